Background: an optimization exercise with open tools, aiming at small area and a short achievable clock period. Do not read the settings as production practice.
The RTL was checked by simulation tests, not by an equivalence proof against the original design.
Runs are listed by start time; runs that overlapped did not see each other's results, and the first one shown may already differ from the original design.
Some runs may be left out. An edit can pass the tests and still lose a function that they never use.
No activity file was given, so power comes from the tool's default toggle rates.

File: flow/design.v
module processor (
    input             CLOCK_50,
    input             rst,
    input             step,
    input             prog_we,
    input       [4:0] prog_addr,
    input      [15:0] prog_data,
    input       [4:0] dbg_addr,
    output reg  [7:0] LED,
    output     [15:0] dbg_data
);
    reg [15:0] sram [15:0];
    reg [15:0] dram [15:0];
    reg [15:0] address;
    reg [15:0] instruction;
    reg [15:0] a;
    reg [15:0] b;
    reg [15:0] c;
    assign dbg_data = dbg_addr[4] ? dram[dbg_addr[3:0]] : sram[dbg_addr[3:0]];
    always @(posedge CLOCK_50) begin
        LED <= sram[0][7:0];
    end
    always @(posedge CLOCK_50) begin
        if (!step && prog_we) begin
            if (prog_addr[4])
                dram[prog_addr[3:0]] <= prog_data;
            else
                sram[prog_addr[3:0]] <= prog_data;
        end
        if (rst) begin
            address <= 16'h0000;
            instruction <= 16'h0000;
            a <= 16'h0000;
            b <= 16'h0000;
            c <= 16'h0000;
        end else if (step) begin
            address <= sram[15];
            instruction <= dram[address[3:0]];
            b <= sram[instruction[7:4]];
            c <= sram[instruction[3:0]];
            case (instruction[15:12])
                'h0: a <= instruction[7:4];
                'h1: a <= dram[b[3:0]];
                'h2: dram[a[3:0]] <= b;
                'h3: a <= b;
                'h4: a <= b + c;
                'h5: a <= b - c;
                'h6: a <= b * c;
                'h7: a <= (c == 16'h0000) ? 16'hffff : b / c;
                'h8: a <= (c == 16'h0000) ? b : b % c;
                'h9: a <= ~b;
                'ha: a <= b | c;
                'hb: a <= b & c;
                'hc: a <= b ^ c;
                'hd: a <= b << c;
                'he: a <= b == c;
                'hf: a <= b < c;
            endcase
            sram[15] <= address + 1;
            sram[instruction[11:8]] <= a;
        end
    end
endmodule
File: flow/run.sh
#!/bin/bash
# synth_recipe.tcl (not shown) runs the flow's synth.tcl, then flattens the netlist and writes it again
# the make line also repeats each setting of config.mk as NAME=value (left out here)
make -C /OpenROAD-flow-scripts/flow DESIGN_CONFIG=/design/flow/config.mk WORK_HOME=/design/flow/orfs CLKGATE_MAP_FILE= SYNTH_SCRIPT=/design/flow/synth_recipe.tcl finish
File: flow/config.mk
export PLATFORM = sky130hd
export DESIGN_NAME = processor
export DESIGN_NICKNAME = processor
export VERILOG_FILES = /design/flow/design.v
export SDC_FILE = /design/flow/constraint.sdc
export NUM_CORES = 4
export LEC_CHECK = 0
export CAP_MARGIN = 30
export CORE_MARGIN = 2
export CORE_UTILIZATION = 40
export SLEW_MARGIN = 30
File: flow/constraint.sdc
create_clock -name core_clock -period 26.0 [get_ports {CLOCK_50}]
set_input_delay 5.2000 -clock core_clock [delete_from_list [all_inputs] [get_ports {CLOCK_50}]]
set_output_delay 5.2000 -clock core_clock [all_outputs]
set_load 0.01 [all_outputs]
==> flow_summary.toml, run 1 <==
[cts]
cts.sinks = 600
clk_pin_slew_worst_paths_ns = 0.06
htree_levels = 3
cts_tree = "done"
clockBufferDepth = 3
insertion_delay_ns = 0.63
hold_buffers = 0
cts-buffers-inserted = 71
cts_root_buf = "clkbuf_16"

[hold_path]
whs_path_depth = 0
hold_end = "LED[6]"
min_from = "sram[0][6]"
hold_path.class = "reg2reg"

[sta]
finalHoldViolCount = 0
holdWs_ns = 0.433
finalSetupViolations = 0
fmax_mhz = 39.4
finalCritPeriodShare = 0.977
tightest_slew_ns = 1.10
period_minus_slack_ns = 25.41
slew-limit-headroom = 0.263
skew_ns = 0.0330
maxSlewViolCount = 0

[grt]
grt_pass1_wl_um = 272000
grt_pass1_vias = 38934
grt_overflow = 0
grt_usage = 0.297
antenna_found_initial = 10
grt_max_degree = 72

[logic_synthesis]
synth_edf_count = 512
async_flop_share = 0
yosysSeqAreaShare = 0.351
synthDominantCellAreaShare = 0.315
synthFlopType = "edfxtp_1"
synth_nets = 4656
synthesis.area_um2 = 48900
ys_top_cells_by_area = "edfxtp_1, mux4_2, ha_1, dfxtp_1, fa_1"
yosys_register_bits = 600
syn_area_per_cell_um2 = 11.4
synthCells = 4306
synth_area_leader_cell = "edfxtp_1"
ys_types = 98
yosysWarnings = 1

[detailed_routing]
wl_um = 191000
final_antenna_net_count = 0
wl_per_cell_um = 30.6
dr.pass1.iters = 6
viasPerCell = 6.52
vias = 40618
route.detailed.drc = 0
drt-initial-drc-count = 6113

[finish]
area_growth_pct = 16.9
layout.cells.non_filler = 6232
mostFrequentLayoutCell = "edfxtp_1"
nets = 4895
utilization = 0.470
drive_above_1_share = 0.301
final_cell_mix = "edfxtp_1, mux4_2, nand2_1, buf_4, nor2_1"

[floorplan]
dieArea_um2 = 125000
io_pins = 54
initial_core_util = 0.402
core-area_um2 = 122000
dieHeight_um = 354
fp-row-count = 128
fp.dieW_um = 354

[setup_path]
reg2reg_slack_ns = 0.59
cp_slowest_cell = "a222oi_1"
worst_r2r_startpoint = "c[11]"
critPathKind = "reg2reg"
cp_data_required_time_ns = 26.51
crit_top_cell = "buf_4"
crit_path_start_kind = "register"
end_kind = "register"
critPathArrivalTime_ns = 25.91
r2r_end = "a[12]"
rr_worst_depth = 121
crit_fanout = 8
max_stage_delay_ns = 0.57

[place]
dpl.hpwl_um = 131000
portBuffers = 53
gp_congestion = 1.00
placedCellCount = 6026

[outcome]
outcome = "finished clean"

[run]
drv_cap = 0
[registers in the layout, indices dropped and copies added, names as in the netlist]
register     count
dram           256
sram           256
a               16
address         16
b               16
c               16
instruction     16
LED              8
[routing by layer]
layer  GRT usage  up-vias  part of all wire
li1            -    17045                 -
met1       0.397    20389              0.38
met2       0.459     2661              0.45
met3      0.0708      515              0.12
met4       0.133        8             0.052
met5           0        -           0.00047
[synth_stat cells (11+ instances only)]
master and instances:
or4_1 11, clkbuf_1 250, nor2_1 355, a21o_1 37
buf_1 66, o221ai_1 16, edfxtp_1 512, or2_2 14
o22ai_1 19, xor2_1 62, nand3_1 56, o2111ai_1 11
xnor2_1 86, o21ai_1 11, a31oi_1 37, a221oi_1 22
o21ai_0 293, o31ai_1 14, mux2i_1 107, mux4_2 483
nand4_1 17, nand2b_1 21, dfxtp_1 88, o211ai_1 35
inv_1 189, a21oi_1 211, nand2_1 434, or3_1 25
nor2b_1 23, ha_1 237, fa_1 83, mux2_2 107
nor4_1 13, and3_1 25, a211oi_1 12, o21a_1 56
nor3_1 74, and2_1 23
[how the worst max path moves through the flow]
stage | start | endpoint | slack [ns] | cells after the start
final | c[11] | a[12] | 0.59 | 121
after global routing | c[11] | a[12] | -0.28 | 120
after CTS | c[15] | a[12] | 0.002 | 113
after detailed placement | c[15] | a[12] | -0.87 | 111
after global placement | c[15] | a[12] | -0.81 | 109
after floorplan | c[15] | a[14] | 0.002 | 116
[cell families after synthesis]
family / Yosys count / synth area share
compound gates: 899 / 0.116
xor+xnor: 148 / 0.0265
fa+ha+maj: 320 / 0.0947
buf+inv: 521 / 0.0407
flops: 600 / 0.351
mux: 698 / 0.269
simple gates: 1120 / 0.102
[cell type report]
class                      count  area [um2]
timing repair buffer         491        3930
clock buffer                 100        1960
multi-input combinational   3186       31100
inverter                     195         732
antenna                        6        15.0
sequential                   600       17200
fill                       10924       64400
tap                         1625        2030
clock inverter                29         254
[timing repair]
action | in CTS | in global routing
resized for setup | 24 | 201
cloned | 0 | 2
pin swaps | 9 | 80
setup buffers | 7 | 60
endpoints found under the setup margin | 16 | 16
[metrics by stage]
stage	setup TNS, ns	instance area (um2)	setup WS, ns
after floorplan	0	48900	0.00150
after global routing	-1.89	57100	-0.282
after global placement	-8.13	53200	-0.812
after CTS	0	55600	0.00217
after detailed placement	-9.33	53300	-0.868
final	0	57200	0.590
[critical path: cells and delay by family, from the launching register on]
kind | cells | cell delay, ns
DFF | 1 | 0.31
muxes | 3 | 0.99
buffers and inverters | 17 | 2.45
and+or+nand+nor | 28 | 5.22
adders and majority gates | 15 | 3.93
AOI/OAI and AO/OA | 58 | 12.37
Power of run 1 is left out: the tool's default activity adds up to more than one toggle a clock period on the data nets, which glitch-free logic cannot reach.
==> run 2: changes to the inputs <==
==> flow/design.v (replaced) <==
module aoi222 (input a, input b, input c, input d, input e, input f, output y);
    assign y = ~((a & b) | (c & d) | (e & f));
endmodule
module aoi22 (input a, input b, input c, input d, output y);
    assign y = ~((a & b) | (c & d));
endmodule
module div_first (
    input  [15:0] bn,
    input  [15:0] cn,
    output [8-1:0] qh_n,
    output [8-1:0] rh_n
);
    wire da_hz0 = ~|cn[15:1];
    wire da0_g0 = ~bn[15] & cn[0];
    wire da0_p0 = ~bn[15] | cn[0];
    wire da0_ge = da_hz0 & ~da0_g0;
    wire da0_r0 = bn[15] ^ (da0_ge & cn[0]);
    wire da_hz1 = ~|cn[15:2];
    wire da1_g0 = ~bn[14] & cn[0];
    wire da1_p0 = ~bn[14] | cn[0];
    wire da1_g1 = ~da0_r0 & cn[1];
    wire da1_p1 = ~da0_r0 | cn[1];
    wire da1_G0_1 = da1_g1 | (da1_p1 & da1_g0);
    wire da1_P0_1 = da1_p1 & da1_p0;
    wire da1_ge = da_hz1 & ~da1_G0_1;
    wire da1_r0 = bn[14] ^ (da1_ge & cn[0]);
    wire da1_r1 = da0_r0 ^ (da1_ge & (cn[1] ^ da1_g0));
    wire da_hz2 = ~|cn[15:3];
    wire da2_g0 = ~bn[13] & cn[0];
    wire da2_p0 = ~bn[13] | cn[0];
    wire da2_g1 = ~da1_r0 & cn[1];
    wire da2_p1 = ~da1_r0 | cn[1];
    wire da2_g2 = ~da1_r1 & cn[2];
    wire da2_p2 = ~da1_r1 | cn[2];
    wire da2_G0_1 = da2_g1 | (da2_p1 & da2_g0);
    wire da2_P0_1 = da2_p1 & da2_p0;
    wire da2_G1_2 = da2_g2 | (da2_p2 & da2_G0_1);
    wire da2_P1_2 = da2_p2 & da2_P0_1;
    wire da2_ge = da_hz2 & ~da2_G1_2;
    wire da2_r0 = bn[13] ^ (da2_ge & cn[0]);
    wire da2_r1 = da1_r0 ^ (da2_ge & (cn[1] ^ da2_g0));
    wire da2_r2 = da1_r1 ^ (da2_ge & (cn[2] ^ da2_G0_1));
    wire da_hz3 = ~|cn[15:4];
    wire da3_g0 = ~bn[12] & cn[0];
    wire da3_p0 = ~bn[12] | cn[0];
    wire da3_g1 = ~da2_r0 & cn[1];
    wire da3_p1 = ~da2_r0 | cn[1];
    wire da3_g2 = ~da2_r1 & cn[2];
    wire da3_p2 = ~da2_r1 | cn[2];
    wire da3_g3 = ~da2_r2 & cn[3];
    wire da3_p3 = ~da2_r2 | cn[3];
    wire da3_G0_1 = da3_g1 | (da3_p1 & da3_g0);
    wire da3_P0_1 = da3_p1 & da3_p0;
    wire da3_G0_3 = da3_g3 | (da3_p3 & da3_g2);
    wire da3_P0_3 = da3_p3 & da3_p2;
    wire da3_G1_2 = da3_g2 | (da3_p2 & da3_G0_1);
    wire da3_P1_2 = da3_p2 & da3_P0_1;
    wire da3_G1_3 = da3_G0_3 | (da3_P0_3 & da3_G0_1);
    wire da3_P1_3 = da3_P0_3 & da3_P0_1;
    wire da3_ge = da_hz3 & ~da3_G1_3;
    wire da3_r0 = bn[12] ^ (da3_ge & cn[0]);
    wire da3_r1 = da2_r0 ^ (da3_ge & (cn[1] ^ da3_g0));
    wire da3_r2 = da2_r1 ^ (da3_ge & (cn[2] ^ da3_G0_1));
    wire da3_r3 = da2_r2 ^ (da3_ge & (cn[3] ^ da3_G1_2));
    wire da_hz4 = ~|cn[15:5];
    wire da4_g0 = ~bn[11] & cn[0];
    wire da4_p0 = ~bn[11] | cn[0];
    wire da4_g1 = ~da3_r0 & cn[1];
    wire da4_p1 = ~da3_r0 | cn[1];
    wire da4_g2 = ~da3_r1 & cn[2];
    wire da4_p2 = ~da3_r1 | cn[2];
    wire da4_g3 = ~da3_r2 & cn[3];
    wire da4_p3 = ~da3_r2 | cn[3];
    wire da4_g4 = ~da3_r3 & cn[4];
    wire da4_p4 = ~da3_r3 | cn[4];
    wire da4_G0_1 = da4_g1 | (da4_p1 & da4_g0);
    wire da4_P0_1 = da4_p1 & da4_p0;
    wire da4_G0_3 = da4_g3 | (da4_p3 & da4_g2);
    wire da4_P0_3 = da4_p3 & da4_p2;
    wire da4_G1_2 = da4_g2 | (da4_p2 & da4_G0_1);
    wire da4_P1_2 = da4_p2 & da4_P0_1;
    wire da4_G1_3 = da4_G0_3 | (da4_P0_3 & da4_G0_1);
    wire da4_P1_3 = da4_P0_3 & da4_P0_1;
    wire da4_G2_4 = da4_g4 | (da4_p4 & da4_G1_3);
    wire da4_P2_4 = da4_p4 & da4_P1_3;
    wire da4_ge = da_hz4 & ~da4_G2_4;
    wire da4_r0 = bn[11] ^ (da4_ge & cn[0]);
    wire da4_r1 = da3_r0 ^ (da4_ge & (cn[1] ^ da4_g0));
    wire da4_r2 = da3_r1 ^ (da4_ge & (cn[2] ^ da4_G0_1));
    wire da4_r3 = da3_r2 ^ (da4_ge & (cn[3] ^ da4_G1_2));
    wire da4_r4 = da3_r3 ^ (da4_ge & (cn[4] ^ da4_G1_3));
    wire da_hz5 = ~|cn[15:6];
    wire da5_g0 = ~bn[10] & cn[0];
    wire da5_p0 = ~bn[10] | cn[0];
    wire da5_g1 = ~da4_r0 & cn[1];
    wire da5_p1 = ~da4_r0 | cn[1];
    wire da5_g2 = ~da4_r1 & cn[2];
    wire da5_p2 = ~da4_r1 | cn[2];
    wire da5_g3 = ~da4_r2 & cn[3];
    wire da5_p3 = ~da4_r2 | cn[3];
    wire da5_g4 = ~da4_r3 & cn[4];
    wire da5_p4 = ~da4_r3 | cn[4];
    wire da5_g5 = ~da4_r4 & cn[5];
    wire da5_p5 = ~da4_r4 | cn[5];
    wire da5_G0_1 = da5_g1 | (da5_p1 & da5_g0);
    wire da5_P0_1 = da5_p1 & da5_p0;
    wire da5_G0_3 = da5_g3 | (da5_p3 & da5_g2);
    wire da5_P0_3 = da5_p3 & da5_p2;
    wire da5_G0_5 = da5_g5 | (da5_p5 & da5_g4);
    wire da5_P0_5 = da5_p5 & da5_p4;
    wire da5_G1_2 = da5_g2 | (da5_p2 & da5_G0_1);
    wire da5_P1_2 = da5_p2 & da5_P0_1;
    wire da5_G1_3 = da5_G0_3 | (da5_P0_3 & da5_G0_1);
    wire da5_P1_3 = da5_P0_3 & da5_P0_1;
    wire da5_G2_4 = da5_g4 | (da5_p4 & da5_G1_3);
    wire da5_P2_4 = da5_p4 & da5_P1_3;
    wire da5_G2_5 = da5_G0_5 | (da5_P0_5 & da5_G1_3);
    wire da5_P2_5 = da5_P0_5 & da5_P1_3;
    wire da5_ge = da_hz5 & ~da5_G2_5;
    wire da5_r0 = bn[10] ^ (da5_ge & cn[0]);
    wire da5_r1 = da4_r0 ^ (da5_ge & (cn[1] ^ da5_g0));
    wire da5_r2 = da4_r1 ^ (da5_ge & (cn[2] ^ da5_G0_1));
    wire da5_r3 = da4_r2 ^ (da5_ge & (cn[3] ^ da5_G1_2));
    wire da5_r4 = da4_r3 ^ (da5_ge & (cn[4] ^ da5_G1_3));
    wire da5_r5 = da4_r4 ^ (da5_ge & (cn[5] ^ da5_G2_4));
    wire da_hz6 = ~|cn[15:7];
    wire da6_g0 = ~bn[9] & cn[0];
    wire da6_p0 = ~bn[9] | cn[0];
    wire da6_g1 = ~da5_r0 & cn[1];
    wire da6_p1 = ~da5_r0 | cn[1];
    wire da6_g2 = ~da5_r1 & cn[2];
    wire da6_p2 = ~da5_r1 | cn[2];
    wire da6_g3 = ~da5_r2 & cn[3];
    wire da6_p3 = ~da5_r2 | cn[3];
    wire da6_g4 = ~da5_r3 & cn[4];
    wire da6_p4 = ~da5_r3 | cn[4];
    wire da6_g5 = ~da5_r4 & cn[5];
    wire da6_p5 = ~da5_r4 | cn[5];
    wire da6_g6 = ~da5_r5 & cn[6];
    wire da6_p6 = ~da5_r5 | cn[6];
    wire da6_G0_1 = da6_g1 | (da6_p1 & da6_g0);
    wire da6_P0_1 = da6_p1 & da6_p0;
    wire da6_G0_3 = da6_g3 | (da6_p3 & da6_g2);
    wire da6_P0_3 = da6_p3 & da6_p2;
    wire da6_G0_5 = da6_g5 | (da6_p5 & da6_g4);
    wire da6_P0_5 = da6_p5 & da6_p4;
    wire da6_G1_2 = da6_g2 | (da6_p2 & da6_G0_1);
    wire da6_P1_2 = da6_p2 & da6_P0_1;
    wire da6_G1_3 = da6_G0_3 | (da6_P0_3 & da6_G0_1);
    wire da6_P1_3 = da6_P0_3 & da6_P0_1;
    wire da6_G1_6 = da6_g6 | (da6_p6 & da6_G0_5);
    wire da6_P1_6 = da6_p6 & da6_P0_5;
    wire da6_G2_4 = da6_g4 | (da6_p4 & da6_G1_3);
    wire da6_P2_4 = da6_p4 & da6_P1_3;
    wire da6_G2_5 = da6_G0_5 | (da6_P0_5 & da6_G1_3);
    wire da6_P2_5 = da6_P0_5 & da6_P1_3;
    wire da6_G2_6 = da6_G1_6 | (da6_P1_6 & da6_G1_3);
    wire da6_P2_6 = da6_P1_6 & da6_P1_3;
    wire da6_ge = da_hz6 & ~da6_G2_6;
    wire da6_r0 = bn[9] ^ (da6_ge & cn[0]);
    wire da6_r1 = da5_r0 ^ (da6_ge & (cn[1] ^ da6_g0));
    wire da6_r2 = da5_r1 ^ (da6_ge & (cn[2] ^ da6_G0_1));
    wire da6_r3 = da5_r2 ^ (da6_ge & (cn[3] ^ da6_G1_2));
    wire da6_r4 = da5_r3 ^ (da6_ge & (cn[4] ^ da6_G1_3));
    wire da6_r5 = da5_r4 ^ (da6_ge & (cn[5] ^ da6_G2_4));
    wire da6_r6 = da5_r5 ^ (da6_ge & (cn[6] ^ da6_G2_5));
    wire da_hz7 = ~|cn[15:8];
    wire da7_g0 = ~bn[8] & cn[0];
    wire da7_p0 = ~bn[8] | cn[0];
    wire da7_g1 = ~da6_r0 & cn[1];
    wire da7_p1 = ~da6_r0 | cn[1];
    wire da7_g2 = ~da6_r1 & cn[2];
    wire da7_p2 = ~da6_r1 | cn[2];
    wire da7_g3 = ~da6_r2 & cn[3];
    wire da7_p3 = ~da6_r2 | cn[3];
    wire da7_g4 = ~da6_r3 & cn[4];
    wire da7_p4 = ~da6_r3 | cn[4];
    wire da7_g5 = ~da6_r4 & cn[5];
    wire da7_p5 = ~da6_r4 | cn[5];
    wire da7_g6 = ~da6_r5 & cn[6];
    wire da7_p6 = ~da6_r5 | cn[6];
    wire da7_g7 = ~da6_r6 & cn[7];
    wire da7_p7 = ~da6_r6 | cn[7];
    wire da7_G0_1 = da7_g1 | (da7_p1 & da7_g0);
    wire da7_P0_1 = da7_p1 & da7_p0;
    wire da7_G0_3 = da7_g3 | (da7_p3 & da7_g2);
    wire da7_P0_3 = da7_p3 & da7_p2;
    wire da7_G0_5 = da7_g5 | (da7_p5 & da7_g4);
    wire da7_P0_5 = da7_p5 & da7_p4;
    wire da7_G0_7 = da7_g7 | (da7_p7 & da7_g6);
    wire da7_P0_7 = da7_p7 & da7_p6;
    wire da7_G1_2 = da7_g2 | (da7_p2 & da7_G0_1);
    wire da7_P1_2 = da7_p2 & da7_P0_1;
    wire da7_G1_3 = da7_G0_3 | (da7_P0_3 & da7_G0_1);
    wire da7_P1_3 = da7_P0_3 & da7_P0_1;
    wire da7_G1_6 = da7_g6 | (da7_p6 & da7_G0_5);
    wire da7_P1_6 = da7_p6 & da7_P0_5;
    wire da7_G1_7 = da7_G0_7 | (da7_P0_7 & da7_G0_5);
    wire da7_P1_7 = da7_P0_7 & da7_P0_5;
    wire da7_G2_4 = da7_g4 | (da7_p4 & da7_G1_3);
    wire da7_P2_4 = da7_p4 & da7_P1_3;
    wire da7_G2_5 = da7_G0_5 | (da7_P0_5 & da7_G1_3);
    wire da7_P2_5 = da7_P0_5 & da7_P1_3;
    wire da7_G2_6 = da7_G1_6 | (da7_P1_6 & da7_G1_3);
    wire da7_P2_6 = da7_P1_6 & da7_P1_3;
    wire da7_G2_7 = da7_G1_7 | (da7_P1_7 & da7_G1_3);
    wire da7_P2_7 = da7_P1_7 & da7_P1_3;
    wire da7_ge = da_hz7 & ~da7_G2_7;
    wire da7_r0 = bn[8] ^ (da7_ge & cn[0]);
    wire da7_r1 = da6_r0 ^ (da7_ge & (cn[1] ^ da7_g0));
    wire da7_r2 = da6_r1 ^ (da7_ge & (cn[2] ^ da7_G0_1));
    wire da7_r3 = da6_r2 ^ (da7_ge & (cn[3] ^ da7_G1_2));
    wire da7_r4 = da6_r3 ^ (da7_ge & (cn[4] ^ da7_G1_3));
    wire da7_r5 = da6_r4 ^ (da7_ge & (cn[5] ^ da7_G2_4));
    wire da7_r6 = da6_r5 ^ (da7_ge & (cn[6] ^ da7_G2_5));
    wire da7_r7 = da6_r6 ^ (da7_ge & (cn[7] ^ da7_G2_6));
    assign qh_n = {da0_ge, da1_ge, da2_ge, da3_ge, da4_ge, da5_ge, da6_ge, da7_ge};
    assign rh_n = {da7_r7, da7_r6, da7_r5, da7_r4, da7_r3, da7_r2, da7_r1, da7_r0};
endmodule
module div_rest (
    input  [15:0] b,
    input  [15:0] c,
    input  [8-1:0] rh,
    output [16-8-1:0] qlo,
    output [15:0] rem
);
    wire db_hz8 = ~|c[15:9];
    wire db8_g0 = ~b[7] & c[0];
    wire db8_p0 = ~b[7] | c[0];
    wire db8_g1 = ~rh[0] & c[1];
    wire db8_p1 = ~rh[0] | c[1];
    wire db8_g2 = ~rh[1] & c[2];
    wire db8_p2 = ~rh[1] | c[2];
    wire db8_g3 = ~rh[2] & c[3];
    wire db8_p3 = ~rh[2] | c[3];
    wire db8_g4 = ~rh[3] & c[4];
    wire db8_p4 = ~rh[3] | c[4];
    wire db8_g5 = ~rh[4] & c[5];
    wire db8_p5 = ~rh[4] | c[5];
    wire db8_g6 = ~rh[5] & c[6];
    wire db8_p6 = ~rh[5] | c[6];
    wire db8_g7 = ~rh[6] & c[7];
    wire db8_p7 = ~rh[6] | c[7];
    wire db8_g8 = ~rh[7] & c[8];
    wire db8_p8 = ~rh[7] | c[8];
    wire db8_G0_1 = db8_g1 | (db8_p1 & db8_g0);
    wire db8_P0_1 = db8_p1 & db8_p0;
    wire db8_G0_3 = db8_g3 | (db8_p3 & db8_g2);
    wire db8_P0_3 = db8_p3 & db8_p2;
    wire db8_G0_5 = db8_g5 | (db8_p5 & db8_g4);
    wire db8_P0_5 = db8_p5 & db8_p4;
    wire db8_G0_7 = db8_g7 | (db8_p7 & db8_g6);
    wire db8_P0_7 = db8_p7 & db8_p6;
    wire db8_G1_2 = db8_g2 | (db8_p2 & db8_G0_1);
    wire db8_P1_2 = db8_p2 & db8_P0_1;
    wire db8_G1_3 = db8_G0_3 | (db8_P0_3 & db8_G0_1);
    wire db8_P1_3 = db8_P0_3 & db8_P0_1;
    wire db8_G1_6 = db8_g6 | (db8_p6 & db8_G0_5);
    wire db8_P1_6 = db8_p6 & db8_P0_5;
    wire db8_G1_7 = db8_G0_7 | (db8_P0_7 & db8_G0_5);
    wire db8_P1_7 = db8_P0_7 & db8_P0_5;
    wire db8_G2_4 = db8_g4 | (db8_p4 & db8_G1_3);
    wire db8_P2_4 = db8_p4 & db8_P1_3;
    wire db8_G2_5 = db8_G0_5 | (db8_P0_5 & db8_G1_3);
    wire db8_P2_5 = db8_P0_5 & db8_P1_3;
    wire db8_G2_6 = db8_G1_6 | (db8_P1_6 & db8_G1_3);
    wire db8_P2_6 = db8_P1_6 & db8_P1_3;
    wire db8_G2_7 = db8_G1_7 | (db8_P1_7 & db8_G1_3);
    wire db8_P2_7 = db8_P1_7 & db8_P1_3;
    wire db8_G3_8 = db8_g8 | (db8_p8 & db8_G2_7);
    wire db8_P3_8 = db8_p8 & db8_P2_7;
    wire db8_ge = db_hz8 & ~db8_G3_8;
    wire db8_r0 = b[7] ^ (db8_ge & c[0]);
    wire db8_r1 = rh[0] ^ (db8_ge & (c[1] ^ db8_g0));
    wire db8_r2 = rh[1] ^ (db8_ge & (c[2] ^ db8_G0_1));
    wire db8_r3 = rh[2] ^ (db8_ge & (c[3] ^ db8_G1_2));
    wire db8_r4 = rh[3] ^ (db8_ge & (c[4] ^ db8_G1_3));
    wire db8_r5 = rh[4] ^ (db8_ge & (c[5] ^ db8_G2_4));
    wire db8_r6 = rh[5] ^ (db8_ge & (c[6] ^ db8_G2_5));
    wire db8_r7 = rh[6] ^ (db8_ge & (c[7] ^ db8_G2_6));
    wire db8_r8 = rh[7] ^ (db8_ge & (c[8] ^ db8_G2_7));
    wire db_hz9 = ~|c[15:10];
    wire db9_g0 = ~b[6] & c[0];
    wire db9_p0 = ~b[6] | c[0];
    wire db9_g1 = ~db8_r0 & c[1];
    wire db9_p1 = ~db8_r0 | c[1];
    wire db9_g2 = ~db8_r1 & c[2];
    wire db9_p2 = ~db8_r1 | c[2];
    wire db9_g3 = ~db8_r2 & c[3];
    wire db9_p3 = ~db8_r2 | c[3];
    wire db9_g4 = ~db8_r3 & c[4];
    wire db9_p4 = ~db8_r3 | c[4];
    wire db9_g5 = ~db8_r4 & c[5];
    wire db9_p5 = ~db8_r4 | c[5];
    wire db9_g6 = ~db8_r5 & c[6];
    wire db9_p6 = ~db8_r5 | c[6];
    wire db9_g7 = ~db8_r6 & c[7];
    wire db9_p7 = ~db8_r6 | c[7];
    wire db9_g8 = ~db8_r7 & c[8];
    wire db9_p8 = ~db8_r7 | c[8];
    wire db9_g9 = ~db8_r8 & c[9];
    wire db9_p9 = ~db8_r8 | c[9];
    wire db9_G0_1 = db9_g1 | (db9_p1 & db9_g0);
    wire db9_P0_1 = db9_p1 & db9_p0;
    wire db9_G0_3 = db9_g3 | (db9_p3 & db9_g2);
    wire db9_P0_3 = db9_p3 & db9_p2;
    wire db9_G0_5 = db9_g5 | (db9_p5 & db9_g4);
    wire db9_P0_5 = db9_p5 & db9_p4;
    wire db9_G0_7 = db9_g7 | (db9_p7 & db9_g6);
    wire db9_P0_7 = db9_p7 & db9_p6;
    wire db9_G0_9 = db9_g9 | (db9_p9 & db9_g8);
    wire db9_P0_9 = db9_p9 & db9_p8;
    wire db9_G1_2 = db9_g2 | (db9_p2 & db9_G0_1);
    wire db9_P1_2 = db9_p2 & db9_P0_1;
    wire db9_G1_3 = db9_G0_3 | (db9_P0_3 & db9_G0_1);
    wire db9_P1_3 = db9_P0_3 & db9_P0_1;
    wire db9_G1_6 = db9_g6 | (db9_p6 & db9_G0_5);
    wire db9_P1_6 = db9_p6 & db9_P0_5;
    wire db9_G1_7 = db9_G0_7 | (db9_P0_7 & db9_G0_5);
    wire db9_P1_7 = db9_P0_7 & db9_P0_5;
    wire db9_G2_4 = db9_g4 | (db9_p4 & db9_G1_3);
    wire db9_P2_4 = db9_p4 & db9_P1_3;
    wire db9_G2_5 = db9_G0_5 | (db9_P0_5 & db9_G1_3);
    wire db9_P2_5 = db9_P0_5 & db9_P1_3;
    wire db9_G2_6 = db9_G1_6 | (db9_P1_6 & db9_G1_3);
    wire db9_P2_6 = db9_P1_6 & db9_P1_3;
    wire db9_G2_7 = db9_G1_7 | (db9_P1_7 & db9_G1_3);
    wire db9_P2_7 = db9_P1_7 & db9_P1_3;
    wire db9_G3_8 = db9_g8 | (db9_p8 & db9_G2_7);
    wire db9_P3_8 = db9_p8 & db9_P2_7;
    wire db9_G3_9 = db9_G0_9 | (db9_P0_9 & db9_G2_7);
    wire db9_P3_9 = db9_P0_9 & db9_P2_7;
    wire db9_ge = db_hz9 & ~db9_G3_9;
    wire db9_r0 = b[6] ^ (db9_ge & c[0]);
    wire db9_r1 = db8_r0 ^ (db9_ge & (c[1] ^ db9_g0));
    wire db9_r2 = db8_r1 ^ (db9_ge & (c[2] ^ db9_G0_1));
    wire db9_r3 = db8_r2 ^ (db9_ge & (c[3] ^ db9_G1_2));
    wire db9_r4 = db8_r3 ^ (db9_ge & (c[4] ^ db9_G1_3));
    wire db9_r5 = db8_r4 ^ (db9_ge & (c[5] ^ db9_G2_4));
    wire db9_r6 = db8_r5 ^ (db9_ge & (c[6] ^ db9_G2_5));
    wire db9_r7 = db8_r6 ^ (db9_ge & (c[7] ^ db9_G2_6));
    wire db9_r8 = db8_r7 ^ (db9_ge & (c[8] ^ db9_G2_7));
    wire db9_r9 = db8_r8 ^ (db9_ge & (c[9] ^ db9_G3_8));
    wire db_hz10 = ~|c[15:11];
    wire db10_g0 = ~b[5] & c[0];
    wire db10_p0 = ~b[5] | c[0];
    wire db10_g1 = ~db9_r0 & c[1];
    wire db10_p1 = ~db9_r0 | c[1];
    wire db10_g2 = ~db9_r1 & c[2];
    wire db10_p2 = ~db9_r1 | c[2];
    wire db10_g3 = ~db9_r2 & c[3];
    wire db10_p3 = ~db9_r2 | c[3];
    wire db10_g4 = ~db9_r3 & c[4];
    wire db10_p4 = ~db9_r3 | c[4];
    wire db10_g5 = ~db9_r4 & c[5];
    wire db10_p5 = ~db9_r4 | c[5];
    wire db10_g6 = ~db9_r5 & c[6];
    wire db10_p6 = ~db9_r5 | c[6];
    wire db10_g7 = ~db9_r6 & c[7];
    wire db10_p7 = ~db9_r6 | c[7];
    wire db10_g8 = ~db9_r7 & c[8];
    wire db10_p8 = ~db9_r7 | c[8];
    wire db10_g9 = ~db9_r8 & c[9];
    wire db10_p9 = ~db9_r8 | c[9];
    wire db10_g10 = ~db9_r9 & c[10];
    wire db10_p10 = ~db9_r9 | c[10];
    wire db10_G0_1 = db10_g1 | (db10_p1 & db10_g0);
    wire db10_P0_1 = db10_p1 & db10_p0;
    wire db10_G0_3 = db10_g3 | (db10_p3 & db10_g2);
    wire db10_P0_3 = db10_p3 & db10_p2;
    wire db10_G0_5 = db10_g5 | (db10_p5 & db10_g4);
    wire db10_P0_5 = db10_p5 & db10_p4;
    wire db10_G0_7 = db10_g7 | (db10_p7 & db10_g6);
    wire db10_P0_7 = db10_p7 & db10_p6;
    wire db10_G0_9 = db10_g9 | (db10_p9 & db10_g8);
    wire db10_P0_9 = db10_p9 & db10_p8;
    wire db10_G1_2 = db10_g2 | (db10_p2 & db10_G0_1);
    wire db10_P1_2 = db10_p2 & db10_P0_1;
    wire db10_G1_3 = db10_G0_3 | (db10_P0_3 & db10_G0_1);
    wire db10_P1_3 = db10_P0_3 & db10_P0_1;
    wire db10_G1_6 = db10_g6 | (db10_p6 & db10_G0_5);
    wire db10_P1_6 = db10_p6 & db10_P0_5;
    wire db10_G1_7 = db10_G0_7 | (db10_P0_7 & db10_G0_5);
    wire db10_P1_7 = db10_P0_7 & db10_P0_5;
    wire db10_G1_10 = db10_g10 | (db10_p10 & db10_G0_9);
    wire db10_P1_10 = db10_p10 & db10_P0_9;
    wire db10_G2_4 = db10_g4 | (db10_p4 & db10_G1_3);
    wire db10_P2_4 = db10_p4 & db10_P1_3;
    wire db10_G2_5 = db10_G0_5 | (db10_P0_5 & db10_G1_3);
    wire db10_P2_5 = db10_P0_5 & db10_P1_3;
    wire db10_G2_6 = db10_G1_6 | (db10_P1_6 & db10_G1_3);
    wire db10_P2_6 = db10_P1_6 & db10_P1_3;
    wire db10_G2_7 = db10_G1_7 | (db10_P1_7 & db10_G1_3);
    wire db10_P2_7 = db10_P1_7 & db10_P1_3;
    wire db10_G3_8 = db10_g8 | (db10_p8 & db10_G2_7);
    wire db10_P3_8 = db10_p8 & db10_P2_7;
    wire db10_G3_9 = db10_G0_9 | (db10_P0_9 & db10_G2_7);
    wire db10_P3_9 = db10_P0_9 & db10_P2_7;
    wire db10_G3_10 = db10_G1_10 | (db10_P1_10 & db10_G2_7);
    wire db10_P3_10 = db10_P1_10 & db10_P2_7;
    wire db10_ge = db_hz10 & ~db10_G3_10;
    wire db10_r0 = b[5] ^ (db10_ge & c[0]);
    wire db10_r1 = db9_r0 ^ (db10_ge & (c[1] ^ db10_g0));
    wire db10_r2 = db9_r1 ^ (db10_ge & (c[2] ^ db10_G0_1));
    wire db10_r3 = db9_r2 ^ (db10_ge & (c[3] ^ db10_G1_2));
    wire db10_r4 = db9_r3 ^ (db10_ge & (c[4] ^ db10_G1_3));
    wire db10_r5 = db9_r4 ^ (db10_ge & (c[5] ^ db10_G2_4));
    wire db10_r6 = db9_r5 ^ (db10_ge & (c[6] ^ db10_G2_5));
    wire db10_r7 = db9_r6 ^ (db10_ge & (c[7] ^ db10_G2_6));
    wire db10_r8 = db9_r7 ^ (db10_ge & (c[8] ^ db10_G2_7));
    wire db10_r9 = db9_r8 ^ (db10_ge & (c[9] ^ db10_G3_8));
    wire db10_r10 = db9_r9 ^ (db10_ge & (c[10] ^ db10_G3_9));
    wire db_hz11 = ~|c[15:12];
    wire db11_g0 = ~b[4] & c[0];
    wire db11_p0 = ~b[4] | c[0];
    wire db11_g1 = ~db10_r0 & c[1];
    wire db11_p1 = ~db10_r0 | c[1];
    wire db11_g2 = ~db10_r1 & c[2];
    wire db11_p2 = ~db10_r1 | c[2];
    wire db11_g3 = ~db10_r2 & c[3];
    wire db11_p3 = ~db10_r2 | c[3];
    wire db11_g4 = ~db10_r3 & c[4];
    wire db11_p4 = ~db10_r3 | c[4];
    wire db11_g5 = ~db10_r4 & c[5];
    wire db11_p5 = ~db10_r4 | c[5];
    wire db11_g6 = ~db10_r5 & c[6];
    wire db11_p6 = ~db10_r5 | c[6];
    wire db11_g7 = ~db10_r6 & c[7];
    wire db11_p7 = ~db10_r6 | c[7];
    wire db11_g8 = ~db10_r7 & c[8];
    wire db11_p8 = ~db10_r7 | c[8];
    wire db11_g9 = ~db10_r8 & c[9];
    wire db11_p9 = ~db10_r8 | c[9];
    wire db11_g10 = ~db10_r9 & c[10];
    wire db11_p10 = ~db10_r9 | c[10];
    wire db11_g11 = ~db10_r10 & c[11];
    wire db11_p11 = ~db10_r10 | c[11];
    wire db11_G0_1 = db11_g1 | (db11_p1 & db11_g0);
    wire db11_P0_1 = db11_p1 & db11_p0;
    wire db11_G0_3 = db11_g3 | (db11_p3 & db11_g2);
    wire db11_P0_3 = db11_p3 & db11_p2;
    wire db11_G0_5 = db11_g5 | (db11_p5 & db11_g4);
    wire db11_P0_5 = db11_p5 & db11_p4;
    wire db11_G0_7 = db11_g7 | (db11_p7 & db11_g6);
    wire db11_P0_7 = db11_p7 & db11_p6;
    wire db11_G0_9 = db11_g9 | (db11_p9 & db11_g8);
    wire db11_P0_9 = db11_p9 & db11_p8;
    wire db11_G0_11 = db11_g11 | (db11_p11 & db11_g10);
    wire db11_P0_11 = db11_p11 & db11_p10;
    wire db11_G1_2 = db11_g2 | (db11_p2 & db11_G0_1);
    wire db11_P1_2 = db11_p2 & db11_P0_1;
    wire db11_G1_3 = db11_G0_3 | (db11_P0_3 & db11_G0_1);
    wire db11_P1_3 = db11_P0_3 & db11_P0_1;
    wire db11_G1_6 = db11_g6 | (db11_p6 & db11_G0_5);
    wire db11_P1_6 = db11_p6 & db11_P0_5;
    wire db11_G1_7 = db11_G0_7 | (db11_P0_7 & db11_G0_5);
    wire db11_P1_7 = db11_P0_7 & db11_P0_5;
    wire db11_G1_10 = db11_g10 | (db11_p10 & db11_G0_9);
    wire db11_P1_10 = db11_p10 & db11_P0_9;
    wire db11_G1_11 = db11_G0_11 | (db11_P0_11 & db11_G0_9);
    wire db11_P1_11 = db11_P0_11 & db11_P0_9;
    wire db11_G2_4 = db11_g4 | (db11_p4 & db11_G1_3);
    wire db11_P2_4 = db11_p4 & db11_P1_3;
    wire db11_G2_5 = db11_G0_5 | (db11_P0_5 & db11_G1_3);
    wire db11_P2_5 = db11_P0_5 & db11_P1_3;
    wire db11_G2_6 = db11_G1_6 | (db11_P1_6 & db11_G1_3);
    wire db11_P2_6 = db11_P1_6 & db11_P1_3;
    wire db11_G2_7 = db11_G1_7 | (db11_P1_7 & db11_G1_3);
    wire db11_P2_7 = db11_P1_7 & db11_P1_3;
    wire db11_G3_8 = db11_g8 | (db11_p8 & db11_G2_7);
    wire db11_P3_8 = db11_p8 & db11_P2_7;
    wire db11_G3_9 = db11_G0_9 | (db11_P0_9 & db11_G2_7);
    wire db11_P3_9 = db11_P0_9 & db11_P2_7;
    wire db11_G3_10 = db11_G1_10 | (db11_P1_10 & db11_G2_7);
    wire db11_P3_10 = db11_P1_10 & db11_P2_7;
    wire db11_G3_11 = db11_G1_11 | (db11_P1_11 & db11_G2_7);
    wire db11_P3_11 = db11_P1_11 & db11_P2_7;
    wire db11_ge = db_hz11 & ~db11_G3_11;
    wire db11_r0 = b[4] ^ (db11_ge & c[0]);
    wire db11_r1 = db10_r0 ^ (db11_ge & (c[1] ^ db11_g0));
    wire db11_r2 = db10_r1 ^ (db11_ge & (c[2] ^ db11_G0_1));
    wire db11_r3 = db10_r2 ^ (db11_ge & (c[3] ^ db11_G1_2));
    wire db11_r4 = db10_r3 ^ (db11_ge & (c[4] ^ db11_G1_3));
    wire db11_r5 = db10_r4 ^ (db11_ge & (c[5] ^ db11_G2_4));
    wire db11_r6 = db10_r5 ^ (db11_ge & (c[6] ^ db11_G2_5));
    wire db11_r7 = db10_r6 ^ (db11_ge & (c[7] ^ db11_G2_6));
    wire db11_r8 = db10_r7 ^ (db11_ge & (c[8] ^ db11_G2_7));
    wire db11_r9 = db10_r8 ^ (db11_ge & (c[9] ^ db11_G3_8));
    wire db11_r10 = db10_r9 ^ (db11_ge & (c[10] ^ db11_G3_9));
    wire db11_r11 = db10_r10 ^ (db11_ge & (c[11] ^ db11_G3_10));
    wire db_hz12 = ~|c[15:13];
    wire db12_g0 = ~b[3] & c[0];
    wire db12_p0 = ~b[3] | c[0];
    wire db12_g1 = ~db11_r0 & c[1];
    wire db12_p1 = ~db11_r0 | c[1];
    wire db12_g2 = ~db11_r1 & c[2];
    wire db12_p2 = ~db11_r1 | c[2];
    wire db12_g3 = ~db11_r2 & c[3];
    wire db12_p3 = ~db11_r2 | c[3];
    wire db12_g4 = ~db11_r3 & c[4];
    wire db12_p4 = ~db11_r3 | c[4];
    wire db12_g5 = ~db11_r4 & c[5];
    wire db12_p5 = ~db11_r4 | c[5];
    wire db12_g6 = ~db11_r5 & c[6];
    wire db12_p6 = ~db11_r5 | c[6];
    wire db12_g7 = ~db11_r6 & c[7];
    wire db12_p7 = ~db11_r6 | c[7];
    wire db12_g8 = ~db11_r7 & c[8];
    wire db12_p8 = ~db11_r7 | c[8];
    wire db12_g9 = ~db11_r8 & c[9];
    wire db12_p9 = ~db11_r8 | c[9];
    wire db12_g10 = ~db11_r9 & c[10];
    wire db12_p10 = ~db11_r9 | c[10];
    wire db12_g11 = ~db11_r10 & c[11];
    wire db12_p11 = ~db11_r10 | c[11];
    wire db12_g12 = ~db11_r11 & c[12];
    wire db12_p12 = ~db11_r11 | c[12];
    wire db12_G0_1 = db12_g1 | (db12_p1 & db12_g0);
    wire db12_P0_1 = db12_p1 & db12_p0;
    wire db12_G0_3 = db12_g3 | (db12_p3 & db12_g2);
    wire db12_P0_3 = db12_p3 & db12_p2;
    wire db12_G0_5 = db12_g5 | (db12_p5 & db12_g4);
    wire db12_P0_5 = db12_p5 & db12_p4;
    wire db12_G0_7 = db12_g7 | (db12_p7 & db12_g6);
    wire db12_P0_7 = db12_p7 & db12_p6;
    wire db12_G0_9 = db12_g9 | (db12_p9 & db12_g8);
    wire db12_P0_9 = db12_p9 & db12_p8;
    wire db12_G0_11 = db12_g11 | (db12_p11 & db12_g10);
    wire db12_P0_11 = db12_p11 & db12_p10;
    wire db12_G1_2 = db12_g2 | (db12_p2 & db12_G0_1);
    wire db12_P1_2 = db12_p2 & db12_P0_1;
    wire db12_G1_3 = db12_G0_3 | (db12_P0_3 & db12_G0_1);
    wire db12_P1_3 = db12_P0_3 & db12_P0_1;
    wire db12_G1_6 = db12_g6 | (db12_p6 & db12_G0_5);
    wire db12_P1_6 = db12_p6 & db12_P0_5;
    wire db12_G1_7 = db12_G0_7 | (db12_P0_7 & db12_G0_5);
    wire db12_P1_7 = db12_P0_7 & db12_P0_5;
    wire db12_G1_10 = db12_g10 | (db12_p10 & db12_G0_9);
    wire db12_P1_10 = db12_p10 & db12_P0_9;
    wire db12_G1_11 = db12_G0_11 | (db12_P0_11 & db12_G0_9);
    wire db12_P1_11 = db12_P0_11 & db12_P0_9;
    wire db12_G2_4 = db12_g4 | (db12_p4 & db12_G1_3);
    wire db12_P2_4 = db12_p4 & db12_P1_3;
    wire db12_G2_5 = db12_G0_5 | (db12_P0_5 & db12_G1_3);
    wire db12_P2_5 = db12_P0_5 & db12_P1_3;
    wire db12_G2_6 = db12_G1_6 | (db12_P1_6 & db12_G1_3);
    wire db12_P2_6 = db12_P1_6 & db12_P1_3;
    wire db12_G2_7 = db12_G1_7 | (db12_P1_7 & db12_G1_3);
    wire db12_P2_7 = db12_P1_7 & db12_P1_3;
    wire db12_G2_12 = db12_g12 | (db12_p12 & db12_G1_11);
    wire db12_P2_12 = db12_p12 & db12_P1_11;
    wire db12_G3_8 = db12_g8 | (db12_p8 & db12_G2_7);
    wire db12_P3_8 = db12_p8 & db12_P2_7;
    wire db12_G3_9 = db12_G0_9 | (db12_P0_9 & db12_G2_7);
    wire db12_P3_9 = db12_P0_9 & db12_P2_7;
    wire db12_G3_10 = db12_G1_10 | (db12_P1_10 & db12_G2_7);
    wire db12_P3_10 = db12_P1_10 & db12_P2_7;
    wire db12_G3_11 = db12_G1_11 | (db12_P1_11 & db12_G2_7);
    wire db12_P3_11 = db12_P1_11 & db12_P2_7;
    wire db12_G3_12 = db12_G2_12 | (db12_P2_12 & db12_G2_7);
    wire db12_P3_12 = db12_P2_12 & db12_P2_7;
    wire db12_ge = db_hz12 & ~db12_G3_12;
    wire db12_r0 = b[3] ^ (db12_ge & c[0]);
    wire db12_r1 = db11_r0 ^ (db12_ge & (c[1] ^ db12_g0));
    wire db12_r2 = db11_r1 ^ (db12_ge & (c[2] ^ db12_G0_1));
    wire db12_r3 = db11_r2 ^ (db12_ge & (c[3] ^ db12_G1_2));
    wire db12_r4 = db11_r3 ^ (db12_ge & (c[4] ^ db12_G1_3));
    wire db12_r5 = db11_r4 ^ (db12_ge & (c[5] ^ db12_G2_4));
    wire db12_r6 = db11_r5 ^ (db12_ge & (c[6] ^ db12_G2_5));
    wire db12_r7 = db11_r6 ^ (db12_ge & (c[7] ^ db12_G2_6));
    wire db12_r8 = db11_r7 ^ (db12_ge & (c[8] ^ db12_G2_7));
    wire db12_r9 = db11_r8 ^ (db12_ge & (c[9] ^ db12_G3_8));
    wire db12_r10 = db11_r9 ^ (db12_ge & (c[10] ^ db12_G3_9));
    wire db12_r11 = db11_r10 ^ (db12_ge & (c[11] ^ db12_G3_10));
    wire db12_r12 = db11_r11 ^ (db12_ge & (c[12] ^ db12_G3_11));
    wire db_hz13 = ~|c[15:14];
    wire db13_g0 = ~b[2] & c[0];
    wire db13_p0 = ~b[2] | c[0];
    wire db13_g1 = ~db12_r0 & c[1];
    wire db13_p1 = ~db12_r0 | c[1];
    wire db13_g2 = ~db12_r1 & c[2];
    wire db13_p2 = ~db12_r1 | c[2];
    wire db13_g3 = ~db12_r2 & c[3];
    wire db13_p3 = ~db12_r2 | c[3];
    wire db13_g4 = ~db12_r3 & c[4];
    wire db13_p4 = ~db12_r3 | c[4];
    wire db13_g5 = ~db12_r4 & c[5];
    wire db13_p5 = ~db12_r4 | c[5];
    wire db13_g6 = ~db12_r5 & c[6];
    wire db13_p6 = ~db12_r5 | c[6];
    wire db13_g7 = ~db12_r6 & c[7];
    wire db13_p7 = ~db12_r6 | c[7];
    wire db13_g8 = ~db12_r7 & c[8];
    wire db13_p8 = ~db12_r7 | c[8];
    wire db13_g9 = ~db12_r8 & c[9];
    wire db13_p9 = ~db12_r8 | c[9];
    wire db13_g10 = ~db12_r9 & c[10];
    wire db13_p10 = ~db12_r9 | c[10];
    wire db13_g11 = ~db12_r10 & c[11];
    wire db13_p11 = ~db12_r10 | c[11];
    wire db13_g12 = ~db12_r11 & c[12];
    wire db13_p12 = ~db12_r11 | c[12];
    wire db13_g13 = ~db12_r12 & c[13];
    wire db13_p13 = ~db12_r12 | c[13];
    wire db13_G0_1 = db13_g1 | (db13_p1 & db13_g0);
    wire db13_P0_1 = db13_p1 & db13_p0;
    wire db13_G0_3 = db13_g3 | (db13_p3 & db13_g2);
    wire db13_P0_3 = db13_p3 & db13_p2;
    wire db13_G0_5 = db13_g5 | (db13_p5 & db13_g4);
    wire db13_P0_5 = db13_p5 & db13_p4;
    wire db13_G0_7 = db13_g7 | (db13_p7 & db13_g6);
    wire db13_P0_7 = db13_p7 & db13_p6;
    wire db13_G0_9 = db13_g9 | (db13_p9 & db13_g8);
    wire db13_P0_9 = db13_p9 & db13_p8;
    wire db13_G0_11 = db13_g11 | (db13_p11 & db13_g10);
    wire db13_P0_11 = db13_p11 & db13_p10;
    wire db13_G0_13 = db13_g13 | (db13_p13 & db13_g12);
    wire db13_P0_13 = db13_p13 & db13_p12;
    wire db13_G1_2 = db13_g2 | (db13_p2 & db13_G0_1);
    wire db13_P1_2 = db13_p2 & db13_P0_1;
    wire db13_G1_3 = db13_G0_3 | (db13_P0_3 & db13_G0_1);
    wire db13_P1_3 = db13_P0_3 & db13_P0_1;
    wire db13_G1_6 = db13_g6 | (db13_p6 & db13_G0_5);
    wire db13_P1_6 = db13_p6 & db13_P0_5;
    wire db13_G1_7 = db13_G0_7 | (db13_P0_7 & db13_G0_5);
    wire db13_P1_7 = db13_P0_7 & db13_P0_5;
    wire db13_G1_10 = db13_g10 | (db13_p10 & db13_G0_9);
    wire db13_P1_10 = db13_p10 & db13_P0_9;
    wire db13_G1_11 = db13_G0_11 | (db13_P0_11 & db13_G0_9);
    wire db13_P1_11 = db13_P0_11 & db13_P0_9;
    wire db13_G2_4 = db13_g4 | (db13_p4 & db13_G1_3);
    wire db13_P2_4 = db13_p4 & db13_P1_3;
    wire db13_G2_5 = db13_G0_5 | (db13_P0_5 & db13_G1_3);
    wire db13_P2_5 = db13_P0_5 & db13_P1_3;
    wire db13_G2_6 = db13_G1_6 | (db13_P1_6 & db13_G1_3);
    wire db13_P2_6 = db13_P1_6 & db13_P1_3;
    wire db13_G2_7 = db13_G1_7 | (db13_P1_7 & db13_G1_3);
    wire db13_P2_7 = db13_P1_7 & db13_P1_3;
    wire db13_G2_12 = db13_g12 | (db13_p12 & db13_G1_11);
    wire db13_P2_12 = db13_p12 & db13_P1_11;
    wire db13_G2_13 = db13_G0_13 | (db13_P0_13 & db13_G1_11);
    wire db13_P2_13 = db13_P0_13 & db13_P1_11;
    wire db13_G3_8 = db13_g8 | (db13_p8 & db13_G2_7);
    wire db13_P3_8 = db13_p8 & db13_P2_7;
    wire db13_G3_9 = db13_G0_9 | (db13_P0_9 & db13_G2_7);
    wire db13_P3_9 = db13_P0_9 & db13_P2_7;
    wire db13_G3_10 = db13_G1_10 | (db13_P1_10 & db13_G2_7);
    wire db13_P3_10 = db13_P1_10 & db13_P2_7;
    wire db13_G3_11 = db13_G1_11 | (db13_P1_11 & db13_G2_7);
    wire db13_P3_11 = db13_P1_11 & db13_P2_7;
    wire db13_G3_12 = db13_G2_12 | (db13_P2_12 & db13_G2_7);
    wire db13_P3_12 = db13_P2_12 & db13_P2_7;
    wire db13_G3_13 = db13_G2_13 | (db13_P2_13 & db13_G2_7);
    wire db13_P3_13 = db13_P2_13 & db13_P2_7;
    wire db13_ge = db_hz13 & ~db13_G3_13;
    wire db13_r0 = b[2] ^ (db13_ge & c[0]);
    wire db13_r1 = db12_r0 ^ (db13_ge & (c[1] ^ db13_g0));
    wire db13_r2 = db12_r1 ^ (db13_ge & (c[2] ^ db13_G0_1));
    wire db13_r3 = db12_r2 ^ (db13_ge & (c[3] ^ db13_G1_2));
    wire db13_r4 = db12_r3 ^ (db13_ge & (c[4] ^ db13_G1_3));
    wire db13_r5 = db12_r4 ^ (db13_ge & (c[5] ^ db13_G2_4));
    wire db13_r6 = db12_r5 ^ (db13_ge & (c[6] ^ db13_G2_5));
    wire db13_r7 = db12_r6 ^ (db13_ge & (c[7] ^ db13_G2_6));
    wire db13_r8 = db12_r7 ^ (db13_ge & (c[8] ^ db13_G2_7));
    wire db13_r9 = db12_r8 ^ (db13_ge & (c[9] ^ db13_G3_8));
    wire db13_r10 = db12_r9 ^ (db13_ge & (c[10] ^ db13_G3_9));
    wire db13_r11 = db12_r10 ^ (db13_ge & (c[11] ^ db13_G3_10));
    wire db13_r12 = db12_r11 ^ (db13_ge & (c[12] ^ db13_G3_11));
    wire db13_r13 = db12_r12 ^ (db13_ge & (c[13] ^ db13_G3_12));
    wire db_hz14 = ~|c[15:15];
    wire db14_g0 = ~b[1] & c[0];
    wire db14_p0 = ~b[1] | c[0];
    wire db14_g1 = ~db13_r0 & c[1];
    wire db14_p1 = ~db13_r0 | c[1];
    wire db14_g2 = ~db13_r1 & c[2];
    wire db14_p2 = ~db13_r1 | c[2];
    wire db14_g3 = ~db13_r2 & c[3];
    wire db14_p3 = ~db13_r2 | c[3];
    wire db14_g4 = ~db13_r3 & c[4];
    wire db14_p4 = ~db13_r3 | c[4];
    wire db14_g5 = ~db13_r4 & c[5];
    wire db14_p5 = ~db13_r4 | c[5];
    wire db14_g6 = ~db13_r5 & c[6];
    wire db14_p6 = ~db13_r5 | c[6];
    wire db14_g7 = ~db13_r6 & c[7];
    wire db14_p7 = ~db13_r6 | c[7];
    wire db14_g8 = ~db13_r7 & c[8];
    wire db14_p8 = ~db13_r7 | c[8];
    wire db14_g9 = ~db13_r8 & c[9];
    wire db14_p9 = ~db13_r8 | c[9];
    wire db14_g10 = ~db13_r9 & c[10];
    wire db14_p10 = ~db13_r9 | c[10];
    wire db14_g11 = ~db13_r10 & c[11];
    wire db14_p11 = ~db13_r10 | c[11];
    wire db14_g12 = ~db13_r11 & c[12];
    wire db14_p12 = ~db13_r11 | c[12];
    wire db14_g13 = ~db13_r12 & c[13];
    wire db14_p13 = ~db13_r12 | c[13];
    wire db14_g14 = ~db13_r13 & c[14];
    wire db14_p14 = ~db13_r13 | c[14];
    wire db14_G0_1 = db14_g1 | (db14_p1 & db14_g0);
    wire db14_P0_1 = db14_p1 & db14_p0;
    wire db14_G0_3 = db14_g3 | (db14_p3 & db14_g2);
    wire db14_P0_3 = db14_p3 & db14_p2;
    wire db14_G0_5 = db14_g5 | (db14_p5 & db14_g4);
    wire db14_P0_5 = db14_p5 & db14_p4;
    wire db14_G0_7 = db14_g7 | (db14_p7 & db14_g6);
    wire db14_P0_7 = db14_p7 & db14_p6;
    wire db14_G0_9 = db14_g9 | (db14_p9 & db14_g8);
    wire db14_P0_9 = db14_p9 & db14_p8;
    wire db14_G0_11 = db14_g11 | (db14_p11 & db14_g10);
    wire db14_P0_11 = db14_p11 & db14_p10;
    wire db14_G0_13 = db14_g13 | (db14_p13 & db14_g12);
    wire db14_P0_13 = db14_p13 & db14_p12;
    wire db14_G1_2 = db14_g2 | (db14_p2 & db14_G0_1);
    wire db14_P1_2 = db14_p2 & db14_P0_1;
    wire db14_G1_3 = db14_G0_3 | (db14_P0_3 & db14_G0_1);
    wire db14_P1_3 = db14_P0_3 & db14_P0_1;
    wire db14_G1_6 = db14_g6 | (db14_p6 & db14_G0_5);
    wire db14_P1_6 = db14_p6 & db14_P0_5;
    wire db14_G1_7 = db14_G0_7 | (db14_P0_7 & db14_G0_5);
    wire db14_P1_7 = db14_P0_7 & db14_P0_5;
    wire db14_G1_10 = db14_g10 | (db14_p10 & db14_G0_9);
    wire db14_P1_10 = db14_p10 & db14_P0_9;
    wire db14_G1_11 = db14_G0_11 | (db14_P0_11 & db14_G0_9);
    wire db14_P1_11 = db14_P0_11 & db14_P0_9;
    wire db14_G1_14 = db14_g14 | (db14_p14 & db14_G0_13);
    wire db14_P1_14 = db14_p14 & db14_P0_13;
    wire db14_G2_4 = db14_g4 | (db14_p4 & db14_G1_3);
    wire db14_P2_4 = db14_p4 & db14_P1_3;
    wire db14_G2_5 = db14_G0_5 | (db14_P0_5 & db14_G1_3);
    wire db14_P2_5 = db14_P0_5 & db14_P1_3;
    wire db14_G2_6 = db14_G1_6 | (db14_P1_6 & db14_G1_3);
    wire db14_P2_6 = db14_P1_6 & db14_P1_3;
    wire db14_G2_7 = db14_G1_7 | (db14_P1_7 & db14_G1_3);
    wire db14_P2_7 = db14_P1_7 & db14_P1_3;
    wire db14_G2_12 = db14_g12 | (db14_p12 & db14_G1_11);
    wire db14_P2_12 = db14_p12 & db14_P1_11;
    wire db14_G2_13 = db14_G0_13 | (db14_P0_13 & db14_G1_11);
    wire db14_P2_13 = db14_P0_13 & db14_P1_11;
    wire db14_G2_14 = db14_G1_14 | (db14_P1_14 & db14_G1_11);
    wire db14_P2_14 = db14_P1_14 & db14_P1_11;
    wire db14_G3_8 = db14_g8 | (db14_p8 & db14_G2_7);
    wire db14_P3_8 = db14_p8 & db14_P2_7;
    wire db14_G3_9 = db14_G0_9 | (db14_P0_9 & db14_G2_7);
    wire db14_P3_9 = db14_P0_9 & db14_P2_7;
    wire db14_G3_10 = db14_G1_10 | (db14_P1_10 & db14_G2_7);
    wire db14_P3_10 = db14_P1_10 & db14_P2_7;
    wire db14_G3_11 = db14_G1_11 | (db14_P1_11 & db14_G2_7);
    wire db14_P3_11 = db14_P1_11 & db14_P2_7;
    wire db14_G3_12 = db14_G2_12 | (db14_P2_12 & db14_G2_7);
    wire db14_P3_12 = db14_P2_12 & db14_P2_7;
    wire db14_G3_13 = db14_G2_13 | (db14_P2_13 & db14_G2_7);
    wire db14_P3_13 = db14_P2_13 & db14_P2_7;
    wire db14_G3_14 = db14_G2_14 | (db14_P2_14 & db14_G2_7);
    wire db14_P3_14 = db14_P2_14 & db14_P2_7;
    wire db14_ge = db_hz14 & ~db14_G3_14;
    wire db14_r0 = b[1] ^ (db14_ge & c[0]);
    wire db14_r1 = db13_r0 ^ (db14_ge & (c[1] ^ db14_g0));
    wire db14_r2 = db13_r1 ^ (db14_ge & (c[2] ^ db14_G0_1));
    wire db14_r3 = db13_r2 ^ (db14_ge & (c[3] ^ db14_G1_2));
    wire db14_r4 = db13_r3 ^ (db14_ge & (c[4] ^ db14_G1_3));
    wire db14_r5 = db13_r4 ^ (db14_ge & (c[5] ^ db14_G2_4));
    wire db14_r6 = db13_r5 ^ (db14_ge & (c[6] ^ db14_G2_5));
    wire db14_r7 = db13_r6 ^ (db14_ge & (c[7] ^ db14_G2_6));
    wire db14_r8 = db13_r7 ^ (db14_ge & (c[8] ^ db14_G2_7));
    wire db14_r9 = db13_r8 ^ (db14_ge & (c[9] ^ db14_G3_8));
    wire db14_r10 = db13_r9 ^ (db14_ge & (c[10] ^ db14_G3_9));
    wire db14_r11 = db13_r10 ^ (db14_ge & (c[11] ^ db14_G3_10));
    wire db14_r12 = db13_r11 ^ (db14_ge & (c[12] ^ db14_G3_11));
    wire db14_r13 = db13_r12 ^ (db14_ge & (c[13] ^ db14_G3_12));
    wire db14_r14 = db13_r13 ^ (db14_ge & (c[14] ^ db14_G3_13));
    wire db_hz15 = 1'b1;
    wire db15_g0 = ~b[0] & c[0];
    wire db15_p0 = ~b[0] | c[0];
    wire db15_g1 = ~db14_r0 & c[1];
    wire db15_p1 = ~db14_r0 | c[1];
    wire db15_g2 = ~db14_r1 & c[2];
    wire db15_p2 = ~db14_r1 | c[2];
    wire db15_g3 = ~db14_r2 & c[3];
    wire db15_p3 = ~db14_r2 | c[3];
    wire db15_g4 = ~db14_r3 & c[4];
    wire db15_p4 = ~db14_r3 | c[4];
    wire db15_g5 = ~db14_r4 & c[5];
    wire db15_p5 = ~db14_r4 | c[5];
    wire db15_g6 = ~db14_r5 & c[6];
    wire db15_p6 = ~db14_r5 | c[6];
    wire db15_g7 = ~db14_r6 & c[7];
    wire db15_p7 = ~db14_r6 | c[7];
    wire db15_g8 = ~db14_r7 & c[8];
    wire db15_p8 = ~db14_r7 | c[8];
    wire db15_g9 = ~db14_r8 & c[9];
    wire db15_p9 = ~db14_r8 | c[9];
    wire db15_g10 = ~db14_r9 & c[10];
    wire db15_p10 = ~db14_r9 | c[10];
    wire db15_g11 = ~db14_r10 & c[11];
    wire db15_p11 = ~db14_r10 | c[11];
    wire db15_g12 = ~db14_r11 & c[12];
    wire db15_p12 = ~db14_r11 | c[12];
    wire db15_g13 = ~db14_r12 & c[13];
    wire db15_p13 = ~db14_r12 | c[13];
    wire db15_g14 = ~db14_r13 & c[14];
    wire db15_p14 = ~db14_r13 | c[14];
    wire db15_g15 = ~db14_r14 & c[15];
    wire db15_p15 = ~db14_r14 | c[15];
    wire db15_G0_1 = db15_g1 | (db15_p1 & db15_g0);
    wire db15_P0_1 = db15_p1 & db15_p0;
    wire db15_G0_3 = db15_g3 | (db15_p3 & db15_g2);
    wire db15_P0_3 = db15_p3 & db15_p2;
    wire db15_G0_5 = db15_g5 | (db15_p5 & db15_g4);
    wire db15_P0_5 = db15_p5 & db15_p4;
    wire db15_G0_7 = db15_g7 | (db15_p7 & db15_g6);
    wire db15_P0_7 = db15_p7 & db15_p6;
    wire db15_G0_9 = db15_g9 | (db15_p9 & db15_g8);
    wire db15_P0_9 = db15_p9 & db15_p8;
    wire db15_G0_11 = db15_g11 | (db15_p11 & db15_g10);
    wire db15_P0_11 = db15_p11 & db15_p10;
    wire db15_G0_13 = db15_g13 | (db15_p13 & db15_g12);
    wire db15_P0_13 = db15_p13 & db15_p12;
    wire db15_G0_15 = db15_g15 | (db15_p15 & db15_g14);
    wire db15_P0_15 = db15_p15 & db15_p14;
    wire db15_G1_2 = db15_g2 | (db15_p2 & db15_G0_1);
    wire db15_P1_2 = db15_p2 & db15_P0_1;
    wire db15_G1_3 = db15_G0_3 | (db15_P0_3 & db15_G0_1);
    wire db15_P1_3 = db15_P0_3 & db15_P0_1;
    wire db15_G1_6 = db15_g6 | (db15_p6 & db15_G0_5);
    wire db15_P1_6 = db15_p6 & db15_P0_5;
    wire db15_G1_7 = db15_G0_7 | (db15_P0_7 & db15_G0_5);
    wire db15_P1_7 = db15_P0_7 & db15_P0_5;
    wire db15_G1_10 = db15_g10 | (db15_p10 & db15_G0_9);
    wire db15_P1_10 = db15_p10 & db15_P0_9;
    wire db15_G1_11 = db15_G0_11 | (db15_P0_11 & db15_G0_9);
    wire db15_P1_11 = db15_P0_11 & db15_P0_9;
    wire db15_G1_14 = db15_g14 | (db15_p14 & db15_G0_13);
    wire db15_P1_14 = db15_p14 & db15_P0_13;
    wire db15_G1_15 = db15_G0_15 | (db15_P0_15 & db15_G0_13);
    wire db15_P1_15 = db15_P0_15 & db15_P0_13;
    wire db15_G2_4 = db15_g4 | (db15_p4 & db15_G1_3);
    wire db15_P2_4 = db15_p4 & db15_P1_3;
    wire db15_G2_5 = db15_G0_5 | (db15_P0_5 & db15_G1_3);
    wire db15_P2_5 = db15_P0_5 & db15_P1_3;
    wire db15_G2_6 = db15_G1_6 | (db15_P1_6 & db15_G1_3);
    wire db15_P2_6 = db15_P1_6 & db15_P1_3;
    wire db15_G2_7 = db15_G1_7 | (db15_P1_7 & db15_G1_3);
    wire db15_P2_7 = db15_P1_7 & db15_P1_3;
    wire db15_G2_12 = db15_g12 | (db15_p12 & db15_G1_11);
    wire db15_P2_12 = db15_p12 & db15_P1_11;
    wire db15_G2_13 = db15_G0_13 | (db15_P0_13 & db15_G1_11);
    wire db15_P2_13 = db15_P0_13 & db15_P1_11;
    wire db15_G2_14 = db15_G1_14 | (db15_P1_14 & db15_G1_11);
    wire db15_P2_14 = db15_P1_14 & db15_P1_11;
    wire db15_G2_15 = db15_G1_15 | (db15_P1_15 & db15_G1_11);
    wire db15_P2_15 = db15_P1_15 & db15_P1_11;
    wire db15_G3_8 = db15_g8 | (db15_p8 & db15_G2_7);
    wire db15_P3_8 = db15_p8 & db15_P2_7;
    wire db15_G3_9 = db15_G0_9 | (db15_P0_9 & db15_G2_7);
    wire db15_P3_9 = db15_P0_9 & db15_P2_7;
    wire db15_G3_10 = db15_G1_10 | (db15_P1_10 & db15_G2_7);
    wire db15_P3_10 = db15_P1_10 & db15_P2_7;
    wire db15_G3_11 = db15_G1_11 | (db15_P1_11 & db15_G2_7);
    wire db15_P3_11 = db15_P1_11 & db15_P2_7;
    wire db15_G3_12 = db15_G2_12 | (db15_P2_12 & db15_G2_7);
    wire db15_P3_12 = db15_P2_12 & db15_P2_7;
    wire db15_G3_13 = db15_G2_13 | (db15_P2_13 & db15_G2_7);
    wire db15_P3_13 = db15_P2_13 & db15_P2_7;
    wire db15_G3_14 = db15_G2_14 | (db15_P2_14 & db15_G2_7);
    wire db15_P3_14 = db15_P2_14 & db15_P2_7;
    wire db15_G3_15 = db15_G2_15 | (db15_P2_15 & db15_G2_7);
    wire db15_P3_15 = db15_P2_15 & db15_P2_7;
    wire db15_ge = db_hz15 & ~db15_G3_15;
    wire db15_r0 = b[0] ^ (db15_ge & c[0]);
    wire db15_r1 = db14_r0 ^ (db15_ge & (c[1] ^ db15_g0));
    wire db15_r2 = db14_r1 ^ (db15_ge & (c[2] ^ db15_G0_1));
    wire db15_r3 = db14_r2 ^ (db15_ge & (c[3] ^ db15_G1_2));
    wire db15_r4 = db14_r3 ^ (db15_ge & (c[4] ^ db15_G1_3));
    wire db15_r5 = db14_r4 ^ (db15_ge & (c[5] ^ db15_G2_4));
    wire db15_r6 = db14_r5 ^ (db15_ge & (c[6] ^ db15_G2_5));
    wire db15_r7 = db14_r6 ^ (db15_ge & (c[7] ^ db15_G2_6));
    wire db15_r8 = db14_r7 ^ (db15_ge & (c[8] ^ db15_G2_7));
    wire db15_r9 = db14_r8 ^ (db15_ge & (c[9] ^ db15_G3_8));
    wire db15_r10 = db14_r9 ^ (db15_ge & (c[10] ^ db15_G3_9));
    wire db15_r11 = db14_r10 ^ (db15_ge & (c[11] ^ db15_G3_10));
    wire db15_r12 = db14_r11 ^ (db15_ge & (c[12] ^ db15_G3_11));
    wire db15_r13 = db14_r12 ^ (db15_ge & (c[13] ^ db15_G3_12));
    wire db15_r14 = db14_r13 ^ (db15_ge & (c[14] ^ db15_G3_13));
    wire db15_r15 = db14_r14 ^ (db15_ge & (c[15] ^ db15_G3_14));
    assign qlo = {db8_ge, db9_ge, db10_ge, db11_ge, db12_ge, db13_ge, db14_ge, db15_ge};
    assign rem = {db15_r15, db15_r14, db15_r13, db15_r12, db15_r11, db15_r10, db15_r9, db15_r8, db15_r7, db15_r6, db15_r5, db15_r4, db15_r3, db15_r2, db15_r1, db15_r0};
endmodule
module processor (
    input             CLOCK_50,
    input             rst,
    input             step,
    input             prog_we,
    input       [4:0] prog_addr,
    input      [15:0] prog_data,
    input       [4:0] dbg_addr,
    output reg  [7:0] LED,
    output     [15:0] dbg_data
);
    localparam K = 8;
    reg [15:0] address;
    reg [15:0] instruction;
    reg [15:0] a;
    reg [15:0] b;
    reg [15:0] c;
    reg [K-1:0] qh;
    reg [K-1:0] rh;
    wire [3:0] op = instruction[15:12];
    wire [3:0] d  = instruction[11:8];
    wire [3:0] s  = instruction[7:4];
    wire [3:0] t  = instruction[3:0];
    wire run  = step & ~rst;
    wire load = ~step & prog_we;
    wire [15:0] pc_next = address + 16'd1;
    wire [15:0] sram_wd = step ? a : prog_data;
    wire [15:0] dram_wd = step ? b : prog_data;
    genvar w, gi;
    generate
        for (w = 0; w < 16; w = w + 1) begin : S
            reg [15:0] q;
            wire ld = load & ~prog_addr[4] & (prog_addr[3:0] == w);
            wire wr = run & (d == w);
            always @(posedge CLOCK_50) begin
                if (w == 15) begin
                    if (ld | run)
                        q <= step ? (wr ? a : pc_next) : prog_data;
                end else begin
                    if (ld | wr)
                        q <= sram_wd;
                end
            end
        end
        for (w = 0; w < 16; w = w + 1) begin : D
            reg [15:0] q;
            wire ld = load & prog_addr[4] & (prog_addr[3:0] == w);
            wire wr = run & (op == 4'h2) & (a[3:0] == w);
            always @(posedge CLOCK_50) begin
                if (ld | wr)
                    q <= dram_wd;
            end
        end
    endgenerate
    wire [15:0] oh_s   = 16'd1 << s;
    wire [15:0] oh_t   = 16'd1 << t;
    wire [15:0] oh_pc  = 16'd1 << address[3:0];
    wire [15:0] oh_b   = 16'd1 << b[3:0];
    wire [31:0] oh_dbg = 32'd1 << dbg_addr;
    wire [15:0] bn;
    generate for (gi = 0; gi < 16; gi = gi + 1) begin : bn_b
        wire [5:0] n;
        aoi222 u0 (.a(oh_s[0]), .b(S[0].q[gi]), .c(oh_s[1]), .d(S[1].q[gi]), .e(oh_s[2]), .f(S[2].q[gi]), .y(n[0]));
        aoi222 u1 (.a(oh_s[3]), .b(S[3].q[gi]), .c(oh_s[4]), .d(S[4].q[gi]), .e(oh_s[5]), .f(S[5].q[gi]), .y(n[1]));
        aoi222 u2 (.a(oh_s[6]), .b(S[6].q[gi]), .c(oh_s[7]), .d(S[7].q[gi]), .e(oh_s[8]), .f(S[8].q[gi]), .y(n[2]));
        aoi222 u3 (.a(oh_s[9]), .b(S[9].q[gi]), .c(oh_s[10]), .d(S[10].q[gi]), .e(oh_s[11]), .f(S[11].q[gi]), .y(n[3]));
        aoi222 u4 (.a(oh_s[12]), .b(S[12].q[gi]), .c(oh_s[13]), .d(S[13].q[gi]), .e(oh_s[14]), .f(S[14].q[gi]), .y(n[4]));
        assign n[5] = ~(oh_s[15] & S[15].q[gi]);
        assign bn[gi] = ~&n;
    end endgenerate
    wire [15:0] cn;
    generate for (gi = 0; gi < 16; gi = gi + 1) begin : cn_b
        wire [5:0] n;
        aoi222 u0 (.a(oh_t[0]), .b(S[0].q[gi]), .c(oh_t[1]), .d(S[1].q[gi]), .e(oh_t[2]), .f(S[2].q[gi]), .y(n[0]));
        aoi222 u1 (.a(oh_t[3]), .b(S[3].q[gi]), .c(oh_t[4]), .d(S[4].q[gi]), .e(oh_t[5]), .f(S[5].q[gi]), .y(n[1]));
        aoi222 u2 (.a(oh_t[6]), .b(S[6].q[gi]), .c(oh_t[7]), .d(S[7].q[gi]), .e(oh_t[8]), .f(S[8].q[gi]), .y(n[2]));
        aoi222 u3 (.a(oh_t[9]), .b(S[9].q[gi]), .c(oh_t[10]), .d(S[10].q[gi]), .e(oh_t[11]), .f(S[11].q[gi]), .y(n[3]));
        aoi222 u4 (.a(oh_t[12]), .b(S[12].q[gi]), .c(oh_t[13]), .d(S[13].q[gi]), .e(oh_t[14]), .f(S[14].q[gi]), .y(n[4]));
        assign n[5] = ~(oh_t[15] & S[15].q[gi]);
        assign cn[gi] = ~&n;
    end endgenerate
    wire [15:0] ins_n;
    generate for (gi = 0; gi < 16; gi = gi + 1) begin : ins_n_b
        wire [5:0] n;
        aoi222 u0 (.a(oh_pc[0]), .b(D[0].q[gi]), .c(oh_pc[1]), .d(D[1].q[gi]), .e(oh_pc[2]), .f(D[2].q[gi]), .y(n[0]));
        aoi222 u1 (.a(oh_pc[3]), .b(D[3].q[gi]), .c(oh_pc[4]), .d(D[4].q[gi]), .e(oh_pc[5]), .f(D[5].q[gi]), .y(n[1]));
        aoi222 u2 (.a(oh_pc[6]), .b(D[6].q[gi]), .c(oh_pc[7]), .d(D[7].q[gi]), .e(oh_pc[8]), .f(D[8].q[gi]), .y(n[2]));
        aoi222 u3 (.a(oh_pc[9]), .b(D[9].q[gi]), .c(oh_pc[10]), .d(D[10].q[gi]), .e(oh_pc[11]), .f(D[11].q[gi]), .y(n[3]));
        aoi222 u4 (.a(oh_pc[12]), .b(D[12].q[gi]), .c(oh_pc[13]), .d(D[13].q[gi]), .e(oh_pc[14]), .f(D[14].q[gi]), .y(n[4]));
        assign n[5] = ~(oh_pc[15] & D[15].q[gi]);
        assign ins_n[gi] = ~&n;
    end endgenerate
    wire [15:0] ld_q;
    generate for (gi = 0; gi < 16; gi = gi + 1) begin : ld_q_b
        wire [5:0] n;
        aoi222 u0 (.a(oh_b[0]), .b(D[0].q[gi]), .c(oh_b[1]), .d(D[1].q[gi]), .e(oh_b[2]), .f(D[2].q[gi]), .y(n[0]));
        aoi222 u1 (.a(oh_b[3]), .b(D[3].q[gi]), .c(oh_b[4]), .d(D[4].q[gi]), .e(oh_b[5]), .f(D[5].q[gi]), .y(n[1]));
        aoi222 u2 (.a(oh_b[6]), .b(D[6].q[gi]), .c(oh_b[7]), .d(D[7].q[gi]), .e(oh_b[8]), .f(D[8].q[gi]), .y(n[2]));
        aoi222 u3 (.a(oh_b[9]), .b(D[9].q[gi]), .c(oh_b[10]), .d(D[10].q[gi]), .e(oh_b[11]), .f(D[11].q[gi]), .y(n[3]));
        aoi222 u4 (.a(oh_b[12]), .b(D[12].q[gi]), .c(oh_b[13]), .d(D[13].q[gi]), .e(oh_b[14]), .f(D[14].q[gi]), .y(n[4]));
        assign n[5] = ~(oh_b[15] & D[15].q[gi]);
        assign ld_q[gi] = ~&n;
    end endgenerate
    wire [15:0] dbg_q;
    generate for (gi = 0; gi < 16; gi = gi + 1) begin : dbg_q_b
        wire [10:0] n;
        aoi222 u0 (.a(oh_dbg[0]), .b(S[0].q[gi]), .c(oh_dbg[1]), .d(S[1].q[gi]), .e(oh_dbg[2]), .f(S[2].q[gi]), .y(n[0]));
        aoi222 u1 (.a(oh_dbg[3]), .b(S[3].q[gi]), .c(oh_dbg[4]), .d(S[4].q[gi]), .e(oh_dbg[5]), .f(S[5].q[gi]), .y(n[1]));
        aoi222 u2 (.a(oh_dbg[6]), .b(S[6].q[gi]), .c(oh_dbg[7]), .d(S[7].q[gi]), .e(oh_dbg[8]), .f(S[8].q[gi]), .y(n[2]));
        aoi222 u3 (.a(oh_dbg[9]), .b(S[9].q[gi]), .c(oh_dbg[10]), .d(S[10].q[gi]), .e(oh_dbg[11]), .f(S[11].q[gi]), .y(n[3]));
        aoi222 u4 (.a(oh_dbg[12]), .b(S[12].q[gi]), .c(oh_dbg[13]), .d(S[13].q[gi]), .e(oh_dbg[14]), .f(S[14].q[gi]), .y(n[4]));
        aoi222 u5 (.a(oh_dbg[15]), .b(S[15].q[gi]), .c(oh_dbg[16]), .d(D[0].q[gi]), .e(oh_dbg[17]), .f(D[1].q[gi]), .y(n[5]));
        aoi222 u6 (.a(oh_dbg[18]), .b(D[2].q[gi]), .c(oh_dbg[19]), .d(D[3].q[gi]), .e(oh_dbg[20]), .f(D[4].q[gi]), .y(n[6]));
        aoi222 u7 (.a(oh_dbg[21]), .b(D[5].q[gi]), .c(oh_dbg[22]), .d(D[6].q[gi]), .e(oh_dbg[23]), .f(D[7].q[gi]), .y(n[7]));
        aoi222 u8 (.a(oh_dbg[24]), .b(D[8].q[gi]), .c(oh_dbg[25]), .d(D[9].q[gi]), .e(oh_dbg[26]), .f(D[10].q[gi]), .y(n[8]));
        aoi222 u9 (.a(oh_dbg[27]), .b(D[11].q[gi]), .c(oh_dbg[28]), .d(D[12].q[gi]), .e(oh_dbg[29]), .f(D[13].q[gi]), .y(n[9]));
        aoi22 u10 (.a(oh_dbg[30]), .b(D[14].q[gi]), .c(oh_dbg[31]), .d(D[15].q[gi]), .y(n[10]));
        assign dbg_q[gi] = ~&n;
    end endgenerate
    assign dbg_data = dbg_q;
    always @(posedge CLOCK_50)
        LED <= S[0].q[7:0];
    wire [K-1:0] qh_n;
    wire [K-1:0] rh_n;
    div_first u_div_first (.bn(bn), .cn(cn), .qh_n(qh_n), .rh_n(rh_n));
    wire [16-K-1:0] qlo;
    wire [15:0] rem;
    div_rest u_div_rest (.b(b), .c(c), .rh(rh), .qlo(qlo), .rem(rem));
    wire [15:0] quo = {qh, qlo};
    wire        sub = (op != 4'h4);
    wire [16:0] sum = {1'b0, b} + {1'b0, c ^ {16{sub}}} + {16'd0, sub};
    reg [15:0] alu;
    always @(*) begin
        case (op)
            4'h0: alu = {12'h000, s};
            4'h1: alu = ld_q;
            4'h2: alu = a;
            4'h3: alu = b;
            4'h4: alu = sum[15:0];
            4'h5: alu = sum[15:0];
            4'h6: alu = b * c;
            4'h7: alu = quo;
            4'h8: alu = rem;
            4'h9: alu = ~b;
            4'ha: alu = b | c;
            4'hb: alu = b & c;
            4'hc: alu = b ^ c;
            4'hd: alu = (|c[15:4]) ? 16'h0000 : (b << c[3:0]);
            4'he: alu = {15'd0, b == c};
            4'hf: alu = {15'd0, ~sum[16]};
        endcase
    end
    always @(posedge CLOCK_50) begin
        if (rst) begin
            address <= 16'h0000;
            instruction <= 16'h0000;
            a <= 16'h0000;
        end else if (step) begin
            address <= S[15].q;
            instruction <= ins_n;
            if (op != 4'h2)
                a <= alu;
        end
        if (rst) begin
            b <= 16'h0000;
            c <= 16'h0000;
            qh <= {K{1'b1}};
            rh <= {K{1'b0}};
        end else if (step) begin
            b <= bn;
            c <= cn;
            qh <= qh_n;
            rh <= rh_n;
        end
    end
endmodule
==> flow/flow/run.sh (new file) <==
#!/bin/bash
# Layout with ORFS through standard.sh. Changes from the standard layout:
#  - synthesis runs flow/my_synth.tcl: the standard flow's synthesis script with the ABC step split by module;
#  - repair_timing over-fixes setup (SETUP_SLACK_MARGIN); the clock and constraints are unchanged.
export MYWORK=$PWD
export MYFLOW=$PWD/flow
bash standard.sh SYNTH_SCRIPT=$PWD/flow/my_synth.tcl SETUP_SLACK_MARGIN=14 TNS_END_PERCENT=5 finish > standard.log 2>&1
==> flow/flow/abc_fast.script (new file) <==
strash
dch
map -B 0.9
topo
stime -c
buffer -c
upsize -c
dnsize -c
==> flow/flow/abc_small.script (new file) <==
&get -n
&st
&dch
&nf -R 30
&put
topo
stime -c
buffer -c
upsize -c
dnsize -c
==> flow/flow/my_synth.tcl (new file) <==
# The standard flow's synthesis script, with the ABC mapping step split by module:
# the divider modules with ORFS's area script, the rest with an area-recovering &nf script.
proc abc {args} {
  set dir $::env(MYFLOW)
  set i [lsearch $args -script]
  set fast $args
  lset fast [expr {$i + 1}] $dir/abc_fast.script
  set small $args
  lset small [expr {$i + 1}] $dir/abc_small.script
  yosys abc {*}$fast div_first div_rest
  yosys abc {*}$small processor aoi222 aoi22
}
source $::env(MYWORK)/synth_recipe.tcl
==> flow/standard.sh (new file) <==
#!/bin/bash
# synth_recipe.tcl (not shown) runs the flow's synth.tcl, then flattens the netlist and writes it again
# the make line also repeats each setting of config.mk as NAME=value (left out here)
make -C /OpenROAD-flow-scripts/flow DESIGN_CONFIG=/design/flow/config.mk WORK_HOME=/design/flow/orfs CLKGATE_MAP_FILE= SYNTH_SCRIPT=/design/flow/synth_recipe.tcl "${@:-finish}"
--- a/flow/config.mk
+++ b/flow/config.mk
@@ -5,7 +5,10 @@
 export SDC_FILE = /design/flow/constraint.sdc
 export NUM_CORES = 4
 export LEC_CHECK = 0
+export ABC_AREA = 1
 export CAP_MARGIN = 30
 export CORE_MARGIN = 2
 export CORE_UTILIZATION = 40
 export SLEW_MARGIN = 30
+export SYNTH_HIERARCHICAL = 1
+export SYNTH_MINIMUM_KEEP_SIZE = 0
removed: flow/run.sh
==> flow_summary.toml, run 2 <==
[sta]
finalCritPeriodShare = 0.475
fmax_mhz = 80.9
rsz0062_at_grt = "yes"
finalSetupTns_ns = 0
maxSlewViolCount = 0
finalSetupViolations = 0
period_minus_slack_ns = 12.36
finalHoldViolCount = 0
slew-limit-headroom = 0.242
tightest_slew_ns = 1.14
skew_ns = 0.0329

[power_and_ir_drop]
p_seq_frac = 0.285
p_per_area_nw_per_um2 = 80.8
p_switching_mw = 1.76
intPower_mw = 2.27
clkPwrFrac = 0.255
p_sw_frac = 0.437
vdd_drop_max_v = 0.0000494
p_leak_nw = 19.2
comb_power_share = 0.460

[place]
portBuffers = 53
gp_congestion = 1.04
dpl.hpwl_um = 136000

[detailed_routing]
final_antenna_net_count = 0
wl_per_cell_um = 29.9
viasPerCell = 6.76
dr.pass1.iters = 17
drt-initial-drc-count = 9458
route.detailed.drc = 0
vias = 43722
wl_um = 193000

[grt]
grt_overflow = 0
grt_max_degree = 69
grt_pass1_wl_um = 275000
grt_pass1_vias = 40905
grt_usage = 0.333
antenna_found_initial = 10

[setup_path]
critPathArrivalTime_ns = 7.16
crit_path_start_kind = "primary input"
critPathKind = "in2out"
end_kind = "primary output"
cp_data_required_time_ns = 20.80
crit_fanout = 8

[logic_synthesis]
yosys_register_bits = 616
syn_area_per_cell_um2 = 8.91
synthCells = 4885
synth_edf_count = 512
synthesis.area_um2 = 43500
yosysWarnings = 7
yosysSeqAreaShare = 0.401
synth_area_leader_cell = "edfxtp_1"
synthDominantCellAreaShare = 0.353
synth_most_common_cell = "nand2_1"
ys_top_cells_by_area = "edfxtp_1, a222oi_1, nand2_1, dfxtp_1, nand3_1"
synthTopCellsByCount = "nand2_1, edfxtp_1, a222oi_1"
ys_types = 88
synthFlopType = "edfxtp_1"
async_flop_share = 0
synth_nets = 5099

[cts]
clockBufferDepth = 3
insertion_delay_ns = 0.63
htree_levels = 3
cts.sinks = 616
hold_buffers = 0
cts-buffers-inserted = 66
clk_pin_slew_worst_paths_ns = 0.06
cts_tree = "done"
cts_root_buf = "clkbuf_16"

[floorplan]
dieArea_um2 = 112000
fp-row-count = 121
io_pins = 54
initial_core_util = 0.402
core-area_um2 = 108000
dieHeight_um = 334
fp.dieW_um = 334

[finish]
fill_cells = 10365
area_growth_pct = 14.5
utilization = 0.460
drive_above_1_share = 0.141
final_cell_mix = "nand2_1, edfxtp_1, a222oi_1, inv_1, nand3_1"
mostFrequentLayoutCell = "nand2_1"
nets = 5209

[hold_path]
hold_path.class = "reg2reg"

[run]
drv_cap = 0

[outcome]
outcome = "finished clean"
[run 2: changes by cell type after synthesis, moves of 58 or more]
cell and change:
a222oi_1 +483, nand2_1 +564, ha_1 -134, mux4_2 -481, clkbuf_1 -141, o21ai_0 -167, mux2i_1 -79, nand4_1 +184
inv_1 +210, nand3_1 +333, nor2_1 -58, mux2_2 -106
[run 2: path summary, 6_finish.rpt]
kind,slack [ns],startpoint,end,cells past startpoint
max,13.64,dbg_addr[0],dbg_data[5],10
max reg2reg,14.68,c[11],a[4],78
min reg2reg,0.49,instruction[7],instruction[7],2
min,0.49,instruction[7],instruction[7],2
[run 2: area by class of cell]
class / instances / area, um2 / share of cell area
Sequential cell: 616 / 17500 / 0.350
Antenna cell: 4 / 10.0 / 0.000201
Timing Repair Buffer: 249 / 2220 / 0.0445
Tap cell: 1414 / 1770 / 0.0355
Clock buffer: 76 / 1710 / 0.0343
Inverter: 452 / 1750 / 0.0351
Multi-Input combinational cell: 3610 / 24300 / 0.488
Clock inverter: 46 / 626 / 0.0126
[run 2: worst max-delay path, stage by stage]
cell	delay (ns)
buf_12	0.11
nand2b_4	0.15
or2_4	0.14
nor3_4	0.05
buf_6	0.16
a222oi_1	0.37
nand4_1	0.33
nor2_2	0.29
nand4_1	0.17
buf_2	0.19
[run 2: through the flow]
step	worst slack, ns	hold slack, ns	instance area [um2]	cells	power [mW]
after floorplan	14.03	0.389	43700	4885	2.50
after global placement	11.66	0.471	46400	6274	2.87
after detailed placement	11.61	0.476	46500	6277	2.89
after CTS	13.73	0.489	49400	6434	3.92
after global routing	13.63	0.500	49800	6463	4.25
final	13.64	0.493	49800	6467	4.03
[run 2: timing repair]
action,in CTS,in global routing
pin swaps,72,28
cloned,5,5
gates resized for setup,167,54
endpoints found under the setup margin,32,32
buffers inserted,30,21
hold endpoints to repair,0,0
[run 2: cells by family after synthesis]
logic type               share of synthesized area
buffers and inverters                       0.0652
XOR/XNOR                                    0.0193
flip-flops                                   0.401
AO/OA/AOI/OAI                                0.191
AND/OR/NAND/NOR                              0.249
multiplexers                               0.00807
adder cells (fa/ha/maj)                     0.0668
[run 2: per-module statistics from Yosys (local to each module, per instance)]
module,flops+latches,cells
aoi22,0,1
aoi222,0,1
div_first,0,443
div_rest,0,1495
processor,616,2451
[run 2: power by group through the flow]
| stage | logic [mW] | clock network, mW | registers (mW) |
|---|---|---|---|
| floorplan | 1.35 | 0 | 1.15 |
| global placement | 1.70 | 0 | 1.17 |
| detailed placement | 1.72 | 0 | 1.17 |
| CTS | 1.75 | 1.03 | 1.15 |
| global route | 2.03 | 1.07 | 1.15 |
| finish | 1.85 | 1.03 | 1.15 |
[run 2: per-layer routing]
metal / wire length, um / GRT usage
met1: 68300 / 0.409
met2: 82600 / 0.508
met3: 26700 / 0.101
met4: 15300 / 0.213
met5: 130 / 0.00782
==> run 3: changes to the inputs <==
==> flow/design.v (replaced) <==
module aoi222 (input a, input b, input c, input d, input e, input f, output y);
    assign y = ~((a & b) | (c & d) | (e & f));
endmodule
module aoi22 (input a, input b, input c, input d, output y);
    assign y = ~((a & b) | (c & d));
endmodule
module div_first (
    input  [15:0] bn,
    input  [15:0] cn,
    output [7-1:0] q,
    output [7-1:0] r
);
    wire da_hz0 = ~|cn[15:1];
    wire da0_g0 = ~bn[15] & cn[0];
    wire da0_p0 = ~bn[15] | cn[0];
    wire da0_ge = da_hz0 & ~da0_g0;
    wire da0_r0 = bn[15] ^ (da0_ge & cn[0]);
    wire da_hz1 = ~|cn[15:2];
    wire da1_g0 = ~bn[14] & cn[0];
    wire da1_p0 = ~bn[14] | cn[0];
    wire da1_g1 = ~da0_r0 & cn[1];
    wire da1_p1 = ~da0_r0 | cn[1];
    wire da1_G0_1 = da1_g1 | (da1_p1 & da1_g0);
    wire da1_P0_1 = da1_p1 & da1_p0;
    wire da1_ge = da_hz1 & ~da1_G0_1;
    wire da1_r0 = bn[14] ^ (da1_ge & cn[0]);
    wire da1_r1 = da0_r0 ^ (da1_ge & (cn[1] ^ da1_g0));
    wire da_hz2 = ~|cn[15:3];
    wire da2_g0 = ~bn[13] & cn[0];
    wire da2_p0 = ~bn[13] | cn[0];
    wire da2_g1 = ~da1_r0 & cn[1];
    wire da2_p1 = ~da1_r0 | cn[1];
    wire da2_g2 = ~da1_r1 & cn[2];
    wire da2_p2 = ~da1_r1 | cn[2];
    wire da2_G0_1 = da2_g1 | (da2_p1 & da2_g0);
    wire da2_P0_1 = da2_p1 & da2_p0;
    wire da2_G1_2 = da2_g2 | (da2_p2 & da2_G0_1);
    wire da2_P1_2 = da2_p2 & da2_P0_1;
    wire da2_ge = da_hz2 & ~da2_G1_2;
    wire da2_r0 = bn[13] ^ (da2_ge & cn[0]);
    wire da2_r1 = da1_r0 ^ (da2_ge & (cn[1] ^ da2_g0));
    wire da2_r2 = da1_r1 ^ (da2_ge & (cn[2] ^ da2_G0_1));
    wire da_hz3 = ~|cn[15:4];
    wire da3_g0 = ~bn[12] & cn[0];
    wire da3_p0 = ~bn[12] | cn[0];
    wire da3_g1 = ~da2_r0 & cn[1];
    wire da3_p1 = ~da2_r0 | cn[1];
    wire da3_g2 = ~da2_r1 & cn[2];
    wire da3_p2 = ~da2_r1 | cn[2];
    wire da3_g3 = ~da2_r2 & cn[3];
    wire da3_p3 = ~da2_r2 | cn[3];
    wire da3_G0_1 = da3_g1 | (da3_p1 & da3_g0);
    wire da3_P0_1 = da3_p1 & da3_p0;
    wire da3_G0_3 = da3_g3 | (da3_p3 & da3_g2);
    wire da3_P0_3 = da3_p3 & da3_p2;
    wire da3_G1_2 = da3_g2 | (da3_p2 & da3_G0_1);
    wire da3_P1_2 = da3_p2 & da3_P0_1;
    wire da3_G1_3 = da3_G0_3 | (da3_P0_3 & da3_G0_1);
    wire da3_P1_3 = da3_P0_3 & da3_P0_1;
    wire da3_ge = da_hz3 & ~da3_G1_3;
    wire da3_r0 = bn[12] ^ (da3_ge & cn[0]);
    wire da3_r1 = da2_r0 ^ (da3_ge & (cn[1] ^ da3_g0));
    wire da3_r2 = da2_r1 ^ (da3_ge & (cn[2] ^ da3_G0_1));
    wire da3_r3 = da2_r2 ^ (da3_ge & (cn[3] ^ da3_G1_2));
    wire da_hz4 = ~|cn[15:5];
    wire da4_g0 = ~bn[11] & cn[0];
    wire da4_p0 = ~bn[11] | cn[0];
    wire da4_g1 = ~da3_r0 & cn[1];
    wire da4_p1 = ~da3_r0 | cn[1];
    wire da4_g2 = ~da3_r1 & cn[2];
    wire da4_p2 = ~da3_r1 | cn[2];
    wire da4_g3 = ~da3_r2 & cn[3];
    wire da4_p3 = ~da3_r2 | cn[3];
    wire da4_g4 = ~da3_r3 & cn[4];
    wire da4_p4 = ~da3_r3 | cn[4];
    wire da4_G0_1 = da4_g1 | (da4_p1 & da4_g0);
    wire da4_P0_1 = da4_p1 & da4_p0;
    wire da4_G0_3 = da4_g3 | (da4_p3 & da4_g2);
    wire da4_P0_3 = da4_p3 & da4_p2;
    wire da4_G1_2 = da4_g2 | (da4_p2 & da4_G0_1);
    wire da4_P1_2 = da4_p2 & da4_P0_1;
    wire da4_G1_3 = da4_G0_3 | (da4_P0_3 & da4_G0_1);
    wire da4_P1_3 = da4_P0_3 & da4_P0_1;
    wire da4_G2_4 = da4_g4 | (da4_p4 & da4_G1_3);
    wire da4_P2_4 = da4_p4 & da4_P1_3;
    wire da4_ge = da_hz4 & ~da4_G2_4;
    wire da4_r0 = bn[11] ^ (da4_ge & cn[0]);
    wire da4_r1 = da3_r0 ^ (da4_ge & (cn[1] ^ da4_g0));
    wire da4_r2 = da3_r1 ^ (da4_ge & (cn[2] ^ da4_G0_1));
    wire da4_r3 = da3_r2 ^ (da4_ge & (cn[3] ^ da4_G1_2));
    wire da4_r4 = da3_r3 ^ (da4_ge & (cn[4] ^ da4_G1_3));
    wire da_hz5 = ~|cn[15:6];
    wire da5_g0 = ~bn[10] & cn[0];
    wire da5_p0 = ~bn[10] | cn[0];
    wire da5_g1 = ~da4_r0 & cn[1];
    wire da5_p1 = ~da4_r0 | cn[1];
    wire da5_g2 = ~da4_r1 & cn[2];
    wire da5_p2 = ~da4_r1 | cn[2];
    wire da5_g3 = ~da4_r2 & cn[3];
    wire da5_p3 = ~da4_r2 | cn[3];
    wire da5_g4 = ~da4_r3 & cn[4];
    wire da5_p4 = ~da4_r3 | cn[4];
    wire da5_g5 = ~da4_r4 & cn[5];
    wire da5_p5 = ~da4_r4 | cn[5];
    wire da5_G0_1 = da5_g1 | (da5_p1 & da5_g0);
    wire da5_P0_1 = da5_p1 & da5_p0;
    wire da5_G0_3 = da5_g3 | (da5_p3 & da5_g2);
    wire da5_P0_3 = da5_p3 & da5_p2;
    wire da5_G0_5 = da5_g5 | (da5_p5 & da5_g4);
    wire da5_P0_5 = da5_p5 & da5_p4;
    wire da5_G1_2 = da5_g2 | (da5_p2 & da5_G0_1);
    wire da5_P1_2 = da5_p2 & da5_P0_1;
    wire da5_G1_3 = da5_G0_3 | (da5_P0_3 & da5_G0_1);
    wire da5_P1_3 = da5_P0_3 & da5_P0_1;
    wire da5_G2_4 = da5_g4 | (da5_p4 & da5_G1_3);
    wire da5_P2_4 = da5_p4 & da5_P1_3;
    wire da5_G2_5 = da5_G0_5 | (da5_P0_5 & da5_G1_3);
    wire da5_P2_5 = da5_P0_5 & da5_P1_3;
    wire da5_ge = da_hz5 & ~da5_G2_5;
    wire da5_r0 = bn[10] ^ (da5_ge & cn[0]);
    wire da5_r1 = da4_r0 ^ (da5_ge & (cn[1] ^ da5_g0));
    wire da5_r2 = da4_r1 ^ (da5_ge & (cn[2] ^ da5_G0_1));
    wire da5_r3 = da4_r2 ^ (da5_ge & (cn[3] ^ da5_G1_2));
    wire da5_r4 = da4_r3 ^ (da5_ge & (cn[4] ^ da5_G1_3));
    wire da5_r5 = da4_r4 ^ (da5_ge & (cn[5] ^ da5_G2_4));
    wire da_hz6 = ~|cn[15:7];
    wire da6_g0 = ~bn[9] & cn[0];
    wire da6_p0 = ~bn[9] | cn[0];
    wire da6_g1 = ~da5_r0 & cn[1];
    wire da6_p1 = ~da5_r0 | cn[1];
    wire da6_g2 = ~da5_r1 & cn[2];
    wire da6_p2 = ~da5_r1 | cn[2];
    wire da6_g3 = ~da5_r2 & cn[3];
    wire da6_p3 = ~da5_r2 | cn[3];
    wire da6_g4 = ~da5_r3 & cn[4];
    wire da6_p4 = ~da5_r3 | cn[4];
    wire da6_g5 = ~da5_r4 & cn[5];
    wire da6_p5 = ~da5_r4 | cn[5];
    wire da6_g6 = ~da5_r5 & cn[6];
    wire da6_p6 = ~da5_r5 | cn[6];
    wire da6_G0_1 = da6_g1 | (da6_p1 & da6_g0);
    wire da6_P0_1 = da6_p1 & da6_p0;
    wire da6_G0_3 = da6_g3 | (da6_p3 & da6_g2);
    wire da6_P0_3 = da6_p3 & da6_p2;
    wire da6_G0_5 = da6_g5 | (da6_p5 & da6_g4);
    wire da6_P0_5 = da6_p5 & da6_p4;
    wire da6_G1_2 = da6_g2 | (da6_p2 & da6_G0_1);
    wire da6_P1_2 = da6_p2 & da6_P0_1;
    wire da6_G1_3 = da6_G0_3 | (da6_P0_3 & da6_G0_1);
    wire da6_P1_3 = da6_P0_3 & da6_P0_1;
    wire da6_G1_6 = da6_g6 | (da6_p6 & da6_G0_5);
    wire da6_P1_6 = da6_p6 & da6_P0_5;
    wire da6_G2_4 = da6_g4 | (da6_p4 & da6_G1_3);
    wire da6_P2_4 = da6_p4 & da6_P1_3;
    wire da6_G2_5 = da6_G0_5 | (da6_P0_5 & da6_G1_3);
    wire da6_P2_5 = da6_P0_5 & da6_P1_3;
    wire da6_G2_6 = da6_G1_6 | (da6_P1_6 & da6_G1_3);
    wire da6_P2_6 = da6_P1_6 & da6_P1_3;
    wire da6_ge = da_hz6 & ~da6_G2_6;
    wire da6_r0 = bn[9] ^ (da6_ge & cn[0]);
    wire da6_r1 = da5_r0 ^ (da6_ge & (cn[1] ^ da6_g0));
    wire da6_r2 = da5_r1 ^ (da6_ge & (cn[2] ^ da6_G0_1));
    wire da6_r3 = da5_r2 ^ (da6_ge & (cn[3] ^ da6_G1_2));
    wire da6_r4 = da5_r3 ^ (da6_ge & (cn[4] ^ da6_G1_3));
    wire da6_r5 = da5_r4 ^ (da6_ge & (cn[5] ^ da6_G2_4));
    wire da6_r6 = da5_r5 ^ (da6_ge & (cn[6] ^ da6_G2_5));
    assign q = {da0_ge, da1_ge, da2_ge, da3_ge, da4_ge, da5_ge, da6_ge};
    assign r = {da6_r6, da6_r5, da6_r4, da6_r3, da6_r2, da6_r1, da6_r0};
endmodule
module div_mid (
    input  [15:0] b,
    input  [15:0] c,
    input  [7-1:0] rh,
    output [12-7-1:0] q,
    output [12-1:0] r
);
    wire db_hz7 = ~|c[15:8];
    wire db7_g0 = ~b[8] & c[0];
    wire db7_p0 = ~b[8] | c[0];
    wire db7_g1 = ~rh[0] & c[1];
    wire db7_p1 = ~rh[0] | c[1];
    wire db7_g2 = ~rh[1] & c[2];
    wire db7_p2 = ~rh[1] | c[2];
    wire db7_g3 = ~rh[2] & c[3];
    wire db7_p3 = ~rh[2] | c[3];
    wire db7_g4 = ~rh[3] & c[4];
    wire db7_p4 = ~rh[3] | c[4];
    wire db7_g5 = ~rh[4] & c[5];
    wire db7_p5 = ~rh[4] | c[5];
    wire db7_g6 = ~rh[5] & c[6];
    wire db7_p6 = ~rh[5] | c[6];
    wire db7_g7 = ~rh[6] & c[7];
    wire db7_p7 = ~rh[6] | c[7];
    wire db7_G0_1 = db7_g1 | (db7_p1 & db7_g0);
    wire db7_P0_1 = db7_p1 & db7_p0;
    wire db7_G0_3 = db7_g3 | (db7_p3 & db7_g2);
    wire db7_P0_3 = db7_p3 & db7_p2;
    wire db7_G0_5 = db7_g5 | (db7_p5 & db7_g4);
    wire db7_P0_5 = db7_p5 & db7_p4;
    wire db7_G0_7 = db7_g7 | (db7_p7 & db7_g6);
    wire db7_P0_7 = db7_p7 & db7_p6;
    wire db7_G1_2 = db7_g2 | (db7_p2 & db7_G0_1);
    wire db7_P1_2 = db7_p2 & db7_P0_1;
    wire db7_G1_3 = db7_G0_3 | (db7_P0_3 & db7_G0_1);
    wire db7_P1_3 = db7_P0_3 & db7_P0_1;
    wire db7_G1_6 = db7_g6 | (db7_p6 & db7_G0_5);
    wire db7_P1_6 = db7_p6 & db7_P0_5;
    wire db7_G1_7 = db7_G0_7 | (db7_P0_7 & db7_G0_5);
    wire db7_P1_7 = db7_P0_7 & db7_P0_5;
    wire db7_G2_4 = db7_g4 | (db7_p4 & db7_G1_3);
    wire db7_P2_4 = db7_p4 & db7_P1_3;
    wire db7_G2_5 = db7_G0_5 | (db7_P0_5 & db7_G1_3);
    wire db7_P2_5 = db7_P0_5 & db7_P1_3;
    wire db7_G2_6 = db7_G1_6 | (db7_P1_6 & db7_G1_3);
    wire db7_P2_6 = db7_P1_6 & db7_P1_3;
    wire db7_G2_7 = db7_G1_7 | (db7_P1_7 & db7_G1_3);
    wire db7_P2_7 = db7_P1_7 & db7_P1_3;
    wire db7_ge = db_hz7 & ~db7_G2_7;
    wire db7_r0 = b[8] ^ (db7_ge & c[0]);
    wire db7_r1 = rh[0] ^ (db7_ge & (c[1] ^ db7_g0));
    wire db7_r2 = rh[1] ^ (db7_ge & (c[2] ^ db7_G0_1));
    wire db7_r3 = rh[2] ^ (db7_ge & (c[3] ^ db7_G1_2));
    wire db7_r4 = rh[3] ^ (db7_ge & (c[4] ^ db7_G1_3));
    wire db7_r5 = rh[4] ^ (db7_ge & (c[5] ^ db7_G2_4));
    wire db7_r6 = rh[5] ^ (db7_ge & (c[6] ^ db7_G2_5));
    wire db7_r7 = rh[6] ^ (db7_ge & (c[7] ^ db7_G2_6));
    wire db_hz8 = ~|c[15:9];
    wire db8_g0 = ~b[7] & c[0];
    wire db8_p0 = ~b[7] | c[0];
    wire db8_g1 = ~db7_r0 & c[1];
    wire db8_p1 = ~db7_r0 | c[1];
    wire db8_g2 = ~db7_r1 & c[2];
    wire db8_p2 = ~db7_r1 | c[2];
    wire db8_g3 = ~db7_r2 & c[3];
    wire db8_p3 = ~db7_r2 | c[3];
    wire db8_g4 = ~db7_r3 & c[4];
    wire db8_p4 = ~db7_r3 | c[4];
    wire db8_g5 = ~db7_r4 & c[5];
    wire db8_p5 = ~db7_r4 | c[5];
    wire db8_g6 = ~db7_r5 & c[6];
    wire db8_p6 = ~db7_r5 | c[6];
    wire db8_g7 = ~db7_r6 & c[7];
    wire db8_p7 = ~db7_r6 | c[7];
    wire db8_g8 = ~db7_r7 & c[8];
    wire db8_p8 = ~db7_r7 | c[8];
    wire db8_G0_1 = db8_g1 | (db8_p1 & db8_g0);
    wire db8_P0_1 = db8_p1 & db8_p0;
    wire db8_G0_3 = db8_g3 | (db8_p3 & db8_g2);
    wire db8_P0_3 = db8_p3 & db8_p2;
    wire db8_G0_5 = db8_g5 | (db8_p5 & db8_g4);
    wire db8_P0_5 = db8_p5 & db8_p4;
    wire db8_G0_7 = db8_g7 | (db8_p7 & db8_g6);
    wire db8_P0_7 = db8_p7 & db8_p6;
    wire db8_G1_2 = db8_g2 | (db8_p2 & db8_G0_1);
    wire db8_P1_2 = db8_p2 & db8_P0_1;
    wire db8_G1_3 = db8_G0_3 | (db8_P0_3 & db8_G0_1);
    wire db8_P1_3 = db8_P0_3 & db8_P0_1;
    wire db8_G1_6 = db8_g6 | (db8_p6 & db8_G0_5);
    wire db8_P1_6 = db8_p6 & db8_P0_5;
    wire db8_G1_7 = db8_G0_7 | (db8_P0_7 & db8_G0_5);
    wire db8_P1_7 = db8_P0_7 & db8_P0_5;
    wire db8_G2_4 = db8_g4 | (db8_p4 & db8_G1_3);
    wire db8_P2_4 = db8_p4 & db8_P1_3;
    wire db8_G2_5 = db8_G0_5 | (db8_P0_5 & db8_G1_3);
    wire db8_P2_5 = db8_P0_5 & db8_P1_3;
    wire db8_G2_6 = db8_G1_6 | (db8_P1_6 & db8_G1_3);
    wire db8_P2_6 = db8_P1_6 & db8_P1_3;
    wire db8_G2_7 = db8_G1_7 | (db8_P1_7 & db8_G1_3);
    wire db8_P2_7 = db8_P1_7 & db8_P1_3;
    wire db8_G3_8 = db8_g8 | (db8_p8 & db8_G2_7);
    wire db8_P3_8 = db8_p8 & db8_P2_7;
    wire db8_ge = db_hz8 & ~db8_G3_8;
    wire db8_r0 = b[7] ^ (db8_ge & c[0]);
    wire db8_r1 = db7_r0 ^ (db8_ge & (c[1] ^ db8_g0));
    wire db8_r2 = db7_r1 ^ (db8_ge & (c[2] ^ db8_G0_1));
    wire db8_r3 = db7_r2 ^ (db8_ge & (c[3] ^ db8_G1_2));
    wire db8_r4 = db7_r3 ^ (db8_ge & (c[4] ^ db8_G1_3));
    wire db8_r5 = db7_r4 ^ (db8_ge & (c[5] ^ db8_G2_4));
    wire db8_r6 = db7_r5 ^ (db8_ge & (c[6] ^ db8_G2_5));
    wire db8_r7 = db7_r6 ^ (db8_ge & (c[7] ^ db8_G2_6));
    wire db8_r8 = db7_r7 ^ (db8_ge & (c[8] ^ db8_G2_7));
    wire db_hz9 = ~|c[15:10];
    wire db9_g0 = ~b[6] & c[0];
    wire db9_p0 = ~b[6] | c[0];
    wire db9_g1 = ~db8_r0 & c[1];
    wire db9_p1 = ~db8_r0 | c[1];
    wire db9_g2 = ~db8_r1 & c[2];
    wire db9_p2 = ~db8_r1 | c[2];
    wire db9_g3 = ~db8_r2 & c[3];
    wire db9_p3 = ~db8_r2 | c[3];
    wire db9_g4 = ~db8_r3 & c[4];
    wire db9_p4 = ~db8_r3 | c[4];
    wire db9_g5 = ~db8_r4 & c[5];
    wire db9_p5 = ~db8_r4 | c[5];
    wire db9_g6 = ~db8_r5 & c[6];
    wire db9_p6 = ~db8_r5 | c[6];
    wire db9_g7 = ~db8_r6 & c[7];
    wire db9_p7 = ~db8_r6 | c[7];
    wire db9_g8 = ~db8_r7 & c[8];
    wire db9_p8 = ~db8_r7 | c[8];
    wire db9_g9 = ~db8_r8 & c[9];
    wire db9_p9 = ~db8_r8 | c[9];
    wire db9_G0_1 = db9_g1 | (db9_p1 & db9_g0);
    wire db9_P0_1 = db9_p1 & db9_p0;
    wire db9_G0_3 = db9_g3 | (db9_p3 & db9_g2);
    wire db9_P0_3 = db9_p3 & db9_p2;
    wire db9_G0_5 = db9_g5 | (db9_p5 & db9_g4);
    wire db9_P0_5 = db9_p5 & db9_p4;
    wire db9_G0_7 = db9_g7 | (db9_p7 & db9_g6);
    wire db9_P0_7 = db9_p7 & db9_p6;
    wire db9_G0_9 = db9_g9 | (db9_p9 & db9_g8);
    wire db9_P0_9 = db9_p9 & db9_p8;
    wire db9_G1_2 = db9_g2 | (db9_p2 & db9_G0_1);
    wire db9_P1_2 = db9_p2 & db9_P0_1;
    wire db9_G1_3 = db9_G0_3 | (db9_P0_3 & db9_G0_1);
    wire db9_P1_3 = db9_P0_3 & db9_P0_1;
    wire db9_G1_6 = db9_g6 | (db9_p6 & db9_G0_5);
    wire db9_P1_6 = db9_p6 & db9_P0_5;
    wire db9_G1_7 = db9_G0_7 | (db9_P0_7 & db9_G0_5);
    wire db9_P1_7 = db9_P0_7 & db9_P0_5;
    wire db9_G2_4 = db9_g4 | (db9_p4 & db9_G1_3);
    wire db9_P2_4 = db9_p4 & db9_P1_3;
    wire db9_G2_5 = db9_G0_5 | (db9_P0_5 & db9_G1_3);
    wire db9_P2_5 = db9_P0_5 & db9_P1_3;
    wire db9_G2_6 = db9_G1_6 | (db9_P1_6 & db9_G1_3);
    wire db9_P2_6 = db9_P1_6 & db9_P1_3;
    wire db9_G2_7 = db9_G1_7 | (db9_P1_7 & db9_G1_3);
    wire db9_P2_7 = db9_P1_7 & db9_P1_3;
    wire db9_G3_8 = db9_g8 | (db9_p8 & db9_G2_7);
    wire db9_P3_8 = db9_p8 & db9_P2_7;
    wire db9_G3_9 = db9_G0_9 | (db9_P0_9 & db9_G2_7);
    wire db9_P3_9 = db9_P0_9 & db9_P2_7;
    wire db9_ge = db_hz9 & ~db9_G3_9;
    wire db9_r0 = b[6] ^ (db9_ge & c[0]);
    wire db9_r1 = db8_r0 ^ (db9_ge & (c[1] ^ db9_g0));
    wire db9_r2 = db8_r1 ^ (db9_ge & (c[2] ^ db9_G0_1));
    wire db9_r3 = db8_r2 ^ (db9_ge & (c[3] ^ db9_G1_2));
    wire db9_r4 = db8_r3 ^ (db9_ge & (c[4] ^ db9_G1_3));
    wire db9_r5 = db8_r4 ^ (db9_ge & (c[5] ^ db9_G2_4));
    wire db9_r6 = db8_r5 ^ (db9_ge & (c[6] ^ db9_G2_5));
    wire db9_r7 = db8_r6 ^ (db9_ge & (c[7] ^ db9_G2_6));
    wire db9_r8 = db8_r7 ^ (db9_ge & (c[8] ^ db9_G2_7));
    wire db9_r9 = db8_r8 ^ (db9_ge & (c[9] ^ db9_G3_8));
    wire db_hz10 = ~|c[15:11];
    wire db10_g0 = ~b[5] & c[0];
    wire db10_p0 = ~b[5] | c[0];
    wire db10_g1 = ~db9_r0 & c[1];
    wire db10_p1 = ~db9_r0 | c[1];
    wire db10_g2 = ~db9_r1 & c[2];
    wire db10_p2 = ~db9_r1 | c[2];
    wire db10_g3 = ~db9_r2 & c[3];
    wire db10_p3 = ~db9_r2 | c[3];
    wire db10_g4 = ~db9_r3 & c[4];
    wire db10_p4 = ~db9_r3 | c[4];
    wire db10_g5 = ~db9_r4 & c[5];
    wire db10_p5 = ~db9_r4 | c[5];
    wire db10_g6 = ~db9_r5 & c[6];
    wire db10_p6 = ~db9_r5 | c[6];
    wire db10_g7 = ~db9_r6 & c[7];
    wire db10_p7 = ~db9_r6 | c[7];
    wire db10_g8 = ~db9_r7 & c[8];
    wire db10_p8 = ~db9_r7 | c[8];
    wire db10_g9 = ~db9_r8 & c[9];
    wire db10_p9 = ~db9_r8 | c[9];
    wire db10_g10 = ~db9_r9 & c[10];
    wire db10_p10 = ~db9_r9 | c[10];
    wire db10_G0_1 = db10_g1 | (db10_p1 & db10_g0);
    wire db10_P0_1 = db10_p1 & db10_p0;
    wire db10_G0_3 = db10_g3 | (db10_p3 & db10_g2);
    wire db10_P0_3 = db10_p3 & db10_p2;
    wire db10_G0_5 = db10_g5 | (db10_p5 & db10_g4);
    wire db10_P0_5 = db10_p5 & db10_p4;
    wire db10_G0_7 = db10_g7 | (db10_p7 & db10_g6);
    wire db10_P0_7 = db10_p7 & db10_p6;
    wire db10_G0_9 = db10_g9 | (db10_p9 & db10_g8);
    wire db10_P0_9 = db10_p9 & db10_p8;
    wire db10_G1_2 = db10_g2 | (db10_p2 & db10_G0_1);
    wire db10_P1_2 = db10_p2 & db10_P0_1;
    wire db10_G1_3 = db10_G0_3 | (db10_P0_3 & db10_G0_1);
    wire db10_P1_3 = db10_P0_3 & db10_P0_1;
    wire db10_G1_6 = db10_g6 | (db10_p6 & db10_G0_5);
    wire db10_P1_6 = db10_p6 & db10_P0_5;
    wire db10_G1_7 = db10_G0_7 | (db10_P0_7 & db10_G0_5);
    wire db10_P1_7 = db10_P0_7 & db10_P0_5;
    wire db10_G1_10 = db10_g10 | (db10_p10 & db10_G0_9);
    wire db10_P1_10 = db10_p10 & db10_P0_9;
    wire db10_G2_4 = db10_g4 | (db10_p4 & db10_G1_3);
    wire db10_P2_4 = db10_p4 & db10_P1_3;
    wire db10_G2_5 = db10_G0_5 | (db10_P0_5 & db10_G1_3);
    wire db10_P2_5 = db10_P0_5 & db10_P1_3;
    wire db10_G2_6 = db10_G1_6 | (db10_P1_6 & db10_G1_3);
    wire db10_P2_6 = db10_P1_6 & db10_P1_3;
    wire db10_G2_7 = db10_G1_7 | (db10_P1_7 & db10_G1_3);
    wire db10_P2_7 = db10_P1_7 & db10_P1_3;
    wire db10_G3_8 = db10_g8 | (db10_p8 & db10_G2_7);
    wire db10_P3_8 = db10_p8 & db10_P2_7;
    wire db10_G3_9 = db10_G0_9 | (db10_P0_9 & db10_G2_7);
    wire db10_P3_9 = db10_P0_9 & db10_P2_7;
    wire db10_G3_10 = db10_G1_10 | (db10_P1_10 & db10_G2_7);
    wire db10_P3_10 = db10_P1_10 & db10_P2_7;
    wire db10_ge = db_hz10 & ~db10_G3_10;
    wire db10_r0 = b[5] ^ (db10_ge & c[0]);
    wire db10_r1 = db9_r0 ^ (db10_ge & (c[1] ^ db10_g0));
    wire db10_r2 = db9_r1 ^ (db10_ge & (c[2] ^ db10_G0_1));
    wire db10_r3 = db9_r2 ^ (db10_ge & (c[3] ^ db10_G1_2));
    wire db10_r4 = db9_r3 ^ (db10_ge & (c[4] ^ db10_G1_3));
    wire db10_r5 = db9_r4 ^ (db10_ge & (c[5] ^ db10_G2_4));
    wire db10_r6 = db9_r5 ^ (db10_ge & (c[6] ^ db10_G2_5));
    wire db10_r7 = db9_r6 ^ (db10_ge & (c[7] ^ db10_G2_6));
    wire db10_r8 = db9_r7 ^ (db10_ge & (c[8] ^ db10_G2_7));
    wire db10_r9 = db9_r8 ^ (db10_ge & (c[9] ^ db10_G3_8));
    wire db10_r10 = db9_r9 ^ (db10_ge & (c[10] ^ db10_G3_9));
    wire db_hz11 = ~|c[15:12];
    wire db11_g0 = ~b[4] & c[0];
    wire db11_p0 = ~b[4] | c[0];
    wire db11_g1 = ~db10_r0 & c[1];
    wire db11_p1 = ~db10_r0 | c[1];
    wire db11_g2 = ~db10_r1 & c[2];
    wire db11_p2 = ~db10_r1 | c[2];
    wire db11_g3 = ~db10_r2 & c[3];
    wire db11_p3 = ~db10_r2 | c[3];
    wire db11_g4 = ~db10_r3 & c[4];
    wire db11_p4 = ~db10_r3 | c[4];
    wire db11_g5 = ~db10_r4 & c[5];
    wire db11_p5 = ~db10_r4 | c[5];
    wire db11_g6 = ~db10_r5 & c[6];
    wire db11_p6 = ~db10_r5 | c[6];
    wire db11_g7 = ~db10_r6 & c[7];
    wire db11_p7 = ~db10_r6 | c[7];
    wire db11_g8 = ~db10_r7 & c[8];
    wire db11_p8 = ~db10_r7 | c[8];
    wire db11_g9 = ~db10_r8 & c[9];
    wire db11_p9 = ~db10_r8 | c[9];
    wire db11_g10 = ~db10_r9 & c[10];
    wire db11_p10 = ~db10_r9 | c[10];
    wire db11_g11 = ~db10_r10 & c[11];
    wire db11_p11 = ~db10_r10 | c[11];
    wire db11_G0_1 = db11_g1 | (db11_p1 & db11_g0);
    wire db11_P0_1 = db11_p1 & db11_p0;
    wire db11_G0_3 = db11_g3 | (db11_p3 & db11_g2);
    wire db11_P0_3 = db11_p3 & db11_p2;
    wire db11_G0_5 = db11_g5 | (db11_p5 & db11_g4);
    wire db11_P0_5 = db11_p5 & db11_p4;
    wire db11_G0_7 = db11_g7 | (db11_p7 & db11_g6);
    wire db11_P0_7 = db11_p7 & db11_p6;
    wire db11_G0_9 = db11_g9 | (db11_p9 & db11_g8);
    wire db11_P0_9 = db11_p9 & db11_p8;
    wire db11_G0_11 = db11_g11 | (db11_p11 & db11_g10);
    wire db11_P0_11 = db11_p11 & db11_p10;
    wire db11_G1_2 = db11_g2 | (db11_p2 & db11_G0_1);
    wire db11_P1_2 = db11_p2 & db11_P0_1;
    wire db11_G1_3 = db11_G0_3 | (db11_P0_3 & db11_G0_1);
    wire db11_P1_3 = db11_P0_3 & db11_P0_1;
    wire db11_G1_6 = db11_g6 | (db11_p6 & db11_G0_5);
    wire db11_P1_6 = db11_p6 & db11_P0_5;
    wire db11_G1_7 = db11_G0_7 | (db11_P0_7 & db11_G0_5);
    wire db11_P1_7 = db11_P0_7 & db11_P0_5;
    wire db11_G1_10 = db11_g10 | (db11_p10 & db11_G0_9);
    wire db11_P1_10 = db11_p10 & db11_P0_9;
    wire db11_G1_11 = db11_G0_11 | (db11_P0_11 & db11_G0_9);
    wire db11_P1_11 = db11_P0_11 & db11_P0_9;
    wire db11_G2_4 = db11_g4 | (db11_p4 & db11_G1_3);
    wire db11_P2_4 = db11_p4 & db11_P1_3;
    wire db11_G2_5 = db11_G0_5 | (db11_P0_5 & db11_G1_3);
    wire db11_P2_5 = db11_P0_5 & db11_P1_3;
    wire db11_G2_6 = db11_G1_6 | (db11_P1_6 & db11_G1_3);
    wire db11_P2_6 = db11_P1_6 & db11_P1_3;
    wire db11_G2_7 = db11_G1_7 | (db11_P1_7 & db11_G1_3);
    wire db11_P2_7 = db11_P1_7 & db11_P1_3;
    wire db11_G3_8 = db11_g8 | (db11_p8 & db11_G2_7);
    wire db11_P3_8 = db11_p8 & db11_P2_7;
    wire db11_G3_9 = db11_G0_9 | (db11_P0_9 & db11_G2_7);
    wire db11_P3_9 = db11_P0_9 & db11_P2_7;
    wire db11_G3_10 = db11_G1_10 | (db11_P1_10 & db11_G2_7);
    wire db11_P3_10 = db11_P1_10 & db11_P2_7;
    wire db11_G3_11 = db11_G1_11 | (db11_P1_11 & db11_G2_7);
    wire db11_P3_11 = db11_P1_11 & db11_P2_7;
    wire db11_ge = db_hz11 & ~db11_G3_11;
    wire db11_r0 = b[4] ^ (db11_ge & c[0]);
    wire db11_r1 = db10_r0 ^ (db11_ge & (c[1] ^ db11_g0));
    wire db11_r2 = db10_r1 ^ (db11_ge & (c[2] ^ db11_G0_1));
    wire db11_r3 = db10_r2 ^ (db11_ge & (c[3] ^ db11_G1_2));
    wire db11_r4 = db10_r3 ^ (db11_ge & (c[4] ^ db11_G1_3));
    wire db11_r5 = db10_r4 ^ (db11_ge & (c[5] ^ db11_G2_4));
    wire db11_r6 = db10_r5 ^ (db11_ge & (c[6] ^ db11_G2_5));
    wire db11_r7 = db10_r6 ^ (db11_ge & (c[7] ^ db11_G2_6));
    wire db11_r8 = db10_r7 ^ (db11_ge & (c[8] ^ db11_G2_7));
    wire db11_r9 = db10_r8 ^ (db11_ge & (c[9] ^ db11_G3_8));
    wire db11_r10 = db10_r9 ^ (db11_ge & (c[10] ^ db11_G3_9));
    wire db11_r11 = db10_r10 ^ (db11_ge & (c[11] ^ db11_G3_10));
    assign q = {db7_ge, db8_ge, db9_ge, db10_ge, db11_ge};
    assign r = {db11_r11, db11_r10, db11_r9, db11_r8, db11_r7, db11_r6, db11_r5, db11_r4, db11_r3, db11_r2, db11_r1, db11_r0};
endmodule
module div_last (
    input  [15:0] a,
    input  [15:0] cl,
    output [16-12-1:0] q,
    output [15:0] r
);
    wire dc_hz12 = ~|cl[15:13];
    wire dc12_g0 = ~a[3] & cl[0];
    wire dc12_p0 = ~a[3] | cl[0];
    wire dc12_g1 = ~a[4] & cl[1];
    wire dc12_p1 = ~a[4] | cl[1];
    wire dc12_g2 = ~a[5] & cl[2];
    wire dc12_p2 = ~a[5] | cl[2];
    wire dc12_g3 = ~a[6] & cl[3];
    wire dc12_p3 = ~a[6] | cl[3];
    wire dc12_g4 = ~a[7] & cl[4];
    wire dc12_p4 = ~a[7] | cl[4];
    wire dc12_g5 = ~a[8] & cl[5];
    wire dc12_p5 = ~a[8] | cl[5];
    wire dc12_g6 = ~a[9] & cl[6];
    wire dc12_p6 = ~a[9] | cl[6];
    wire dc12_g7 = ~a[10] & cl[7];
    wire dc12_p7 = ~a[10] | cl[7];
    wire dc12_g8 = ~a[11] & cl[8];
    wire dc12_p8 = ~a[11] | cl[8];
    wire dc12_g9 = ~a[12] & cl[9];
    wire dc12_p9 = ~a[12] | cl[9];
    wire dc12_g10 = ~a[13] & cl[10];
    wire dc12_p10 = ~a[13] | cl[10];
    wire dc12_g11 = ~a[14] & cl[11];
    wire dc12_p11 = ~a[14] | cl[11];
    wire dc12_g12 = ~a[15] & cl[12];
    wire dc12_p12 = ~a[15] | cl[12];
    wire dc12_G0_1 = dc12_g1 | (dc12_p1 & dc12_g0);
    wire dc12_P0_1 = dc12_p1 & dc12_p0;
    wire dc12_G0_3 = dc12_g3 | (dc12_p3 & dc12_g2);
    wire dc12_P0_3 = dc12_p3 & dc12_p2;
    wire dc12_G0_5 = dc12_g5 | (dc12_p5 & dc12_g4);
    wire dc12_P0_5 = dc12_p5 & dc12_p4;
    wire dc12_G0_7 = dc12_g7 | (dc12_p7 & dc12_g6);
    wire dc12_P0_7 = dc12_p7 & dc12_p6;
    wire dc12_G0_9 = dc12_g9 | (dc12_p9 & dc12_g8);
    wire dc12_P0_9 = dc12_p9 & dc12_p8;
    wire dc12_G0_11 = dc12_g11 | (dc12_p11 & dc12_g10);
    wire dc12_P0_11 = dc12_p11 & dc12_p10;
    wire dc12_G1_2 = dc12_g2 | (dc12_p2 & dc12_G0_1);
    wire dc12_P1_2 = dc12_p2 & dc12_P0_1;
    wire dc12_G1_3 = dc12_G0_3 | (dc12_P0_3 & dc12_G0_1);
    wire dc12_P1_3 = dc12_P0_3 & dc12_P0_1;
    wire dc12_G1_6 = dc12_g6 | (dc12_p6 & dc12_G0_5);
    wire dc12_P1_6 = dc12_p6 & dc12_P0_5;
    wire dc12_G1_7 = dc12_G0_7 | (dc12_P0_7 & dc12_G0_5);
    wire dc12_P1_7 = dc12_P0_7 & dc12_P0_5;
    wire dc12_G1_10 = dc12_g10 | (dc12_p10 & dc12_G0_9);
    wire dc12_P1_10 = dc12_p10 & dc12_P0_9;
    wire dc12_G1_11 = dc12_G0_11 | (dc12_P0_11 & dc12_G0_9);
    wire dc12_P1_11 = dc12_P0_11 & dc12_P0_9;
    wire dc12_G2_4 = dc12_g4 | (dc12_p4 & dc12_G1_3);
    wire dc12_P2_4 = dc12_p4 & dc12_P1_3;
    wire dc12_G2_5 = dc12_G0_5 | (dc12_P0_5 & dc12_G1_3);
    wire dc12_P2_5 = dc12_P0_5 & dc12_P1_3;
    wire dc12_G2_6 = dc12_G1_6 | (dc12_P1_6 & dc12_G1_3);
    wire dc12_P2_6 = dc12_P1_6 & dc12_P1_3;
    wire dc12_G2_7 = dc12_G1_7 | (dc12_P1_7 & dc12_G1_3);
    wire dc12_P2_7 = dc12_P1_7 & dc12_P1_3;
    wire dc12_G2_12 = dc12_g12 | (dc12_p12 & dc12_G1_11);
    wire dc12_P2_12 = dc12_p12 & dc12_P1_11;
    wire dc12_G3_8 = dc12_g8 | (dc12_p8 & dc12_G2_7);
    wire dc12_P3_8 = dc12_p8 & dc12_P2_7;
    wire dc12_G3_9 = dc12_G0_9 | (dc12_P0_9 & dc12_G2_7);
    wire dc12_P3_9 = dc12_P0_9 & dc12_P2_7;
    wire dc12_G3_10 = dc12_G1_10 | (dc12_P1_10 & dc12_G2_7);
    wire dc12_P3_10 = dc12_P1_10 & dc12_P2_7;
    wire dc12_G3_11 = dc12_G1_11 | (dc12_P1_11 & dc12_G2_7);
    wire dc12_P3_11 = dc12_P1_11 & dc12_P2_7;
    wire dc12_G3_12 = dc12_G2_12 | (dc12_P2_12 & dc12_G2_7);
    wire dc12_P3_12 = dc12_P2_12 & dc12_P2_7;
    wire dc12_ge = dc_hz12 & ~dc12_G3_12;
    wire dc12_r0 = a[3] ^ (dc12_ge & cl[0]);
    wire dc12_r1 = a[4] ^ (dc12_ge & (cl[1] ^ dc12_g0));
    wire dc12_r2 = a[5] ^ (dc12_ge & (cl[2] ^ dc12_G0_1));
    wire dc12_r3 = a[6] ^ (dc12_ge & (cl[3] ^ dc12_G1_2));
    wire dc12_r4 = a[7] ^ (dc12_ge & (cl[4] ^ dc12_G1_3));
    wire dc12_r5 = a[8] ^ (dc12_ge & (cl[5] ^ dc12_G2_4));
    wire dc12_r6 = a[9] ^ (dc12_ge & (cl[6] ^ dc12_G2_5));
    wire dc12_r7 = a[10] ^ (dc12_ge & (cl[7] ^ dc12_G2_6));
    wire dc12_r8 = a[11] ^ (dc12_ge & (cl[8] ^ dc12_G2_7));
    wire dc12_r9 = a[12] ^ (dc12_ge & (cl[9] ^ dc12_G3_8));
    wire dc12_r10 = a[13] ^ (dc12_ge & (cl[10] ^ dc12_G3_9));
    wire dc12_r11 = a[14] ^ (dc12_ge & (cl[11] ^ dc12_G3_10));
    wire dc12_r12 = a[15] ^ (dc12_ge & (cl[12] ^ dc12_G3_11));
    wire dc_hz13 = ~|cl[15:14];
    wire dc13_g0 = ~a[2] & cl[0];
    wire dc13_p0 = ~a[2] | cl[0];
    wire dc13_g1 = ~dc12_r0 & cl[1];
    wire dc13_p1 = ~dc12_r0 | cl[1];
    wire dc13_g2 = ~dc12_r1 & cl[2];
    wire dc13_p2 = ~dc12_r1 | cl[2];
    wire dc13_g3 = ~dc12_r2 & cl[3];
    wire dc13_p3 = ~dc12_r2 | cl[3];
    wire dc13_g4 = ~dc12_r3 & cl[4];
    wire dc13_p4 = ~dc12_r3 | cl[4];
    wire dc13_g5 = ~dc12_r4 & cl[5];
    wire dc13_p5 = ~dc12_r4 | cl[5];
    wire dc13_g6 = ~dc12_r5 & cl[6];
    wire dc13_p6 = ~dc12_r5 | cl[6];
    wire dc13_g7 = ~dc12_r6 & cl[7];
    wire dc13_p7 = ~dc12_r6 | cl[7];
    wire dc13_g8 = ~dc12_r7 & cl[8];
    wire dc13_p8 = ~dc12_r7 | cl[8];
    wire dc13_g9 = ~dc12_r8 & cl[9];
    wire dc13_p9 = ~dc12_r8 | cl[9];
    wire dc13_g10 = ~dc12_r9 & cl[10];
    wire dc13_p10 = ~dc12_r9 | cl[10];
    wire dc13_g11 = ~dc12_r10 & cl[11];
    wire dc13_p11 = ~dc12_r10 | cl[11];
    wire dc13_g12 = ~dc12_r11 & cl[12];
    wire dc13_p12 = ~dc12_r11 | cl[12];
    wire dc13_g13 = ~dc12_r12 & cl[13];
    wire dc13_p13 = ~dc12_r12 | cl[13];
    wire dc13_G0_1 = dc13_g1 | (dc13_p1 & dc13_g0);
    wire dc13_P0_1 = dc13_p1 & dc13_p0;
    wire dc13_G0_3 = dc13_g3 | (dc13_p3 & dc13_g2);
    wire dc13_P0_3 = dc13_p3 & dc13_p2;
    wire dc13_G0_5 = dc13_g5 | (dc13_p5 & dc13_g4);
    wire dc13_P0_5 = dc13_p5 & dc13_p4;
    wire dc13_G0_7 = dc13_g7 | (dc13_p7 & dc13_g6);
    wire dc13_P0_7 = dc13_p7 & dc13_p6;
    wire dc13_G0_9 = dc13_g9 | (dc13_p9 & dc13_g8);
    wire dc13_P0_9 = dc13_p9 & dc13_p8;
    wire dc13_G0_11 = dc13_g11 | (dc13_p11 & dc13_g10);
    wire dc13_P0_11 = dc13_p11 & dc13_p10;
    wire dc13_G0_13 = dc13_g13 | (dc13_p13 & dc13_g12);
    wire dc13_P0_13 = dc13_p13 & dc13_p12;
    wire dc13_G1_2 = dc13_g2 | (dc13_p2 & dc13_G0_1);
    wire dc13_P1_2 = dc13_p2 & dc13_P0_1;
    wire dc13_G1_3 = dc13_G0_3 | (dc13_P0_3 & dc13_G0_1);
    wire dc13_P1_3 = dc13_P0_3 & dc13_P0_1;
    wire dc13_G1_6 = dc13_g6 | (dc13_p6 & dc13_G0_5);
    wire dc13_P1_6 = dc13_p6 & dc13_P0_5;
    wire dc13_G1_7 = dc13_G0_7 | (dc13_P0_7 & dc13_G0_5);
    wire dc13_P1_7 = dc13_P0_7 & dc13_P0_5;
    wire dc13_G1_10 = dc13_g10 | (dc13_p10 & dc13_G0_9);
    wire dc13_P1_10 = dc13_p10 & dc13_P0_9;
    wire dc13_G1_11 = dc13_G0_11 | (dc13_P0_11 & dc13_G0_9);
    wire dc13_P1_11 = dc13_P0_11 & dc13_P0_9;
    wire dc13_G2_4 = dc13_g4 | (dc13_p4 & dc13_G1_3);
    wire dc13_P2_4 = dc13_p4 & dc13_P1_3;
    wire dc13_G2_5 = dc13_G0_5 | (dc13_P0_5 & dc13_G1_3);
    wire dc13_P2_5 = dc13_P0_5 & dc13_P1_3;
    wire dc13_G2_6 = dc13_G1_6 | (dc13_P1_6 & dc13_G1_3);
    wire dc13_P2_6 = dc13_P1_6 & dc13_P1_3;
    wire dc13_G2_7 = dc13_G1_7 | (dc13_P1_7 & dc13_G1_3);
    wire dc13_P2_7 = dc13_P1_7 & dc13_P1_3;
    wire dc13_G2_12 = dc13_g12 | (dc13_p12 & dc13_G1_11);
    wire dc13_P2_12 = dc13_p12 & dc13_P1_11;
    wire dc13_G2_13 = dc13_G0_13 | (dc13_P0_13 & dc13_G1_11);
    wire dc13_P2_13 = dc13_P0_13 & dc13_P1_11;
    wire dc13_G3_8 = dc13_g8 | (dc13_p8 & dc13_G2_7);
    wire dc13_P3_8 = dc13_p8 & dc13_P2_7;
    wire dc13_G3_9 = dc13_G0_9 | (dc13_P0_9 & dc13_G2_7);
    wire dc13_P3_9 = dc13_P0_9 & dc13_P2_7;
    wire dc13_G3_10 = dc13_G1_10 | (dc13_P1_10 & dc13_G2_7);
    wire dc13_P3_10 = dc13_P1_10 & dc13_P2_7;
    wire dc13_G3_11 = dc13_G1_11 | (dc13_P1_11 & dc13_G2_7);
    wire dc13_P3_11 = dc13_P1_11 & dc13_P2_7;
    wire dc13_G3_12 = dc13_G2_12 | (dc13_P2_12 & dc13_G2_7);
    wire dc13_P3_12 = dc13_P2_12 & dc13_P2_7;
    wire dc13_G3_13 = dc13_G2_13 | (dc13_P2_13 & dc13_G2_7);
    wire dc13_P3_13 = dc13_P2_13 & dc13_P2_7;
    wire dc13_ge = dc_hz13 & ~dc13_G3_13;
    wire dc13_r0 = a[2] ^ (dc13_ge & cl[0]);
    wire dc13_r1 = dc12_r0 ^ (dc13_ge & (cl[1] ^ dc13_g0));
    wire dc13_r2 = dc12_r1 ^ (dc13_ge & (cl[2] ^ dc13_G0_1));
    wire dc13_r3 = dc12_r2 ^ (dc13_ge & (cl[3] ^ dc13_G1_2));
    wire dc13_r4 = dc12_r3 ^ (dc13_ge & (cl[4] ^ dc13_G1_3));
    wire dc13_r5 = dc12_r4 ^ (dc13_ge & (cl[5] ^ dc13_G2_4));
    wire dc13_r6 = dc12_r5 ^ (dc13_ge & (cl[6] ^ dc13_G2_5));
    wire dc13_r7 = dc12_r6 ^ (dc13_ge & (cl[7] ^ dc13_G2_6));
    wire dc13_r8 = dc12_r7 ^ (dc13_ge & (cl[8] ^ dc13_G2_7));
    wire dc13_r9 = dc12_r8 ^ (dc13_ge & (cl[9] ^ dc13_G3_8));
    wire dc13_r10 = dc12_r9 ^ (dc13_ge & (cl[10] ^ dc13_G3_9));
    wire dc13_r11 = dc12_r10 ^ (dc13_ge & (cl[11] ^ dc13_G3_10));
    wire dc13_r12 = dc12_r11 ^ (dc13_ge & (cl[12] ^ dc13_G3_11));
    wire dc13_r13 = dc12_r12 ^ (dc13_ge & (cl[13] ^ dc13_G3_12));
    wire dc_hz14 = ~|cl[15:15];
    wire dc14_g0 = ~a[1] & cl[0];
    wire dc14_p0 = ~a[1] | cl[0];
    wire dc14_g1 = ~dc13_r0 & cl[1];
    wire dc14_p1 = ~dc13_r0 | cl[1];
    wire dc14_g2 = ~dc13_r1 & cl[2];
    wire dc14_p2 = ~dc13_r1 | cl[2];
    wire dc14_g3 = ~dc13_r2 & cl[3];
    wire dc14_p3 = ~dc13_r2 | cl[3];
    wire dc14_g4 = ~dc13_r3 & cl[4];
    wire dc14_p4 = ~dc13_r3 | cl[4];
    wire dc14_g5 = ~dc13_r4 & cl[5];
    wire dc14_p5 = ~dc13_r4 | cl[5];
    wire dc14_g6 = ~dc13_r5 & cl[6];
    wire dc14_p6 = ~dc13_r5 | cl[6];
    wire dc14_g7 = ~dc13_r6 & cl[7];
    wire dc14_p7 = ~dc13_r6 | cl[7];
    wire dc14_g8 = ~dc13_r7 & cl[8];
    wire dc14_p8 = ~dc13_r7 | cl[8];
    wire dc14_g9 = ~dc13_r8 & cl[9];
    wire dc14_p9 = ~dc13_r8 | cl[9];
    wire dc14_g10 = ~dc13_r9 & cl[10];
    wire dc14_p10 = ~dc13_r9 | cl[10];
    wire dc14_g11 = ~dc13_r10 & cl[11];
    wire dc14_p11 = ~dc13_r10 | cl[11];
    wire dc14_g12 = ~dc13_r11 & cl[12];
    wire dc14_p12 = ~dc13_r11 | cl[12];
    wire dc14_g13 = ~dc13_r12 & cl[13];
    wire dc14_p13 = ~dc13_r12 | cl[13];
    wire dc14_g14 = ~dc13_r13 & cl[14];
    wire dc14_p14 = ~dc13_r13 | cl[14];
    wire dc14_G0_1 = dc14_g1 | (dc14_p1 & dc14_g0);
    wire dc14_P0_1 = dc14_p1 & dc14_p0;
    wire dc14_G0_3 = dc14_g3 | (dc14_p3 & dc14_g2);
    wire dc14_P0_3 = dc14_p3 & dc14_p2;
    wire dc14_G0_5 = dc14_g5 | (dc14_p5 & dc14_g4);
    wire dc14_P0_5 = dc14_p5 & dc14_p4;
    wire dc14_G0_7 = dc14_g7 | (dc14_p7 & dc14_g6);
    wire dc14_P0_7 = dc14_p7 & dc14_p6;
    wire dc14_G0_9 = dc14_g9 | (dc14_p9 & dc14_g8);
    wire dc14_P0_9 = dc14_p9 & dc14_p8;
    wire dc14_G0_11 = dc14_g11 | (dc14_p11 & dc14_g10);
    wire dc14_P0_11 = dc14_p11 & dc14_p10;
    wire dc14_G0_13 = dc14_g13 | (dc14_p13 & dc14_g12);
    wire dc14_P0_13 = dc14_p13 & dc14_p12;
    wire dc14_G1_2 = dc14_g2 | (dc14_p2 & dc14_G0_1);
    wire dc14_P1_2 = dc14_p2 & dc14_P0_1;
    wire dc14_G1_3 = dc14_G0_3 | (dc14_P0_3 & dc14_G0_1);
    wire dc14_P1_3 = dc14_P0_3 & dc14_P0_1;
    wire dc14_G1_6 = dc14_g6 | (dc14_p6 & dc14_G0_5);
    wire dc14_P1_6 = dc14_p6 & dc14_P0_5;
    wire dc14_G1_7 = dc14_G0_7 | (dc14_P0_7 & dc14_G0_5);
    wire dc14_P1_7 = dc14_P0_7 & dc14_P0_5;
    wire dc14_G1_10 = dc14_g10 | (dc14_p10 & dc14_G0_9);
    wire dc14_P1_10 = dc14_p10 & dc14_P0_9;
    wire dc14_G1_11 = dc14_G0_11 | (dc14_P0_11 & dc14_G0_9);
    wire dc14_P1_11 = dc14_P0_11 & dc14_P0_9;
    wire dc14_G1_14 = dc14_g14 | (dc14_p14 & dc14_G0_13);
    wire dc14_P1_14 = dc14_p14 & dc14_P0_13;
    wire dc14_G2_4 = dc14_g4 | (dc14_p4 & dc14_G1_3);
    wire dc14_P2_4 = dc14_p4 & dc14_P1_3;
    wire dc14_G2_5 = dc14_G0_5 | (dc14_P0_5 & dc14_G1_3);
    wire dc14_P2_5 = dc14_P0_5 & dc14_P1_3;
    wire dc14_G2_6 = dc14_G1_6 | (dc14_P1_6 & dc14_G1_3);
    wire dc14_P2_6 = dc14_P1_6 & dc14_P1_3;
    wire dc14_G2_7 = dc14_G1_7 | (dc14_P1_7 & dc14_G1_3);
    wire dc14_P2_7 = dc14_P1_7 & dc14_P1_3;
    wire dc14_G2_12 = dc14_g12 | (dc14_p12 & dc14_G1_11);
    wire dc14_P2_12 = dc14_p12 & dc14_P1_11;
    wire dc14_G2_13 = dc14_G0_13 | (dc14_P0_13 & dc14_G1_11);
    wire dc14_P2_13 = dc14_P0_13 & dc14_P1_11;
    wire dc14_G2_14 = dc14_G1_14 | (dc14_P1_14 & dc14_G1_11);
    wire dc14_P2_14 = dc14_P1_14 & dc14_P1_11;
    wire dc14_G3_8 = dc14_g8 | (dc14_p8 & dc14_G2_7);
    wire dc14_P3_8 = dc14_p8 & dc14_P2_7;
    wire dc14_G3_9 = dc14_G0_9 | (dc14_P0_9 & dc14_G2_7);
    wire dc14_P3_9 = dc14_P0_9 & dc14_P2_7;
    wire dc14_G3_10 = dc14_G1_10 | (dc14_P1_10 & dc14_G2_7);
    wire dc14_P3_10 = dc14_P1_10 & dc14_P2_7;
    wire dc14_G3_11 = dc14_G1_11 | (dc14_P1_11 & dc14_G2_7);
    wire dc14_P3_11 = dc14_P1_11 & dc14_P2_7;
    wire dc14_G3_12 = dc14_G2_12 | (dc14_P2_12 & dc14_G2_7);
    wire dc14_P3_12 = dc14_P2_12 & dc14_P2_7;
    wire dc14_G3_13 = dc14_G2_13 | (dc14_P2_13 & dc14_G2_7);
    wire dc14_P3_13 = dc14_P2_13 & dc14_P2_7;
    wire dc14_G3_14 = dc14_G2_14 | (dc14_P2_14 & dc14_G2_7);
    wire dc14_P3_14 = dc14_P2_14 & dc14_P2_7;
    wire dc14_ge = dc_hz14 & ~dc14_G3_14;
    wire dc14_r0 = a[1] ^ (dc14_ge & cl[0]);
    wire dc14_r1 = dc13_r0 ^ (dc14_ge & (cl[1] ^ dc14_g0));
    wire dc14_r2 = dc13_r1 ^ (dc14_ge & (cl[2] ^ dc14_G0_1));
    wire dc14_r3 = dc13_r2 ^ (dc14_ge & (cl[3] ^ dc14_G1_2));
    wire dc14_r4 = dc13_r3 ^ (dc14_ge & (cl[4] ^ dc14_G1_3));
    wire dc14_r5 = dc13_r4 ^ (dc14_ge & (cl[5] ^ dc14_G2_4));
    wire dc14_r6 = dc13_r5 ^ (dc14_ge & (cl[6] ^ dc14_G2_5));
    wire dc14_r7 = dc13_r6 ^ (dc14_ge & (cl[7] ^ dc14_G2_6));
    wire dc14_r8 = dc13_r7 ^ (dc14_ge & (cl[8] ^ dc14_G2_7));
    wire dc14_r9 = dc13_r8 ^ (dc14_ge & (cl[9] ^ dc14_G3_8));
    wire dc14_r10 = dc13_r9 ^ (dc14_ge & (cl[10] ^ dc14_G3_9));
    wire dc14_r11 = dc13_r10 ^ (dc14_ge & (cl[11] ^ dc14_G3_10));
    wire dc14_r12 = dc13_r11 ^ (dc14_ge & (cl[12] ^ dc14_G3_11));
    wire dc14_r13 = dc13_r12 ^ (dc14_ge & (cl[13] ^ dc14_G3_12));
    wire dc14_r14 = dc13_r13 ^ (dc14_ge & (cl[14] ^ dc14_G3_13));
    wire dc_hz15 = 1'b1;
    wire dc15_g0 = ~a[0] & cl[0];
    wire dc15_p0 = ~a[0] | cl[0];
    wire dc15_g1 = ~dc14_r0 & cl[1];
    wire dc15_p1 = ~dc14_r0 | cl[1];
    wire dc15_g2 = ~dc14_r1 & cl[2];
    wire dc15_p2 = ~dc14_r1 | cl[2];
    wire dc15_g3 = ~dc14_r2 & cl[3];
    wire dc15_p3 = ~dc14_r2 | cl[3];
    wire dc15_g4 = ~dc14_r3 & cl[4];
    wire dc15_p4 = ~dc14_r3 | cl[4];
    wire dc15_g5 = ~dc14_r4 & cl[5];
    wire dc15_p5 = ~dc14_r4 | cl[5];
    wire dc15_g6 = ~dc14_r5 & cl[6];
    wire dc15_p6 = ~dc14_r5 | cl[6];
    wire dc15_g7 = ~dc14_r6 & cl[7];
    wire dc15_p7 = ~dc14_r6 | cl[7];
    wire dc15_g8 = ~dc14_r7 & cl[8];
    wire dc15_p8 = ~dc14_r7 | cl[8];
    wire dc15_g9 = ~dc14_r8 & cl[9];
    wire dc15_p9 = ~dc14_r8 | cl[9];
    wire dc15_g10 = ~dc14_r9 & cl[10];
    wire dc15_p10 = ~dc14_r9 | cl[10];
    wire dc15_g11 = ~dc14_r10 & cl[11];
    wire dc15_p11 = ~dc14_r10 | cl[11];
    wire dc15_g12 = ~dc14_r11 & cl[12];
    wire dc15_p12 = ~dc14_r11 | cl[12];
    wire dc15_g13 = ~dc14_r12 & cl[13];
    wire dc15_p13 = ~dc14_r12 | cl[13];
    wire dc15_g14 = ~dc14_r13 & cl[14];
    wire dc15_p14 = ~dc14_r13 | cl[14];
    wire dc15_g15 = ~dc14_r14 & cl[15];
    wire dc15_p15 = ~dc14_r14 | cl[15];
    wire dc15_G0_1 = dc15_g1 | (dc15_p1 & dc15_g0);
    wire dc15_P0_1 = dc15_p1 & dc15_p0;
    wire dc15_G0_3 = dc15_g3 | (dc15_p3 & dc15_g2);
    wire dc15_P0_3 = dc15_p3 & dc15_p2;
    wire dc15_G0_5 = dc15_g5 | (dc15_p5 & dc15_g4);
    wire dc15_P0_5 = dc15_p5 & dc15_p4;
    wire dc15_G0_7 = dc15_g7 | (dc15_p7 & dc15_g6);
    wire dc15_P0_7 = dc15_p7 & dc15_p6;
    wire dc15_G0_9 = dc15_g9 | (dc15_p9 & dc15_g8);
    wire dc15_P0_9 = dc15_p9 & dc15_p8;
    wire dc15_G0_11 = dc15_g11 | (dc15_p11 & dc15_g10);
    wire dc15_P0_11 = dc15_p11 & dc15_p10;
    wire dc15_G0_13 = dc15_g13 | (dc15_p13 & dc15_g12);
    wire dc15_P0_13 = dc15_p13 & dc15_p12;
    wire dc15_G0_15 = dc15_g15 | (dc15_p15 & dc15_g14);
    wire dc15_P0_15 = dc15_p15 & dc15_p14;
    wire dc15_G1_2 = dc15_g2 | (dc15_p2 & dc15_G0_1);
    wire dc15_P1_2 = dc15_p2 & dc15_P0_1;
    wire dc15_G1_3 = dc15_G0_3 | (dc15_P0_3 & dc15_G0_1);
    wire dc15_P1_3 = dc15_P0_3 & dc15_P0_1;
    wire dc15_G1_6 = dc15_g6 | (dc15_p6 & dc15_G0_5);
    wire dc15_P1_6 = dc15_p6 & dc15_P0_5;
    wire dc15_G1_7 = dc15_G0_7 | (dc15_P0_7 & dc15_G0_5);
    wire dc15_P1_7 = dc15_P0_7 & dc15_P0_5;
    wire dc15_G1_10 = dc15_g10 | (dc15_p10 & dc15_G0_9);
    wire dc15_P1_10 = dc15_p10 & dc15_P0_9;
    wire dc15_G1_11 = dc15_G0_11 | (dc15_P0_11 & dc15_G0_9);
    wire dc15_P1_11 = dc15_P0_11 & dc15_P0_9;
    wire dc15_G1_14 = dc15_g14 | (dc15_p14 & dc15_G0_13);
    wire dc15_P1_14 = dc15_p14 & dc15_P0_13;
    wire dc15_G1_15 = dc15_G0_15 | (dc15_P0_15 & dc15_G0_13);
    wire dc15_P1_15 = dc15_P0_15 & dc15_P0_13;
    wire dc15_G2_4 = dc15_g4 | (dc15_p4 & dc15_G1_3);
    wire dc15_P2_4 = dc15_p4 & dc15_P1_3;
    wire dc15_G2_5 = dc15_G0_5 | (dc15_P0_5 & dc15_G1_3);
    wire dc15_P2_5 = dc15_P0_5 & dc15_P1_3;
    wire dc15_G2_6 = dc15_G1_6 | (dc15_P1_6 & dc15_G1_3);
    wire dc15_P2_6 = dc15_P1_6 & dc15_P1_3;
    wire dc15_G2_7 = dc15_G1_7 | (dc15_P1_7 & dc15_G1_3);
    wire dc15_P2_7 = dc15_P1_7 & dc15_P1_3;
    wire dc15_G2_12 = dc15_g12 | (dc15_p12 & dc15_G1_11);
    wire dc15_P2_12 = dc15_p12 & dc15_P1_11;
    wire dc15_G2_13 = dc15_G0_13 | (dc15_P0_13 & dc15_G1_11);
    wire dc15_P2_13 = dc15_P0_13 & dc15_P1_11;
    wire dc15_G2_14 = dc15_G1_14 | (dc15_P1_14 & dc15_G1_11);
    wire dc15_P2_14 = dc15_P1_14 & dc15_P1_11;
    wire dc15_G2_15 = dc15_G1_15 | (dc15_P1_15 & dc15_G1_11);
    wire dc15_P2_15 = dc15_P1_15 & dc15_P1_11;
    wire dc15_G3_8 = dc15_g8 | (dc15_p8 & dc15_G2_7);
    wire dc15_P3_8 = dc15_p8 & dc15_P2_7;
    wire dc15_G3_9 = dc15_G0_9 | (dc15_P0_9 & dc15_G2_7);
    wire dc15_P3_9 = dc15_P0_9 & dc15_P2_7;
    wire dc15_G3_10 = dc15_G1_10 | (dc15_P1_10 & dc15_G2_7);
    wire dc15_P3_10 = dc15_P1_10 & dc15_P2_7;
    wire dc15_G3_11 = dc15_G1_11 | (dc15_P1_11 & dc15_G2_7);
    wire dc15_P3_11 = dc15_P1_11 & dc15_P2_7;
    wire dc15_G3_12 = dc15_G2_12 | (dc15_P2_12 & dc15_G2_7);
    wire dc15_P3_12 = dc15_P2_12 & dc15_P2_7;
    wire dc15_G3_13 = dc15_G2_13 | (dc15_P2_13 & dc15_G2_7);
    wire dc15_P3_13 = dc15_P2_13 & dc15_P2_7;
    wire dc15_G3_14 = dc15_G2_14 | (dc15_P2_14 & dc15_G2_7);
    wire dc15_P3_14 = dc15_P2_14 & dc15_P2_7;
    wire dc15_G3_15 = dc15_G2_15 | (dc15_P2_15 & dc15_G2_7);
    wire dc15_P3_15 = dc15_P2_15 & dc15_P2_7;
    wire dc15_ge = dc_hz15 & ~dc15_G3_15;
    wire dc15_r0 = a[0] ^ (dc15_ge & cl[0]);
    wire dc15_r1 = dc14_r0 ^ (dc15_ge & (cl[1] ^ dc15_g0));
    wire dc15_r2 = dc14_r1 ^ (dc15_ge & (cl[2] ^ dc15_G0_1));
    wire dc15_r3 = dc14_r2 ^ (dc15_ge & (cl[3] ^ dc15_G1_2));
    wire dc15_r4 = dc14_r3 ^ (dc15_ge & (cl[4] ^ dc15_G1_3));
    wire dc15_r5 = dc14_r4 ^ (dc15_ge & (cl[5] ^ dc15_G2_4));
    wire dc15_r6 = dc14_r5 ^ (dc15_ge & (cl[6] ^ dc15_G2_5));
    wire dc15_r7 = dc14_r6 ^ (dc15_ge & (cl[7] ^ dc15_G2_6));
    wire dc15_r8 = dc14_r7 ^ (dc15_ge & (cl[8] ^ dc15_G2_7));
    wire dc15_r9 = dc14_r8 ^ (dc15_ge & (cl[9] ^ dc15_G3_8));
    wire dc15_r10 = dc14_r9 ^ (dc15_ge & (cl[10] ^ dc15_G3_9));
    wire dc15_r11 = dc14_r10 ^ (dc15_ge & (cl[11] ^ dc15_G3_10));
    wire dc15_r12 = dc14_r11 ^ (dc15_ge & (cl[12] ^ dc15_G3_11));
    wire dc15_r13 = dc14_r12 ^ (dc15_ge & (cl[13] ^ dc15_G3_12));
    wire dc15_r14 = dc14_r13 ^ (dc15_ge & (cl[14] ^ dc15_G3_13));
    wire dc15_r15 = dc14_r14 ^ (dc15_ge & (cl[15] ^ dc15_G3_14));
    assign q = {dc12_ge, dc13_ge, dc14_ge, dc15_ge};
    assign r = {dc15_r15, dc15_r14, dc15_r13, dc15_r12, dc15_r11, dc15_r10, dc15_r9, dc15_r8, dc15_r7, dc15_r6, dc15_r5, dc15_r4, dc15_r3, dc15_r2, dc15_r1, dc15_r0};
endmodule
module processor (
    input             CLOCK_50,
    input             rst,
    input             step,
    input             prog_we,
    input       [4:0] prog_addr,
    input      [15:0] prog_data,
    input       [4:0] dbg_addr,
    output reg  [7:0] LED,
    output     [15:0] dbg_data
);
    localparam K = 7;
    localparam M = 12;
    reg [15:0] address;
    reg [15:0] instruction;
    reg [15:0] a;
    reg [15:0] b;
    reg [15:0] c;
    reg [K-1:0] qh;
    reg [K-1:0] rh;
    reg [1:0] lz;
    reg [M-1:0] qm;
    reg [15:0] cl;
    wire [3:0] op = instruction[15:12];
    wire [3:0] d  = instruction[11:8];
    wire [3:0] s  = instruction[7:4];
    wire [3:0] t  = instruction[3:0];
    wire run  = step & ~rst;
    wire load = ~step & prog_we;
    wire [15:0] pc_next = address + 16'd1;
    wire [15:0] a_eff;
    wire [15:0] sram_wd = step ? a_eff : prog_data;
    wire [15:0] dram_wd = step ? b : prog_data;
    genvar w, gi;
    generate
        for (w = 0; w < 16; w = w + 1) begin : S
            reg [15:0] q;
            wire ld = load & ~prog_addr[4] & (prog_addr[3:0] == w);
            wire wr = run & (d == w);
            always @(posedge CLOCK_50) begin
                if (w == 15) begin
                    if (ld | run)
                        q <= step ? (wr ? a_eff : pc_next) : prog_data;
                end else begin
                    if (ld | wr)
                        q <= sram_wd;
                end
            end
        end
        for (w = 0; w < 16; w = w + 1) begin : D
            reg [15:0] q;
            wire ld = load & prog_addr[4] & (prog_addr[3:0] == w);
            wire wr = run & (op == 4'h2) & (a_eff[3:0] == w);
            always @(posedge CLOCK_50) begin
                if (ld | wr)
                    q <= dram_wd;
            end
        end
    endgenerate
    wire [15:0] oh_s   = 16'd1 << s;
    wire [15:0] oh_t   = 16'd1 << t;
    wire [15:0] oh_pc  = 16'd1 << address[3:0];
    wire [15:0] oh_b   = 16'd1 << b[3:0];
    wire [15:0] oh_dbg = 16'd1 << dbg_addr[3:0];
    wire [15:0] bn;
    generate for (gi = 0; gi < 16; gi = gi + 1) begin : bn_b
        wire [5:0] n;
        aoi222 u0 (.a(oh_s[0]), .b(S[0].q[gi]), .c(oh_s[1]), .d(S[1].q[gi]), .e(oh_s[2]), .f(S[2].q[gi]), .y(n[0]));
        aoi222 u1 (.a(oh_s[3]), .b(S[3].q[gi]), .c(oh_s[4]), .d(S[4].q[gi]), .e(oh_s[5]), .f(S[5].q[gi]), .y(n[1]));
        aoi222 u2 (.a(oh_s[6]), .b(S[6].q[gi]), .c(oh_s[7]), .d(S[7].q[gi]), .e(oh_s[8]), .f(S[8].q[gi]), .y(n[2]));
        aoi222 u3 (.a(oh_s[9]), .b(S[9].q[gi]), .c(oh_s[10]), .d(S[10].q[gi]), .e(oh_s[11]), .f(S[11].q[gi]), .y(n[3]));
        aoi222 u4 (.a(oh_s[12]), .b(S[12].q[gi]), .c(oh_s[13]), .d(S[13].q[gi]), .e(oh_s[14]), .f(S[14].q[gi]), .y(n[4]));
        assign n[5] = ~(oh_s[15] & S[15].q[gi]);
        assign bn[gi] = ~&n;
    end endgenerate
    wire [15:0] cn;
    generate for (gi = 0; gi < 16; gi = gi + 1) begin : cn_b
        wire [5:0] n;
        aoi222 u0 (.a(oh_t[0]), .b(S[0].q[gi]), .c(oh_t[1]), .d(S[1].q[gi]), .e(oh_t[2]), .f(S[2].q[gi]), .y(n[0]));
        aoi222 u1 (.a(oh_t[3]), .b(S[3].q[gi]), .c(oh_t[4]), .d(S[4].q[gi]), .e(oh_t[5]), .f(S[5].q[gi]), .y(n[1]));
        aoi222 u2 (.a(oh_t[6]), .b(S[6].q[gi]), .c(oh_t[7]), .d(S[7].q[gi]), .e(oh_t[8]), .f(S[8].q[gi]), .y(n[2]));
        aoi222 u3 (.a(oh_t[9]), .b(S[9].q[gi]), .c(oh_t[10]), .d(S[10].q[gi]), .e(oh_t[11]), .f(S[11].q[gi]), .y(n[3]));
        aoi222 u4 (.a(oh_t[12]), .b(S[12].q[gi]), .c(oh_t[13]), .d(S[13].q[gi]), .e(oh_t[14]), .f(S[14].q[gi]), .y(n[4]));
        assign n[5] = ~(oh_t[15] & S[15].q[gi]);
        assign cn[gi] = ~&n;
    end endgenerate
    wire [15:0] ins_n;
    generate for (gi = 0; gi < 16; gi = gi + 1) begin : ins_n_b
        wire [5:0] n;
        aoi222 u0 (.a(oh_pc[0]), .b(D[0].q[gi]), .c(oh_pc[1]), .d(D[1].q[gi]), .e(oh_pc[2]), .f(D[2].q[gi]), .y(n[0]));
        aoi222 u1 (.a(oh_pc[3]), .b(D[3].q[gi]), .c(oh_pc[4]), .d(D[4].q[gi]), .e(oh_pc[5]), .f(D[5].q[gi]), .y(n[1]));
        aoi222 u2 (.a(oh_pc[6]), .b(D[6].q[gi]), .c(oh_pc[7]), .d(D[7].q[gi]), .e(oh_pc[8]), .f(D[8].q[gi]), .y(n[2]));
        aoi222 u3 (.a(oh_pc[9]), .b(D[9].q[gi]), .c(oh_pc[10]), .d(D[10].q[gi]), .e(oh_pc[11]), .f(D[11].q[gi]), .y(n[3]));
        aoi222 u4 (.a(oh_pc[12]), .b(D[12].q[gi]), .c(oh_pc[13]), .d(D[13].q[gi]), .e(oh_pc[14]), .f(D[14].q[gi]), .y(n[4]));
        assign n[5] = ~(oh_pc[15] & D[15].q[gi]);
        assign ins_n[gi] = ~&n;
    end endgenerate
    wire [15:0] ld_q;
    generate for (gi = 0; gi < 16; gi = gi + 1) begin : ld_q_b
        wire [5:0] n;
        aoi222 u0 (.a(oh_b[0]), .b(D[0].q[gi]), .c(oh_b[1]), .d(D[1].q[gi]), .e(oh_b[2]), .f(D[2].q[gi]), .y(n[0]));
        aoi222 u1 (.a(oh_b[3]), .b(D[3].q[gi]), .c(oh_b[4]), .d(D[4].q[gi]), .e(oh_b[5]), .f(D[5].q[gi]), .y(n[1]));
        aoi222 u2 (.a(oh_b[6]), .b(D[6].q[gi]), .c(oh_b[7]), .d(D[7].q[gi]), .e(oh_b[8]), .f(D[8].q[gi]), .y(n[2]));
        aoi222 u3 (.a(oh_b[9]), .b(D[9].q[gi]), .c(oh_b[10]), .d(D[10].q[gi]), .e(oh_b[11]), .f(D[11].q[gi]), .y(n[3]));
        aoi222 u4 (.a(oh_b[12]), .b(D[12].q[gi]), .c(oh_b[13]), .d(D[13].q[gi]), .e(oh_b[14]), .f(D[14].q[gi]), .y(n[4]));
        assign n[5] = ~(oh_b[15] & D[15].q[gi]);
        assign ld_q[gi] = ~&n;
    end endgenerate
    wire [15:0] dbg_sq;
    generate for (gi = 0; gi < 16; gi = gi + 1) begin : dbg_sq_b
        wire [5:0] n;
        aoi222 u0 (.a(oh_dbg[0]), .b(S[0].q[gi]), .c(oh_dbg[1]), .d(S[1].q[gi]), .e(oh_dbg[2]), .f(S[2].q[gi]), .y(n[0]));
        aoi222 u1 (.a(oh_dbg[3]), .b(S[3].q[gi]), .c(oh_dbg[4]), .d(S[4].q[gi]), .e(oh_dbg[5]), .f(S[5].q[gi]), .y(n[1]));
        aoi222 u2 (.a(oh_dbg[6]), .b(S[6].q[gi]), .c(oh_dbg[7]), .d(S[7].q[gi]), .e(oh_dbg[8]), .f(S[8].q[gi]), .y(n[2]));
        aoi222 u3 (.a(oh_dbg[9]), .b(S[9].q[gi]), .c(oh_dbg[10]), .d(S[10].q[gi]), .e(oh_dbg[11]), .f(S[11].q[gi]), .y(n[3]));
        aoi222 u4 (.a(oh_dbg[12]), .b(S[12].q[gi]), .c(oh_dbg[13]), .d(S[13].q[gi]), .e(oh_dbg[14]), .f(S[14].q[gi]), .y(n[4]));
        assign n[5] = ~(oh_dbg[15] & S[15].q[gi]);
        assign dbg_sq[gi] = ~&n;
    end endgenerate
    wire [15:0] dbg_dq;
    generate for (gi = 0; gi < 16; gi = gi + 1) begin : dbg_dq_b
        wire [5:0] n;
        aoi222 u0 (.a(oh_dbg[0]), .b(D[0].q[gi]), .c(oh_dbg[1]), .d(D[1].q[gi]), .e(oh_dbg[2]), .f(D[2].q[gi]), .y(n[0]));
        aoi222 u1 (.a(oh_dbg[3]), .b(D[3].q[gi]), .c(oh_dbg[4]), .d(D[4].q[gi]), .e(oh_dbg[5]), .f(D[5].q[gi]), .y(n[1]));
        aoi222 u2 (.a(oh_dbg[6]), .b(D[6].q[gi]), .c(oh_dbg[7]), .d(D[7].q[gi]), .e(oh_dbg[8]), .f(D[8].q[gi]), .y(n[2]));
        aoi222 u3 (.a(oh_dbg[9]), .b(D[9].q[gi]), .c(oh_dbg[10]), .d(D[10].q[gi]), .e(oh_dbg[11]), .f(D[11].q[gi]), .y(n[3]));
        aoi222 u4 (.a(oh_dbg[12]), .b(D[12].q[gi]), .c(oh_dbg[13]), .d(D[13].q[gi]), .e(oh_dbg[14]), .f(D[14].q[gi]), .y(n[4]));
        assign n[5] = ~(oh_dbg[15] & D[15].q[gi]);
        assign dbg_dq[gi] = ~&n;
    end endgenerate
    assign dbg_data = dbg_addr[4] ? dbg_dq : dbg_sq;
    always @(posedge CLOCK_50)
        LED <= S[0].q[7:0];
    wire [K-1:0] qh_n;
    wire [K-1:0] rh_n;
    div_first u_div_first (.bn(bn), .cn(cn), .q(qh_n), .r(rh_n));
    wire [M-K-1:0] qmid;
    wire [M-1:0] rmid;
    div_mid u_div_mid (.b(b), .c(c), .rh(rh), .q(qmid), .r(rmid));
    wire [16-M-1:0] qlast;
    wire [15:0] rlast;
    div_last u_div_last (.a(a), .cl(cl), .q(qlast), .r(rlast));
    assign a_eff = lz[0] ? {qm, qlast} : lz[1] ? rlast : a;
    wire        sub = (op != 4'h4);
    wire [16:0] sum = {1'b0, b} + {1'b0, c ^ {16{sub}}} + {16'd0, sub};
    reg [15:0] alu;
    always @(*) begin
        case (op)
            4'h0: alu = {12'h000, s};
            4'h1: alu = ld_q;
            4'h2: alu = a;
            4'h3: alu = b;
            4'h4: alu = sum[15:0];
            4'h5: alu = sum[15:0];
            4'h6: alu = b * c;
            4'h7: alu = {rmid, b[15-M:0]};
            4'h8: alu = {rmid, b[15-M:0]};
            4'h9: alu = ~b;
            4'ha: alu = b | c;
            4'hb: alu = b & c;
            4'hc: alu = b ^ c;
            4'hd: alu = (|c[15:4]) ? 16'h0000 : (b << c[3:0]);
            4'he: alu = {15'd0, b == c};
            4'hf: alu = {15'd0, ~sum[16]};
        endcase
    end
    always @(posedge CLOCK_50) begin
        if (rst) begin
            address <= 16'h0000;
            instruction <= 16'h0000;
            a <= 16'h0000;
            lz <= 2'b00;
        end else if (step) begin
            address <= S[15].q;
            instruction <= ins_n;
            if (op != 4'h2) begin
                a <= alu;
                lz <= {op == 4'h8, op == 4'h7};
                qm <= {qh, qmid};
                cl <= c;
            end
        end
        if (step) begin
            b <= bn;
            c <= cn;
            qh <= qh_n;
            rh <= rh_n;
        end
    end
endmodule
==> flow/flow/run.sh (replaced) <==
#!/bin/bash
# Layout with ORFS through standard.sh. Changes from the standard layout:
#  - synthesis runs flow/my_synth.tcl: the standard flow's synthesis script with another ABC mapping script;
#  - repair_timing over-fixes setup (SETUP_SLACK_MARGIN); the clock and constraints are unchanged;
#  - clock tree built from clkbuf_8, without dummy loads.
export MYWORK=$PWD
export MYFLOW=$PWD/flow
bash standard.sh SYNTH_SCRIPT=$PWD/flow/my_synth.tcl SETUP_SLACK_MARGIN=14 TNS_END_PERCENT=5 \
  "CTS_ARGS=-sink_clustering_enable -repair_clock_nets -buf_list sky130_fd_sc_hd__clkbuf_8 -sink_clustering_size 10 -sink_clustering_max_diameter 50 -dont_use_dummy_load" \
  finish > standard.log 2>&1
==> flow/flow/my_synth.tcl (replaced) <==
# The standard flow's synthesis script, with ABC run with flow/abc_small.script (an area-recovering
# &nf mapping) in place of ORFS's script. Registers are mapped before ABC, so they are
# the same as the standard synthesis gives.
proc abc {args} {
  set i [lsearch $args -script]
  lset args [expr {$i + 1}] $::env(MYFLOW)/abc_small.script
  yosys abc {*}$args
}
source $::env(MYWORK)/synth_recipe.tcl
--- a/flow/config.mk
+++ b/flow/config.mk
@@ -6,9 +6,9 @@
 export NUM_CORES = 4
 export LEC_CHECK = 0
 export ABC_AREA = 1
-export CAP_MARGIN = 30
+export CAP_MARGIN = 20
 export CORE_MARGIN = 2
 export CORE_UTILIZATION = 40
-export SLEW_MARGIN = 30
+export SLEW_MARGIN = 20
 export SYNTH_HIERARCHICAL = 1
 export SYNTH_MINIMUM_KEEP_SIZE = 0
removed: flow/flow/abc_fast.script
==> flow_summary.toml, run 3 <==
[power_and_ir_drop]
vdd_drop_max_v = 0.000194
p_seq_frac = 0.327
clkPwrFrac = 0.175
p_sw_frac = 0.427
comb_power_share = 0.498
p_switching_mw = 1.61
intPower_mw = 2.15
finalPower_mw = 3.76
p_leak_nw = 15.6
p_per_area_nw_per_um2 = 81.1

[logic_synthesis]
syn_area_per_cell_um2 = 10.7
yosysWarnings = 7
ys_types = 114
async_flop_share = 0
ys_top_cells_by_area = "edfxtp_1, a222oi_1, fa_1, nand2_1, xnor2_1"
synthFlopType = "edfxtp_1"
synthDominantCellAreaShare = 0.425
synth_nets = 4101
synthesis.area_um2 = 41400
yosysSeqAreaShare = 0.453
yosys_register_bits = 644
synth_area_leader_cell = "edfxtp_1"
synth_most_common_cell = "edfxtp_1"
synthCells = 3887
synthTopCellsByCount = "edfxtp_1, a222oi_1, nand2_1"
synth_edf_count = 586

[finish]
area_growth_pct = 11.9
final_cell_mix = "edfxtp_1, a222oi_1, nand2_1, nor2_1, inv_1"
nets = 4196
drive_above_1_share = 0.120
layout.cells.non_filler = 5365
mostFrequentLayoutCell = "edfxtp_1"
fill_cells = 9598

[cts]
clk_pin_slew_worst_paths_ns = 0.07
cts_root_buf = "clkbuf_8"
htree_levels = 3
cts_tree = "done"
clockBufferDepth = 3
cts.sinks = 644
insertion_delay_ns = 0.76
hold_buffers = 0
cts-buffers-inserted = 86

[detailed_routing]
viasPerCell = 7.13
drt-initial-drc-count = 9386
final_antenna_net_count = 0
dr.pass1.iters = 22
vias = 38266
wl_per_cell_um = 33.7
wl_um = 181000
route.detailed.drc = 0

[place]
pre_cts_ws_ns = 11.75
placedCellCount = 5244
dpl.hpwl_um = 114000
gp_congestion = 0.971
portBuffers = 53

[floorplan]
fp-row-count = 118
fp.dieW_um = 326
io_pins = 54
initial_core_util = 0.402
dieHeight_um = 326
dieArea_um2 = 106000
core-area_um2 = 103000

[setup_path]
worst_r2r_startpoint = "c[14]"
end_kind = "primary output"
crit_path_start_kind = "primary input"
critPathArrivalTime_ns = 7.23
rr_worst_depth = 41
cp_data_required_time_ns = 20.80
critPathKind = "in2out"
crit_start = "dbg_addr[3]"
crit_fanout = 32

[sta]
skew_ns = 0.150
period_minus_slack_ns = 12.43
finalCritPeriodShare = 0.478
slew-limit-headroom = 0.165
fmax_mhz = 80.4
holdWs_ns = 0.422
tightest_slew_ns = 1.25
rsz0062_at_grt = "yes"
maxSlewViolCount = 0
fin_ws_ns = 13.57
finalSetupTns_ns = 0
finalHoldViolCount = 0
finalSetupViolations = 0

[grt]
grt_pass1_vias = 35851
antenna_found_initial = 7
grt_max_degree = 76
grt_usage = 0.328
grt_pass1_wl_um = 254000
grt_overflow = 0

[outcome]
outcome = "finished clean"

[hold_path]
min_from = "qh[2]"
whs_path_depth = 0
hold_path.class = "reg2reg"

[run]
drv_cap = 0
-- run 3: cell types whose count changed in the layout (fill, tap and decap cells not counted), moves of 32 or more --
cell / change
clkbuf_16: -67
nand4_1: -109
inv_2: -32
dfxtp_1: -42
inv_1: -214
nand3_1: -334
buf_4: -37
nand3_2: -46
nand2_1: -575
xnor2_1: +118
edfxtp_1: +74
nand2_2: -48
xor2_1: +68
clkbuf_8: +83
-- run 3: cells by family after synthesis --
logic type               share of synthesized area
AND/OR/NAND/NOR                              0.141
AO/OA/AOI/OAI                                0.215
flip-flops                                   0.453
buffers and inverters                       0.0419
XOR/XNOR                                    0.0614
adder cells (fa/ha/maj)                     0.0785
multiplexers                               0.00924
-- run 3: final timing paths --
| path | endpoint | slack [ns] |
|---|---|---|
| worst max register to register | a[8] | 14.99 |
| worst min register to register | qm[7] | 0.42 |
| worst max-delay path | dbg_data[14] | 13.57 |
| worst min-delay path | qm[7] | 0.42 |
-- run 3: per-layer routing --
| layer | part of all wire | GRT usage | vias up |
|---|---|---|---|
| met5 | 0.00070 | 0.00754 | - |
| met4 | 0.066 | 0.163 | 4 |
| met3 | 0.16 | 0.129 | 825 |
| met2 | 0.40 | 0.460 | 3396 |
| met1 | 0.37 | 0.436 | 18371 |
| li1 | - | - | 15670 |
-- run 3: layout make-up --
class,count,area [um2],area share
flip-flops and latches,644,18800,0.405
inverters,190,713,0.0154
repair buffers,209,1990,0.0428
well taps,1380,1730,0.0372
clock buffers,86,1180,0.0255
diodes,5,12.5,0.000270
multi-input cells,2851,22000,0.474
-- run 3: what timing repair did --
item / in CTS / in global routing
buffers inserted: 21 / 0
endpoints found under the setup margin: 16 / 16
gates cloned: 7 / 0
resized for setup: 180 / 9
pin swaps: 64 / 17
-- run 3: modules after synthesis (local to each module, per instance) --
| module | copies in the design | cells inside |
|---|---|---|
| processor | 1 | 2460 |
| div_last | 1 | 421 |
| div_first | 1 | 181 |
| aoi222 | 480 | 1 |
| div_mid | 1 | 345 |
-- run 3: per-stage QoR --
stage | util | instance area [um2]
floorplan | - | 41600
global route | 0.449 | 46400
global placement | 0.430 | 44400
CTS | 0.449 | 46300
detailed placement | 0.430 | 44400
finish | 0.449 | 46400
-- run 3: power by group through the flow --
stage	Sequential, mW	Combinational, mW	Clock [mW]
final	1.23	1.87	0.658
after global routing	1.23	2.05	0.694
after CTS	1.23	1.85	0.658
after detailed placement	1.25	1.82	0
after global placement	1.25	1.81	0
after floorplan	1.23	1.27	0
-- run 3: critical path, cell delays in order --
cell and delay, ns:
buf_12 0.14, nor4b_4 0.31, buf_8 0.44, a222oi_1 0.15, nand4_1 0.12, a21oi_1 0.05, nand2_2 0.15, nor2_1 0.06
a31oi_2 0.31, clkdlybuf4s15_2 0.28
==> run 4: changes to the inputs <==
--- a/flow/config.mk
+++ b/flow/config.mk
@@ -6,9 +6,11 @@
 export NUM_CORES = 4
 export LEC_CHECK = 0
 export ABC_AREA = 1
-export CAP_MARGIN = 20
+export CAP_MARGIN = 10
+export CELL_PAD_IN_SITES_DETAIL_PLACEMENT = 2
+export CELL_PAD_IN_SITES_GLOBAL_PLACEMENT = 2
 export CORE_MARGIN = 2
 export CORE_UTILIZATION = 40
-export SLEW_MARGIN = 20
+export SLEW_MARGIN = 10
 export SYNTH_HIERARCHICAL = 1
 export SYNTH_MINIMUM_KEEP_SIZE = 0
==> flow_summary.toml, run 4 <==
[setup_path]
crit_chain = "buf_12, nor2b_4, and3b_2, buf_12, buf_12, a222oi_1, nand4_1, nor3_4, nor2_4, buf_2"
cp_slowest_cell = "a222oi_1"
max_stage_delay_ns = 0.39
rr_worst_depth = 33
crit_fanout = 8
critPathArrivalTime_ns = 7.26
crit_path_start_kind = "primary input"
worst_r2r_startpoint = "cl[2]"
crit_family = "simple AND/OR/NAND/NOR gates"
r2r_end = "D[5].q[8]"
crit_top_cell = "buf_12"
cp_data_required_time_ns = 20.80
reg2reg_slack_ns = 14.28
critPathKind = "in2out"
end_kind = "primary output"
path_buf_inv = 4

[logic_synthesis]
synthesis.area_um2 = 41400
yosysWarnings = 7
synthDominantCellAreaShare = 0.425
synth_edf_count = 586
synthCells = 3887
yosys_register_bits = 644
yosysSeqAreaShare = 0.453
synth_area_leader_cell = "edfxtp_1"
synthFlopType = "edfxtp_1"
async_flop_share = 0
synth_most_common_cell = "edfxtp_1"
ys_types = 114
ys_top_cells_by_area = "edfxtp_1, a222oi_1, fa_1, nand2_1, xnor2_1"
syn_area_per_cell_um2 = 10.7
synthTopCellsByCount = "edfxtp_1, a222oi_1, nand2_1"
synth_nets = 4101

[power_and_ir_drop]
vdd_drop_max_v = 0.000183
comb_power_share = 0.510
p_sw_frac = 0.445
clkPwrFrac = 0.179
intPower_mw = 2.20
p_seq_frac = 0.311
p_per_area_nw_per_um2 = 84.6
p_switching_mw = 1.76
p_leak_nw = 15.8

[hold_path]
min_from = "qh[0]"
whs_path_depth = 0
hold_end = "qm[5]"
hold_path.class = "reg2reg"

[floorplan]
initial_core_util = 0.402
fp-row-count = 118
fp.dieW_um = 326
dieArea_um2 = 106000
core-area_um2 = 103000
io_pins = 54
dieHeight_um = 326

[finish]
mostFrequentLayoutCell = "edfxtp_1"
area_growth_pct = 13.0
nets = 4224
final_cell_mix = "edfxtp_1, a222oi_1, nand2_1, nor2_1, inv_1"
fill_cells = 10486
drive_above_1_share = 0.128
utilization = 0.454
layout.cells.non_filler = 5392

[cts]
clockBufferDepth = 3
cts-buffers-inserted = 94
htree_levels = 3
hold_buffers = 0
clk_pin_slew_worst_paths_ns = 0.07
cts.sinks = 644
cts_root_buf = "clkbuf_8"
insertion_delay_ns = 0.79
cts_tree = "done"

[grt]
grt_usage = 0.395
grt_pass1_vias = 41279
grt_max_degree = 69
grt_pass1_wl_um = 304000
grt_overflow = 0
antenna_found_initial = 18

[detailed_routing]
dr.pass1.iters = 17
final_antenna_net_count = 0
viasPerCell = 7.30
vias = 39382
route.detailed.drc = 0
wl_um = 216000
wl_per_cell_um = 40.0
drt-initial-drc-count = 7762

[run]
drv_cap = 0

[sta]
finalHoldViolCount = 0
finalCritPeriodShare = 0.479
slew-limit-headroom = 0.0996
fmax_mhz = 80.3
rsz0062_at_grt = "yes"
finalSetupTns_ns = 0
period_minus_slack_ns = 12.46
finalSetupViolations = 0
skew_ns = 0.128
tightest_slew_ns = 1.34
maxSlewViolCount = 0

[outcome]
outcome = "finished clean"

[place]
placedCellCount = 5251
portBuffers = 53
dpl.hpwl_um = 139000
gp_congestion = 0.972
## run 4: through the flow
| step | area [um2] | worst slack, ns | hold WS (ns) | power, mW |
|---|---|---|---|---|
| CTS | 46700 | 13.62 | 0.424 | 3.96 |
| detailed placement | 44400 | 11.80 | 0.406 | 3.24 |
| global placement | 44400 | 11.94 | 0.403 | 3.13 |
| global route | 46800 | 13.53 | 0.427 | 4.17 |
| finish | 46800 | 13.54 | 0.423 | 3.96 |
| floorplan | 41600 | 13.87 | 0.389 | 2.50 |
## run 4: kinds of logic (layout without fill, tap and decap cells)
family / Yosys count / count (layout) / share of synthesized area
buffers and inverters: 394 / 515 / 0.0419
xor gates and xnor gates: 286 / 286 / 0.0614
AOI/OAI and AO/OA: 1081 / 1081 / 0.215
muxes: 38 / 38 / 0.00924
other: 0 / 4 / 0
adders and majority gates: 217 / 217 / 0.0785
and+or+nand+nor: 1227 / 1227 / 0.141
DFF: 644 / 644 / 0.453
## run 4: power groups by stage
stage	Sequential, mW	Combinational (mW)	Clock [mW]
finish	1.23	2.02	0.708
detailed placement	1.25	1.98	0
global placement	1.25	1.88	0
global route	1.24	2.19	0.743
CTS	1.23	2.02	0.715
floorplan	1.23	1.27	0
## run 4: modules after synthesis, one instance, submodules excluded
module     copies in the design  cells  area [um2]
div_last                      1    421        2810
processor                     1   2460       30300
div_first                     1    181        1260
aoi222                      480      1        10.0
div_mid                       1    345        2310
## run 4: layout make-up
type | instances | area (um2) | area share
diodes | 4 | 10.0 | 0.000214
well taps | 1380 | 1730 | 0.0369
inverters | 190 | 713 | 0.0152
flip-flops and latches | 644 | 18800 | 0.401
multi-input cells | 2849 | 21900 | 0.469
clock buffers | 94 | 1290 | 0.0276
repair buffers | 231 | 2350 | 0.0503
## run 4: timing repair
item,in CTS,in global routing
setup endpoints to repair,16,188
setup buffers,23,6
cloned,13,1
pin swaps,88,39
endpoints found under the hold margin,0,0
gates resized for setup,210,6
## run 4: how the worst max path moves through the flow
stage,slack [ns],from,end,cells after the start
3_3_place_gp,11.94,dbg_addr[3],dbg_data[13],8
6_report,13.54,dbg_addr[0],dbg_data[9],10
5_1_grt,13.53,dbg_addr[0],dbg_data[8],10
2_1_floorplan,13.87,dbg_addr[2],dbg_data[14],8
3_5_place_dp,11.80,dbg_addr[3],dbg_data[13],8
4_1_cts,13.62,dbg_addr[0],dbg_data[13],9
## run 4: per-layer routing
layer | vias up | GRT usage | routed length, um
met5 | - | 0 | 103
met2 | 2935 | 0.619 | 95900
met3 | 870 | 0.105 | 25600
met1 | 19881 | 0.495 | 79200
li1 | 15680 | - | -
met4 | 16 | 0.221 | 14700

[separate check: timing with driven ports]
In the flow no input, the clock included, has a driving cell. The finished layouts below were timed again as built, in two steps.
Step 1, drivers: a clkbuf_16 drives CLOCK_50 and a buf_2 each remaining input, both assumed.
Step 2 times the ports against the registers' clock, not the clock port: input delays grow and output delays shrink by t, the midpoint of the rising clock arrivals with the driver on.
Three values: ideal, step 1, step 2; two values: the first two.
run | t, ns | slack for setup (ns) | latest minus earliest clock arrival (ns)
run 1 | 0.693 | 0.590 / 0.590 / 0.590 | 0.034 / 0.034
run 2 | 0.687 | 13.642 / 13.561 / 13.561 | 0.043 / 0.042
run 3 | 0.759 | 13.565 / 13.513 / 13.513 | 0.149 / 0.150
run 4 | 0.802 | 13.545 / 13.478 / 13.478 | 0.128 / 0.128
After both steps setup and hold are still met in every run listed. For run 2, which loses most, drivers alone change the setup slack by -0.081 ns; drivers and shift together by -0.081 ns.
